This design comes from an exercise in tuning for small area on the open sky130 flow, not from production work. RTL that was checked went through simulation tests only; none was proved equivalent to the original. Order is by start time. A run may have started before the one above it ended, and the first run may already hold edits. Some runs may be left out. An edit can pass the tests and still lose a function that they never use. Function not checked in runs 3 and 4: the RTL went through the layout flow alone. In runs 16 to 24 the design's own scripts or RTL, not TritonCTS, make the clock network. The clock port is modelled as an ideal driver, which makes a skipped or thinned clock tree look cheaper than it is; a real chip needs a root buffer or a tree. Power and IR drop assume default switching activity.

==> flow/design.v <==
`timescale 1ns / 1ps
module display_controller(
	input clk,
	input rst,
	output hSync, vSync,
	output reg bright,
	output reg[9:0] hCount, 
	output reg [9:0] vCount  
	);
	reg [1:0] div4;
	wire tick25 = (div4 == 2'd0);
	always @(posedge clk)
		if (rst)
			div4 <= 2'd0;
		else
			div4 <= div4 + 2'd1;
	always @ (posedge clk)
		begin
		if (rst)
			begin
			hCount <= 0;
			vCount <= 0;
			end
		else if (tick25)
			begin
			if (hCount < 10'd799)
				begin
				hCount <= hCount + 1;
				end
			else if (vCount < 10'd524)
				begin
				hCount <= 0;
				vCount <= vCount + 1;
				end
			else
				begin
				hCount <= 0;
				vCount <= 0;
				end
			end
		end
	assign hSync = (hCount < 96) ? 1:0;
	assign vSync = (vCount < 2) ? 1:0;
	always @(posedge clk)
		begin
		if (rst)
			bright <= 0;
		else if (tick25)
			begin
			if(hCount > 10'd143 && hCount < 10'd784 && vCount > 10'd34 && vCount < 10'd516)
				bright <= 1;
			else
				bright <= 0;
			end
		end	
endmodule
`timescale 1ns / 1ps
module pong_vga_bitchange(
	input clk,
	input rst,
	input bright,
	input p1_button_u,
	input p1_button_d,
	input p2_button_u,
	input p2_button_d,
	input start_btn,
	input [9:0] hCount, vCount,
	output reg [11:0] rgb,
	output reg [15:0] score1,
	output reg [15:0] score2
   );
	parameter BLACK = 12'b0000_0000_0000;
	parameter WHITE = 12'b1111_1111_1111;
	parameter RED   = 12'b1111_0000_0000;
	parameter GREEN = 12'b0000_1111_0000;
	localparam [49:0] PADDLE_WAIT = 50'd50;
	localparam [49:0] BALL_WAIT   = 50'd100;
	wire p1_paddle;
	wire p2_paddle;
	wire ball;
	reg enable;
	wire p1_seg1, p1_seg2, p1_seg3, p1_seg4, p1_seg5, p1_seg6, p1_seg7, p1_one;
	wire p2_seg1, p2_seg2, p2_seg3, p2_seg4, p2_seg5, p2_seg6, p2_seg7, p2_one;
	reg [27:0]  divclk;
	reg[49:0] I;
	reg[49:0] J;
	reg[49:0] K;
	reg[1:0] trajectory_sign;
	reg[9:0] p1_paddle_mid; 
	reg[9:0] p2_paddle_mid; 
	reg[9:0] ball_mid_x; 
	reg[9:0] ball_mid_y; 
	reg[1:0] ball_shift_x; 
	reg[1:0] ball_shift_y; 
	always @(posedge clk) 	
	    begin							
	        if (rst)
				divclk <= 0;
	        else
				divclk <= divclk + 1'b1;
	    end
	always@ (*)  
         begin 
            if (p1_paddle == 1 || p2_paddle == 1 || ball == 1)
                rgb = WHITE;
            else
                rgb = BLACK;
            if(score1 == 16'd0 && ((p1_seg1 == 1) || (p1_seg2 == 1) || (p1_seg3 == 1) || (p1_seg4 == 1) || (p1_seg5 == 1) || (p1_seg6 == 1)))
            	rgb = WHITE;
            if(score1 == 16'd1 && ((p1_seg2 == 1) || (p1_seg3 == 1)))
            	rgb = WHITE;
            if(score1 == 16'd2 && ((p1_seg1 == 1) || (p1_seg2 == 1) || (p1_seg7 == 1) || (p1_seg5 == 1) || (p1_seg4 == 1)))
            	rgb = WHITE;
            if(score1 == 16'd3 && ((p1_seg1 == 1) || (p1_seg2 == 1) || (p1_seg3 == 1) || (p1_seg4 == 1) || (p1_seg7 == 1)))
            	rgb = WHITE;
           	if(score1 == 16'd4 && ((p1_seg2 == 1) || (p1_seg3 == 1) || (p1_seg6 == 1) || (p1_seg7 == 1)))
           		rgb = WHITE;
           	if(score1 == 16'd5 && ((p1_seg1 == 1) || (p1_seg3 == 1) || (p1_seg4 == 1) || (p1_seg6 == 1) || (p1_seg7 == 1)))
           		rgb = WHITE;
           	if(score1 == 16'd6 && ((p1_seg1 == 1) || (p1_seg3 == 1) || (p1_seg4 == 1) || (p1_seg5 == 1) || (p1_seg6 == 1) || (p1_seg7 == 1)))
           		rgb = WHITE;
           	if(score1 == 16'd7 && ((p1_seg1 == 1) || (p1_seg2 == 1) || (p1_seg3 == 1)))
           		rgb = WHITE;
           	if(score1 == 16'd8 && ((p1_seg1 == 1) || (p1_seg2 == 1) || (p1_seg3 == 1) || (p1_seg4 == 1) || (p1_seg5 == 1) || (p1_seg6 == 1) || (p1_seg7 == 1)))
           		rgb = WHITE;
           	if(score1 == 16'd9 && ((p1_seg1 == 1) || (p1_seg2 == 1) || (p1_seg3 == 1) || (p1_seg6 == 1) || (p1_seg7 == 1)))
           		rgb = WHITE;
           	if(score1 == 16'd10 && (p1_one == 1 || (p1_seg1 == 1) || (p1_seg2 == 1) || (p1_seg3 == 1) || (p1_seg4 == 1) || (p1_seg5 == 1) || (p1_seg6 == 1)))
           		rgb = WHITE;
           	if(score2 == 16'd0 && ((p2_seg1 == 1) || (p2_seg2 == 1) || (p2_seg3 == 1) || (p2_seg4 == 1) || (p2_seg5 == 1) || (p2_seg6 == 1)))
            	rgb = WHITE;
            if(score2 == 16'd1 && ((p2_seg2 == 1) || (p2_seg3 == 1)))
            	rgb = WHITE;
            if(score2 == 16'd2 && ((p2_seg1 == 1) || (p2_seg2 == 1) || (p2_seg7 == 1) || (p2_seg5 == 1) || (p2_seg4 == 1)))
            	rgb = WHITE;
            if(score2 == 16'd3 && ((p2_seg1 == 1) || (p2_seg2 == 1) || (p2_seg3 == 1) || (p2_seg4 == 1) || (p2_seg7 == 1)))
            	rgb = WHITE;
           	if(score2 == 16'd4 && ((p2_seg2 == 1) || (p2_seg3 == 1) || (p2_seg6 == 1) || (p2_seg7 == 1)))
           		rgb = WHITE;
           	if(score2 == 16'd5 && ((p2_seg1 == 1) || (p2_seg3 == 1) || (p2_seg4 == 1) || (p2_seg6 == 1) || (p2_seg7 == 1)))
           		rgb = WHITE;
           	if(score2 == 16'd6 && ((p2_seg1 == 1) || (p2_seg3 == 1) || (p2_seg4 == 1) || (p2_seg5 == 1) || (p2_seg6 == 1) || (p2_seg7 == 1)))
           		rgb = WHITE;
           	if(score2 == 16'd7 && ((p2_seg1 == 1) || (p2_seg2 == 1) || (p2_seg3 == 1)))
           		rgb = WHITE;
           	if(score2 == 16'd8 && ((p2_seg1 == 1) || (p2_seg2 == 1) || (p2_seg3 == 1) || (p2_seg4 == 1) || (p2_seg5 == 1) || (p2_seg6 == 1) || (p2_seg7 == 1)))
           		rgb = WHITE;
           	if(score2 == 16'd9 && ((p2_seg1 == 1) || (p2_seg2 == 1) || (p2_seg3 == 1) || (p2_seg6 == 1) || (p2_seg7 == 1)))
           		rgb = WHITE;
           	if(score2 == 16'd10 && (p2_one == 1 || (p2_seg1 == 1) || (p2_seg2 == 1) || (p2_seg3 == 1) || (p2_seg4 == 1) || (p2_seg5 == 1) || (p2_seg6 == 1)))
           		rgb = WHITE;
        end
	always@ (posedge clk)
	   begin
		if (rst)
			begin
				enable <= 1'b0;
				score1 <= 16'd0;
				score2 <= 16'd0;
			end
		else
			begin
				if(start_btn == 1'b1 && enable == 1'b0)
					begin
						enable <= 1'b1;  
						if(score1 == 16'd10 || score2 == 16'd10)
							begin
								score1 <= 16'd0;
								score2 <= 16'd0;
							end
					end
				if((ball_mid_x + 5 >= 10'd727) && (enable == 1'b1) && (start_btn == 1'b0))
					begin
						enable <= 1'b0;
						score1 <= score1 + 1;
					end 
				else if((ball_mid_x - 5 <= 10'd200) && (enable == 1'b1) && (start_btn == 1'b0))
					begin
						enable <= 1'b0;
						score2 <= score2 + 1;
					end
			end
		end
	always@ (posedge clk)
	begin
		if (rst)
			begin
				I <= 50'd0;
				J <= 50'd0;
				p1_paddle_mid <= 10'd275;
				p2_paddle_mid <= 10'd275;
			end
		else if(enable == 1'b1)
			begin
				if ((p1_button_u == 1'b1) && (hCount >= 10'd144) && (hCount <= 10'd784) && (p1_paddle_mid >= 10'd64))
					begin
						if(I < PADDLE_WAIT) 
							I <= I + 50'd1;
						else
							begin
								I <= 50'd0;
								p1_paddle_mid <= p1_paddle_mid - 10'd1;
							end
					end
				else if ((p1_button_d == 1'b1) && (hCount >= 10'd144) && (hCount <= 10'd784) && (p1_paddle_mid <= 10'd484))
					begin
						if(I < PADDLE_WAIT)
							I <= I + 50'd1;
						else
							begin
								I <= 50'd0;
								p1_paddle_mid <= p1_paddle_mid + 10'd1;
							end
					end
				if ((p2_button_u == 1'b1) && (hCount >= 10'd144) && (hCount <= 10'd784) && (p2_paddle_mid >= 10'd64))
					begin
						if(J < PADDLE_WAIT)
							J <= J + 50'd1;
						else
							begin
								J <= 50'd0;
								p2_paddle_mid <= p2_paddle_mid - 10'd1;
							end
					end 
				else if ((p2_button_d == 1'b1) && (hCount >= 10'd144) && (hCount <= 10'd784) && (p2_paddle_mid <= 10'd484))
					begin
						if(J < PADDLE_WAIT)
							J <= J + 50'd1;
						else
							begin
								J <= 50'd0;
								p2_paddle_mid <= p2_paddle_mid + 10'd1;
							end
					end 
			end
		else 
			begin
				p1_paddle_mid <= 10'd275;
				p2_paddle_mid <= 10'd275;
			end
	end
	reg [9:0] bx, by;
	reg [1:0] tr, sx, sy;
	reg [49:0] kn;
	always@(*)
	begin
		bx = ball_mid_x;
		by = ball_mid_y;
		tr = trajectory_sign;
		sx = ball_shift_x;
		sy = ball_shift_y;
		kn = K;
		if(start_btn == 1'b1 && enable == 1'b0)
			begin
				tr = divclk[1:0];
				sx = 2'd1 + divclk[2];
				sy = 2'd1 + divclk[2];
			end
		if(enable == 1'b1)
			begin
				if(kn < BALL_WAIT) 
					begin
						kn = kn + 50'd1;
					end
				else
					begin
						kn = 50'd0;
						case (trajectory_sign) 
						2'b00:
				            begin
				                bx = bx - sx;
				                by = by + sy;
				            end
						2'b01:
				            begin 
				                bx = bx + sx;
				                by = by + sy;
				            end
						2'b10:
				            begin
				                bx = bx - sx;
				                by = by - sy;
				            end
						2'b11:
				            begin
				                bx = bx + sx;
				                by = by - sy;
				            end
						endcase
					end
				if(by + 5 >= 10'd516)
					if(trajectory_sign[0] == 0) 
						begin
							tr = 2'b10;
						end
					else					    
						begin
							tr = 2'b11;
						end
				else if(by - 5 <= 10'd34)
					if(trajectory_sign[0] == 0) 
						begin
							tr = 2'b00;
						end
					else                        
						begin
							tr = 2'b01;
						end
				if(((bx - 5 <= 10'd210) && (bx - 5 >= 10'd200)) && ((by < p1_paddle_mid + 30) && (by > p1_paddle_mid - 30)))
					begin
						if(trajectory_sign[1] == 1)
							begin
								tr = 2'b11;
							end
						else
							begin
								tr = 2'b01;
							end
						if((by <= p1_paddle_mid + 30) && (by >= p1_paddle_mid + 18))
							begin
								sx = 2'd2;
								sy = 2'd3;
							end
						else if ((ball_shift_y < p1_paddle_mid + 18) && (ball_shift_y >= p1_paddle_mid + 6))
							begin
								sx = 2'd2;
								sy = 2'd1;
							end
						else if ((ball_shift_y < p1_paddle_mid + 6) && (ball_shift_y >= p1_paddle_mid - 6))
							begin
								sx = 2'd1;
								sy = 2'd1;
							end
						else if ((ball_shift_y < p1_paddle_mid - 6) && (ball_shift_y >= p1_paddle_mid - 18))
							begin
								sx = 2'd2;
								sy = 2'd1;
							end
						else if ((ball_shift_y < p1_paddle_mid - 18) && (ball_shift_y >= p1_paddle_mid - 30))
							begin
								sx = 2'd2;
								sy = 2'd3;
							end
					end
				else if(((bx + 5 >= 10'd717) && (bx + 5 <= 10'd727)) && ((by < p2_paddle_mid + 30) && (by > p2_paddle_mid - 30)))
					begin
						if(trajectory_sign[1] == 1)
							begin
								tr = 2'b10;
							end
						else
							begin
								tr = 2'b00;
							end
						if((by <= p2_paddle_mid + 30) && (by >= p2_paddle_mid + 18))
							begin
								sx = 2'd2;
								sy = 2'd3;
							end
						else if ((ball_shift_y < p2_paddle_mid + 18) && (ball_shift_y >= p2_paddle_mid + 6))
							begin
								sx = 2'd2;
								sy = 2'd1;
							end
						else if ((ball_shift_y < p2_paddle_mid + 6) && (ball_shift_y >= p2_paddle_mid - 6))
							begin
								sx = 2'd1;
								sy = 2'd1;
							end
						else if ((ball_shift_y < p2_paddle_mid - 6) && (ball_shift_y >= p2_paddle_mid - 18))
							begin
								sx = 2'd2;
								sy = 2'd1;
							end
						else if ((ball_shift_y < p2_paddle_mid - 18) && (ball_shift_y >= p2_paddle_mid - 30))
							begin
								sx = 2'd2;
								sy = 2'd3;
							end
					end 
			end
		else 
			begin
				bx = 10'd464;
				by = 10'd275;
			end
	end
	always@(posedge clk)
	begin
		if (rst)
			begin
				ball_mid_x <= 10'd464;
				ball_mid_y <= 10'd275;
				trajectory_sign <= 2'b00;
				ball_shift_x <= 2'd1;
				ball_shift_y <= 2'd1;
				K <= 50'd0;
			end
		else
			begin
				ball_mid_x <= bx;
				ball_mid_y <= by;
				trajectory_sign <= tr;
				ball_shift_x <= sx;
				ball_shift_y <= sy;
				K <= kn;
			end
	end
	assign p1_paddle = ((hCount >= 10'd200) && (hCount <= 10'd210)) && (vCount <= p1_paddle_mid + 30) && (vCount >= p1_paddle_mid - 30);
	assign p2_paddle = ((hCount >= 10'd717) && (hCount <= 10'd727)) && (vCount <= p2_paddle_mid + 30) && (vCount >= p2_paddle_mid - 30);
	assign ball = ((hCount >= ball_mid_x - 5) && (hCount <= ball_mid_x + 5)) && ((vCount <= ball_mid_y + 5) && (vCount >= ball_mid_y - 5));
	assign p1_seg1 = ((hCount >= 10'd337) && (hCount <= 10'd357)) && ((vCount >= 10'd44) && (vCount <= 10'd49));
	assign p1_seg2 = ((hCount >= 10'd352) && (hCount <= 10'd357)) && ((vCount > 10'd49) && (vCount <= 10'd64));
	assign p1_seg3 = ((hCount >= 10'd352) && (hCount <= 10'd357)) && ((vCount > 10'd64) && (vCount <= 10'd79));
	assign p1_seg4 = ((hCount >= 10'd337) && (hCount <= 10'd357)) && ((vCount > 10'd79) && (vCount <= 10'd84));
	assign p1_seg5 = ((hCount >= 10'd337) && (hCount <= 10'd342)) && ((vCount > 10'd64) && (vCount <= 10'd79));
	assign p1_seg6 = ((hCount >= 10'd337) && (hCount <= 10'd342)) && ((vCount > 10'd49) && (vCount <= 10'd64));
	assign p1_seg7 = ((hCount >= 10'd337) && (hCount <= 10'd357)) && ((vCount > 10'd62) && (vCount <= 10'd67));
	assign p1_one = ((hCount >= 10'd317) && (hCount <= 10'd322)) && ((vCount >= 10'd44) && (vCount <= 10'd84));
	assign p2_seg1 = ((hCount >= 10'd570) && (hCount <= 10'd590)) && ((vCount >= 10'd44) && (vCount <= 10'd49));
	assign p2_seg2 = ((hCount >= 10'd585) && (hCount <= 10'd590)) && ((vCount > 10'd49) && (vCount <= 10'd64));
	assign p2_seg3 = ((hCount >= 10'd585) && (hCount <= 10'd590)) && ((vCount > 10'd64) && (vCount <= 10'd79));
	assign p2_seg4 = ((hCount >= 10'd570) && (hCount <= 10'd590)) && ((vCount > 10'd79) && (vCount <= 10'd84));
	assign p2_seg5 = ((hCount >= 10'd570) && (hCount <= 10'd575)) && ((vCount > 10'd64) && (vCount <= 10'd79));
	assign p2_seg6 = ((hCount >= 10'd570) && (hCount <= 10'd575)) && ((vCount > 10'd49) && (vCount <= 10'd64));
	assign p2_seg7 = ((hCount >= 10'd570) && (hCount <= 10'd590)) && ((vCount > 10'd62) && (vCount <= 10'd67));
	assign p2_one = ((hCount >= 10'd550) && (hCount <= 10'd555)) && ((vCount >= 10'd44) && (vCount <= 10'd84));
endmodule
`timescale 1ns / 1ps
module counter(
	input clk,
	input rst,
	input[15:0] displayNumber1, 
	input[15:0] displayNumber2, 
	output reg [7:0] anode,
	output reg [6:0] ssdOut	
    );
	reg [20:0] refresh;
	reg [3:0] LEDNumber;
	wire [2:0] LEDCounter;
	always @ (posedge clk)
	begin
		if (rst)
			refresh <= 21'd0;
		else
			refresh <= refresh + 21'd1;
	end
	assign LEDCounter = refresh[20:18];
	always @ (*)
	 begin
		case (LEDCounter) 
		3'b000: begin
			anode = 8'b01111111;
			LEDNumber = displayNumber1/1000;
				end
		3'b001: begin
			anode = 8'b10111111;
			LEDNumber = (displayNumber1 % 1000)/100;
				end
		3'b010: begin
			anode = 8'b11011111;
			LEDNumber = ((displayNumber1 % 1000)%100)/10;
				end
		3'b011: begin
			anode = 8'b11101111;
			LEDNumber = ((displayNumber1 % 1000)%100)%10;
				end
		3'b100: begin
			anode = 8'b11110111;
			LEDNumber = displayNumber2/1000;
				end
		3'b101: begin
			anode = 8'b11111011;
			LEDNumber = (displayNumber2 % 1000)/100;
				end
		3'b110: begin
			anode = 8'b11111101;
			LEDNumber = ((displayNumber2 % 1000)%100)/10;
				end
		3'b111: begin
			anode = 8'b11111110;
			LEDNumber = ((displayNumber2 % 1000)%100)%10;
				end		
		endcase
	end
	always @ (*)
    begin
        case (LEDNumber) 
        4'b0000: ssdOut = 7'b0000001;     
        4'b0001: ssdOut = 7'b1001111; 
        4'b0010: ssdOut = 7'b0010010; 
        4'b0011: ssdOut = 7'b0000110;  
        4'b0100: ssdOut = 7'b1001100;  
        4'b0101: ssdOut = 7'b0100100; 
        4'b0110: ssdOut = 7'b0100000;  
        4'b0111: ssdOut = 7'b0001111;  
        4'b1000: ssdOut = 7'b0000000;     
        4'b1001: ssdOut = 7'b0000100; 
        default: ssdOut = 7'b0000001; 
        endcase
    end
endmodule
`timescale 1ns / 1ps
module pong_vga_top(
	input ClkPort,
	input rst,  
	input BtnC,
	input BtnU,
	input BtnD,
	input BtnL, 
	input BtnR,
	output hSync, vSync,
	output [3:0] vgaR, vgaG, vgaB,
	output An0, An1, An2, An3, An4, An5, An6, An7,
	output Ca, Cb, Cc, Cd, Ce, Cf, Cg, Dp,
	output MemOE, MemWR, RamCS, QuadSpiFlashCS
	);
	wire bright;
	wire[9:0] hc, vc;
	wire[15:0] score;
	wire[15:0] score1;
	wire[15:0] score2;
	wire [6:0] ssdOut;
	wire [7:0] anode;
	wire [11:0] rgb;
	display_controller dc(.clk(ClkPort), .rst(rst), .hSync(hSync), .vSync(vSync), .bright(bright), .hCount(hc), .vCount(vc));
	pong_vga_bitchange vbc(.clk(ClkPort), .rst(rst), .start_btn(BtnC), .bright(bright), .p1_button_u(BtnL), .p1_button_d(BtnD), .p2_button_u(BtnU), .p2_button_d(BtnR), .hCount(hc), .vCount(vc), .rgb(rgb), .score1(score1), .score2(score2));
	counter cnt(.clk(ClkPort), .rst(rst), .displayNumber1(score1), .displayNumber2(score2), .anode(anode), .ssdOut(ssdOut));
	assign Dp = 1;
	assign {Ca, Cb, Cc, Cd, Ce, Cf, Cg} = ssdOut[6 : 0];
    assign {An7, An6, An5, An4, An3, An2, An1, An0} = {anode};
	assign vgaR = rgb[11 : 8];
	assign vgaG = rgb[7  : 4];
	assign vgaB = rgb[3  : 0];
	assign {MemOE, MemWR, RamCS, QuadSpiFlashCS} = 4'b1111;
endmodule
==> flow/run.sh <==
#!/bin/bash
# synth_recipe.tcl (not shown) runs the flow's synth.tcl, then flattens the netlist and writes it again
# the make line also repeats each setting of config.mk as NAME=value (left out here)
make -C /OpenROAD-flow-scripts/flow DESIGN_CONFIG=/design/flow/config.mk WORK_HOME=/design/flow/orfs CLKGATE_MAP_FILE= SYNTH_SCRIPT=/design/flow/synth_recipe.tcl finish
==> flow/config.mk <==
export PLATFORM = sky130hd
export DESIGN_NAME = pong_vga_top
export DESIGN_NICKNAME = pong_vga_top
export VERILOG_FILES = /design/flow/design.v
export SDC_FILE = /design/flow/constraint.sdc
export NUM_CORES = 4
export LEC_CHECK = 0
export CAP_MARGIN = 20
export CORE_MARGIN = 2
export CORE_UTILIZATION = 40
export SLEW_MARGIN = 20
==> flow/constraint.sdc <==
create_clock -name core_clock -period 120.0 [get_ports {ClkPort}]
set_input_delay 24.0000 -clock core_clock [delete_from_list [all_inputs] [get_ports {ClkPort}]]
set_output_delay 24.0000 -clock core_clock [all_outputs]
set_load 0.01 [all_outputs]
==> results of run 1 <==
[metal layers]
| metal | vias to the layer above | track usage | routed length (um) |
|---|---|---|---|
| met5 | - | 0 | 0 |
| met4 | 0 | 0.05362 | 1871 |
| met3 | 110 | 0.02497 | 4312 |
| met2 | 821 | 0.3526 | 37800 |
| met1 | 13960 | 0.3052 | 41190 |
| li1 | 14970 | - | - |
[flip-flops by register name, indices dropped and copies added, names as in the netlist]
signal and cells:
vbc.I 50, vbc.J 50, vbc.K 50, cnt.refresh 21, vbc.score1 16, vbc.score2 16, dc.hCount 10, dc.vCount 10
vbc.ball_mid_x 10, vbc.ball_mid_y 10, vbc.p1_paddle_mid 10, vbc.p2_paddle_mid 10, vbc.divclk 3, dc.div4 2, vbc.ball_shift_x 2, vbc.ball_shift_y 2
vbc.trajectory_sign 2, vbc.enable 1
[cells by family after synthesis]
family | after synthesis | share of synthesized area
compound gates | 1185 | 0.2748
xor+xnor | 261 | 0.07838
fa+ha+maj | 225 | 0.09510
buf+inv | 326 | 0.04611
flops | 275 | 0.1863
mux | 80 | 0.02803
other cells | 1 | 0.0001269
simple gates | 1739 | 0.2911
[through the flow]
| stage | area, um2 | hold WS (ns) | power [mW] |
|---|---|---|---|
| 2_1_floorplan | 29560 | 0.3925 | 0.1013 |
| 3_3_place_gp | 30480 | 0.4011 | 0.1035 |
| 3_5_place_dp | 30490 | 0.4013 | 0.1036 |
| 4_1_cts | 31640 | 0.4092 | 0.2097 |
| 5_1_grt | 31650 | 0.4326 | 0.2145 |
| 6_report | 31650 | 0.4111 | 0.2069 |
[cell type report]
| class | count | area [um2] | area share |
|---|---|---|---|
| Clock inverter | 15 | 187.7 | 0.005930 |
| Timing Repair Buffer | 64 | 563.0 | 0.01779 |
| Tap cell | 959 | 1200 | 0.03791 |
| Clock buffer | 43 | 964.7 | 0.03048 |
| Inverter | 125 | 469.2 | 0.01483 |
| Sequential cell | 275 | 5505 | 0.1739 |
| Multi-Input combinational cell | 3495 | 22760 | 0.7191 |
[power breakdown]
group	switching, mW	internal (mW)
sequential	0.000589	0.0918
clock	0.0451	0.0602
combinational	0.00575	0.00344
total	0.0514	0.155
[final timing paths]
kind / from / to / slack (ns) / depth (start not counted)
max: vbc.score2[13] / Cg / 80.28 / 46
min: dc.div4[0] / dc.div4[0] / 0.41 / 1
max reg2reg: vbc.enable / vbc.trajectory_sign[0] / 112.74 / 33
min reg2reg: dc.div4[0] / dc.div4[0] / 0.41 / 1
[placed cells by master, fill, tap and decap left out, types with 67 or more instances in the layout]
cell / Yosys / routed
inv_1: 119 / 119
o21ai_0: 222 / 222
a31oi_1: 88 / 88
nor3_1: 113 / 113
ha_1: 207 / 207
nand3_1: 157 / 157
xor2_1: 116 / 116
nand4_1: 72 / 72
dfxtp_1: 275 / 275
xnor2_1: 141 / 141
a21oi_1: 284 / 284
nor2_1: 555 / 555
a21o_1: 67 / 67
nand2_1: 330 / 330
and3_1: 90 / 90
==> notes.md, run 1 <==
EDFF count, synth 0; WP data arrival 15.72 ns; Critical Path RT between 90 and 100 ns; vias after detailed routing between 20000 and 30000; Synth top area share 0.1863; Setup Fix Bufs, Post-CTS 0; final hold vios 0; Static Leakage 12.23 nW; Final ANT Viol Nets 0; vias in the first global route around 27000; Detailed Place HPWL 63050 um; pin count of the biggest net entering global routing 68; RSZ-0062 raised after global routing no; clk root buf clkbuf_16; GR Util All Layers 0.2172; antenna violations before repair 0; CP max FO 15; endpoints failing setup 0; # placed instances 4918; Num CTS Buffers 34; Rel. slew slack 0.3328; post-cts hold buffer count 0; global-route wire length before repair 139300 um; crit-path max cell delay about 0.67 ns; Core Region between 70000 and 80000 um2; FF+latch count, synth 275; minimum clock period a little under 40 ns; WL/cell 17.12 um; Non-Filler Instances between 4000 and 5000; synth warn 3; status complete, no violations; final-layout fill cell count roughly 7600; WP buf/inv 2; DRC 0; TritonCTS Sinks approximately 280; PostCTS Resize Cnt 0; Die Height 275.8 um; H-tree levels 2; Initial DRC Count 2592; CP Launch Type flop; Mapped Area 29550 um2; Worst Hold Class reg2reg; prevailing post-synth register cell dfxtp_1; Initial DRT Pass Iterations 24; die width 275.8 um; Post-Route WL 85170 um; total power per unit cell area 6.536 nW/um2; Commonest cells post-synth 555 x nor2_1, 330 x nand2_1, 284 x a21oi_1; WS Path Type reg2out; worst vdd ir about 0.000011 V; asr flop ratio synth 0; io pins 41; register area share after synthesis 0.1863; top cell type by total area after synthesis dfxtp_1; total negative slack 0 ns; Crit-path slowest cell o2bb2ai_1; NumNets Final 4213; syn_area_per_cell ~7.2 um2; CTS clk-pin slew, worst paths 0.06 ns; share of layout cells above drive strength 1 0.05626; die area approximately 76000 um2; Final Slew Violations 0; Skew-Pair Late Insertion Delay just under 0.6 ns; Layout Skew 0.01571 ns; # port buffers 35; initial cell density of the core 0.4043; GPL Wtd Cong a little over 0.9; remaining global-route overflow 0; CTS tree built; final design utilization 0.4331; max cap viols 0; via-per-instance ratio between 6 and 7; clk buf depth 3; Post-Syn Instances 4092; Slew @ Worst Pin 0.9730 ns; Yosys cell types 130; Final period util 0.3310; Worst Setup Slack, final about 80 ns; area grow syn2layout 7.110%; delay-heaviest family, CP compound AO/OA/AOI/OAI gates; Place WS ~81 ns; Max Clk Rate 25.18 MHz; Crit. End Element output port; most frequent cell after synthesis nor2_1; antenna cells 0; Site Rows 99; Synth area leaders dfxtp_1 19%, ha_1 8.8%, nor2_1 7.1%
==> inputs of run 2 (changes only) <==
==> flow/design.v (replaced) <==
`timescale 1ns / 1ps
module display_controller(
	input clk,
	input rst,
	input tick,
	output hSync, vSync,
	output reg [9:0] hCount,
	output reg [9:0] vCount
	);
	wire hEnd = hCount[9] & hCount[8] & (&hCount[4:0]);
	wire vEnd = vCount[9] & vCount[3] & vCount[2];
	reg [9:0] hn, vn;
	reg hc, vc;
	integer i;
	always @(*) begin
		hc = tick;
		vc = tick & hEnd;
		for (i = 0; i < 10; i = i + 1) begin
			hn[i] = hCount[i] ^ hc;
			hc = hCount[i] & hc;
			vn[i] = vCount[i] ^ vc;
			vc = vCount[i] & vc;
		end
	end
	always @(posedge clk) begin
		hCount <= (rst | (tick & hEnd)) ? 10'd0 : hn;
		vCount <= (rst | (tick & hEnd & vEnd)) ? 10'd0 : vn;
	end
	assign hSync = ~(hCount[9] | hCount[8] | hCount[7] | (hCount[6] & hCount[5]));
	assign vSync = ~(|vCount[9:1]);
endmodule
`timescale 1ns / 1ps
module pong_vga_bitchange(
	input clk,
	input rst,
	input p1_button_u,
	input p1_button_d,
	input p2_button_u,
	input p2_button_d,
	input start_btn,
	input [2:0] divclk,
	input [9:0] hCount, vCount,
	output white,
	output reg [3:0] score1,
	output reg [3:0] score2
	);
	function ge(input [10:0] x, input [10:0] c);
		integer i;
		reg r;
		begin
			r = 1'b1;
			for (i = 0; i < 11; i = i + 1)
				r = c[i] ? (x[i] & r) : (x[i] | r);
			ge = r;
		end
	endfunction
	function [10:0] inc(input [10:0] x, input c);
		integer i;
		reg k;
		begin
			k = c;
			for (i = 0; i < 11; i = i + 1) begin
				inc[i] = x[i] ^ k;
				k = x[i] & k;
			end
		end
	endfunction
	function [10:0] add(input [10:0] a, input [10:0] b, input c);
		integer i;
		reg k;
		begin
			k = c;
			for (i = 0; i < 11; i = i + 1) begin
				add[i] = a[i] ^ b[i] ^ k;
				k = (a[i] & b[i]) | (k & (a[i] ^ b[i]));
			end
		end
	endfunction
	reg enable;
	reg [5:0] I, J;
	reg [6:0] K;
	reg [8:0] p1_paddle_mid, p2_paddle_mid;
	reg [9:0] ball_mid_x, ball_mid_y;
	reg [1:0] trajectory_sign;  
	reg [1:0] ball_shift_y;     
	wire run = enable & ~rst;
	wire start = start_btn & ~enable;
	wire s1_ten = score1[3] & score1[1];
	wire s2_ten = score2[3] & score2[1];
	wire goal1 = enable & ~start_btn & ge(ball_mid_x, 722);
	wire goal2 = enable & ~start_btn & ge(ball_mid_x, 5) & ~ge(ball_mid_x, 206);
	wire clr = rst | (start & (s1_ten | s2_ten));
	wire [10:0] s1n = inc(score1, goal1);
	wire [10:0] s2n = inc(score2, goal2);
	always @(posedge clk) begin
		enable <= ~rst & (start | (enable & ~goal1 & ~goal2));
		score1 <= clr ? 4'd0 : s1n[3:0];
		score2 <= clr ? 4'd0 : s2n[3:0];
	end
	wire hq = ge(hCount, 144) & ~ge(hCount, 785);
	wire u1 = p1_button_u & hq & ge(p1_paddle_mid, 64);
	wire d1 = ~u1 & p1_button_d & hq & ~ge(p1_paddle_mid, 485);
	wire u2 = p2_button_u & hq & ge(p2_paddle_mid, 64);
	wire d2 = ~u2 & p2_button_d & hq & ~ge(p2_paddle_mid, 485);
	wire st1 = enable & (u1 | d1);
	wire st2 = enable & (u2 | d2);
	wire iw = I[5] & I[4] & I[1];  
	wire jw = J[5] & J[4] & J[1];  
	wire [10:0] In = inc(I, st1);
	wire [10:0] Jn = inc(J, st2);
	wire [10:0] m1n = add(p1_paddle_mid, {11{u1 & iw}}, d1 & iw);
	wire [10:0] m2n = add(p2_paddle_mid, {11{u2 & jw}}, d2 & jw);
	always @(posedge clk) begin
		I <= (rst | (st1 & iw)) ? 6'd0 : In[5:0];
		J <= (rst | (st2 & jw)) ? 6'd0 : Jn[5:0];
		p1_paddle_mid <= run ? m1n[8:0] : 9'd275;
		p2_paddle_mid <= run ? m2n[8:0] : 9'd275;
	end
	wire kw = K[6] & K[5] & K[2];  
	wire move = enable & kw;
	wire [10:0] Kn = inc(K, enable);
	wire xr = trajectory_sign[0], yu = trajectory_sign[1];
	wire sx2 = ball_shift_y[1];
	wire [10:0] dx = move ? {{9{~xr}}, sx2 | ~xr, ~sx2} : 11'd0;
	wire [10:0] dy = move ? (yu ? {9'h1ff, ~ball_shift_y} : {9'd0, ball_shift_y}) : 11'd0;
	wire [10:0] bxs = add(ball_mid_x, dx, 1'b0);
	wire [10:0] bys = add(ball_mid_y, dy, move & yu);
	wire [9:0] bx = bxs[9:0];
	wire [9:0] by = bys[9:0];
	wire wall_lo = ge(by, 511);
	wire wall_hi = ge(by, 5) & ~ge(by, 40);
	wire [8:0] pm = bx[9] ? p2_paddle_mid : p1_paddle_mid;
	wire [10:0] e = add({1'b0, by}, ~{2'b0, pm}, 1'b1);  
	wire [10:0] es = {~e[10], e[9:0]};                   
	wire near = ge(es, 1024 - 29) & ~ge(es, 1024 + 30);
	wire edg = ge(es, 1024 + 18);
	wire hit1 = ge(bx, 205) & ~ge(bx, 216) & near;
	wire hit2 = ge(bx, 712) & ~ge(bx, 723) & near;
	always @(posedge clk) begin
		K <= (rst | move) ? 7'd0 : Kn[6:0];
		ball_mid_x <= run ? bx : 10'd464;
		ball_mid_y <= run ? by : 10'd275;
		if (rst) begin
			trajectory_sign <= 2'b00;
			ball_shift_y <= 2'd1;
		end else if (start) begin
			trajectory_sign <= divclk[1:0];
			ball_shift_y <= {divclk[2], ~divclk[2]};
		end else if (enable) begin
			if (hit1)
				trajectory_sign <= {trajectory_sign[1], 1'b1};
			else if (hit2)
				trajectory_sign <= {trajectory_sign[1], 1'b0};
			else if (wall_lo)
				trajectory_sign <= {1'b1, trajectory_sign[0]};
			else if (wall_hi)
				trajectory_sign <= {1'b0, trajectory_sign[0]};
			if ((hit1 | hit2) & edg)
				ball_shift_y <= 2'd3;
		end
	end
	wire [8:0] qm = hCount[9] ? p2_paddle_mid : p1_paddle_mid;
	wire [10:0] f = add({1'b0, vCount}, ~{2'b0, qm}, 1'b1);
	wire [10:0] fs = {~f[10], f[9:0]};
	wire pad = (ge(fs, 1024 - 30) & ~ge(fs, 1024 + 31)) &
		((ge(hCount, 200) & ~ge(hCount, 211)) | (ge(hCount, 717) & ~ge(hCount, 728)));
	wire [10:0] gx = add({1'b0, hCount}, ~{1'b0, ball_mid_x}, 1'b1);
	wire [10:0] gy = add({1'b0, vCount}, ~{1'b0, ball_mid_y}, 1'b1);
	wire [10:0] gxs = {~gx[10], gx[9:0]};
	wire [10:0] gys = {~gy[10], gy[9:0]};
	wire ball = ge(ball_mid_x, 5) & ge(ball_mid_y, 5) &
		ge(gxs, 1024 - 5) & ~ge(gxs, 1024 + 6) & ge(gys, 1024 - 5) & ~ge(gys, 1024 + 6);
	wire [3:0] s = hCount[9] ? score2 : score1;
	wire z0 = s == 4'd0, z1 = s == 4'd1, z2 = s == 4'd2, z3 = s == 4'd3, z4 = s == 4'd4,
		z5 = s == 4'd5, z6 = s == 4'd6, z7 = s == 4'd7, z8 = s == 4'd8, z9 = s == 4'd9,
		z10 = s == 4'd10;
	wire g1 = z0 | z2 | z3 | z5 | z6 | z7 | z8 | z9 | z10;
	wire g2 = z0 | z1 | z2 | z3 | z4 | z7 | z8 | z9 | z10;
	wire g3 = z0 | z1 | z3 | z4 | z5 | z6 | z7 | z8 | z9 | z10;
	wire g4 = z0 | z2 | z3 | z5 | z6 | z8 | z10;
	wire g5 = z0 | z2 | z6 | z8 | z10;
	wire g6 = z0 | z4 | z5 | z6 | z8 | z9 | z10;
	wire g7 = z2 | z3 | z4 | z5 | z6 | z8 | z9;
	wire v1  = ge(vCount, 44) & ~ge(vCount, 50);
	wire v26 = ge(vCount, 50) & ~ge(vCount, 65);
	wire v35 = ge(vCount, 65) & ~ge(vCount, 80);
	wire v4  = ge(vCount, 80) & ~ge(vCount, 85);
	wire v7  = ge(vCount, 63) & ~ge(vCount, 68);
	wire vo  = ge(vCount, 44) & ~ge(vCount, 85);
	wire hl = (ge(hCount, 337) & ~ge(hCount, 343)) | (ge(hCount, 570) & ~ge(hCount, 576));
	wire hr = (ge(hCount, 352) & ~ge(hCount, 358)) | (ge(hCount, 585) & ~ge(hCount, 591));
	wire ha = (ge(hCount, 337) & ~ge(hCount, 358)) | (ge(hCount, 570) & ~ge(hCount, 591));
	wire ho = (ge(hCount, 317) & ~ge(hCount, 323)) | (ge(hCount, 550) & ~ge(hCount, 556));
	wire dig = (ha & ((g1 & v1) | (g4 & v4) | (g7 & v7))) |
		(hr & ((g2 & v26) | (g3 & v35))) |
		(hl & ((g6 & v26) | (g5 & v35))) |
		(ho & z10 & vo);
	assign white = pad | ball | dig;
endmodule
`timescale 1ns / 1ps
module counter(
	input clk,
	input rst,
	input [3:0] displayNumber1,  
	input [3:0] displayNumber2,  
	output [2:0] fast,
	output [7:0] anode,
	output [6:0] ssdOut
	);
	reg [20:0] refresh;
	reg [20:0] nxt;
	reg c;
	integer i;
	always @(*) begin
		c = 1'b1;
		for (i = 0; i < 21; i = i + 1) begin
			nxt[i] = refresh[i] ^ c;
			c = refresh[i] & c;
		end
	end
	always @(posedge clk)
		refresh <= rst ? 21'd0 : nxt;
	assign fast = refresh[2:0];
	wire [2:0] sel = refresh[20:18];
	wire [3:0] num = sel[2] ? displayNumber2 : displayNumber1;
	wire ten = num[3] & num[1];
	wire [3:0] digit = (sel[1:0] == 2'd2) ? {3'd0, ten} :
		((sel[1:0] == 2'd3) & ~ten) ? num : 4'd0;
	assign anode = ~(8'b10000000 >> sel);
	wire d0 = digit == 4'd0, d1 = digit == 4'd1, d2 = digit == 4'd2, d3 = digit == 4'd3,
		d4 = digit == 4'd4, d5 = digit == 4'd5, d6 = digit == 4'd6, d7 = digit == 4'd7,
		d8 = digit == 4'd8, d9 = digit == 4'd9;
	assign ssdOut[6] = d1 | d4;                  
	assign ssdOut[5] = d5 | d6;                  
	assign ssdOut[4] = d2;                       
	assign ssdOut[3] = d1 | d4 | d7;             
	assign ssdOut[2] = d1 | d3 | d4 | d5 | d7 | d9;  
	assign ssdOut[1] = d1 | d2 | d3 | d7;        
	assign ssdOut[0] = d0 | d1 | d7;             
endmodule
`timescale 1ns / 1ps
module pong_vga_top(
	input ClkPort,
	input rst,  
	input BtnC,
	input BtnU,
	input BtnD,
	input BtnL,
	input BtnR,
	output hSync, vSync,
	output [3:0] vgaR, vgaG, vgaB,
	output An0, An1, An2, An3, An4, An5, An6, An7,
	output Ca, Cb, Cc, Cd, Ce, Cf, Cg, Dp,
	output MemOE, MemWR, RamCS, QuadSpiFlashCS
	);
	wire [9:0] hc, vc;
	wire [3:0] score1, score2;
	wire [6:0] ssdOut;
	wire [7:0] anode;
	wire [2:0] fast;   
	wire white;
	counter cnt(.clk(ClkPort), .rst(rst), .displayNumber1(score1), .displayNumber2(score2),
		.fast(fast), .anode(anode), .ssdOut(ssdOut));
	display_controller dc(.clk(ClkPort), .rst(rst), .tick(fast[1:0] == 2'd0),
		.hSync(hSync), .vSync(vSync), .hCount(hc), .vCount(vc));
	pong_vga_bitchange vbc(.clk(ClkPort), .rst(rst), .start_btn(BtnC), .divclk(fast),
		.p1_button_u(BtnL), .p1_button_d(BtnD), .p2_button_u(BtnU), .p2_button_d(BtnR),
		.hCount(hc), .vCount(vc), .white(white), .score1(score1), .score2(score2));
	assign Dp = 1;
	assign {Ca, Cb, Cc, Cd, Ce, Cf, Cg} = ssdOut;
	assign {An7, An6, An5, An4, An3, An2, An1, An0} = anode;
	assign vgaR = {4{white}};
	assign vgaG = {4{white}};
	assign vgaB = {4{white}};
	assign {MemOE, MemWR, RamCS, QuadSpiFlashCS} = 4'b1111;
endmodule
==> run 2 against run 1 <==
Compared with the run above:
- largest power group is now sequential cells
- still clean
- first-iteration DRC count down 90%
- synthesized cell count fell by 81%
- sequential power shrank 59%
- wire length is 81% lower
- via count down 82%
- count of clock-buffer cells in the layout decreased by 33
- area after synthesis is 74% lower
- highest routed layer unchanged
- critical endpoint is now vgaR[0]
==> notes.md, run 2 <==
crit-path max cell delay 0.72 ns (was 0.67 ns); Initial DRC Count 270 (was 2592); Crit. End Element output port (unchanged); total power per unit cell area 8.716 nW/um2 (was 6.536 nW/um2); CTS clk-pin slew, worst paths 0.08 ns (was 0.06 ns); NumNets Final 937 (was 4213); top cell type by total area after synthesis dfxtp_1 (unchanged); TritonCTS Sinks 111 (was 275); Final period util 0.2568 (was 0.3310); status complete, no violations (unchanged); initial cell density of the core 0.4094 (was 0.4043); mux cell area share after synthesis 0.03924 (was 0.02803); Slew @ Worst Pin 0.6281 ns (was 0.9730 ns); synth warn 3 (unchanged); RSZ-0062 raised after global routing no (unchanged); reg-to-reg startpoint vbc.enable (unchanged); Final Slew Violations 0 (unchanged); CP max FO 12 (was 15); vias in the first global route 5191 (was 27050); EDFF count, synth 0 (unchanged); endpoints failing setup 0 (unchanged); reg2reg setup slack 110.50 ns (was 112.74 ns); final-layout fill cell count 1837 (was 7561); Crit-path slowest cell or4_1 (was o2bb2ai_1); post-cts hold buffer count 0 (unchanged); Hold EP cnt.refresh[0] (was dc.div4[0]); routing usage on met1 0.2410 (was 0.3052); Rel. slew slack 0.5693 (was 0.3328); Simple-Gate Fraction of Synth Area 0.2125 (was 0.2911); Max Clk Rate 32.46 MHz (was 25.18 MHz); Hold Path Depth 1 (unchanged); Mapped Area 7684 um2 (was 29550 um2); main combinational cell family by area after synthesis adder cells (was simple AND/OR/NAND/NOR gates); antenna violations before repair 0 (unchanged); Final ANT Viol Nets 0 (unchanged); met3 usage 0.02355 (was 0.02497); # port buffers 35 (unchanged); Biggest register cnt.refresh; H-tree levels 3 (was 2); most frequent cells in the layout 111 x dfxtp_1, 67 x fa_1, 67 x ha_1 (was 555 x nor2_1, 330 x nand2_1, 284 x a21oi_1); Reg2Reg Depth 40 (was 33); prevailing post-synth register cell dfxtp_1 (unchanged); area grow syn2layout 10.11% (was 7.110%); max reg flops 21; Layout Skew 0.009655 ns (was 0.01571 ns); Die Height 142.6 um (was 275.8 um); Synth Area in Adders 0.2837 (was 0.09511); WL/cell 15.36 um (was 17.12 um); CTS tree built (unchanged); capturing point of the worst reg2reg path vbc.trajectory_sign[1] (was vbc.trajectory_sign[0]); Post-Syn Instances 784 (was 4092); syn_area_per_cell 9.801 um2 (was 7.221 um2); global-route wire length before repair 26630 um (was 139300 um); Skew-Pair Late Insertion Delay 0.36 ns (was 0.58 ns); Static Leakage 3.716 nW (was 12.23 nW); max cap viols 0 (unchanged); Synth area leaders dfxtp_1 29%, fa_1 17%, ha_1 11% (was dfxtp_1 19%, ha_1 8.8%, nor2_1 7.1%); die width 142.6 um (was 275.8 um); vias after detailed routing 5377 (was 29860); Commonest cells post-synth 111 x dfxtp_1, 67 x fa_1, 67 x ha_1 (was 555 x nor2_1, 330 x nand2_1, 284 x a21oi_1); Yosys cell types 70 (was 130); register area share after synthesis 0.2892 (was 0.1863); grt peak-use layer met2 (unchanged); WP data arrival 6.81 ns (was 15.72 ns); met2 usage 0.2540 (was 0.3526); pin count of the biggest net entering global routing 47 (was 68); crit-path cells inv_1, ha_1, inv_1, fa_1, fa_1, fa_1, fa_1, fa_1, fa_1, fa_1, fa_1, inv_1, fa_1, nor4b_1, nand3_1, o31ai_1, a31oi_1, o21ai_0, or4_1, clkdlybuf4s50_1; Post-Route WL 15890 um (was 85170 um); Core Region 18770 um2 (was 73080 um2); GR Util All Layers 0.1662 (was 0.2172); FF+latch count, synth 111 (was 275); share of layout cells above drive strength 1 0.05368 (was 0.05626); CP Launch Type flop (unchanged); DRC 0 (unchanged); Synth Area in Compound Gates 0.09021 (was 0.2748); die area 20330 um2 (was 76060 um2); FF/Latch Area 2222 um2 (was 5505 um2); WS Path Type reg2out (unchanged); PostCTS Resize Cnt 0 (unchanged); WP buf/inv 4 (was 2); clk buf depth 2 (was 3); final hold vios 0 (unchanged); clk root buf clkbuf_16 (unchanged); Setup Fix Bufs, Post-CTS 0 (unchanged); Detailed Place HPWL 12190 um (was 63050 um); asr flop ratio synth 0 (unchanged); most common cell after layout, fill and taps aside dfxtp_1 (was nor2_1); Num CTS Buffers 9 (was 34); Final Total Pwr 0.07374 mW (was 0.2069 mW); most frequent cell after synthesis dfxtp_1 (was nor2_1); Synth top area share 0.2892 (was 0.1863); remaining global-route overflow 0 (unchanged); Site Rows 50 (was 99); worst vdd ir 0.000007120 V (was 0.00001142 V); antenna cells 0 (unchanged); Synth Area in XOR/XNOR 0.02394 (was 0.07838); delay-heaviest family, CP adder cells (was compound AO/OA/AOI/OAI gates); Initial DRT Pass Iterations 5 (was 24); GPL Wtd Cong 0.8075 (was 0.9095); total negative slack 0 ns (unchanged); Worst Hold Class reg2reg (unchanged); minimum clock period 30.81 ns (was 39.72 ns); HP Start cnt.refresh[0] (was dc.div4[0]); via-per-instance ratio 5.195 (was 6.001); CP most frequent cell fa_1; area of the multi-input gates 5010 um2 (was 22760 um2); Critical Path RT 96.00 ns (about the same); io pins 41 (unchanged)
-- run 2: through the flow --
step	hold slack [ns]	cell area, um2	std cells	utilization	setup slack [ns]
6_report	0.5027	8461	1035	0.4508	89.19
5_1_grt	0.5501	8461	1035	0.4508	88.86
4_1_cts	0.5088	8461	1035	0.4508	89.12
3_5_place_dp	0.4905	8129	1019	0.4331	89.53
3_3_place_gp	0.4852	8129	1019	0.4331	89.65
2_1_floorplan	0.4297	7699	788	-	90.27
-- run 2: report_power, final --
part | internal, mW | leakage [nW] | switching (mW)
Combinational | 0.000949 | 2.66 | 0.00144
Sequential | 0.0372 | 0.897 | 0.000680
Clock | 0.0187 | 0.160 | 0.0148
-- run 2: area by class of cell --
cell class | instances | area share
clock inverters | 6 | 0.01213
repair buffers | 38 | 0.04348
well taps | 234 | 0.03461
multi-input cells | 573 | 0.5921
clock buffers | 10 | 0.02706
inverters | 63 | 0.02795
flip-flops and latches | 111 | 0.2626
-- run 2: layer usage --
metal  vias up  part of all wire
li1       2706                 -
met1      2572              0.51
met2        83              0.44
met3        16             0.033
met4         0             0.017
met5         -                 0
-- run 2: logic make-up (layout without fill, tap and decap cells) --
kind of cell / Yosys count / count (layout)
other cells: 1 / 5
mux: 28 / 28
compound gates: 105 / 105
xor+xnor: 21 / 21
buf+inv: 104 / 117
fa+ha+maj: 134 / 134
flops: 111 / 111
simple gates: 280 / 280
-- run 2: worst register-to-register path, delay by kind of cell, from the launching register on --
| family | cells | cell delay, ns |
|---|---|---|
| compound gates | 5 | 1.15 |
| simple gates | 6 | 1.73 |
| flops | 1 | 0.57 |
| fa+ha+maj | 19 | 5.25 |
| xor+xnor | 1 | 0.15 |
| buf+inv | 9 | 0.55 |
-- run 2: worst max path at each step --
stage	endpoint	depth (start not counted)	startpoint	slack, ns
after CTS	vgaB[2]	20	dc.vCount[0]	89.12
after global routing	vgaB[0]	20	dc.vCount[0]	88.86
final	vgaR[0]	20	dc.vCount[0]	89.19
after detailed placement	vgaB[2]	20	dc.vCount[0]	89.53
after floorplan	vgaB[0]	20	dc.vCount[0]	90.27
after global placement	vgaB[2]	20	dc.vCount[0]	89.65
==> inputs of run 3 (changes only) <==
--- a/flow/design.v
+++ b/flow/design.v
@@ -2,11 +2,16 @@
 module display_controller(
 	input clk,
 	input rst,
-	input tick,
 	output hSync, vSync,
 	output reg [9:0] hCount,
-	output reg [9:0] vCount
-	);
+	output reg [9:0] vCount,
+	output [2:0] divclk,  
+	output carry7         
+	);
+	reg [1:0] phase;  
+	wire tick = ~phase[1] & ~phase[0];
+	assign divclk = {hCount[0] ^ (phase[1] | phase[0]), phase};
+	assign carry7 = phase[1] & phase[0] & ~(|hCount[4:0]);
 	wire hEnd = hCount[9] & hCount[8] & (&hCount[4:0]);
 	wire vEnd = vCount[9] & vCount[3] & vCount[2];
 	reg [9:0] hn, vn;
@@ -23,6 +28,7 @@
 		end
 	end
 	always @(posedge clk) begin
+		phase <= rst ? 2'd0 : {phase[1] ^ phase[0], ~phase[0]};
 		hCount <= (rst | (tick & hEnd)) ? 10'd0 : hn;
 		vCount <= (rst | (tick & hEnd & vEnd)) ? 10'd0 : vn;
 	end
@@ -201,26 +207,25 @@
 module counter(
 	input clk,
 	input rst,
+	input cin,                   
 	input [3:0] displayNumber1,  
 	input [3:0] displayNumber2,  
-	output [2:0] fast,
 	output [7:0] anode,
 	output [6:0] ssdOut
 	);
-	reg [20:0] refresh;
-	reg [20:0] nxt;
+	reg [20:7] refresh;
+	reg [20:7] nxt;
 	reg c;
 	integer i;
 	always @(*) begin
-		c = 1'b1;
-		for (i = 0; i < 21; i = i + 1) begin
+		c = cin;
+		for (i = 7; i < 21; i = i + 1) begin
 			nxt[i] = refresh[i] ^ c;
 			c = refresh[i] & c;
 		end
 	end
 	always @(posedge clk)
-		refresh <= rst ? 21'd0 : nxt;
-	assign fast = refresh[2:0];
+		refresh <= rst ? 14'd0 : nxt;
 	wire [2:0] sel = refresh[20:18];
 	wire [3:0] num = sel[2] ? displayNumber2 : displayNumber1;
 	wire ten = num[3] & num[1];
@@ -257,13 +262,14 @@
 	wire [3:0] score1, score2;
 	wire [6:0] ssdOut;
 	wire [7:0] anode;
-	wire [2:0] fast;   
+	wire [2:0] divclk;  
+	wire carry7;        
 	wire white;
-	counter cnt(.clk(ClkPort), .rst(rst), .displayNumber1(score1), .displayNumber2(score2),
-		.fast(fast), .anode(anode), .ssdOut(ssdOut));
-	display_controller dc(.clk(ClkPort), .rst(rst), .tick(fast[1:0] == 2'd0),
-		.hSync(hSync), .vSync(vSync), .hCount(hc), .vCount(vc));
-	pong_vga_bitchange vbc(.clk(ClkPort), .rst(rst), .start_btn(BtnC), .divclk(fast),
+	display_controller dc(.clk(ClkPort), .rst(rst), .hSync(hSync), .vSync(vSync),
+		.hCount(hc), .vCount(vc), .divclk(divclk), .carry7(carry7));
+	counter cnt(.clk(ClkPort), .rst(rst), .cin(carry7), .displayNumber1(score1), .displayNumber2(score2),
+		.anode(anode), .ssdOut(ssdOut));
+	pong_vga_bitchange vbc(.clk(ClkPort), .rst(rst), .start_btn(BtnC), .divclk(divclk),
 		.p1_button_u(BtnL), .p1_button_d(BtnD), .p2_button_u(BtnU), .p2_button_d(BtnR),
 		.hCount(hc), .vCount(vc), .white(white), .score1(score1), .score2(score2));
 	assign Dp = 1;
--- a/flow/config.mk
+++ b/flow/config.mk
@@ -8,4 +8,5 @@
 export CAP_MARGIN = 20
 export CORE_MARGIN = 2
 export CORE_UTILIZATION = 40
+export CTS_BUF_LIST = sky130_fd_sc_hd__clkbuf_2 sky130_fd_sc_hd__clkbuf_4 sky130_fd_sc_hd__clkbuf_8
 export SLEW_MARGIN = 20
==> run 3 against run 2 <==
Compared with the run above:
- setup slack worse by 0.00080 ns
- via count increased by 0.17%
- sequential share of layout area shrank 0.079 points
- critical path depth stayed put
- count of clock-buffer cells in the layout is the same
- critical path type unchanged
- highest routed layer unchanged
==> notes.md, run 3 <==
endpoints failing setup 0 (unchanged); area grow syn2layout 8.674% (was 10.11%); Critical Path RT 96.00 ns (about the same); Max Clk Rate 32.45 MHz (was 32.46 MHz); Final period util 0.2568 (about the same); crit-path max cell delay 0.74 ns (was 0.72 ns); Static Leakage 3.547 nW (was 3.716 nW); # placed instances 1011 (was 1019); Final Slew Violations 0 (unchanged); WS Path Type reg2out (unchanged); delay-heaviest family, CP adder cells (unchanged); PostCTS Resize Cnt 0 (unchanged); synth warn 3 (unchanged); WP buf/inv 4 (unchanged); share of layout cells above drive strength 1 0.05388 (was 0.05368); clk buf depth 2 (unchanged); Rel. slew slack 0.3501 (was 0.5693); asr flop ratio synth 0 (unchanged); CTS clk-pin slew, worst paths 0.11 ns (was 0.08 ns); Initial DRC Count 292 (was 270); vias in the first global route 5230 (was 5191); prevailing post-synth register cell dfxtp_1 (unchanged); Final Instance Area 8104 um2 (was 8461 um2); Slew @ Worst Pin 0.9738 ns (was 0.6281 ns); CP Launch Type flop (unchanged); # port buffers 35 (unchanged); Crit. End Element output port (unchanged); clk root buf clkbuf_8 (was clkbuf_16); Site Rows 49 (was 50); total negative slack 0 ns (unchanged); NumNets Final 929 (was 937); syn_area_per_cell 9.585 um2 (was 9.801 um2); global-route wire length before repair 26640 um (was 26630 um); final hold vios 0 (unchanged); worst vdd ir 0.000004751 V (was 0.000007120 V); top cell type by total area after synthesis dfxtp_1 (unchanged); antenna violations before repair 0 (unchanged); placed inst area 7916 um2 (was 8129 um2); final design utilization 0.4466 (was 0.4508); RSZ-0062 raised after global routing no (unchanged); vias after detailed routing 5386 (was 5377); GR Util All Layers 0.1698 (was 0.1662); Crit-path slowest cell or4_1 (unchanged); FF+latch count, synth 106 (was 111); initial cell density of the core 0.4109 (was 0.4094); status complete, no violations (unchanged); Detailed Place HPWL 12090 um (was 12190 um); Skew-Pair Late Insertion Delay 0.41 ns (was 0.36 ns); Yosys cell types 67 (was 70); crit-path cells inv_1, ha_1, inv_1, fa_1, fa_1, fa_1, fa_1, fa_1, fa_1, fa_1, fa_1, inv_1, fa_1, nor4b_1, nand3_1, o31ai_1, a31oi_1, o311ai_1, or4_1, clkdlybuf4s50_1 (was inv_1, ha_1, inv_1, fa_1, fa_1, fa_1, fa_1, fa_1, fa_1, fa_1, fa_1, inv_1, fa_1, nor4b_1, nand3_1, o31ai_1, a31oi_1, o21ai_0, or4_1, clkdlybuf4s50_1); register area share after synthesis 0.2846 (was 0.2892); most common cell after layout, fill and taps aside dfxtp_1 (unchanged); Worst Hold Class reg2reg (unchanged); Biggest register cnt.refresh (unchanged); Synth area leaders dfxtp_1 28%, fa_1 18%, ha_1 10% (was dfxtp_1 29%, fa_1 17%, ha_1 11%); Non-Filler Instances 1027 (was 1035); most frequent cell after synthesis dfxtp_1 (unchanged); DRC 0 (unchanged); Die Height 140.5 um (was 142.6 um); antenna cells 0 (unchanged); die width 140.5 um (was 142.6 um); pin count of the biggest net entering global routing 33 (was 47); minimum clock period 30.81 ns (about the same); reg2reg setup slack 110.31 ns (was 110.50 ns); Mapped Area 7457 um2 (was 7684 um2); Num CTS Buffers 9 (unchanged); post-cts hold buffer count 0 (unchanged); most frequent cells in the layout 106 x dfxtp_1, 73 x inv_1, 67 x fa_1 (was 111 x dfxtp_1, 67 x fa_1, 67 x ha_1); WP data arrival 6.81 ns (about the same); Setup Fix Bufs, Post-CTS 0 (unchanged); max cap viols 0 (unchanged); Layout Skew 0.01683 ns (was 0.009655 ns); CTS tree built (unchanged); CP most frequent cell fa_1 (unchanged); WL/cell 15.31 um (was 15.36 um); TritonCTS Sinks 106 (was 111); Post-Syn Instances 778 (was 784); via-per-instance ratio 5.244 (was 5.195); max reg flops 14 (was 21); io pins 41 (unchanged); total power per unit cell area 7.580 nW/um2 (was 8.716 nW/um2); EDFF count, synth 0 (unchanged); Post-Route WL 15730 um (was 15890 um); H-tree levels 3 (unchanged); die area 19750 um2 (was 20330 um2); CP max FO 12 (unchanged); Commonest cells post-synth 106 x dfxtp_1, 73 x inv_1, 67 x fa_1 (was 111 x dfxtp_1, 67 x fa_1, 67 x ha_1); Synth top area share 0.2846 (was 0.2892); Core Region 18150 um2 (was 18770 um2); remaining global-route overflow 0 (unchanged); GPL Wtd Cong 0.8561 (was 0.8075); Final ANT Viol Nets 0 (unchanged); Initial DRT Pass Iterations 5 (unchanged)
==> run 3: cell types whose count changed after synthesis, moves of 5 or more <==
cell,change
dfxtp_1,-5
nand3_1,+5
inv_1,+10
or2_2,+6
o21ai_0,-7
nor2b_1,-6
ha_1,-5
nor2_1,+19
nand4_1,+5
a21oi_1,-5
==> run 3: final cells by class <==
class,instances,area [um2]
clock buffers,10,131.4
inverters,73,274.0
repair buffers,39,380.4
fillers,1776,10040
multi-input cells,564,4853
well taps,229,286.5
flip-flops and latches,106,2122
clock inverters,6,56.30
==> run 3: power by group <==
part	switching, mW	total (mW)	internal [mW]
Sequential	0.000546	0.0361	0.0356
Combinational	0.00192	0.00318	0.00125
Clock	0.0139	0.0221	0.00827
==> run 3: worst register-to-register path, delay by kind of cell (launching register included) <==
family	cells	cell delay (ns)
xor+xnor	2	0.31
buf+inv	11	1.30
simple gates	6	2.21
compound gates	4	0.64
flops	1	0.32
fa+ha+maj	16	4.83
==> run 3: metrics by stage <==
step	setup WS [ns]	hold WS, ns	power [mW]
finish	89.19	0.4774	0.06143
global route	88.79	0.5149	0.06446
CTS	89.12	0.4942	0.06264
detailed placement	89.59	0.4697	0.04008
global placement	89.70	0.4544	0.04008
floorplan	90.05	0.4142	0.03905
==> run 3: kinds of logic (layout without fill, tap and decap cells) <==
kind of cell | Yosys count | in the layout | synth area share
AND/OR/NAND/NOR | 282 | 282 | 0.2075
adder cells (fa/ha/maj) | 129 | 129 | 0.2839
buffers and inverters | 112 | 128 | 0.06694
flip-flops | 106 | 106 | 0.2846
AO/OA/AOI/OAI | 97 | 97 | 0.09027
multiplexers | 29 | 29 | 0.04044
XOR/XNOR | 22 | 22 | 0.02584
other | 1 | 5 | 0.0005029
==> run 3: path summary, 6_finish.rpt <==
path,from,to,depth (start not counted)
worst max-delay path,dc.vCount[0],vgaR[1],20
worst min-delay path,dc.phase[0],dc.phase[0],1
worst max register to register,vbc.enable,vbc.ball_shift_y[1],39
worst min register to register,dc.phase[0],dc.phase[0],1
==> run 3: per-layer routing <==
layer	wire length, um	up-vias	global-route usage
met5	0	-	0
met4	237	0	0.04263
met3	798	16	0.04103
met2	7115	127	0.2626
met1	7576	2565	0.2403
li1	-	2678	-
==> inputs of run 4 (changes only) <==
--- a/flow/config.mk
+++ b/flow/config.mk
@@ -8,5 +8,6 @@
 export CAP_MARGIN = 20
 export CORE_MARGIN = 2
 export CORE_UTILIZATION = 40
-export CTS_BUF_LIST = sky130_fd_sc_hd__clkbuf_2 sky130_fd_sc_hd__clkbuf_4 sky130_fd_sc_hd__clkbuf_8
+export CTS_BUF_LIST = sky130_fd_sc_hd__clkbuf_8
+export CTS_CLUSTER_SIZE = 20
 export SLEW_MARGIN = 20
==> run 4 against run 3 <==
Compared with the run above:
- critical path depth stayed put
- sequential cell count stayed put
- die area unchanged
- sequential power hardly changed
- final cell count unchanged
- fmax about the same
- critical path type unchanged
- critical endpoint unchanged
- largest cell class unchanged
- largest power group unchanged
==> notes.md, run 4 <==
Hold EP dc.phase[0] (unchanged); met2 WL post-DR 7203 um (was 7115 um); CP Launch Type flop (unchanged); Flop pwr share 0.591 (was 0.588); max reg flops 14 (unchanged); die area 19750 um2 (unchanged); max cap viols 0 (unchanged); Skew-Pair Late Insertion Delay 0.41 ns (about the same); remaining global-route overflow 0 (unchanged); routed length on met1 7678 um (was 7576 um); Post-Syn Instances 778 (unchanged); prevailing post-synth register cell dfxtp_1 (unchanged); Max Used Layer met4 (unchanged); most common cell after layout, fill and taps aside dfxtp_1 (unchanged); FF+latch count, synth 106 (unchanged); Final period util 0.2567 (was 0.2568); Non-Filler Instances 1027 (unchanged); register area share after synthesis 0.2846 (unchanged); syn_area_per_cell 9.585 um2 (unchanged); WL/cell 15.46 um (was 15.31 um); reg-to-reg startpoint vbc.enable (unchanged); Mapped Area 7457 um2 (unchanged); DRC 0 (unchanged); vias in the first global route 5240 (was 5230); Logic pwr share 0.052 (about the same); Rel. slew slack 0.3476 (was 0.3501); EDFF count, synth 0 (unchanged); clk buf depth 2 (unchanged); Yosys cell types 67 (unchanged); Synth area leaders dfxtp_1 28%, fa_1 18%, ha_1 10% (unchanged); via-per-instance ratio 5.244 (unchanged); Site Rows 49 (unchanged); Num CTS Buffers 9 (unchanged); reg2reg setup slack 110.30 ns (was 110.31 ns); Slew @ Worst Pin 0.9775 ns (was 0.9738 ns); WP data arrival 6.81 ns (about the same); final hold vios 0 (unchanged); WS Path Type reg2out (unchanged); die width 140.5 um (unchanged); antenna violations before repair 0 (unchanged); Worst Hold Class reg2reg (unchanged); # port buffers 35 (unchanged); Final ANT Viol Nets 0 (unchanged); H-tree levels 3 (unchanged); total negative slack 0 ns (unchanged); Static Leakage 3.547 nW (about the same); Core Region 18150 um2 (unchanged); clk root buf clkbuf_8 (unchanged); post-cts hold buffer count 0 (unchanged); PostCTS Resize Cnt 0 (unchanged); most frequent cell after synthesis dfxtp_1 (unchanged); antenna cells 0 (unchanged); switching part of the total 0.2677 (was 0.2657); GPL Wtd Cong 0.8561 (unchanged); status complete, no violations (unchanged); P_int 0.04480 mW (was 0.04511 mW); minimum clock period 30.81 ns (about the same); top cell type by total area after synthesis dfxtp_1 (unchanged); # placed instances 1011 (unchanged); initial cell density of the core 0.4109 (unchanged); Final Slew Violations 0 (unchanged); CTS tree built (unchanged); asr flop ratio synth 0 (unchanged); HP Start dc.phase[0] (unchanged); Layout Skew 0.01662 ns (was 0.01683 ns); Hold Path Depth 1 (unchanged); Synth top area share 0.2846 (unchanged); endpoints failing setup 0 (unchanged); io pins 41 (unchanged); Crit. End Element output port (unchanged); Die Height 140.5 um (unchanged); worst vdd ir 0.000004799 V (was 0.000004751 V); Post-Route WL 15870 um (was 15730 um); area grow syn2layout 8.624% (was 8.674%); Commonest cells post-synth 106 x dfxtp_1, 73 x inv_1, 67 x fa_1 (unchanged); Biggest register cnt.refresh (unchanged); Reg2Reg Depth 39 (unchanged); Max Clk Rate 32.46 MHz (was 32.45 MHz); most frequent cells in the layout 106 x dfxtp_1, 74 x inv_1, 67 x fa_1 (was 106 x dfxtp_1, 73 x inv_1, 67 x fa_1); RSZ-0062 raised after global routing no (unchanged); NumNets Final 929 (unchanged); capturing point of the worst reg2reg path vbc.ball_shift_y[1] (unchanged); Detailed Place HPWL 12090 um (unchanged); global-route wire length before repair 26700 um (was 26640 um); Initial DRT Pass Iterations 5 (unchanged); synth warn 3 (unchanged); GR Util All Layers 0.1703 (was 0.1698); TritonCTS Sinks 106 (unchanged); share of layout cells above drive strength 1 0.05263 (was 0.05388); Clk pwr share 0.357 (was 0.360); Initial DRC Count 335 (was 292); CTS clk-pin slew, worst paths 0.11 ns (about the same); P_sw 0.01638 mW (was 0.01632 mW); met3 WL 754 um (was 798 um); pin count of the biggest net entering global routing 33 (unchanged); Critical Path RT 96.00 ns (about the same); total power per unit cell area 7.553 nW/um2 (was 7.580 nW/um2); vias after detailed routing 5386 (unchanged); Setup Fix Bufs, Post-CTS 0 (unchanged); CP max FO 12 (unchanged)
-- run 4: cell counts after synthesis --
Identical to the previous run, type by type.
-- run 4: per-layer routing --
metal	GRT usage	up-vias
met1	0.2402	2574
met2	0.2642	123
met4	0.04263	0
met3	0.04103	16
li1	-	2673
met5	0	-
-- run 4: power groups by stage --
stage	Combinational, mW	Sequential [mW]	Clock [mW]
4_1_cts	0.00317	0.0361	0.0231
6_report	0.00319	0.0361	0.0218
2_1_floorplan	0.00227	0.0368	0
3_3_place_gp	0.00316	0.0369	0
3_5_place_dp	0.00314	0.0369	0
5_1_grt	0.00357	0.0362	0.0243
-- run 4: how the worst max path moves through the flow --
stage / from / end / slack [ns] / cells after the start
detailed placement: dc.hCount[0] / vgaR[1] / 89.59 / 20
finish: dc.vCount[0] / vgaR[1] / 89.19 / 20
global placement: dc.vCount[0] / vgaG[0] / 89.70 / 20
floorplan: dc.hCount[9] / vgaB[0] / 90.05 / 25
global route: dc.hCount[0] / vgaR[2] / 88.79 / 20
CTS: dc.vCount[0] / vgaR[1] / 89.12 / 20
-- run 4: cells by family after synthesis --
logic type      share of synthesized area
compound gates                    0.09027
other cells                     0.0005029
simple gates                       0.2075
buf+inv                           0.06694
fa+ha+maj                          0.2839
mux                               0.04044
flops                              0.2846
xor+xnor                          0.02584
-- run 4: metrics by stage --
step / instance area (um2) / setup slack (ns) / util / total power, mW / hold WS, ns
3_3_place_gp: 7916 / 89.70 / 0.4362 / 0.04008 / 0.4544
2_1_floorplan: 7472 / 90.05 / - / 0.03905 / 0.4142
3_5_place_dp: 7916 / 89.59 / 0.4362 / 0.04008 / 0.4697
4_1_cts: 8100 / 89.12 / 0.4464 / 0.06239 / 0.4942
6_report: 8100 / 89.19 / 0.4464 / 0.06118 / 0.4786
5_1_grt: 8100 / 88.79 / 0.4464 / 0.06413 / 0.5149
-- run 4: layout make-up --
cell class,count,area (um2)
clock buffers,9,123.9
fillers,1778,10050
flip-flops and latches,106,2122
repair buffers,39,380.4
inverters,73,274.0
well taps,229,286.5
clock inverters,7,60.06
multi-input cells,564,4853
-- run 4: worst max-delay path, stage by stage, from the launching register on --
cell             delay, ns
dfxtp_1               0.37
inv_1                 0.09
ha_1                  0.14
inv_1                 0.05
fa_1                  0.41
fa_1                  0.43
fa_1                  0.44
fa_1                  0.43
fa_1                  0.43
fa_1                  0.42
fa_1                  0.43
fa_1                  0.39
inv_1                 0.08
fa_1                  0.42
nor4b_1               0.16
nand3_1               0.06
o31ai_1               0.07
a31oi_1               0.18
o311ai_1              0.11
or4_1                 0.73
clkdlybuf4s50_1       0.57
==> inputs of run 5 (changes only) <==
--- a/flow/design.v
+++ b/flow/design.v
@@ -86,7 +86,9 @@
 	reg [5:0] I, J;
 	reg [6:0] K;
 	reg [8:0] p1_paddle_mid, p2_paddle_mid;
-	reg [9:0] ball_mid_x, ball_mid_y;
+	reg [9:0] nbx, nby;   
+	wire [9:0] ball_mid_x = ~nbx;
+	wire [9:0] ball_mid_y = ~nby;
 	reg [1:0] trajectory_sign;  
 	reg [1:0] ball_shift_y;     
 	wire run = enable & ~rst;
@@ -127,25 +129,25 @@
 	wire [10:0] Kn = inc(K, enable);
 	wire xr = trajectory_sign[0], yu = trajectory_sign[1];
 	wire sx2 = ball_shift_y[1];
-	wire [10:0] dx = move ? {{9{~xr}}, sx2 | ~xr, ~sx2} : 11'd0;
-	wire [10:0] dy = move ? (yu ? {9'h1ff, ~ball_shift_y} : {9'd0, ball_shift_y}) : 11'd0;
-	wire [10:0] bxs = add(ball_mid_x, dx, 1'b0);
-	wire [10:0] bys = add(ball_mid_y, dy, move & yu);
-	wire [9:0] bx = bxs[9:0];
-	wire [9:0] by = bys[9:0];
+	wire [10:0] ndx = move ? ~{{9{~xr}}, sx2 | ~xr, ~sx2} : 11'h7ff;
+	wire [10:0] ndy = move ? (yu ? {9'd0, ball_shift_y} : {9'h1ff, ~ball_shift_y}) : 11'd0;
+	wire [10:0] nbxs = add(nbx, ndx, 1'b1);
+	wire [10:0] nbys = add(nby, ndy, move & ~yu);
+	wire [9:0] bx = ~nbxs[9:0];
+	wire [9:0] by = ~nbys[9:0];
 	wire wall_lo = ge(by, 511);
 	wire wall_hi = ge(by, 5) & ~ge(by, 40);
 	wire [8:0] pm = bx[9] ? p2_paddle_mid : p1_paddle_mid;
-	wire [10:0] e = add({1'b0, by}, ~{2'b0, pm}, 1'b1);  
-	wire [10:0] es = {~e[10], e[9:0]};                   
+	wire [10:0] e = add({2'b0, pm}, {1'b1, nbys[9:0]}, 1'b1);  
+	wire [10:0] es = {~e[10], e[9:0]};                         
 	wire near = ge(es, 1024 - 29) & ~ge(es, 1024 + 30);
-	wire edg = ge(es, 1024 + 18);
+	wire edg = ~ge(es, 1024 - 17);
 	wire hit1 = ge(bx, 205) & ~ge(bx, 216) & near;
 	wire hit2 = ge(bx, 712) & ~ge(bx, 723) & near;
 	always @(posedge clk) begin
 		K <= (rst | move) ? 7'd0 : Kn[6:0];
-		ball_mid_x <= run ? bx : 10'd464;
-		ball_mid_y <= run ? by : 10'd275;
+		nbx <= run ? nbxs[9:0] : ~10'd464;
+		nby <= run ? nbys[9:0] : ~10'd275;
 		if (rst) begin
 			trajectory_sign <= 2'b00;
 			ball_shift_y <= 2'd1;
@@ -165,13 +167,13 @@
 				ball_shift_y <= 2'd3;
 		end
 	end
-	wire [8:0] qm = hCount[9] ? p2_paddle_mid : p1_paddle_mid;
-	wire [10:0] f = add({1'b0, vCount}, ~{2'b0, qm}, 1'b1);
+	wire [8:0] nqm = hCount[9] ? ~p2_paddle_mid : ~p1_paddle_mid;
+	wire [10:0] f = add({1'b0, vCount}, {2'b11, nqm}, 1'b1);
 	wire [10:0] fs = {~f[10], f[9:0]};
 	wire pad = (ge(fs, 1024 - 30) & ~ge(fs, 1024 + 31)) &
 		((ge(hCount, 200) & ~ge(hCount, 211)) | (ge(hCount, 717) & ~ge(hCount, 728)));
-	wire [10:0] gx = add({1'b0, hCount}, ~{1'b0, ball_mid_x}, 1'b1);
-	wire [10:0] gy = add({1'b0, vCount}, ~{1'b0, ball_mid_y}, 1'b1);
+	wire [10:0] gx = add({1'b0, hCount}, {1'b1, nbx}, 1'b1);
+	wire [10:0] gy = add({1'b0, vCount}, {1'b1, nby}, 1'b1);
 	wire [10:0] gxs = {~gx[10], gx[9:0]};
 	wire [10:0] gys = {~gy[10], gy[9:0]};
 	wire ball = ge(ball_mid_x, 5) & ge(ball_mid_y, 5) &
--- a/flow/config.mk
+++ b/flow/config.mk
@@ -7,7 +7,7 @@
 export LEC_CHECK = 0
 export CAP_MARGIN = 20
 export CORE_MARGIN = 2
-export CORE_UTILIZATION = 40
+export CORE_UTILIZATION = 75
 export CTS_BUF_LIST = sky130_fd_sc_hd__clkbuf_8
-export CTS_CLUSTER_SIZE = 20
+export PLACE_DENSITY = 0.85
 export SLEW_MARGIN = 20
==> run 5 against run 4 <==
Compared with the run above:
- count of clock-buffer cells in the layout did not move
- sequential share of layout area rose by 0.35 points
- setup slack got worse by 0.25 ns
- area after synthesis barely moved
- power fell by 1.7%
- sequential power barely moved
- critical path depth fell by 1
- synthesized cell count fell by 0.26%
- non-clock buffer count did not move
- wire length rose by 1.8%
- largest power group unchanged
- highest routed layer unchanged
==> notes.md, run 5 <==
status complete, no violations (unchanged); Rel. slew slack 0.4437 (was 0.3476); Layout Skew 0.008995 ns (was 0.01662 ns); Final Instance Area 7993 um2 (was 8100 um2); total negative slack 0 ns (unchanged); Flop pwr share 0.602 (was 0.591); P_sw 0.01560 mW (was 0.01638 mW); most frequent cell after synthesis dfxtp_1 (unchanged); endpoints failing setup 0 (unchanged); total power per unit cell area 7.522 nW/um2 (was 7.553 nW/um2); remaining global-route overflow 0 (unchanged); Final period util 0.2588 (was 0.2567); Synth area leaders dfxtp_1 28%, fa_1 18%, ha_1 10% (unchanged); via-per-instance ratio 6.090 (was 5.244); Core Region 9729 um2 (was 18150 um2); WL/cell 17.34 um (was 15.46 um); Post-Syn Instances 776 (was 778); vias after detailed routing 5676 (was 5386); final hold vios 0 (unchanged); top cell type by total area after synthesis dfxtp_1 (unchanged); RSZ-0062 raised after global routing no (unchanged); clk root buf clkbuf_8 (unchanged); H-tree levels 3 (unchanged); max cap viols 0 (unchanged); asr flop ratio synth 0 (unchanged); Max Clk Rate 32.20 MHz (was 32.46 MHz); worst vdd ir 0.000006956 V (was 0.000004799 V); WP data arrival 7.06 ns (was 6.81 ns); Static Leakage 3.386 nW (was 3.547 nW); PostCTS Resize Cnt 0 (unchanged); CTS tree built (unchanged); most frequent cells in the layout 106 x dfxtp_1, 82 x inv_1, 67 x fa_1 (was 106 x dfxtp_1, 74 x inv_1, 67 x fa_1); minimum clock period 31.06 ns (was 30.81 ns); Logic pwr share 0.044 (was 0.052); vias in the first global route 5910 (was 5240); P_int 0.04452 mW (was 0.04480 mW); Yosys cell types 66 (was 67); Num CTS Buffers 9 (unchanged); pin count of the biggest net entering global routing 33 (unchanged); # port buffers 35 (unchanged); Clk pwr share 0.354 (was 0.357); io pins 41 (unchanged); Worst Setup Slack, final 88.94 ns (was 89.19 ns); area grow syn2layout 7.145% (was 8.624%); Worst Hold Class reg2reg (unchanged); NumNets Final 930 (was 929); placed inst area 7812 um2 (was 7916 um2); GR Util All Layers 0.3202 (was 0.1703); CP Launch Type flop (unchanged); post-cts hold buffer count 0 (unchanged); antenna cells 0 (unchanged); die area 10760 um2 (was 19750 um2); prevailing post-synth register cell dfxtp_1 (unchanged); initial cell density of the core 0.7667 (was 0.4109); TritonCTS Sinks 106 (unchanged); CTS clk-pin slew, worst paths 0.11 ns (about the same); Final ANT Viol Nets 0 (unchanged); Synth top area share 0.2845 (was 0.2846); Slew @ Worst Pin 0.8314 ns (was 0.9775 ns); Detailed Place HPWL 12480 um (was 12090 um); WS Path Type reg2out (unchanged); GPL Wtd Cong 0.9213 (was 0.8561); synth warn 3 (unchanged); Post-Route WL 16160 um (was 15870 um); Setup Fix Bufs, Post-CTS 0 (unchanged); Initial DRT Pass Iterations 8 (was 5); share of layout cells above drive strength 1 0.06508 (was 0.05263); Site Rows 36 (was 49); Skew-Pair Late Insertion Delay 0.38 ns (was 0.41 ns); register area share after synthesis 0.2845 (was 0.2846); switching part of the total 0.2595 (was 0.2677); clk buf depth 2 (unchanged); global-route wire length before repair 27830 um (was 26700 um); Place WS 89.42 ns (was 89.59 ns); Critical Path RT 96.00 ns (about the same); Final Slew Violations 0 (unchanged); DRC 0 (unchanged); Die Height 103.7 um (was 140.5 um); most common cell after layout, fill and taps aside dfxtp_1 (unchanged); die width 103.7 um (was 140.5 um); max reg flops 14 (unchanged); syn_area_per_cell 9.613 um2 (was 9.585 um2); Mapped Area 7460 um2 (was 7457 um2); EDFF count, synth 0 (unchanged); Initial DRC Count 424 (was 335); reg2reg setup slack 109.67 ns (was 110.30 ns); CP max FO 12 (unchanged); FF+latch count, synth 106 (unchanged); Commonest cells post-synth 106 x dfxtp_1, 82 x inv_1, 67 x fa_1 (was 106 x dfxtp_1, 73 x inv_1, 67 x fa_1); Biggest register cnt.refresh (unchanged); antenna violations before repair 0 (unchanged); Crit. End Element output port (unchanged)
[run 5: cell types whose count changed after synthesis, moves of 4 or more]
cell,change
and3_1,+4
inv_1,+9
mux2_2,+4
mux2i_1,-5
nor2_1,-13
o21ai_0,+11
[run 5: area by class of cell]
class	count	area [um2]
sequential	106	2122
fill	601	1737
inverter	82	307.8
clock inverter	7	56.30
clock buffer	9	123.9
timing repair buffer	39	380.4
multi-input combinational	556	4836
tap	133	166.4
[run 5: cells by family (layout without fill, tap and decap cells)]
kind of cell             count (synthesis)  count (layout)  share of synthesized area
flip-flops                             106             106                     0.2845
AO/OA/AOI/OAI                          101             101                    0.09074
AND/OR/NAND/NOR                        271             271                     0.2048
buffers and inverters                  118             137                    0.06927
adder cells (fa/ha/maj)                129             129                     0.2838
XOR/XNOR                                21              21                    0.02466
other                                    1               5                  0.0005027
multiplexers                            29              29                    0.04176
[run 5: final timing paths]
path / to / start / depth (start not counted)
min reg2reg: dc.phase[0] / dc.phase[0] / 1
max: vgaG[1] / dc.hCount[0] / 19
max reg2reg: vbc.ball_shift_y[1] / vbc.enable / 33
min: dc.phase[0] / dc.phase[0] / 1
[run 5: critical path, stage by stage, from the launching register on]
cell,delay (ns)
dfxtp_1,0.46
inv_1,0.10
ha_1,0.23
fa_1,0.42
fa_1,0.45
fa_1,0.44
fa_1,0.43
fa_1,0.43
fa_1,0.43
fa_1,0.43
fa_1,0.41
inv_1,0.08
fa_1,0.43
nor4b_1,0.17
nand3_1,0.09
a211oi_1,0.08
a32oi_1,0.21
o31ai_1,0.09
or4b_1,0.72
clkdlybuf4s50_1,0.57
[run 5: per-layer routing]
| metal | global-route usage | up-vias | routed length [um] |
|---|---|---|---|
| met1 | 0.3950 | 2729 | 6459 |
| met3 | 0.04972 | 57 | 1008 |
| met4 | 0.1293 | 0 | 516 |
| met5 | 0 | - | 0 |
| met2 | 0.5639 | 231 | 8180 |
| li1 | - | 2659 | - |
[run 5: stage by stage]
step	hold WS (ns)	power (mW)	std cells	util
after floorplan	0.4144	0.03866	780	-
after global placement	0.4496	0.03934	916	0.8030
after detailed placement	0.4569	0.03955	916	0.8030
after CTS	0.4863	0.06032	932	0.8215
after global routing	0.5153	0.06228	932	0.8215
final	0.4812	0.06012	932	0.8215
[run 5: power groups by stage]
| stage | Sequential [mW] | Combinational (mW) | Clock (mW) |
|---|---|---|---|
| global placement | 0.0369 | 0.00244 | 0 |
| floorplan | 0.0367 | 0.00192 | 0 |
| CTS | 0.0362 | 0.00266 | 0.0215 |
| finish | 0.0362 | 0.00267 | 0.0213 |
| detailed placement | 0.0369 | 0.00261 | 0 |
| global route | 0.0362 | 0.00298 | 0.0231 |
==> inputs of run 6 (changes only) <==
==> flow/flow/run.sh (new file) <==
#!/bin/bash
# Own layout flow: the standard flow (standard.sh) with two changes in how
# the layout is made:
#  - ABC maps the logic with an area-oriented script (abc.script here) instead
#    of ORFS's speed script, whose buffering and upsizing aim at delay;
#  - the port buffers that global placement adds are sky130_fd_sc_hd__buf_1.
# Everything else (synthesis passes, floorplan, power grid, taps, CTS, routing)
# is the standard flow. Each tool's output goes to a log in this folder.
set -euo pipefail
here=$(pwd)
rm -rf "$here/scripts_mod"
cp -r "$FLOW_HOME/scripts" "$here/scripts_mod"
cp "$here/flow/abc.script" "$here/scripts_mod/abc_area.script"
export SCRIPTS_DIR="$here/scripts_mod"
export ABC_AREA=1
export BUFFER_PORTS_ARGS="-buffer_cell sky130_fd_sc_hd__buf_1"
bash standard.sh > "$here/standard_flow.log" 2>&1
==> flow/flow/abc.script (new file) <==
strash
dch
map -a
&get -n
&st
&dch
&nf -R 1000
&put
topo
dnsize -c
==> flow/standard.sh (new file) <==
#!/bin/bash
# synth_recipe.tcl (not shown) runs the flow's synth.tcl, then flattens the netlist and writes it again
# the make line also repeats each setting of config.mk as NAME=value (left out here)
make -C /OpenROAD-flow-scripts/flow DESIGN_CONFIG=/design/flow/config.mk WORK_HOME=/design/flow/orfs CLKGATE_MAP_FILE= SYNTH_SCRIPT=/design/flow/synth_recipe.tcl "${@:-finish}"
--- a/flow/config.mk
+++ b/flow/config.mk
@@ -7,7 +7,6 @@
 export LEC_CHECK = 0
 export CAP_MARGIN = 20
 export CORE_MARGIN = 2
-export CORE_UTILIZATION = 75
-export CTS_BUF_LIST = sky130_fd_sc_hd__clkbuf_8
-export PLACE_DENSITY = 0.85
+export CORE_UTILIZATION = 40
+export CTS_BUF_LIST = sky130_fd_sc_hd__clkbuf_2 sky130_fd_sc_hd__clkbuf_4 sky130_fd_sc_hd__clkbuf_8
 export SLEW_MARGIN = 20
removed: flow/run.sh
==> run 6 against run 5 <==
Compared with the run above:
- still clean
- hold slack better by 0.012 ns
- cell area down 4.3%
- sequential cell count unchanged
- highest routed layer unchanged
- critical endpoint is now vgaG[0]
- setup slack better by 0.76 ns
- critical path depth unchanged
- clock skew up 0.0029 ns
- via count down 7.6%
- combinational power down about 10%
- area after synthesis down 4.3%
==> notes.md, run 6 <==
placed inst area 7475 um2 (was 7812 um2); Rel. slew slack 0.3702 (was 0.4437); Logic pwr share 0.040 (was 0.044); TritonCTS Sinks 106 (unchanged); minimum clock period 30.30 ns (was 31.06 ns); CTS clk-pin slew, worst paths 0.10 ns (was 0.11 ns); CP max FO 12 (unchanged); Final Slew Violations 0 (unchanged); GPL Wtd Cong 0.8430 (was 0.9213); WS Path Type reg2out (unchanged); die width 137.6 um (was 103.7 um); Num CTS Buffers 9 (unchanged); vias in the first global route 5035 (was 5910); Core Region 17360 um2 (was 9729 um2); Place WS 90.02 ns (was 89.42 ns); worst vdd ir 0.000006301 V (was 0.000006956 V); switching part of the total 0.2564 (was 0.2595); P_sw 0.01523 mW (was 0.01560 mW); H-tree levels 3 (unchanged); clk root buf clkbuf_8 (unchanged); Flop pwr share 0.609 (was 0.602); Detailed Place HPWL 11500 um (was 12480 um); Mapped Area 7142 um2 (was 7460 um2); Post-Syn Instances 747 (was 776); Commonest cells post-synth 106 x dfxtp_1, 83 x clkinv_1, 67 x fa_1 (was 106 x dfxtp_1, 82 x inv_1, 67 x fa_1); Setup Fix Bufs, Post-CTS 0 (unchanged); Site Rows 48 (was 36); Max Used Layer met4 (unchanged); CTS tree built (unchanged); max cap viols 0 (unchanged); CP Launch Type flop (unchanged); Max Clk Rate 33.01 MHz (was 32.20 MHz); Final period util 0.2525 (was 0.2588); Layout Skew 0.01188 ns (was 0.008995 ns); area grow syn2layout 7.130% (was 7.145%); CP most frequent cell fa_1 (unchanged); initial cell density of the core 0.4115 (was 0.7667); Yosys cell types 45 (was 66); Worst Hold Class reg2reg (unchanged); Slew @ Worst Pin 0.9367 ns (was 0.8314 ns); remaining global-route overflow 0 (unchanged); die area 18940 um2 (was 10760 um2); WP data arrival 6.30 ns (was 7.06 ns); via-per-instance ratio 5.176 (was 6.090); final design utilization 0.4408 (was 0.8215); Crit-path slowest cell dfxtp_1 (was or4b_1); Clk pwr share 0.351 (was 0.354); NumNets Final 920 (was 930); top cell type by total area after synthesis dfxtp_1 (unchanged); status complete, no violations (unchanged); Worst Setup Slack, final 89.70 ns (was 88.94 ns); Critical Path RT 96.00 ns (about the same); register area share after synthesis 0.2971 (was 0.2845); met3 WL 734 um (was 1008 um); EDFF count, synth 0 (unchanged); clk buf depth 2 (unchanged); Synth top area share 0.2971 (was 0.2845); post-cts hold buffer count 0 (unchanged); crit-path max cell delay 0.45 ns (was 0.72 ns); pin count of the biggest net entering global routing 33 (unchanged); total power per unit cell area 7.763 nW/um2 (was 7.522 nW/um2); routed length on met1 7088 um (was 6459 um); FF+latch count, synth 106 (unchanged); asr flop ratio synth 0 (unchanged); max reg flops 14 (unchanged); most common cell after layout, fill and taps aside dfxtp_1 (unchanged); total negative slack 0 ns (unchanged); syn_area_per_cell 9.561 um2 (was 9.613 um2); Final Total Pwr 0.05940 mW (was 0.06012 mW); endpoints failing setup 0 (unchanged); vias after detailed routing 5243 (was 5676); Final ANT Viol Nets 0 (unchanged); antenna violations before repair 0 (unchanged); # port buffers 35 (unchanged); Final Instance Area 7651 um2 (was 7993 um2); RSZ-0062 raised after global routing no (unchanged); GR Util All Layers 0.1674 (was 0.3202); synth warn 3 (unchanged); Crit. End Element output port (unchanged); Initial DRC Count 260 (was 424); io pins 41 (unchanged); met2 WL post-DR 6489 um (was 8180 um); DRC 0 (unchanged); share of layout cells above drive strength 1 0.02538 (was 0.06508); WL/cell 14.31 um (was 17.34 um); global-route wire length before repair 24600 um (was 27830 um); crit-path cells clkinv_1, ha_1, fa_1, fa_1, fa_1, fa_1, fa_1, fa_1, fa_1, fa_1, clkinv_1, fa_1, nand4b_1, nor3_1, a31oi_1, nor4_1, nor3_1, o2111ai_1, buf_1 (was inv_1, ha_1, fa_1, fa_1, fa_1, fa_1, fa_1, fa_1, fa_1, fa_1, inv_1, fa_1, nor4b_1, nand3_1, a211oi_1, a32oi_1, o31ai_1, or4b_1, clkdlybuf4s50_1); Skew-Pair Late Insertion Delay 0.40 ns (was 0.38 ns); Static Leakage 2.998 nW (was 3.386 nW); final hold vios 0 (unchanged); Biggest register cnt.refresh (unchanged); Die Height 137.6 um (was 103.7 um); P_int 0.04416 mW (was 0.04452 mW); antenna cells 0 (unchanged); most frequent cell after synthesis dfxtp_1 (unchanged); prevailing post-synth register cell dfxtp_1 (unchanged); most frequent cells in the layout 106 x dfxtp_1, 83 x clkinv_1, 67 x fa_1 (was 106 x dfxtp_1, 82 x inv_1, 67 x fa_1); Post-Route WL 14490 um (was 16160 um); PostCTS Resize Cnt 0 (unchanged); Initial DRT Pass Iterations 5 (was 8); Synth area leaders dfxtp_1 30%, fa_1 19%, ha_1 11% (was dfxtp_1 28%, fa_1 18%, ha_1 10%)
## run 6: cell count changes in the layout (fill, tap and decap cells not counted), moves of 16 or more
| cell | delta |
|---|---|
| a21oi_1 | +16 |
| and2_0 | +48 |
| clkdlybuf4s50_1 | -35 |
| and2_1 | -50 |
| buf_1 | +35 |
| clkinv_1 | +83 |
| inv_1 | -82 |
## run 6: stage by stage
step                      cells  hold slack, ns
after detailed placement    998          0.4667
after floorplan             751          0.4178
after global routing       1013          0.5165
after CTS                  1013          0.4907
after global placement      998          0.4572
final                      1013          0.4930
## run 6: path summary, 6_finish.rpt
kind	from	endpoint	slack, ns	cells past startpoint
setup / recovery	dc.hCount[0]	vgaG[0]	89.70	19
hold reg to reg	dc.phase[0]	dc.phase[0]	0.49	1
hold / removal	dc.phase[0]	dc.phase[0]	0.49	1
setup reg to reg	vbc.enable	vbc.trajectory_sign[1]	109.40	39
## run 6: layer usage
| layer | up-vias | global-route usage |
|---|---|---|
| li1 | 2624 | - |
| met1 | 2498 | 0.2347 |
| met2 | 109 | 0.2640 |
| met3 | 12 | 0.03753 |
| met4 | 0 | 0.03723 |
| met5 | - | 0 |
## run 6: logic make-up after synthesis
family                     after synthesis  share of synthesized area
adders and majority gates              129                     0.2964
buffers and inverters                  100                    0.06149
other                                    1                  0.0005251
muxes                                   26                    0.03854
DFF                                    106                     0.2971
xor gates and xnor gates                16                    0.01962
and+or+nand+nor                        260                     0.1950
AOI/OAI and AO/OA                      109                    0.09128
## run 6: final cells by class
type	instances	area, um2
clock inverter	6	52.55
sequential	106	2122
fill	1689	9706
tap	225	281.5
timing repair buffer	39	161.4
inverter	83	311.5
clock buffer	9	123.9
multi-input combinational	545	4598
## run 6: critical path: cells and delay by family (launching register included)
kind | cells | cell delay, ns
flops | 1 | 0.45
fa+ha+maj | 10 | 3.99
compound gates | 2 | 0.42
simple gates | 4 | 0.66
buf+inv | 3 | 0.38
## run 6: power by group through the flow
stage / logic, mW / clock network [mW] / registers [mW]
floorplan: 0.00160 / 0 / 0.0368
global placement: 0.00242 / 0 / 0.0369
detailed placement: 0.00243 / 0 / 0.0370
CTS: 0.00244 / 0.0221 / 0.0362
global route: 0.00276 / 0.0233 / 0.0363
finish: 0.00240 / 0.0208 / 0.0362
==> inputs of run 7 (changes only) <==
--- a/flow/flow/run.sh
+++ b/flow/flow/run.sh
@@ -3,6 +3,8 @@
 # the layout is made:
 #  - ABC maps the logic with an area-oriented script (abc.script here) instead
 #    of ORFS's speed script, whose buffering and upsizing aim at delay;
+#  - Yosys's synth runs without its early "abc -fast", so the full adders
+#    are extracted from the written-out carry chains without inverters;
 #  - the port buffers that global placement adds are sky130_fd_sc_hd__buf_1.
 # Everything else (synthesis passes, floorplan, power grid, taps, CTS, routing)
 # is the standard flow. Each tool's output goes to a log in this folder.
@@ -13,5 +15,6 @@
 cp "$here/flow/abc.script" "$here/scripts_mod/abc_area.script"
 export SCRIPTS_DIR="$here/scripts_mod"
 export ABC_AREA=1
+export SYNTH_ARGS=-noabc
 export BUFFER_PORTS_ARGS="-buffer_cell sky130_fd_sc_hd__buf_1"
 bash standard.sh > "$here/standard_flow.log" 2>&1
==> run 7 against run 6 <==
Compared with the run above:
- wire length increased by 6.2%
- largest power group unchanged
- synthesized cell count shrank 4.7%
- cell area shrank 0.77%
- still clean
- first-iteration DRC count is 29% higher
- sequential cell count unchanged
==> notes.md, run 7 <==
status complete, no violations (unchanged); Yosys cell types 48 (was 45); syn_area_per_cell 9.869 um2 (was 9.561 um2); synth warn 3 (unchanged); Mapped Area 7027 um2 (was 7142 um2); clk buf depth 2 (unchanged); Crit. End Element output port (unchanged); NumNets Final 888 (was 920); CP Launch Type flop (unchanged); grt peak-use layer met2 (unchanged); total power per unit cell area 8.442 nW/um2 (was 7.763 nW/um2); area grow syn2layout 8.048% (was 7.130%); switching part of the total 0.2547 (was 0.2564); endpoints failing setup 0 (unchanged); most common cell after layout, fill and taps aside dfxtp_1 (unchanged); max cap viols 0 (unchanged); asr flop ratio synth 0 (unchanged); Setup Fix Bufs, Post-CTS 0 (unchanged); Final Slew Violations 0 (unchanged); Layout Skew 0.01423 ns (was 0.01188 ns); antenna violations before repair 0 (unchanged); DRC 0 (unchanged); Critical Path RT 96.00 ns (about the same); WL/cell 15.68 um (was 14.31 um); Slew @ Worst Pin 0.9471 ns (was 0.9367 ns); routing usage on met1 0.2391 (was 0.2347); register area share after synthesis 0.3020 (was 0.2971); remaining global-route overflow 0 (unchanged); WP data arrival 6.44 ns (was 6.30 ns); Die Height 136.5 um (was 137.6 um); crit-path max cell delay 0.54 ns (was 0.45 ns); die width 136.5 um (was 137.6 um); Logic pwr share 0.046 (was 0.040); CP Launch Point dc.hCount[0] (unchanged); Core Region 17240 um2 (was 17360 um2); CP most frequent cell fa_1 (unchanged); Synth area leaders dfxtp_1 30%, fa_1 19%, ha_1 11% (unchanged); final-layout fill cell count 1616 (was 1689); Max Clk Rate 32.85 MHz (was 33.01 MHz); max reg flops 14 (unchanged); final hold vios 0 (unchanged); crit-path cells clkinv_1, ha_1, clkinv_1, fa_1, fa_1, fa_1, fa_1, fa_1, fa_1, fa_1, fa_1, fa_1, nand2_1, o41ai_1, nand4_1, o221ai_1, a221oi_1, o21ai_1, buf_1 (was clkinv_1, ha_1, fa_1, fa_1, fa_1, fa_1, fa_1, fa_1, fa_1, fa_1, clkinv_1, fa_1, nand4b_1, nor3_1, a31oi_1, nor4_1, nor3_1, o2111ai_1, buf_1); Post-Route WL 15390 um (was 14490 um); Rel. slew slack 0.3632 (was 0.3702); TritonCTS Sinks 106 (unchanged); Static Leakage 3.089 nW (was 2.998 nW); prevailing post-synth register cell dfxtp_1 (unchanged); vias in the first global route 5292 (was 5035); CTS clk-pin slew, worst paths 0.11 ns (was 0.10 ns); # port buffers 35 (unchanged); PostCTS Resize Cnt 0 (unchanged); P_sw 0.01633 mW (was 0.01523 mW); post-cts hold buffer count 0 (unchanged); global-route wire length before repair 26370 um (was 24600 um); Initial DRC Count 336 (was 260); Commonest cells post-synth 106 x dfxtp_1, 74 x nor2_1, 67 x fa_1 (was 106 x dfxtp_1, 83 x clkinv_1, 67 x fa_1); antenna cells 0 (unchanged); worst vdd ir 0.000005045 V (was 0.000006301 V); CTS tree built (unchanged); share of layout cells above drive strength 1 0.03042 (was 0.02538); most frequent cell after synthesis dfxtp_1 (unchanged); P_int 0.04777 mW (was 0.04416 mW); Num CTS Buffers 9 (unchanged); Final period util 0.2537 (was 0.2525); WS Path Type reg2out (unchanged); initial cell density of the core 0.4077 (was 0.4115); H-tree levels 3 (unchanged); met2 usage 0.3000 (was 0.2640); HP Start vbc.ball_shift_y[0] (was dc.phase[0]); io pins 41 (unchanged); Flop pwr share 0.565 (was 0.609); RSZ-0062 raised after global routing no (unchanged); CP max FO 12 (unchanged); Crit-path slowest cell fa_1 (was dfxtp_1); Worst Setup Slack, final 89.56 ns (was 89.70 ns); Final ANT Viol Nets 0 (unchanged); reg-to-reg startpoint vbc.enable (unchanged); Biggest register cnt.refresh (unchanged); Detailed Place HPWL 11790 um (was 11500 um); die area 18640 um2 (was 18940 um2); via-per-instance ratio 5.463 (was 5.176); Site Rows 48 (unchanged); Worst Hold Class reg2reg (unchanged); met3 usage 0.03333 (was 0.03753); Place WS 89.90 ns (was 90.02 ns); Synth top area share 0.3020 (was 0.2971); Skew-Pair Late Insertion Delay 0.40 ns (about the same); most frequent cells in the layout 106 x dfxtp_1, 74 x nor2_1, 67 x fa_1 (was 106 x dfxtp_1, 83 x clkinv_1, 67 x fa_1); GR Util All Layers 0.1811 (was 0.1674); minimum clock period 30.44 ns (was 30.30 ns); Post-Syn Instances 712 (was 747); Initial DRT Pass Iterations 5 (unchanged); Clk pwr share 0.390 (was 0.351); GPL Wtd Cong 0.8999 (was 0.8430); pin count of the biggest net entering global routing 48 (was 33); vias after detailed routing 5359 (was 5243); total negative slack 0 ns (unchanged); EDFF count, synth 0 (unchanged); top cell type by total area after synthesis dfxtp_1 (unchanged); FF+latch count, synth 106 (unchanged); clk root buf clkbuf_8 (unchanged)
run 7: changes by cell type in the layout (fill, tap and decap cells not counted), moves of 17 or more:
| cell | change |
|---|---|
| or3_1 | +18 |
| a21oi_1 | -19 |
| nor2_1 | +17 |
| clkinv_1 | -51 |
run 7: routing by layer:
layer / vias up / share of wire
met3: 23 / 0.042
met2: 148 / 0.48
met1: 2624 / 0.46
li1: 2564 / -
met4: 0 / 0.017
met5: - / 0
run 7: cell type report:
type	instances	area, um2	area share
clock buffer	11	151.4	0.01994
clock inverter	5	67.56	0.008899
inverter	32	120.1	0.01582
multi-input combinational	561	4672	0.6154
sequential	106	2122	0.2795
tap	225	281.5	0.03708
timing repair buffer	41	177.7	0.02340
run 7: final timing paths:
path / slack (ns) / end / cells past startpoint
worst max-delay path: 89.56 / vgaB[1] / 19
worst max register to register: 108.47 / vbc.ball_shift_y[1] / 33
worst min-delay path: 0.50 / vbc.ball_shift_y[0] / 1
worst min register to register: 0.50 / vbc.ball_shift_y[0] / 1
run 7: power by group through the flow:
stage	clock [mW]	sequential, mW	combinational (mW)
6_report	0.0250	0.0362	0.00292
3_5_place_dp	0	0.0370	0.00291
3_3_place_gp	0	0.0370	0.00287
2_1_floorplan	0	0.0369	0.00193
4_1_cts	0.0257	0.0362	0.00294
5_1_grt	0.0272	0.0363	0.00338
run 7: worst max-delay path: cells and delay by family, from the launching register on:
kind | cells | cell delay (ns)
adders and majority gates | 10 | 4.13
AOI/OAI and AO/OA | 4 | 0.91
buffers and inverters | 3 | 0.37
DFF | 1 | 0.41
and+or+nand+nor | 2 | 0.20
run 7: through the flow:
stage / instance area (um2) / power (mW) / utilization / std cells / hold WS (ns)
3_3_place_gp: 7373 / 0.03984 / 0.4278 / 965 / 0.4740
4_1_cts: 7592 / 0.06482 / 0.4405 / 981 / 0.5052
2_1_floorplan: 7042 / 0.03878 / - / 716 / 0.4332
5_1_grt: 7592 / 0.06691 / 0.4405 / 981 / 0.5212
3_5_place_dp: 7373 / 0.03991 / 0.4278 / 965 / 0.4792
6_report: 7592 / 0.06410 / 0.4405 / 981 / 0.5034
run 7: cells by family (layout without fill, tap and decap cells):
| family | after synthesis | count (layout) | synth area share |
|---|---|---|---|
| muxes | 29 | 29 | 0.04362 |
| adders and majority gates | 130 | 130 | 0.3031 |
| and+or+nand+nor | 283 | 283 | 0.2078 |
| xor gates and xnor gates | 15 | 15 | 0.01870 |
| DFF | 106 | 106 | 0.3020 |
| other | 1 | 5 | 0.0005337 |
| buffers and inverters | 49 | 89 | 0.03526 |
| AOI/OAI and AO/OA | 99 | 99 | 0.08903 |
==> inputs of run 8 (changes only) <==
--- a/flow/flow/run.sh
+++ b/flow/flow/run.sh
@@ -1,5 +1,5 @@
 #!/bin/bash
-# Own layout flow: the standard flow (standard.sh) with two changes in how
+# Own layout flow: the standard flow (standard.sh) with these changes in how
 # the layout is made:
 #  - ABC maps the logic with an area-oriented script (abc.script here) instead
 #    of ORFS's speed script, whose buffering and upsizing aim at delay;
==> run 8 against run 7 <==
Compared with the run above:
- clock skew stayed put
- sequential share of layout area stayed put
- fmax stayed put
- die area stayed put
- global-route usage stayed put
- utilization stayed put
- non-clock buffer count stayed put
- area after synthesis stayed put
- hold slack stayed put
- critical endpoint unchanged
==> notes.md, run 8 <==
CP Launch Type flop (unchanged); status complete, no violations (unchanged); Worst Hold Class reg2reg (unchanged); Max Clk Rate 32.85 MHz (unchanged); die area 18640 um2 (unchanged); Synth top area share 0.3020 (unchanged); GPL Wtd Cong 0.8999 (unchanged); final design utilization 0.4405 (unchanged); die width 136.5 um (unchanged); Static Leakage 3.089 nW (unchanged); FF+latch count, synth 106 (unchanged); most frequent cell after synthesis dfxtp_1 (unchanged); WP data arrival 6.44 ns (about the same); most common cell after layout, fill and taps aside dfxtp_1 (unchanged); EDFF count, synth 0 (unchanged); vias in the first global route 5292 (unchanged); post-cts hold buffer count 0 (unchanged); prevailing post-synth register cell dfxtp_1 (unchanged); Skew-Pair Late Insertion Delay 0.40 ns (about the same); met3 usage 0.03333 (unchanged); final hold vios 0 (unchanged); Final Instance Area 7592 um2 (unchanged); pin count of the biggest net entering global routing 48 (unchanged); GR Util All Layers 0.1811 (unchanged); Initial DRT Pass Iterations 5 (unchanged); routing usage on met1 0.2391 (unchanged); placed inst area 7373 um2 (unchanged); register area share after synthesis 0.3020 (unchanged); clk buf depth 2 (unchanged); Die Height 136.5 um (unchanged); # port buffers 35 (unchanged); via-per-instance ratio 5.463 (unchanged); clk root buf clkbuf_8 (unchanged); io pins 41 (unchanged); WS Path Type reg2out (unchanged); Final Slew Violations 0 (unchanged); DRC 0 (unchanged); met2 usage 0.3000 (unchanged); Synth Area in XOR/XNOR 0.01870 (unchanged); Rel. slew slack 0.3632 (unchanged); H-tree levels 3 (unchanged); Post-Syn Instances 712 (unchanged); antenna violations before repair 0 (unchanged); global-route wire length before repair 26370 um (unchanged); area grow syn2layout 8.048% (unchanged); Crit. End Element output port (unchanged); Layout Skew 0.01423 ns (unchanged); CP max FO 12 (unchanged); RSZ-0062 raised after global routing no (unchanged); worst vdd ir 0.000005045 V (unchanged); Final ANT Viol Nets 0 (unchanged); syn_area_per_cell 9.869 um2 (unchanged); PostCTS Resize Cnt 0 (unchanged); NumNets Final 888 (unchanged); endpoints failing setup 0 (unchanged); Biggest register cnt.refresh (unchanged); synth warn 3 (unchanged); asr flop ratio synth 0 (unchanged); total power per unit cell area 8.442 nW/um2 (unchanged); antenna cells 0 (unchanged); Initial DRC Count 336 (unchanged); Synth area leaders dfxtp_1 30%, fa_1 19%, ha_1 11% (unchanged); Critical Path RT 96.00 ns (about the same); most frequent cells in the layout 106 x dfxtp_1, 74 x nor2_1, 67 x fa_1 (unchanged); grt peak-use layer met2 (unchanged); Final period util 0.2537 (unchanged); top cell type by total area after synthesis dfxtp_1 (unchanged); remaining global-route overflow 0 (unchanged); CTS tree built (unchanged); max reg flops 14 (unchanged); Setup Fix Bufs, Post-CTS 0 (unchanged); Synth Area in Adders 0.3031 (unchanged); minimum clock period 30.44 ns (unchanged); Mapped Area 7027 um2 (unchanged); Site Rows 48 (unchanged); Slew @ Worst Pin 0.9471 ns (unchanged); Final Total Pwr 0.06410 mW (unchanged); main combinational cell family by area after synthesis adder cells (unchanged); mux cell area share after synthesis 0.04363 (unchanged); max cap viols 0 (unchanged); Yosys cell types 48 (unchanged); Simple-Gate Fraction of Synth Area 0.2078 (unchanged); CTS clk-pin slew, worst paths 0.11 ns (about the same); Detailed Place HPWL 11790 um (unchanged); Num CTS Buffers 9 (unchanged); Commonest cells post-synth 106 x dfxtp_1, 74 x nor2_1, 67 x fa_1 (unchanged); Core Region 17240 um2 (unchanged); WL/cell 15.68 um (unchanged); total negative slack 0 ns (unchanged); share of layout cells above drive strength 1 0.03042 (unchanged); Post-Route WL 15390 um (unchanged); TritonCTS Sinks 106 (unchanged); Synth Area in Compound Gates 0.08903 (unchanged); vias after detailed routing 5359 (unchanged); initial cell density of the core 0.4077 (unchanged)
run 8: cell counts after synthesis:
Identical to the previous run, type by type.
run 8: kinds of logic (layout without fill, tap and decap cells):
| logic type | after synthesis | in the layout |
|---|---|---|
| AND/OR/NAND/NOR | 283 | 283 |
| adder cells (fa/ha/maj) | 130 | 130 |
| flip-flops | 106 | 106 |
| AO/OA/AOI/OAI | 99 | 99 |
| buffers and inverters | 49 | 89 |
| multiplexers | 29 | 29 |
| XOR/XNOR | 15 | 15 |
| other | 1 | 5 |
run 8: final cells by class:
class | count | area [um2]
Multi-Input combinational cell | 561 | 4672
Tap cell | 225 | 281.5
Sequential cell | 106 | 2122
Timing Repair Buffer | 41 | 177.7
Clock buffer | 11 | 151.4
Fill cell | 1616 | 9644
Clock inverter | 5 | 67.56
Inverter | 32 | 120.1
run 8: where the power goes:
group | internal, mW | total, mW | leakage [nW] | switching, mW
clock | 0.0112 | 0.0250 | 0.113 | 0.0138
combinational | 0.000988 | 0.00292 | 2.12 | 0.00193
sequential | 0.0356 | 0.0362 | 0.857 | 0.000594
total | 0.0478 | 0.0641 | 3.09 | 0.0163
run 8: critical path, cell delays in order (launching register included):
cell and delay [ns]:
dfxtp_1 0.41, clkinv_1 0.08, ha_1 0.14, clkinv_1 0.08, fa_1 0.43, fa_1 0.43, fa_1 0.42, fa_1 0.43
fa_1 0.43, fa_1 0.44, fa_1 0.44, fa_1 0.43, fa_1 0.54, nand2_1 0.06, o41ai_1 0.37, nand4_1 0.14
o221ai_1 0.09, a221oi_1 0.07, o21ai_1 0.38, buf_1 0.21
run 8: final timing paths:
check                           start             endpoint  slack [ns]  cells after the start
setup / recovery         dc.hCount[0]              vgaB[1]       89.56                     19
hold / removal    vbc.ball_shift_y[0]  vbc.ball_shift_y[0]        0.50                      1
setup reg to reg           vbc.enable  vbc.ball_shift_y[1]      108.47                     33
hold reg to reg   vbc.ball_shift_y[0]  vbc.ball_shift_y[0]        0.50                      1
run 8: stage by stage:
stage | hold slack, ns | setup slack (ns) | instances
after floorplan | 0.4332 | 89.83 | 716
final | 0.5034 | 89.56 | 981
after CTS | 0.5052 | 89.44 | 981
after global placement | 0.4740 | 90.04 | 965
after global routing | 0.5212 | 88.99 | 981
after detailed placement | 0.4792 | 89.90 | 965
run 8: layer usage:
layer  vias up  wire length (um)
met5         -                 0
met4         0               258
met3        23               644
met2       148              7395
met1      2624              7086
li1       2564                 -
==> inputs of run 9 (changes only) <==
--- a/flow/flow/run.sh
+++ b/flow/flow/run.sh
@@ -16,5 +16,6 @@
 export SCRIPTS_DIR="$here/scripts_mod"
 export ABC_AREA=1
 export SYNTH_ARGS=-noabc
+export CTS_ARGS="-sink_clustering_enable -repair_clock_nets -buf_list {sky130_fd_sc_hd__clkbuf_4 sky130_fd_sc_hd__clkbuf_8} -dont_use_dummy_load"
 export BUFFER_PORTS_ARGS="-buffer_cell sky130_fd_sc_hd__buf_1"
 bash standard.sh > "$here/standard_flow.log" 2>&1
==> run 9 against run 8 <==
Compared with the run above:
- sequential cell count stayed put
- critical path type unchanged
- clock power is 27% lower
- wire length is 0.80% lower
==> notes.md, run 9 <==
Final ANT Viol Nets 0 (unchanged); share of layout cells above drive strength 1 0.02136 (was 0.03042); Crit-path slowest cell fa_1 (unchanged); worst vdd ir 0.000005043 V (was 0.000005045 V); Crit. End Element output port (unchanged); total power per unit cell area 7.656 nW/um2 (was 8.442 nW/um2); WP buf/inv 3 (unchanged); Post-Route WL 15260 um (was 15390 um); reg2reg setup slack 108.47 ns (about the same); register area share after synthesis 0.3020 (unchanged); vias in the first global route 5271 (was 5292); endpoints failing setup 0 (unchanged); Core Region 17240 um2 (unchanged); pin count of the biggest net entering global routing 48 (unchanged); Detailed Place HPWL 11790 um (unchanged); crit-path cells clkinv_1, ha_1, clkinv_1, fa_1, fa_1, fa_1, fa_1, fa_1, fa_1, fa_1, fa_1, fa_1, nand2_1, o41ai_1, nand4_1, o221ai_1, a221oi_1, o21ai_1, buf_1 (unchanged); most common cell after layout, fill and taps aside dfxtp_1 (unchanged); Max Clk Rate 32.86 MHz (was 32.85 MHz); area grow syn2layout 6.695% (was 8.048%); Post-Syn Instances 712 (unchanged); Yosys cell types 48 (unchanged); Mapped Area 7027 um2 (unchanged); Skew-Pair Late Insertion Delay 0.40 ns (about the same); Critical Path RT 96.00 ns (about the same); Final period util 0.2536 (was 0.2537); antenna violations before repair 0 (unchanged); max reg flops 14 (unchanged); io pins 41 (unchanged); vias after detailed routing 5333 (was 5359); final-layout fill cell count 1626 (was 1616); Final Total Pwr 0.05740 mW (was 0.06410 mW); H-tree levels 3 (unchanged); CP max FO 12 (unchanged); clk root buf clkbuf_8 (unchanged); die area 18640 um2 (unchanged); crit-path max cell delay 0.54 ns (about the same); placed inst area 7373 um2 (unchanged); CP Launch Type flop (unchanged); prevailing post-synth register cell dfxtp_1 (unchanged); status complete, no violations (unchanged); global-route wire length before repair 26140 um (was 26370 um); TritonCTS Sinks 106 (unchanged); Die Height 136.5 um (unchanged); DRC 0 (unchanged); minimum clock period 30.43 ns (was 30.44 ns); total negative slack 0 ns (unchanged); # port buffers 35 (unchanged); clk buf depth 2 (unchanged); GR Util All Layers 0.1789 (was 0.1811); Initial DRC Count 384 (was 336); asr flop ratio synth 0 (unchanged); CTS clk-pin slew, worst paths 0.11 ns (about the same); delay-heaviest family, CP adder cells (unchanged); GPL Wtd Cong 0.8999 (unchanged); Layout Skew 0.03552 ns (was 0.01423 ns); Num CTS Buffers 9 (unchanged); Initial DRT Pass Iterations 5 (unchanged); remaining global-route overflow 0 (unchanged); WP data arrival 6.43 ns (was 6.44 ns); Final Slew Violations 0 (unchanged); Worst Hold Class reg2reg (unchanged); PostCTS Resize Cnt 0 (unchanged); CTS tree built (unchanged); Commonest cells post-synth 106 x dfxtp_1, 74 x nor2_1, 67 x fa_1 (unchanged); most frequent cell after synthesis dfxtp_1 (unchanged); synth warn 3 (unchanged); max cap viols 0 (unchanged); initial cell density of the core 0.4077 (unchanged); post-cts hold buffer count 0 (unchanged); Biggest register cnt.refresh (unchanged); Rel. slew slack 0.4097 (was 0.3632); Synth top area share 0.3020 (unchanged); most frequent cells in the layout 106 x dfxtp_1, 74 x nor2_1, 67 x fa_1 (unchanged); Static Leakage 3.041 nW (was 3.089 nW); syn_area_per_cell 9.869 um2 (unchanged); Final Instance Area 7497 um2 (was 7592 um2); Synth area leaders dfxtp_1 30%, fa_1 19%, ha_1 11% (unchanged); Slew @ Worst Pin 0.8780 ns (was 0.9471 ns); CP most frequent cell fa_1 (unchanged); RSZ-0062 raised after global routing no (unchanged); Setup Fix Bufs, Post-CTS 0 (unchanged); via-per-instance ratio 5.475 (was 5.463); antenna cells 0 (unchanged); die width 136.5 um (unchanged); Min Hold Slack 0.4999 ns (was 0.5034 ns); WL/cell 15.67 um (was 15.68 um); FF+latch count, synth 106 (unchanged); WS Path Type reg2out (unchanged); EDFF count, synth 0 (unchanged); top cell type by total area after synthesis dfxtp_1 (unchanged); final hold vios 0 (unchanged); Site Rows 48 (unchanged); NumNets Final 888 (unchanged)
-- run 9: area by class of cell --
type                       instances  area, um2  area share
multi-input combinational        561       4672      0.6232
sequential                       106       2122      0.2830
tap                              225      281.5     0.03755
timing repair buffer              41      177.7     0.02370
clock buffer                       9      123.9     0.01652
inverter                          32      120.1     0.01602
-- run 9: through the flow --
stage	worst slack, ns	cells	utilization
2_1_floorplan	89.83	716	-
3_3_place_gp	90.04	965	0.4278
3_5_place_dp	89.90	965	0.4278
4_1_cts	89.45	974	0.4350
5_1_grt	89.00	974	0.4350
6_report	89.57	974	0.4350
-- run 9: path summary, 6_finish.rpt --
check | cells past startpoint | end | from
worst max-delay path | 19 | vgaB[1] | dc.hCount[0]
worst max register to register | 33 | vbc.ball_shift_y[1] | vbc.enable
worst min-delay path | 1 | vbc.ball_shift_y[0] | vbc.ball_shift_y[0]
worst min register to register | 1 | vbc.ball_shift_y[0] | vbc.ball_shift_y[0]
-- run 9: per-layer routing --
metal | global-route usage | part of all wire | vias to the layer above
li1 | - | - | 2555
met1 | 0.2370 | 0.46 | 2631
met2 | 0.2967 | 0.48 | 126
met3 | 0.03444 | 0.041 | 21
met4 | 0.05382 | 0.016 | 0
met5 | 0 | 0 | -
-- run 9: power breakdown --
part | leakage (nW) | switching (mW) | internal (mW) | total [mW]
clock network | 0.0647 | 0.0115 | 0.00677 | 0.0183
logic | 2.12 | 0.00194 | 0.000987 | 0.00293
registers | 0.857 | 0.000599 | 0.0356 | 0.0362
-- run 9: cell families after synthesis --
group                      after synthesis  share of synthesized area
AOI/OAI and AO/OA                       99                    0.08903
and+or+nand+nor                        283                     0.2078
adders and majority gates              130                     0.3031
other                                    1                  0.0005337
muxes                                   29                    0.04362
buffers and inverters                   49                    0.03526
DFF                                    106                     0.3020
xor gates and xnor gates                15                    0.01870
==> inputs of run 10 (changes only) <==
--- a/flow/flow/run.sh
+++ b/flow/flow/run.sh
@@ -16,6 +16,6 @@
 export SCRIPTS_DIR="$here/scripts_mod"
 export ABC_AREA=1
 export SYNTH_ARGS=-noabc
-export CTS_ARGS="-sink_clustering_enable -repair_clock_nets -buf_list {sky130_fd_sc_hd__clkbuf_4 sky130_fd_sc_hd__clkbuf_8} -dont_use_dummy_load"
+export CTS_ARGS="-sink_clustering_enable -repair_clock_nets -buf_list {sky130_fd_sc_hd__clkbuf_2 sky130_fd_sc_hd__clkbuf_4 sky130_fd_sc_hd__clkbuf_8} -sink_clustering_size 10 -sink_clustering_max_diameter 60 -dont_use_dummy_load"
 export BUFFER_PORTS_ARGS="-buffer_cell sky130_fd_sc_hd__buf_1"
 bash standard.sh > "$here/standard_flow.log" 2>&1
==> run 10 against run 9 <==
Compared with the run above:
- hold slack is the same
- first-iteration DRC count unchanged
- global-route usage is the same
- combinational power hardly changed
- area after synthesis did not move
- critical path depth is the same
- power did not move
- critical path type unchanged
- fmax did not move
- largest power group unchanged
- highest routed layer unchanged
==> notes.md, run 10 <==
area grow syn2layout 6.695% (unchanged); Hold EP vbc.ball_shift_y[0] (unchanged); Rel. slew slack 0.4097 (unchanged); H-tree levels 3 (unchanged); post-cts hold buffer count 0 (unchanged); clk root buf clkbuf_8 (unchanged); total power per unit cell area 7.656 nW/um2 (unchanged); Hold Path Depth 1 (unchanged); die width 136.5 um (unchanged); Mapped Area 7027 um2 (unchanged); WP data arrival 6.43 ns (about the same); Num CTS Buffers 9 (unchanged); status complete, no violations (unchanged); CP Launch Type flop (unchanged); reg-to-reg startpoint vbc.enable (unchanged); Final Total Pwr 0.05740 mW (unchanged); Post-Syn Instances 712 (unchanged); GR Util All Layers 0.1789 (unchanged); Initial DRC Count 384 (unchanged); Die Height 136.5 um (unchanged); top cell type by total area after synthesis dfxtp_1 (unchanged); Commonest cells post-synth 106 x dfxtp_1, 74 x nor2_1, 67 x fa_1 (unchanged); RSZ-0062 raised after global routing no (unchanged); endpoints failing setup 0 (unchanged); remaining global-route overflow 0 (unchanged); Setup Fix Bufs, Post-CTS 0 (unchanged); register area share after synthesis 0.3020 (unchanged); total negative slack 0 ns (unchanged); Final Slew Violations 0 (unchanged); most frequent cell after synthesis dfxtp_1 (unchanged); syn_area_per_cell 9.869 um2 (unchanged); antenna violations before repair 0 (unchanged); final design utilization 0.4350 (unchanged); worst vdd ir 0.000005043 V (unchanged); initial cell density of the core 0.4077 (unchanged); GPL Wtd Cong 0.8999 (unchanged); Layout Skew 0.03552 ns (unchanged); PostCTS Resize Cnt 0 (unchanged); final hold vios 0 (unchanged); capturing point of the worst reg2reg path vbc.ball_shift_y[1] (unchanged); most common cell after layout, fill and taps aside dfxtp_1 (unchanged); CP max FO 12 (unchanged); EDFF count, synth 0 (unchanged); Yosys cell types 48 (unchanged); Final period util 0.2536 (unchanged); asr flop ratio synth 0 (unchanged); pin count of the biggest net entering global routing 48 (unchanged); CP most frequent cell fa_1 (unchanged); Core Region 17240 um2 (unchanged); reg2reg setup slack 108.47 ns (about the same); share of layout cells above drive strength 1 0.02136 (unchanged); prevailing post-synth register cell dfxtp_1 (unchanged); crit-path cells clkinv_1, ha_1, clkinv_1, fa_1, fa_1, fa_1, fa_1, fa_1, fa_1, fa_1, fa_1, fa_1, nand2_1, o41ai_1, nand4_1, o221ai_1, a221oi_1, o21ai_1, buf_1 (unchanged); io pins 41 (unchanged); Max Clk Rate 32.86 MHz (unchanged); FF+latch count, synth 106 (unchanged); # port buffers 35 (unchanged); CTS tree built (unchanged); max reg flops 14 (unchanged); most frequent cells in the layout 106 x dfxtp_1, 74 x nor2_1, 67 x fa_1 (unchanged); max cap viols 0 (unchanged); Skew-Pair Late Insertion Delay 0.40 ns (about the same); Reg2Reg Depth 33 (unchanged); Crit-path slowest cell fa_1 (unchanged); Final ANT Viol Nets 0 (unchanged); Biggest register cnt.refresh (unchanged); Crit. End Element output port (unchanged); WP buf/inv 3 (unchanged); Synth area leaders dfxtp_1 30%, fa_1 19%, ha_1 11% (unchanged); WL/cell 15.67 um (unchanged); Static Leakage 3.041 nW (unchanged); Site Rows 48 (unchanged); Synth top area share 0.3020 (unchanged); HP Start vbc.ball_shift_y[0] (unchanged); Critical Path RT 96.00 ns (about the same); synth warn 3 (unchanged); Detailed Place HPWL 11790 um (unchanged); via-per-instance ratio 5.475 (unchanged); Worst Hold Class reg2reg (unchanged); CTS clk-pin slew, worst paths 0.11 ns (about the same); global-route wire length before repair 26140 um (unchanged); vias after detailed routing 5333 (unchanged); WS Path Type reg2out (unchanged); TritonCTS Sinks 106 (unchanged); crit-path max cell delay 0.54 ns (about the same); clk buf depth 2 (unchanged); vias in the first global route 5271 (unchanged); minimum clock period 30.43 ns (unchanged); Initial DRT Pass Iterations 5 (unchanged); NumNets Final 888 (unchanged); die area 18640 um2 (unchanged); Slew @ Worst Pin 0.8780 ns (unchanged); DRC 0 (unchanged); delay-heaviest family, CP adder cells (unchanged); antenna cells 0 (unchanged); Post-Route WL 15260 um (unchanged)
run 10: cell counts after synthesis:
No cell type changed its count.
run 10: cells by family after synthesis:
family	Yosys count	share of synthesized area
AO/OA/AOI/OAI	99	0.08903
other	1	0.0005337
XOR/XNOR	15	0.01870
adder cells (fa/ha/maj)	130	0.3031
flip-flops	106	0.3020
multiplexers	29	0.04362
buffers and inverters	49	0.03526
AND/OR/NAND/NOR	283	0.2078
run 10: cell type report:
class                           instances  area (um2)
Clock buffer                            9       123.9
Fill cell                            1626        9739
Multi-Input combinational cell        561        4672
Tap cell                              225       281.5
Timing Repair Buffer                   41       177.7
Inverter                               32       120.1
Sequential cell                       106        2122
run 10: worst max-delay path by stage:
stage          slack, ns      end  depth (start not counted)    startpoint
2_1_floorplan      89.83  vgaB[0]                         19  dc.hCount[9]
3_3_place_gp       90.04  vgaB[0]                         20  dc.hCount[0]
3_5_place_dp       89.90  vgaB[1]                         20  dc.hCount[0]
4_1_cts            89.45  vgaB[1]                         20  dc.hCount[0]
5_1_grt            89.00  vgaG[2]                         19  dc.hCount[0]
6_report           89.57  vgaB[1]                         19  dc.hCount[0]
run 10: through the flow:
stage	cells	setup slack [ns]	area, um2	hold WS, ns
6_report	974	89.57	7497	0.4999
5_1_grt	974	89.00	7497	0.5173
4_1_cts	974	89.45	7497	0.5022
3_5_place_dp	965	89.90	7373	0.4792
3_3_place_gp	965	90.04	7373	0.4740
2_1_floorplan	716	89.83	7042	0.4332
run 10: routing by layer:
| layer | routed length [um] | GRT usage | vias to the layer above | share of wire |
|---|---|---|---|---|
| met1 | 7083 | 0.2370 | 2631 | 0.46 |
| met4 | 238 | 0.05382 | 0 | 0.016 |
| met5 | 0 | 0 | - | 0 |
| li1 | - | - | 2555 | - |
| met2 | 7312 | 0.2967 | 126 | 0.48 |
| met3 | 627 | 0.03444 | 21 | 0.041 |
run 10: power breakdown:
| part | total (mW) | internal, mW | switching, mW |
|---|---|---|---|
| combinational | 0.00293 | 0.000987 | 0.00194 |
| sequential | 0.0362 | 0.0356 | 0.000599 |
| clock | 0.0183 | 0.00677 | 0.0115 |
run 10: worst reg2reg max path, delay by kind of cell, from the launching register on:
kind	cells	cell delay, ns
adders and majority gates	19	8.03
and+or+nand+nor	5	1.17
AOI/OAI and AO/OA	3	0.82
DFF	1	0.51
buffers and inverters	3	0.40
xor gates and xnor gates	2	0.31
muxes	1	0.25
==> inputs of run 11 (changes only) <==
--- a/flow/design.v
+++ b/flow/design.v
@@ -85,18 +85,17 @@
 	reg enable;
 	reg [5:0] I, J;
 	reg [6:0] K;
-	reg [8:0] p1_paddle_mid, p2_paddle_mid;
-	reg [9:0] nbx, nby;   
-	wire [9:0] ball_mid_x = ~nbx;
-	wire [9:0] ball_mid_y = ~nby;
+	reg [8:0] p1_top, p2_top;
+	reg [9:0] nbx, nby;
+	wire [9:0] xo = ~nbx;
 	reg [1:0] trajectory_sign;  
 	reg [1:0] ball_shift_y;     
 	wire run = enable & ~rst;
 	wire start = start_btn & ~enable;
 	wire s1_ten = score1[3] & score1[1];
 	wire s2_ten = score2[3] & score2[1];
-	wire goal1 = enable & ~start_btn & ge(ball_mid_x, 722);
-	wire goal2 = enable & ~start_btn & ge(ball_mid_x, 5) & ~ge(ball_mid_x, 206);
+	wire goal1 = enable & ~start_btn & ge(xo, 717) & ~ge(xo, 1019);
+	wire goal2 = enable & ~start_btn & ~ge(xo, 201);
 	wire clr = rst | (start & (s1_ten | s2_ten));
 	wire [10:0] s1n = inc(score1, goal1);
 	wire [10:0] s2n = inc(score2, goal2);
@@ -106,23 +105,23 @@
 		score2 <= clr ? 4'd0 : s2n[3:0];
 	end
 	wire hq = ge(hCount, 144) & ~ge(hCount, 785);
-	wire u1 = p1_button_u & hq & ge(p1_paddle_mid, 64);
-	wire d1 = ~u1 & p1_button_d & hq & ~ge(p1_paddle_mid, 485);
-	wire u2 = p2_button_u & hq & ge(p2_paddle_mid, 64);
-	wire d2 = ~u2 & p2_button_d & hq & ~ge(p2_paddle_mid, 485);
+	wire u1 = p1_button_u & hq & ge(p1_top, 34);
+	wire d1 = ~u1 & p1_button_d & hq & ~ge(p1_top, 455);
+	wire u2 = p2_button_u & hq & ge(p2_top, 34);
+	wire d2 = ~u2 & p2_button_d & hq & ~ge(p2_top, 455);
 	wire st1 = enable & (u1 | d1);
 	wire st2 = enable & (u2 | d2);
 	wire iw = I[5] & I[4] & I[1];  
 	wire jw = J[5] & J[4] & J[1];  
 	wire [10:0] In = inc(I, st1);
 	wire [10:0] Jn = inc(J, st2);
-	wire [10:0] m1n = add(p1_paddle_mid, {11{u1 & iw}}, d1 & iw);
-	wire [10:0] m2n = add(p2_paddle_mid, {11{u2 & jw}}, d2 & jw);
+	wire [10:0] t1n = add(p1_top, {11{u1 & iw}}, d1 & iw);
+	wire [10:0] t2n = add(p2_top, {11{u2 & jw}}, d2 & jw);
 	always @(posedge clk) begin
 		I <= (rst | (st1 & iw)) ? 6'd0 : In[5:0];
 		J <= (rst | (st2 & jw)) ? 6'd0 : Jn[5:0];
-		p1_paddle_mid <= run ? m1n[8:0] : 9'd275;
-		p2_paddle_mid <= run ? m2n[8:0] : 9'd275;
+		p1_top <= run ? t1n[8:0] : 9'd245;
+		p2_top <= run ? t2n[8:0] : 9'd245;
 	end
 	wire kw = K[6] & K[5] & K[2];  
 	wire move = enable & kw;
@@ -133,21 +132,21 @@
 	wire [10:0] ndy = move ? (yu ? {9'd0, ball_shift_y} : {9'h1ff, ~ball_shift_y}) : 11'd0;
 	wire [10:0] nbxs = add(nbx, ndx, 1'b1);
 	wire [10:0] nbys = add(nby, ndy, move & ~yu);
-	wire [9:0] bx = ~nbxs[9:0];
-	wire [9:0] by = ~nbys[9:0];
-	wire wall_lo = ge(by, 511);
-	wire wall_hi = ge(by, 5) & ~ge(by, 40);
-	wire [8:0] pm = bx[9] ? p2_paddle_mid : p1_paddle_mid;
-	wire [10:0] e = add({2'b0, pm}, {1'b1, nbys[9:0]}, 1'b1);  
-	wire [10:0] es = {~e[10], e[9:0]};                         
-	wire near = ge(es, 1024 - 29) & ~ge(es, 1024 + 30);
-	wire edg = ~ge(es, 1024 - 17);
-	wire hit1 = ge(bx, 205) & ~ge(bx, 216) & near;
-	wire hit2 = ge(bx, 712) & ~ge(bx, 723) & near;
+	wire [9:0] bxo = ~nbxs[9:0];  
+	wire [9:0] byo = ~nbys[9:0];  
+	wire wall_lo = ge(byo, 506);
+	wire wall_hi = ~ge(byo, 35);
+	wire [8:0] pt = bxo[9] ? p2_top : p1_top;
+	wire [10:0] c = add({2'b0, pt}, {1'b0, nbys[9:0]}, 1'b1);
+	wire [9:0] cs = {~c[9], c[8:0]};  
+	wire near = ge(cs, 512 - 54) & ~ge(cs, 512 + 5);   
+	wire edg = ~ge(cs, 512 - 42);                      
+	wire hit1 = ge(bxo, 200) & ~ge(bxo, 211) & near;   
+	wire hit2 = ge(bxo, 707) & ~ge(bxo, 718) & near;   
 	always @(posedge clk) begin
 		K <= (rst | move) ? 7'd0 : Kn[6:0];
-		nbx <= run ? nbxs[9:0] : ~10'd464;
-		nby <= run ? nbys[9:0] : ~10'd275;
+		nbx <= run ? nbxs[9:0] : ~10'd459;
+		nby <= run ? nbys[9:0] : ~10'd270;
 		if (rst) begin
 			trajectory_sign <= 2'b00;
 			ball_shift_y <= 2'd1;
@@ -167,17 +166,13 @@
 				ball_shift_y <= 2'd3;
 		end
 	end
-	wire [8:0] nqm = hCount[9] ? ~p2_paddle_mid : ~p1_paddle_mid;
-	wire [10:0] f = add({1'b0, vCount}, {2'b11, nqm}, 1'b1);
-	wire [10:0] fs = {~f[10], f[9:0]};
-	wire pad = (ge(fs, 1024 - 30) & ~ge(fs, 1024 + 31)) &
+	wire [8:0] nqt = hCount[9] ? ~p2_top : ~p1_top;
+	wire [10:0] f = add({1'b0, vCount}, {1'b0, 1'b1, nqt}, 1'b1);  
+	wire pad = f[10] & ~ge(f[9:0], 61) &
 		((ge(hCount, 200) & ~ge(hCount, 211)) | (ge(hCount, 717) & ~ge(hCount, 728)));
-	wire [10:0] gx = add({1'b0, hCount}, {1'b1, nbx}, 1'b1);
-	wire [10:0] gy = add({1'b0, vCount}, {1'b1, nby}, 1'b1);
-	wire [10:0] gxs = {~gx[10], gx[9:0]};
-	wire [10:0] gys = {~gy[10], gy[9:0]};
-	wire ball = ge(ball_mid_x, 5) & ge(ball_mid_y, 5) &
-		ge(gxs, 1024 - 5) & ~ge(gxs, 1024 + 6) & ge(gys, 1024 - 5) & ~ge(gys, 1024 + 6);
+	wire [10:0] gx = add({1'b0, hCount}, {1'b0, nbx}, 1'b1);
+	wire [10:0] gy = add({1'b0, vCount}, {1'b0, nby}, 1'b1);
+	wire ball = gx[10] & ~ge(gx[9:0], 11) & gy[10] & ~ge(gy[9:0], 11);
 	wire [3:0] s = hCount[9] ? score2 : score1;
 	wire z0 = s == 4'd0, z1 = s == 4'd1, z2 = s == 4'd2, z3 = s == 4'd3, z4 = s == 4'd4,
 		z5 = s == 4'd5, z6 = s == 4'd6, z7 = s == 4'd7, z8 = s == 4'd8, z9 = s == 4'd9,
--- a/flow/flow/run.sh
+++ b/flow/flow/run.sh
@@ -16,6 +16,6 @@
 export SCRIPTS_DIR="$here/scripts_mod"
 export ABC_AREA=1
 export SYNTH_ARGS=-noabc
-export CTS_ARGS="-sink_clustering_enable -repair_clock_nets -buf_list {sky130_fd_sc_hd__clkbuf_2 sky130_fd_sc_hd__clkbuf_4 sky130_fd_sc_hd__clkbuf_8} -sink_clustering_size 10 -sink_clustering_max_diameter 60 -dont_use_dummy_load"
+export CTS_ARGS="-sink_clustering_enable -repair_clock_nets -buf_list {sky130_fd_sc_hd__clkbuf_4 sky130_fd_sc_hd__clkbuf_8} -dont_use_dummy_load"
 export BUFFER_PORTS_ARGS="-buffer_cell sky130_fd_sc_hd__buf_1"
 bash standard.sh > "$here/standard_flow.log" 2>&1
--- a/flow/config.mk
+++ b/flow/config.mk
@@ -7,6 +7,5 @@
 export LEC_CHECK = 0
 export CAP_MARGIN = 20
 export CORE_MARGIN = 2
-export CORE_UTILIZATION = 40
-export CTS_BUF_LIST = sky130_fd_sc_hd__clkbuf_2 sky130_fd_sc_hd__clkbuf_4 sky130_fd_sc_hd__clkbuf_8
+export CORE_UTILIZATION = 70
 export SLEW_MARGIN = 20
==> run 11 against run 10 <==
Compared with the run above:
- clock power fell by 2%
- wire length fell by 3.8%
- final cell count down 12%
- register-to-register slack got worse by 0.25 ns
- via count decreased by 4.5%
==> notes.md, run 11 <==
CTS tree built (unchanged); DRC 0 (unchanged); final design utilization 0.7536 (was 0.4350); Hold EP dc.phase[0] (was vbc.ball_shift_y[0]); # port buffers 35 (unchanged); most common cell after layout, fill and taps aside dfxtp_1 (unchanged); WP data arrival 6.19 ns (was 6.43 ns); asr flop ratio synth 0 (unchanged); P_int 0.04347 mW (was 0.04336 mW); via-per-instance ratio 5.959 (was 5.475); post-cts hold buffer count 0 (unchanged); total negative slack 0 ns (unchanged); Non-Filler Instances 855 (was 974); Final Slew Violations 0 (unchanged); most frequent cell after synthesis dfxtp_1 (unchanged); Commonest cells post-synth 106 x dfxtp_1, 67 x fa_1, 62 x ha_1 (was 106 x dfxtp_1, 74 x nor2_1, 67 x fa_1); Final period util 0.2516 (was 0.2536); Initial DRT Pass Iterations 5 (unchanged); max reg flops 14 (unchanged); Max Clk Rate 33.12 MHz (was 32.86 MHz); Biggest register cnt.refresh (unchanged); vias after detailed routing 5095 (was 5333); final-layout fill cell count 707 (was 1626); Final ANT Viol Nets 0 (unchanged); Die Height 103.6 um (was 136.5 um); CP Launch Type flop (unchanged); Synth area leaders dfxtp_1 31%, fa_1 19%, ha_1 11% (was dfxtp_1 30%, fa_1 19%, ha_1 11%); global-route wire length before repair 24950 um (was 26140 um); Critical Path RT 96.00 ns (about the same); pin count of the biggest net entering global routing 35 (was 48); Synth top area share 0.3057 (was 0.3020); Final Total Pwr 0.05707 mW (was 0.05740 mW); max cap viols 0 (unchanged); initial cell density of the core 0.7168 (was 0.4077); capturing point of the worst reg2reg path vbc.ball_shift_y[0] (was vbc.ball_shift_y[1]); CTS clk-pin slew, worst paths 0.09 ns (was 0.11 ns); area grow syn2layout 5.137% (was 6.695%); status complete, no violations (unchanged); Skew-Pair Late Insertion Delay 0.37 ns (was 0.40 ns); placed inst area 7174 um2 (was 7373 um2); reg-to-reg startpoint vbc.enable (unchanged); Final Instance Area 7298 um2 (was 7497 um2); clk buf depth 2 (unchanged); EDFF count, synth 0 (unchanged); CP max FO 28 (was 12); FF+latch count, synth 106 (unchanged); Post-Syn Instances 685 (was 712); Crit. End Element output port (unchanged); P_sw 0.01360 mW (was 0.01404 mW); switching part of the total 0.2384 (was 0.2446); syn_area_per_cell 10.13 um2 (was 9.869 um2); die width 103.6 um (was 136.5 um); remaining global-route overflow 0 (unchanged); Site Rows 36 (was 48); Slew @ Worst Pin 0.8672 ns (was 0.8780 ns); share of layout cells above drive strength 1 0.02216 (was 0.02136); Mapped Area 6942 um2 (was 7027 um2); GPL Wtd Cong 0.9245 (was 0.8999); HP Start dc.phase[0] (was vbc.ball_shift_y[0]); Static Leakage 2.985 nW (was 3.041 nW); Yosys cell types 55 (was 48); clk root buf clkbuf_8 (unchanged); NumNets Final 860 (was 888); Setup Fix Bufs, Post-CTS 0 (unchanged); reg2reg setup slack 108.22 ns (was 108.47 ns); Rel. slew slack 0.4197 (was 0.4097); Logic pwr share 0.053 (was 0.051); TritonCTS Sinks 106 (unchanged); Initial DRC Count 304 (was 384); H-tree levels 3 (unchanged); Reg2Reg Depth 35 (was 33); io pins 41 (unchanged); minimum clock period 30.19 ns (was 30.43 ns); total power per unit cell area 7.820 nW/um2 (was 7.656 nW/um2); synth warn 3 (unchanged); PostCTS Resize Cnt 0 (unchanged); die area 10730 um2 (was 18640 um2); RSZ-0062 raised after global routing no (unchanged); Min Hold Slack 0.4725 ns (was 0.4999 ns); Worst Setup Slack, final 89.81 ns (was 89.57 ns); Hold Path Depth 1 (unchanged); WS Path Type reg2out (unchanged); Post-Route WL 14680 um (was 15260 um); Flop pwr share 0.634 (was 0.631); antenna violations before repair 0 (unchanged); Worst Hold Class reg2reg (unchanged); register area share after synthesis 0.3057 (was 0.3020); GR Util All Layers 0.2910 (was 0.1789); Layout Skew 0.01991 ns (was 0.03552 ns); endpoints failing setup 0 (unchanged); WL/cell 17.17 um (was 15.67 um); vias in the first global route 5220 (was 5271); Detailed Place HPWL 11510 um (was 11790 um); # placed instances 846 (was 965); Clk pwr share 0.313 (was 0.318); most frequent cells in the layout 106 x dfxtp_1, 67 x fa_1, 62 x ha_1 (was 106 x dfxtp_1, 74 x nor2_1, 67 x fa_1); top cell type by total area after synthesis dfxtp_1 (unchanged); Place WS 90.20 ns (was 89.90 ns); Core Region 9684 um2 (was 17240 um2); antenna cells 0 (unchanged); final hold vios 0 (unchanged); prevailing post-synth register cell dfxtp_1 (unchanged); worst vdd ir 0.000008072 V (was 0.000005043 V); Num CTS Buffers 9 (unchanged)
==> run 11: changes by cell type after synthesis, sizes merged, moves of 5 or more <==
cell	delta
or3	-16
and2	+7
nor2b	+7
clkinv	-7
and3	-6
nand2b	+20
nor4	-6
a211oi	+5
nor2	-31
==> run 11: layer usage <==
| layer | wire length, um | global-route usage | part of all wire | vias up |
|---|---|---|---|---|
| li1 | - | - | - | 2450 |
| met1 | 6142 | 0.3551 | 0.42 | 2435 |
| met2 | 7523 | 0.5246 | 0.51 | 179 |
| met3 | 708 | 0.04342 | 0.048 | 31 |
| met4 | 308 | 0.1052 | 0.021 | 0 |
| met5 | 0 | 0 | 0 | - |
==> run 11: how the worst max path moves through the flow <==
| stage | startpoint | end | slack [ns] | depth (start not counted) |
|---|---|---|---|---|
| floorplan | dc.hCount[9] | vgaB[0] | 90.26 | 18 |
| global placement | dc.hCount[9] | vgaB[0] | 90.37 | 19 |
| detailed placement | dc.hCount[9] | vgaG[1] | 90.20 | 19 |
| CTS | dc.hCount[9] | vgaG[1] | 89.76 | 19 |
| global route | dc.hCount[9] | vgaG[0] | 89.51 | 19 |
| finish | dc.hCount[9] | vgaG[0] | 89.81 | 19 |
==> run 11: power groups by stage <==
stage / registers [mW] / clock network [mW] / logic [mW]
detailed placement: 0.0370 / 0 / 0.00298
global placement: 0.0369 / 0 / 0.00282
global route: 0.0362 / 0.0195 / 0.00344
floorplan: 0.0368 / 0 / 0.00207
finish: 0.0362 / 0.0179 / 0.00304
CTS: 0.0361 / 0.0183 / 0.00304
==> run 11: final cells by class <==
cell class                      count  area [um2]  area share
Multi-Input combinational cell    541        4616      0.6324
Sequential cell                   106        2122      0.2908
Timing Repair Buffer               41       176.4     0.02417
Tap cell                          133       166.4     0.02280
Clock buffer                        9       123.9     0.01697
Inverter                           25       93.84     0.01286
==> run 11: cell families after synthesis <==
kind of cell | Yosys count | synth area share
simple gates | 263 | 0.2021
fa+ha+maj | 129 | 0.3050
flops | 106 | 0.3057
compound gates | 102 | 0.09517
buf+inv | 42 | 0.03190
mux | 26 | 0.03947
xor+xnor | 16 | 0.02019
other cells | 1 | 0.0005402
==> run 11: worst max-delay path, cell delays in order (launching register included) <==
cell	delay [ns]
dfxtp_1	0.32
buf_4	0.34
mux2_1	0.21
ha_1	0.14
clkinv_1	0.08
fa_1	0.41
fa_1	0.42
fa_1	0.43
fa_1	0.43
fa_1	0.45
fa_1	0.45
fa_1	0.45
fa_1	0.41
clkinv_1	0.06
ha_1	0.11
nand4_1	0.08
o41ai_1	0.42
a21oi_1	0.12
nand2_1	0.27
buf_1	0.20
==> inputs of run 12 (changes only) <==
--- a/flow/config.mk
+++ b/flow/config.mk
@@ -7,5 +7,6 @@
 export LEC_CHECK = 0
 export CAP_MARGIN = 20
 export CORE_MARGIN = 2
-export CORE_UTILIZATION = 70
+export CORE_UTILIZATION = 40
+export CTS_BUF_LIST = sky130_fd_sc_hd__clkbuf_2 sky130_fd_sc_hd__clkbuf_4 sky130_fd_sc_hd__clkbuf_8
 export SLEW_MARGIN = 20
==> run 12 against run 11 <==
Compared with the run above:
- clock skew increased by 0.016 ns
- fmax rose by 0.46%
- critical endpoint is now vgaR[2]
- critical path depth did not move
- cell area up 1.5%
- hold slack improved by 0.0053 ns
- clock power about the same
- area after synthesis unchanged
- critical path type unchanged
- synthesized cell count unchanged
- register-to-register slack got worse by 0.07 ns
==> notes.md, run 12 <==
main combinational cell family by area after synthesis adder cells (unchanged); Static Leakage 2.983 nW (was 2.985 nW); EDFF count, synth 0 (unchanged); total power per unit cell area 7.732 nW/um2 (was 7.820 nW/um2); most common cell after layout, fill and taps aside dfxtp_1 (unchanged); # port buffers 35 (unchanged); vias in the first global route 5083 (was 5220); met3 WL 568 um (was 708 um); Skew-Pair Late Insertion Delay 0.39 ns (was 0.37 ns); initial cell density of the core 0.4056 (was 0.7168); syn_area_per_cell 10.13 um2 (unchanged); Detailed Place HPWL 11840 um (was 11510 um); Worst Hold Class reg2reg (unchanged); clk root buf clkbuf_8 (unchanged); prevailing post-synth register cell dfxtp_1 (unchanged); top cell type by total area after synthesis dfxtp_1 (unchanged); remaining global-route overflow 0 (unchanged); Crit. End Element output port (unchanged); Critical Path RT 96.00 ns (about the same); crit-path cells clkinv_1, ha_1, clkinv_1, fa_1, fa_1, fa_1, fa_1, fa_1, fa_1, fa_1, fa_1, fa_1, nor4_1, nand4_1, nand4b_1, o41ai_1, a21oi_1, nand2_1, buf_1 (was buf_4, mux2_1, ha_1, clkinv_1, fa_1, fa_1, fa_1, fa_1, fa_1, fa_1, fa_1, fa_1, clkinv_1, ha_1, nand4_1, o41ai_1, a21oi_1, nand2_1, buf_1); max cap viols 0 (unchanged); placed inst area 7283 um2 (was 7174 um2); clk buf depth 2 (unchanged); Worst Setup Slack, final 89.95 ns (was 89.81 ns); FF+latch count, synth 106 (unchanged); Max Clk Rate 33.27 MHz (was 33.12 MHz); Non-Filler Instances 946 (was 855); io pins 41 (unchanged); Final Total Pwr 0.05729 mW (was 0.05707 mW); Biggest register cnt.refresh (unchanged); total negative slack 0 ns (unchanged); Clk pwr share 0.317 (was 0.313); Initial DRC Count 322 (was 304); Core Region 17120 um2 (was 9684 um2); Reg2Reg Depth 35 (unchanged); RSZ-0062 raised after global routing no (unchanged); max reg flops 14 (unchanged); Synth Area in Adders 0.3050 (unchanged); TritonCTS Sinks 106 (unchanged); PostCTS Resize Cnt 0 (unchanged); Slew @ Worst Pin 0.8901 ns (was 0.8672 ns); WS Path Type reg2out (unchanged); H-tree levels 3 (unchanged); Final ANT Viol Nets 0 (unchanged); final hold vios 0 (unchanged); P_int 0.04344 mW (was 0.04347 mW); pin count of the biggest net entering global routing 34 (was 35); synth warn 3 (unchanged); Flop pwr share 0.631 (was 0.634); met2 WL post-DR 7182 um (was 7523 um); die area 18420 um2 (was 10730 um2); antenna violations before repair 0 (unchanged); Max Used Layer met4 (unchanged); P_sw 0.01384 mW (was 0.01360 mW); GR Util All Layers 0.1765 (was 0.2910); # placed instances 937 (was 846); Simple-Gate Fraction of Synth Area 0.2021 (unchanged); most frequent cell after synthesis dfxtp_1 (unchanged); Setup Fix Bufs, Post-CTS 0 (unchanged); Synth Area in Compound Gates 0.09517 (unchanged); Hold Path Depth 1 (unchanged); Logic pwr share 0.052 (was 0.053); Hold EP dc.phase[0] (unchanged); status complete, no violations (unchanged); WP data arrival 6.05 ns (was 6.19 ns); most frequent cells in the layout 106 x dfxtp_1, 67 x fa_1, 62 x ha_1 (unchanged); routed length on met1 6989 um (was 6142 um); Die Height 135.7 um (was 103.6 um); Synth Area in XOR/XNOR 0.02019 (unchanged); minimum clock period 30.05 ns (was 30.19 ns); Crit-path slowest cell fa_1 (unchanged); Layout Skew 0.03551 ns (was 0.01991 ns); Commonest cells post-synth 106 x dfxtp_1, 67 x fa_1, 62 x ha_1 (unchanged); area grow syn2layout 6.741% (was 5.137%); die width 135.7 um (was 103.6 um); crit-path max cell delay 0.45 ns (about the same); Synth top area share 0.3057 (unchanged); Initial DRT Pass Iterations 5 (unchanged); Site Rows 48 (was 36); CTS clk-pin slew, worst paths 0.09 ns (about the same); HP Start dc.phase[0] (unchanged); endpoints failing setup 0 (unchanged); GPL Wtd Cong 0.8538 (was 0.9245); switching part of the total 0.2416 (was 0.2384); register area share after synthesis 0.3057 (unchanged); global-route wire length before repair 25360 um (was 24950 um); antenna cells 0 (unchanged); Synth area leaders dfxtp_1 31%, fa_1 19%, ha_1 11% (unchanged); Rel. slew slack 0.4044 (was 0.4197); reg-to-reg startpoint vbc.enable (unchanged); via-per-instance ratio 5.251 (was 5.959); Place WS 90.26 ns (was 90.20 ns); Num CTS Buffers 9 (unchanged); CP most frequent cell fa_1 (unchanged); Final Instance Area 7410 um2 (was 7298 um2); Final period util 0.2504 (was 0.2516); post-cts hold buffer count 0 (unchanged); Post-Syn Instances 685 (unchanged); Post-Route WL 15030 um (was 14680 um); WL/cell 15.89 um (was 17.17 um); CP Launch Type flop (unchanged); capturing point of the worst reg2reg path vbc.ball_shift_y[0] (unchanged); share of layout cells above drive strength 1 0.02358 (was 0.02216); NumNets Final 859 (was 860); CTS tree built (unchanged); reg2reg setup slack 108.15 ns (was 108.22 ns); vias after detailed routing 4967 (was 5095); mux cell area share after synthesis 0.03947 (unchanged); DRC 0 (unchanged); Yosys cell types 55 (unchanged); CP max FO 12 (was 28); asr flop ratio synth 0 (unchanged); worst vdd ir 0.000005372 V (was 0.000008072 V); Final Slew Violations 0 (unchanged); Mapped Area 6942 um2 (unchanged)
-- run 12: cell counts after synthesis --
No cell type changed its count.
-- run 12: logic make-up (layout without fill, tap and decap cells) --
family	Yosys count	in the layout
multiplexers	26	26
flip-flops	106	106
XOR/XNOR	16	16
adder cells (fa/ha/maj)	129	129
other	1	5
AND/OR/NAND/NOR	263	263
buffers and inverters	42	74
AO/OA/AOI/OAI	102	102
-- run 12: worst max-delay path by stage --
stage               cells past startpoint    startpoint       to
finish                                 19  dc.vCount[0]  vgaR[2]
floorplan                              18  dc.hCount[9]  vgaB[0]
CTS                                    19  dc.vCount[0]  vgaB[1]
global placement                       19  dc.vCount[0]  vgaR[2]
detailed placement                     19  dc.vCount[0]  vgaB[1]
global route                           19  dc.vCount[0]  vgaB[3]
-- run 12: layer usage --
layer	up-vias	global-route usage
li1	2447	-
met1	2394	0.2324
met2	101	0.2932
met3	25	0.03704
met4	0	0.05150
met5	-	0
-- run 12: layout make-up --
class                           count  area [um2]
Clock buffer                        9       123.9
Fill cell                        1680        9707
Inverter                           25       93.84
Multi-Input combinational cell    541        4618
Sequential cell                   106        2122
Tap cell                          225       281.5
Timing Repair Buffer               40       170.2
-- run 12: worst max-delay path: cells and delay by family, from the launching register on --
family | cells | cell delay, ns
simple gates | 4 | 0.74
fa+ha+maj | 10 | 3.99
flops | 1 | 0.34
compound gates | 2 | 0.21
buf+inv | 3 | 0.36
-- run 12: power by group through the flow --
stage | logic (mW) | clock network, mW | registers, mW
after floorplan | 0.00207 | 0 | 0.0368
after global placement | 0.00289 | 0 | 0.0369
after detailed placement | 0.00298 | 0 | 0.0370
after CTS | 0.00301 | 0.0193 | 0.0361
after global routing | 0.00348 | 0.0205 | 0.0363
final | 0.00296 | 0.0182 | 0.0362
-- run 12: through the flow --
stage          hold slack [ns]  utilization
6_report                0.4778       0.4329
5_1_grt                 0.5080       0.4329
4_1_cts                 0.4751       0.4327
3_5_place_dp            0.4559       0.4255
3_3_place_gp            0.4532       0.4255
2_1_floorplan           0.4175            -
==> inputs of run 13 (changes only) <==
--- a/flow/design.v
+++ b/flow/design.v
@@ -174,16 +174,14 @@
 	wire [10:0] gy = add({1'b0, vCount}, {1'b0, nby}, 1'b1);
 	wire ball = gx[10] & ~ge(gx[9:0], 11) & gy[10] & ~ge(gy[9:0], 11);
 	wire [3:0] s = hCount[9] ? score2 : score1;
-	wire z0 = s == 4'd0, z1 = s == 4'd1, z2 = s == 4'd2, z3 = s == 4'd3, z4 = s == 4'd4,
-		z5 = s == 4'd5, z6 = s == 4'd6, z7 = s == 4'd7, z8 = s == 4'd8, z9 = s == 4'd9,
-		z10 = s == 4'd10;
-	wire g1 = z0 | z2 | z3 | z5 | z6 | z7 | z8 | z9 | z10;
-	wire g2 = z0 | z1 | z2 | z3 | z4 | z7 | z8 | z9 | z10;
-	wire g3 = z0 | z1 | z3 | z4 | z5 | z6 | z7 | z8 | z9 | z10;
-	wire g4 = z0 | z2 | z3 | z5 | z6 | z8 | z10;
-	wire g5 = z0 | z2 | z6 | z8 | z10;
-	wire g6 = z0 | z4 | z5 | z6 | z8 | z9 | z10;
-	wire g7 = z2 | z3 | z4 | z5 | z6 | z8 | z9;
+	wire g1 = s[3] | s[1] | ~(s[2] ^ s[0]);                        
+	wire g2 = s[3] | ~s[2] | ~(s[1] ^ s[0]);                       
+	wire g3 = s[3] | s[2] | ~s[1] | s[0];                          
+	wire g4 = s[2] ? (s[1] ^ s[0]) : (s[1] | ~s[0]);               
+	wire g5 = ~s[0] & (~s[2] | s[1]);                              
+	wire g6 = s[3] | (s[2] & ~(s[1] & s[0])) | ~(s[2] | s[1] | s[0]);  
+	wire g7 = s[3] ? ~s[1] : ((s[2] | s[1]) & ~(s[2] & s[1] & s[0]));  
+	wire z10 = s[3] & s[1];                                        
 	wire v1  = ge(vCount, 44) & ~ge(vCount, 50);
 	wire v26 = ge(vCount, 50) & ~ge(vCount, 65);
 	wire v35 = ge(vCount, 65) & ~ge(vCount, 80);
==> run 13 against run 12 <==
Compared with the run above:
- non-clock buffer count unchanged
- register-to-register slack better by 0.40 ns
- final cell count down 0.74%
- area after synthesis down 0.50%
- via count down 0.50%
- clock skew down 0.00064 ns
- critical path depth unchanged
- sequential power about the same
- largest cell class unchanged
- largest power group unchanged
==> notes.md, run 13 <==
status complete, no violations (unchanged); Mapped Area 6907 um2 (was 6942 um2); Crit-path slowest cell o221ai_1 (was fa_1); # port buffers 35 (unchanged); Static Leakage 3.039 nW (was 2.983 nW); NumNets Final 854 (was 859); Final Total Pwr 0.05640 mW (was 0.05729 mW); FF+latch count, synth 106 (unchanged); max cap viols 0 (unchanged); CP Launch Type flop (unchanged); Skew-Pair Late Insertion Delay 0.39 ns (about the same); TritonCTS Sinks 106 (unchanged); Simple-Gate Fraction of Synth Area 0.2060 (was 0.2021); Setup Fix Bufs, Post-CTS 0 (unchanged); EDFF count, synth 0 (unchanged); Synth Area in Adders 0.3101 (was 0.3050); antenna violations before repair 0 (unchanged); Yosys cell types 48 (was 55); Worst Hold Class reg2reg (unchanged); Site Rows 48 (unchanged); antenna cells 0 (unchanged); via-per-instance ratio 5.263 (was 5.251); synth warn 3 (unchanged); Non-Filler Instances 939 (was 946); Synth Area in XOR/XNOR 0.01902 (was 0.02019); CTS tree built (unchanged); crit-path max cell delay 0.48 ns (was 0.45 ns); remaining global-route overflow 0 (unchanged); Synth area leaders dfxtp_1 31%, fa_1 19%, ha_1 12% (was dfxtp_1 31%, fa_1 19%, ha_1 11%); share of layout cells above drive strength 1 0.02241 (was 0.02358); die width 135.4 um (was 135.7 um); top cell type by total area after synthesis dfxtp_1 (unchanged); Num CTS Buffers 9 (unchanged); io pins 41 (unchanged); worst vdd ir 0.000004937 V (was 0.000005372 V); die area 18330 um2 (was 18420 um2); GPL Wtd Cong 0.8421 (was 0.8538); crit-path cells buf_4, mux2_1, ha_1, clkinv_1, fa_1, fa_1, fa_1, fa_1, fa_1, fa_1, fa_1, fa_1, clkinv_1, ha_1, nand4_1, nor3_1, a2111oi_0, o221ai_1, buf_1 (was clkinv_1, ha_1, clkinv_1, fa_1, fa_1, fa_1, fa_1, fa_1, fa_1, fa_1, fa_1, fa_1, nor4_1, nand4_1, nand4b_1, o41ai_1, a21oi_1, nand2_1, buf_1); asr flop ratio synth 0 (unchanged); Slew @ Worst Pin 0.8517 ns (was 0.8901 ns); Final Slew Violations 0 (unchanged); CP most frequent cell fa_1 (unchanged); endpoints failing setup 0 (unchanged); register area share after synthesis 0.3072 (was 0.3057); main combinational cell family by area after synthesis adder cells (unchanged); most common cell after layout, fill and taps aside dfxtp_1 (unchanged); H-tree levels 3 (unchanged); RSZ-0062 raised after global routing no (unchanged); WP data arrival 6.40 ns (was 6.05 ns); placed inst area 7247 um2 (was 7283 um2); Critical Path RT 96.00 ns (about the same); Post-Syn Instances 678 (was 685); Biggest register cnt.refresh (unchanged); syn_area_per_cell 10.19 um2 (was 10.13 um2); CTS clk-pin slew, worst paths 0.10 ns (was 0.09 ns); DRC 0 (unchanged); Layout Skew 0.03487 ns (was 0.03551 ns); prevailing post-synth register cell dfxtp_1 (unchanged); Final ANT Viol Nets 0 (unchanged); area of the multi-input gates 4587 um2 (was 4618 um2); minimum clock period 30.40 ns (was 30.05 ns); CP max FO 23 (was 12); Final Instance Area 7373 um2 (was 7410 um2); total negative slack 0 ns (unchanged); Crit. End Element output port (unchanged); Rel. slew slack 0.4322 (was 0.4044); clk buf depth 2 (unchanged); area grow syn2layout 6.757% (was 6.741%); clk root buf clkbuf_8 (unchanged); Final period util 0.2534 (was 0.2504); mux cell area share after synthesis 0.03949 (was 0.03947); Max Clk Rate 32.89 MHz (was 33.27 MHz); Detailed Place HPWL 11140 um (was 11840 um); initial cell density of the core 0.4035 (was 0.4056); Core Region 17120 um2 (unchanged); final design utilization 0.4308 (was 0.4329); most frequent cell after synthesis dfxtp_1 (unchanged); Synth Area in Compound Gates 0.08605 (was 0.09517); Post-Route WL 14090 um (was 15030 um); WS Path Type reg2out (unchanged); # placed instances 930 (was 937); most frequent cells in the layout 106 x dfxtp_1, 67 x fa_1, 64 x ha_1 (was 106 x dfxtp_1, 67 x fa_1, 62 x ha_1); vias after detailed routing 4942 (was 4967); vias in the first global route 4996 (was 5083); max reg flops 14 (unchanged); Initial DRT Pass Iterations 4 (was 5); global-route wire length before repair 24430 um (was 25360 um); Initial DRC Count 268 (was 322); GR Util All Layers 0.1684 (was 0.1765); Synth top area share 0.3072 (was 0.3057); pin count of the biggest net entering global routing 30 (was 34); total power per unit cell area 7.649 nW/um2 (was 7.732 nW/um2); Die Height 135.4 um (was 135.7 um); PostCTS Resize Cnt 0 (unchanged); FF/Latch Area 2122 um2 (unchanged); Commonest cells post-synth 106 x dfxtp_1, 67 x fa_1, 64 x ha_1 (was 106 x dfxtp_1, 67 x fa_1, 62 x ha_1); final hold vios 0 (unchanged); final-layout fill cell count 1689 (was 1680); post-cts hold buffer count 0 (unchanged); WL/cell 15.00 um (was 15.89 um)
==> run 13: cell families (layout without fill, tap and decap cells) <==
family | count (synthesis) | in the layout
xor+xnor | 15 | 15
other cells | 1 | 5
fa+ha+maj | 131 | 131
simple gates | 263 | 263
mux | 26 | 26
buf+inv | 41 | 73
flops | 106 | 106
compound gates | 95 | 95
==> run 13: worst max-delay path, delay by kind of cell, from the launching register on <==
kind | cells | cell delay [ns]
multiplexers | 1 | 0.20
adder cells (fa/ha/maj) | 10 | 3.78
AO/OA/AOI/OAI | 2 | 0.87
AND/OR/NAND/NOR | 2 | 0.15
buffers and inverters | 4 | 0.70
flip-flops | 1 | 0.32
==> run 13: area by class of cell <==
type / count / area share
clock buffer: 9 / 0.01680
inverter: 24 / 0.01222
multi-input combinational: 535 / 0.6221
tap: 225 / 0.03818
timing repair buffer: 40 / 0.02291
sequential: 106 / 0.2878
==> run 13: final timing paths <==
path | endpoint | cells past startpoint | slack (ns) | start
max | vgaR[3] | 19 | 89.60 | dc.hCount[9]
min | dc.phase[0] | 1 | 0.49 | dc.phase[0]
min reg2reg | dc.phase[0] | 1 | 0.49 | dc.phase[0]
max reg2reg | vbc.ball_shift_y[0] | 34 | 108.55 | vbc.enable
==> run 13: stage by stage <==
step / hold WS (ns) / setup WS, ns
2_1_floorplan: 0.4178 / 90.01
3_3_place_gp: 0.4394 / 89.89
3_5_place_dp: 0.4595 / 89.96
4_1_cts: 0.4798 / 89.50
5_1_grt: 0.4911 / 89.07
6_report: 0.4899 / 89.60
==> run 13: power by group <==
part           total (mW)  switching (mW)  internal, mW
registers          0.0361        0.000571        0.0356
clock network      0.0178          0.0111       0.00676
logic             0.00245         0.00152      0.000925
total              0.0564          0.0131        0.0432
==> run 13: routing by layer <==
layer / wire [um] / GRT usage
met4: 279 / 0.05613
met5: 0 / 0
met3: 582 / 0.02581
met2: 6704 / 0.2865
met1: 6522 / 0.2202
==> inputs of run 14 (changes only) <==
--- a/flow/flow/run.sh
+++ b/flow/flow/run.sh
@@ -17,5 +17,6 @@
 export ABC_AREA=1
 export SYNTH_ARGS=-noabc
 export CTS_ARGS="-sink_clustering_enable -repair_clock_nets -buf_list {sky130_fd_sc_hd__clkbuf_4 sky130_fd_sc_hd__clkbuf_8} -dont_use_dummy_load"
+export SKIP_REPAIR_TIE_FANOUT=1
 export BUFFER_PORTS_ARGS="-buffer_cell sky130_fd_sc_hd__buf_1"
 bash standard.sh > "$here/standard_flow.log" 2>&1
==> flow/config.mk (replaced) <==
export PLATFORM = sky130hd
export DESIGN_NAME = pong_vga_top
export DESIGN_NICKNAME = pong_vga_top
export VERILOG_FILES = /design/flow/design.v
export SDC_FILE = /design/flow/constraint.sdc
export NUM_CORES = 4
export LEC_CHECK = 0
export CAP_MARGIN = 0
export CORE_MARGIN = 2
export CORE_UTILIZATION = 40
export SLEW_MARGIN = 0
==> run 14 against run 13 <==
Compared with the run above:
- sequential share of layout area rose by 0.069 points
- setup slack got worse by 0.024 ns
- first-iteration DRC count grew 9.3%
- synthesized cell count unchanged
- combinational power barely moved
- final cell count decreased by 0.43%
- power up 0.10%
- area after synthesis stayed put
- hold slack worse by 0.020 ns
- sequential cell count did not move
- fmax is essentially flat
==> notes.md, run 14 <==
Hold Path Depth 1 (unchanged); TritonCTS Sinks 106 (unchanged); minimum clock period 30.43 ns (was 30.40 ns); CTS tree built (unchanged); Rel. slew slack 0.2748 (was 0.4322); # placed instances 926 (was 930); Mapped Area 6907 um2 (unchanged); Reg2Reg Depth 34 (unchanged); final design utilization 0.4298 (was 0.4308); Num CTS Buffers 9 (unchanged); syn_area_per_cell 10.19 um2 (unchanged); synth warn 3 (unchanged); reg-to-reg startpoint vbc.enable (unchanged); clk buf depth 2 (unchanged); Skew-Pair Late Insertion Delay 0.39 ns (about the same); Yosys cell types 48 (unchanged); remaining global-route overflow 0 (unchanged); # port buffers 35 (unchanged); worst vdd ir 0.000006673 V (was 0.000004937 V); share of layout cells above drive strength 1 0.02113 (was 0.02241); Site Rows 48 (unchanged); capturing point of the worst reg2reg path vbc.ball_shift_y[0] (unchanged); register area share after synthesis 0.3072 (unchanged); Non-Filler Instances 935 (was 939); Max Clk Rate 32.86 MHz (was 32.89 MHz); Place WS 89.95 ns (was 89.96 ns); total power per unit cell area 7.675 nW/um2 (was 7.649 nW/um2); asr flop ratio synth 0 (unchanged); Min Hold Slack 0.4701 ns (was 0.4899 ns); endpoints failing setup 0 (unchanged); WS Path Type reg2out (unchanged); PostCTS Resize Cnt 0 (unchanged); initial cell density of the core 0.4035 (unchanged); WL/cell 15.01 um (was 15.00 um); GPL Wtd Cong 0.8326 (was 0.8421); Post-Route WL 14040 um (was 14090 um); Hold EP dc.phase[0] (unchanged); area of the multi-input gates 4569 um2 (was 4587 um2); Synth Area in XOR/XNOR 0.01902 (unchanged); Commonest cells post-synth 106 x dfxtp_1, 67 x fa_1, 64 x ha_1 (unchanged); most common cell after layout, fill and taps aside dfxtp_1 (unchanged); Synth Area in Adders 0.3101 (unchanged); area grow syn2layout 6.504% (was 6.757%); CTS clk-pin slew, worst paths 0.10 ns (about the same); most frequent cells in the layout 106 x dfxtp_1, 67 x fa_1, 64 x ha_1 (unchanged); Setup Fix Bufs, Post-CTS 0 (unchanged); status complete, no violations (unchanged); Final Total Pwr 0.05646 mW (was 0.05640 mW); FF/Latch Area 2122 um2 (unchanged); EDFF count, synth 0 (unchanged); vias in the first global route 4865 (was 4996); max reg flops 14 (unchanged); Biggest register cnt.refresh (unchanged); placed inst area 7232 um2 (was 7247 um2); mux cell area share after synthesis 0.03949 (unchanged); CP most frequent cell fa_1 (unchanged); Die Height 135.4 um (unchanged); Core Region 17120 um2 (unchanged); pin count of the biggest net entering global routing 30 (unchanged); antenna violations before repair 0 (unchanged); clk root buf clkbuf_8 (unchanged); main combinational cell family by area after synthesis adder cells (unchanged); max cap viols 0 (unchanged); crit-path cells buf_4, mux2_1, ha_1, clkinv_1, fa_1, fa_1, fa_1, fa_1, fa_1, fa_1, fa_1, fa_1, clkinv_1, ha_1, nor3_1, nand4_1, nor3_1, a2111oi_0, o221ai_1, buf_1 (was buf_4, mux2_1, ha_1, clkinv_1, fa_1, fa_1, fa_1, fa_1, fa_1, fa_1, fa_1, fa_1, clkinv_1, ha_1, nand4_1, nor3_1, a2111oi_0, o221ai_1, buf_1); Synth Area in Compound Gates 0.08605 (unchanged); die area 18330 um2 (unchanged); CP max FO 23 (unchanged); crit-path max cell delay 0.48 ns (about the same); Final Slew Violations 0 (unchanged); Synth top area share 0.3072 (unchanged); Synth area leaders dfxtp_1 31%, fa_1 19%, ha_1 12% (unchanged); H-tree levels 3 (unchanged); Crit-path slowest cell o221ai_1 (unchanged); reg2reg setup slack 108.58 ns (was 108.55 ns); Simple-Gate Fraction of Synth Area 0.2060 (unchanged); NumNets Final 850 (was 854); GR Util All Layers 0.1672 (was 0.1684); FF+latch count, synth 106 (unchanged); post-cts hold buffer count 0 (unchanged); Final period util 0.2536 (was 0.2534); Worst Hold Class reg2reg (unchanged); via-per-instance ratio 5.232 (was 5.263); WP data arrival 6.43 ns (was 6.40 ns); global-route wire length before repair 23960 um (was 24430 um); antenna cells 0 (unchanged); Slew @ Worst Pin 1.084 ns (was 0.8517 ns); HP Start dc.phase[0] (unchanged); Final ANT Viol Nets 0 (unchanged); final-layout fill cell count 1643 (was 1689); Initial DRT Pass Iterations 5 (was 4); top cell type by total area after synthesis dfxtp_1 (unchanged); Layout Skew 0.03368 ns (was 0.03487 ns); Detailed Place HPWL 10990 um (was 11140 um); io pins 41 (unchanged); most frequent cell after synthesis dfxtp_1 (unchanged); Initial DRC Count 293 (was 268); Static Leakage 3.026 nW (was 3.039 nW); Critical Path RT 96.00 ns (about the same); final hold vios 0 (unchanged); Post-Syn Instances 678 (unchanged); Final Instance Area 7356 um2 (was 7373 um2); DRC 0 (unchanged); vias after detailed routing 4892 (was 4942); prevailing post-synth register cell dfxtp_1 (unchanged); Crit. End Element output port (unchanged); RSZ-0062 raised after global routing no (unchanged); total negative slack 0 ns (unchanged); die width 135.4 um (unchanged); Worst Setup Slack, final 89.57 ns (was 89.60 ns); CP Launch Type flop (unchanged)
[run 14: power by group]
group | switching (mW) | leakage [nW] | internal (mW) | total [mW]
combinational | 0.00153 | 2.11 | 0.000929 | 0.00246
sequential | 0.000578 | 0.857 | 0.0356 | 0.0361
clock | 0.0111 | 0.0647 | 0.00676 | 0.0179
total | 0.0132 | 3.03 | 0.0433 | 0.0565
[run 14: kinds of logic (layout without fill, tap and decap cells)]
family / count (synthesis) / after routing
muxes: 26 / 26
DFF: 106 / 106
other: 1 / 1
buffers and inverters: 41 / 73
xor gates and xnor gates: 15 / 15
adders and majority gates: 131 / 131
and+or+nand+nor: 263 / 263
AOI/OAI and AO/OA: 95 / 95
[run 14: cell type report]
type	count	share of cell area
multi-input cells	531	0.6212
flip-flops and latches	106	0.2885
repair buffers	40	0.02296
well taps	225	0.03827
inverters	24	0.01225
clock buffers	9	0.01684
[run 14: per-layer routing]
metal  wire (um)  track usage  up-vias
met3         521      0.04003       13
met5           0            0        -
met1        6693       0.2195     2359
met4         146      0.03935        0
li1            -            -     2415
met2        6673       0.2803      105
[run 14: worst max path at each step]
| stage | from | to | slack, ns | depth (start not counted) |
|---|---|---|---|---|
| global route | dc.hCount[9] | vgaB[1] | 88.98 | 20 |
| floorplan | dc.hCount[9] | vgaB[0] | 90.01 | 18 |
| CTS | dc.hCount[9] | vgaR[1] | 89.49 | 20 |
| finish | dc.hCount[9] | vgaR[3] | 89.57 | 20 |
| detailed placement | dc.hCount[9] | vgaR[1] | 89.95 | 19 |
| global placement | dc.hCount[9] | vgaB[0] | 89.88 | 19 |
[run 14: worst max-delay path: cells and delay by family (launching register included)]
family	cells	cell delay (ns)
buffers and inverters	4	0.71
AOI/OAI and AO/OA	2	0.89
muxes	1	0.22
DFF	1	0.32
adders and majority gates	10	3.66
and+or+nand+nor	3	0.22
==> inputs of run 15 (changes only) <==
--- a/flow/flow/run.sh
+++ b/flow/flow/run.sh
@@ -18,5 +18,6 @@
 export SYNTH_ARGS=-noabc
 export CTS_ARGS="-sink_clustering_enable -repair_clock_nets -buf_list {sky130_fd_sc_hd__clkbuf_4 sky130_fd_sc_hd__clkbuf_8} -dont_use_dummy_load"
 export SKIP_REPAIR_TIE_FANOUT=1
+export REMOVE_ABC_BUFFERS=1
 export BUFFER_PORTS_ARGS="-buffer_cell sky130_fd_sc_hd__buf_1"
 bash standard.sh > "$here/standard_flow.log" 2>&1
--- a/flow/config.mk
+++ b/flow/config.mk
@@ -8,4 +8,5 @@
 export CAP_MARGIN = 0
 export CORE_MARGIN = 2
 export CORE_UTILIZATION = 40
+export GPL_TIMING_DRIVEN = 0
 export SLEW_MARGIN = 0
==> run 15 against run 14 <==
Compared with the run above:
- power grew 0.68%
- count of clock-buffer cells in the layout unchanged
- largest cell class unchanged
- clock skew shrank 0.0028 ns
- via count decreased by 0.41%
- still clean
==> notes.md, run 15 <==
CP max FO 23 (unchanged); status complete, no violations (unchanged); Crit-path slowest cell dfxtp_1 (was o221ai_1); prevailing post-synth register cell dfxtp_1 (unchanged); share of layout cells above drive strength 1 0.01700 (was 0.02113); post-cts hold buffer count 0 (unchanged); Die Height 135.4 um (unchanged); most common cell after layout, fill and taps aside dfxtp_1 (unchanged); Max Clk Rate 32.30 MHz (was 32.86 MHz); clk root buf clkbuf_8 (unchanged); Setup Fix Bufs, Post-CTS 0 (unchanged); crit-path cells mux2_1, ha_1, clkinv_1, fa_1, fa_1, fa_1, fa_1, fa_1, fa_1, fa_1, fa_1, clkinv_1, ha_1, nand4_1, nor3_1, a2111oi_0, o221ai_1, buf_1 (was buf_4, mux2_1, ha_1, clkinv_1, fa_1, fa_1, fa_1, fa_1, fa_1, fa_1, fa_1, fa_1, clkinv_1, ha_1, nor3_1, nand4_1, nor3_1, a2111oi_0, o221ai_1, buf_1); vias in the first global route 5052 (was 4865); CTS tree built (unchanged); GPL Wtd Cong 0.8610 (was 0.8326); synth warn 3 (unchanged); H-tree levels 3 (unchanged); endpoints failing setup 0 (unchanged); Initial DRT Pass Iterations 4 (was 5); most frequent cell after synthesis dfxtp_1 (unchanged); area grow syn2layout 6.196% (was 6.504%); Detailed Place HPWL 11320 um (was 10990 um); register area share after synthesis 0.3072 (unchanged); final hold vios 0 (unchanged); Slew @ Worst Pin 1.280 ns (was 1.084 ns); WP data arrival 6.96 ns (was 6.43 ns); FF+latch count, synth 106 (unchanged); EDFF count, synth 0 (unchanged); Post-Syn Instances 678 (unchanged); antenna violations before repair 0 (unchanged); total power per unit cell area 7.750 nW/um2 (was 7.675 nW/um2); CP Launch Type flop (unchanged); Skew-Pair Late Insertion Delay 0.39 ns (about the same); total negative slack 0 ns (unchanged); Rel. slew slack 0.1406 (was 0.2748); max reg flops 14 (unchanged); Place WS 89.38 ns (was 89.95 ns); Commonest cells post-synth 106 x dfxtp_1, 67 x fa_1, 64 x ha_1 (unchanged); PostCTS Resize Cnt 0 (unchanged); Final period util 0.2580 (was 0.2536); most frequent cells in the layout 106 x dfxtp_1, 67 x fa_1, 64 x ha_1 (unchanged); Static Leakage 3.011 nW (was 3.026 nW); die area 18330 um2 (unchanged); pin count of the biggest net entering global routing 30 (unchanged); Biggest register cnt.refresh (unchanged); RSZ-0062 raised after global routing no (unchanged); WL/cell 15.53 um (was 15.01 um); GR Util All Layers 0.1699 (was 0.1672); Synth area leaders dfxtp_1 31%, fa_1 19%, ha_1 12% (unchanged); worst vdd ir 0.000004800 V (was 0.000006673 V); Final Total Pwr 0.05684 mW (was 0.05646 mW); Yosys cell types 48 (unchanged); Num CTS Buffers 9 (unchanged); Crit. End Element output port (unchanged); clk buf depth 2 (unchanged); die width 135.4 um (unchanged); io pins 41 (unchanged); final design utilization 0.4285 (was 0.4298); Core Region 17120 um2 (unchanged); Mapped Area 6907 um2 (unchanged); Initial DRC Count 157 (was 293); CTS clk-pin slew, worst paths 0.08 ns (was 0.10 ns); Post-Route WL 14460 um (was 14040 um); top cell type by total area after synthesis dfxtp_1 (unchanged); Worst Setup Slack, final 89.04 ns (was 89.57 ns); NumNets Final 846 (was 850); max cap viols 0 (unchanged); Critical Path RT 96.00 ns (about the same); remaining global-route overflow 0 (unchanged); global-route wire length before repair 24500 um (was 23960 um); vias after detailed routing 4872 (was 4892); Final Slew Violations 0 (unchanged); syn_area_per_cell 10.19 um2 (unchanged); Synth top area share 0.3072 (unchanged); initial cell density of the core 0.4035 (unchanged); DRC 0 (unchanged); # port buffers 35 (unchanged); Final ANT Viol Nets 0 (unchanged); Worst Hold Class reg2reg (unchanged); TritonCTS Sinks 106 (unchanged); CP most frequent cell fa_1 (unchanged); Layout Skew 0.03092 ns (was 0.03368 ns); Site Rows 48 (unchanged); crit-path max cell delay 1.13 ns (was 0.48 ns); antenna cells 0 (unchanged); minimum clock period 30.96 ns (was 30.43 ns); asr flop ratio synth 0 (unchanged); WS Path Type reg2out (unchanged); via-per-instance ratio 5.233 (was 5.232)
## run 15: cell families (layout without fill, tap and decap cells)
logic type / count (synthesis) / in the layout / synth area share
simple gates: 263 / 263 / 0.2060
compound gates: 95 / 95 / 0.08606
xor+xnor: 15 / 15 / 0.01902
flops: 106 / 106 / 0.3072
buf+inv: 41 / 69 / 0.03152
mux: 26 / 26 / 0.03949
other cells: 1 / 1 / 0.0005430
fa+ha+maj: 131 / 131 / 0.3101
## run 15: through the flow
step	cell area (um2)	hold slack (ns)	std cells
after floorplan	6779	0.4178	661
final	7335	0.4689	931
after detailed placement	7211	0.4578	922
after global placement	7192	0.4425	921
after global routing	7335	0.5099	931
after CTS	7335	0.4786	931
## run 15: layout make-up
class,instances,area [um2]
Multi-Input combinational cell,531,4569
Fill cell,1644,9782
Tap cell,225,281.5
Sequential cell,106,2122
Inverter,24,90.09
Timing Repair Buffer,36,147.6
Clock buffer,9,123.9
## run 15: routing by layer
metal | vias up | global-route usage | routed length, um
li1 | 2404 | - | -
met1 | 2355 | 0.2084 | 6467
met2 | 92 | 0.2984 | 7134
met3 | 21 | 0.03180 | 560
met4 | 0 | 0.06134 | 293
met5 | - | 0 | 0
## run 15: critical path, delay by kind of cell (launching register included)
| kind | cells | cell delay, ns |
|---|---|---|
| simple gates | 2 | 0.19 |
| fa+ha+maj | 10 | 3.74 |
| buf+inv | 3 | 0.39 |
| compound gates | 2 | 0.82 |
| mux | 1 | 0.29 |
| flops | 1 | 1.13 |
## run 15: path summary, 6_finish.rpt
kind / cells past startpoint / to / start / slack (ns)
hold reg to reg: 1 / dc.phase[0] / dc.phase[0] / 0.47
setup / recovery: 18 / vgaG[1] / dc.hCount[9] / 89.04
setup reg to reg: 33 / vbc.ball_shift_y[0] / vbc.enable / 107.96
hold / removal: 1 / dc.phase[0] / dc.phase[0] / 0.47
## run 15: power breakdown
part / internal (mW) / total (mW) / switching (mW)
clock: 0.00677 / 0.0182 / 0.0114
sequential: 0.0356 / 0.0361 / 0.000594
combinational: 0.000932 / 0.00250 / 0.00157
total: 0.0433 / 0.0568 / 0.0136
==> inputs of run 16 (changes only) <==
==> flow/flow/run.sh (replaced) <==
#!/bin/bash
# Own layout flow: the standard flow (standard.sh) with these changes in how
# the layout is made:
#  - ABC maps the logic with an area-oriented script (abc.script here) instead
#    of ORFS's speed script, whose buffering and upsizing aim at delay;
#  - Yosys's synth runs without its early "abc -fast", so the full adders
#    are extracted from the written-out carry chains without inverters;
#  - the port buffers that global placement adds are sky130_fd_sc_hd__buf_1;
#  - one tie cell drives all the constant outputs;
#  - the clock tree is flow/clock_tree.tcl: four clkbuf_16, each driving the
#    flip-flops of one region, instead of TritonCTS's two-level tree.
# Everything else (synthesis passes, floorplan, power grid, taps, placement,
# routing) is the standard flow. Each tool's output goes to a log in this folder.
set -euo pipefail
here=$(pwd)
rm -rf "$here/scripts_mod"
cp -r "$FLOW_HOME/scripts" "$here/scripts_mod"
cp "$here/flow/abc.script" "$here/scripts_mod/abc_area.script"
# the CTS step builds the clock tree with flow/clock_tree.tcl
sed -i "s|^log_cmd clock_tree_synthesis {\*}\$cts_args|source $here/flow/clock_tree.tcl|" "$here/scripts_mod/cts.tcl"
grep -q "source $here/flow/clock_tree.tcl" "$here/scripts_mod/cts.tcl"
export SCRIPTS_DIR="$here/scripts_mod"
export ABC_AREA=1
export SYNTH_ARGS=-noabc
export SKIP_REPAIR_TIE_FANOUT=1
export REMOVE_ABC_BUFFERS=1
export BUFFER_PORTS_ARGS="-buffer_cell sky130_fd_sc_hd__buf_1"
bash standard.sh > "$here/standard_flow.log" 2>&1
==> flow/flow/clock_tree.tcl (new file) <==
# Clock tree used in place of clock_tree_synthesis (sourced by the CTS step):
# the flip-flops are split by position into 4 groups (k-means), and each group
# gets one sky130_fd_sc_hd__clkbuf_16 driven by the clock port, placed at the
# group's centre. All groups have the same buffer and depth, so the clock
# reaches every register through exactly one buffer.
set n_groups 4
set buf_cell sky130_fd_sc_hd__clkbuf_16
set block [ord::get_db_block]
set clknet [$block findNet [get_full_name [lindex [get_property [lindex [all_clocks] 0] sources] 0]]]
set sinks {}
foreach it [$clknet getITerms] {
  set bb [[$it getInst] getBBox]
  lappend sinks [list $it [expr {([$bb xMin] + [$bb xMax]) / 2.0}] [expr {([$bb yMin] + [$bb yMax]) / 2.0}]]
}
set n [llength $sinks]
puts "clock_tree.tcl: [$clknet getName] has $n sinks"
# k-means on the sink positions, started from the sinks' order along x
set sorted [lsort -real -index 1 $sinks]
set cent {}
for {set k 0} {$k < $n_groups} {incr k} {
  set s [lindex $sorted [expr {int(($k + 0.5) * $n / $n_groups)}]]
  lappend cent [list [lindex $s 1] [lindex $s 2]]
}
for {set iter 0} {$iter < 50} {incr iter} {
  set assign {}
  for {set k 0} {$k < $n_groups} {incr k} { set sx($k) 0.0; set sy($k) 0.0; set cnt($k) 0 }
  foreach s $sinks {
    set best 0
    set bd 1e30
    for {set k 0} {$k < $n_groups} {incr k} {
      set c [lindex $cent $k]
      set d [expr {abs([lindex $s 1] - [lindex $c 0]) + abs([lindex $s 2] - [lindex $c 1])}]
      if {$d < $bd} { set bd $d; set best $k }
    }
    lappend assign $best
    set sx($best) [expr {$sx($best) + [lindex $s 1]}]
    set sy($best) [expr {$sy($best) + [lindex $s 2]}]
    incr cnt($best)
  }
  set cent {}
  for {set k 0} {$k < $n_groups} {incr k} {
    if {$cnt($k) > 0} {
      lappend cent [list [expr {$sx($k) / $cnt($k)}] [expr {$sy($k) / $cnt($k)}]]
    } else {
      lappend cent [list 0 0]
    }
  }
}
set master [[ord::get_db] findMaster $buf_cell]
for {set k 0} {$k < $n_groups} {incr k} {
  set inst [odb::dbInst_create $block $master "clkbuf_grp_$k"]
  set net [odb::dbNet_create $block "clknet_grp_$k"]
  $net setSigType CLOCK
  [$inst findITerm A] connect $clknet
  [$inst findITerm X] connect $net
  set c [lindex $cent $k]
  $inst setLocation [expr {int([lindex $c 0])}] [expr {int([lindex $c 1])}]
  $inst setPlacementStatus PLACED
  set grp_net($k) $net
  puts "clock_tree.tcl: group $k: $cnt($k) sinks"
}
set i 0
foreach s $sinks {
  set k [lindex $assign $i]
  incr i
  set it [lindex $s 0]
  $it disconnect
  $it connect $grp_net($k)
}
set_propagated_clock [all_clocks]
==> run 16 against run 15 <==
Compared with the run above:
- still clean on timing, DRC and antenna
- hold slack better by 0.0051 ns
- utilization down 0.14 points
- critical path depth unchanged
- wire length down 0.78%
- clock skew up 0.0059 ns
- combinational power about the same
- register-to-register slack better by 0.02 ns
- fmax up 0.65%
- synthesized cell count unchanged
- cell area down 0.32%
- final cell count down 0.54%
- critical endpoint unchanged
- largest cell class unchanged
- highest routed layer unchanged
==> notes.md, run 16 <==
Min Hold Slack 0.4740 ns (was 0.4689 ns); pin count of the biggest net entering global routing 34 (was 30); die area 18330 um2 (unchanged); max reg flops 14 (unchanged); Core Region 17120 um2 (unchanged); Static Leakage 2.996 nW (was 3.011 nW); Place WS 89.38 ns (unchanged); Biggest register cnt.refresh (unchanged); Layout Skew 0.03686 ns (was 0.03092 ns); Rel. slew slack 0.1280 (was 0.1406); Commonest cells post-synth 106 x dfxtp_1, 67 x fa_1, 64 x ha_1 (unchanged); total power per unit cell area 7.386 nW/um2 (was 7.750 nW/um2); global-route wire length before repair 24220 um (was 24500 um); post-cts hold buffer count 0 (unchanged); WP buf/inv 3 (unchanged); synth warn 3 (unchanged); share of layout cells above drive strength 1 0.009986 (was 0.01700); Synth top area share 0.3072 (unchanged); crit-path cells mux2_1, ha_1, clkinv_1, fa_1, fa_1, fa_1, fa_1, fa_1, fa_1, fa_1, fa_1, clkinv_1, ha_1, nand4_1, nor3_1, a2111oi_0, o221ai_1, buf_1 (unchanged); Skew-Pair Late Insertion Delay 0.18 ns (was 0.39 ns); antenna cells 0 (unchanged); WS Path Type reg2out (unchanged); Yosys cell types 48 (unchanged); Final period util 0.2563 (was 0.2580); via-per-instance ratio 5.213 (was 5.233); CTS clk-pin slew, worst paths 0.11 ns (was 0.08 ns); Setup Fix Bufs, Post-CTS 0 (unchanged); top cell type by total area after synthesis dfxtp_1 (unchanged); Synth area leaders dfxtp_1 31%, fa_1 19%, ha_1 12% (unchanged); die width 135.4 um (unchanged); asr flop ratio synth 0 (unchanged); register area share after synthesis 0.3072 (unchanged); Initial DRT Pass Iterations 4 (unchanged); FF+latch count, synth 106 (unchanged); PostCTS Resize Cnt 0 (unchanged); Worst Setup Slack, final 89.24 ns (was 89.04 ns); Site Rows 48 (unchanged); most frequent cell after synthesis dfxtp_1 (unchanged); final-layout fill cell count 1645 (was 1644); max cap viols 0 (unchanged); Max Clk Rate 32.51 MHz (was 32.30 MHz); Post-Syn Instances 678 (unchanged); WP data arrival 6.76 ns (was 6.96 ns); Crit. End Element output port (unchanged); CP Launch Type flop (unchanged); DRC 0 (unchanged); FF/Latch Area 2122 um2 (unchanged); prevailing post-synth register cell dfxtp_1 (unchanged); Mapped Area 6907 um2 (unchanged); Slew @ Worst Pin 1.299 ns (was 1.280 ns); GPL Wtd Cong 0.8610 (unchanged); most common cell after layout, fill and taps aside dfxtp_1 (unchanged); most frequent cells in the layout 106 x dfxtp_1, 67 x fa_1, 64 x ha_1 (unchanged); vias in the first global route 4989 (was 5052); Worst Hold Class reg2reg (unchanged); endpoints failing setup 0 (unchanged); io pins 41 (unchanged); CP max FO 23 (unchanged); worst vdd ir 0.000007441 V (was 0.000004800 V); area of the multi-input gates 4569 um2 (unchanged); status complete, no violations (unchanged); Final ANT Viol Nets 0 (unchanged); total negative slack 0 ns (unchanged); final hold vios 0 (unchanged); Critical Path RT 96.00 ns (about the same); CP most frequent cell fa_1 (unchanged); Detailed Place HPWL 11320 um (unchanged); remaining global-route overflow 0 (unchanged); crit-path max cell delay 1.14 ns (was 1.13 ns); # port buffers 35 (unchanged); Post-Route WL 14340 um (was 14460 um); RSZ-0062 raised after global routing no (unchanged); Final Slew Violations 0 (unchanged); Die Height 135.4 um (unchanged); Crit-path slowest cell dfxtp_1 (unchanged); Initial DRC Count 164 (was 157); antenna violations before repair 0 (unchanged); delay-heaviest family, CP adder cells (unchanged); WL/cell 15.49 um (was 15.53 um); EDFF count, synth 0 (unchanged); syn_area_per_cell 10.19 um2 (unchanged); GR Util All Layers 0.1598 (was 0.1699); area grow syn2layout 5.851% (was 6.196%); NumNets Final 841 (was 846); minimum clock period 30.76 ns (was 30.96 ns); vias after detailed routing 4827 (was 4872); initial cell density of the core 0.4035 (unchanged)
-- run 16: final cells by class --
type / count / area share
plain buffers: 4 / 0.01369
flip-flops and latches: 106 / 0.2903
well taps: 225 / 0.03851
multi-input cells: 531 / 0.6250
inverters: 24 / 0.01232
repair buffers: 36 / 0.02020
-- run 16: report_power, final --
| group | internal (mW) | switching (mW) |
|---|---|---|
| combinational | 0.000930 | 0.00157 |
| sequential | 0.0356 | 0.000615 |
| clock | 0.00617 | 0.00915 |
| total | 0.0427 | 0.0113 |
-- run 16: metal layers --
layer | global-route usage | wire (um) | up-vias
li1 | - | - | 2394
met1 | 0.2074 | 6589 | 2337
met2 | 0.2941 | 7025 | 81
met3 | 0.01235 | 488 | 15
met4 | 0.02951 | 240 | 0
met5 | 0 | 0 | -
-- run 16: cells by family (layout without fill, tap and decap cells) --
family                     Yosys count  count (layout)  share of synthesized area
AOI/OAI and AO/OA                   95              95                    0.08606
muxes                               26              26                    0.03949
other                                1               1                  0.0005430
DFF                                106             106                     0.3072
and+or+nand+nor                    263             263                     0.2060
buffers and inverters               41              64                    0.03152
adders and majority gates          131             131                     0.3101
xor gates and xnor gates            15              15                    0.01902
-- run 16: final timing paths --
kind | slack (ns) | from | cells after the start | end
max reg2reg | 107.98 | vbc.enable | 33 | vbc.ball_shift_y[0]
max | 89.24 | dc.hCount[9] | 18 | vgaG[1]
min reg2reg | 0.47 | dc.phase[0] | 1 | dc.phase[0]
min | 0.47 | dc.phase[0] | 1 | dc.phase[0]
-- run 16: per-stage QoR --
| stage | power [mW] | instances | cell area (um2) | util |
|---|---|---|---|---|
| floorplan | 0.03840 | 661 | 6779 | - |
| global placement | 0.03928 | 921 | 7192 | 0.4202 |
| detailed placement | 0.03947 | 922 | 7211 | 0.4213 |
| CTS | 0.05457 | 926 | 7311 | 0.4271 |
| global route | 0.05623 | 926 | 7311 | 0.4271 |
| finish | 0.05400 | 926 | 7311 | 0.4271 |
==> inputs of run 17 (changes only) <==
--- a/flow/config.mk
+++ b/flow/config.mk
@@ -7,6 +7,6 @@
 export LEC_CHECK = 0
 export CAP_MARGIN = 0
 export CORE_MARGIN = 2
-export CORE_UTILIZATION = 40
+export CORE_UTILIZATION = 70
 export GPL_TIMING_DRIVEN = 0
 export SLEW_MARGIN = 0
==> run 17 against run 16 <==
Compared with the run above:
- still clean on timing, DRC and antenna
- register-to-register slack got worse by 0.03 ns
- sequential power hardly changed
- sequential share of layout area grew 0.36 points
- clock power fell by 3%
- die area shrank 42%
- power shrank 0.24%
- setup slack worse by 0.033 ns
- hold slack better by 0.018 ns
- cell area shrank 1.2%
- critical path depth did not move
- clock skew decreased by 0.017 ns
- via count increased by 2.7%
- critical endpoint is now vgaG[0]
==> notes.md, run 17 <==
Static Leakage 3.005 nW (was 2.996 nW); Worst Setup Slack, final 89.21 ns (was 89.24 ns); FF+latch count, synth 106 (unchanged); # port buffers 35 (unchanged); worst vdd ir 0.000007562 V (was 0.000007441 V); remaining global-route overflow 0 (unchanged); total negative slack 0 ns (unchanged); post-cts hold buffer count 0 (unchanged); GR Util All Layers 0.2670 (was 0.1598); syn_area_per_cell 10.19 um2 (unchanged); Final Instance Area 7222 um2 (was 7311 um2); RSZ-0062 raised after global routing no (unchanged); Post-Route WL 13700 um (was 14340 um); prevailing post-synth register cell dfxtp_1 (unchanged); Biggest register cnt.refresh (unchanged); Max Clk Rate 32.48 MHz (was 32.51 MHz); io pins 41 (unchanged); reg2reg setup slack 107.95 ns (was 107.98 ns); Critical Path RT 96.00 ns (about the same); Die Height 103.3 um (was 135.4 um); routed length on met1 5884 um (was 6589 um); Worst Hold Class reg2reg (unchanged); die area 10680 um2 (was 18330 um2); HP Start dc.phase[0] (unchanged); NumNets Final 842 (was 841); max cap viols 0 (unchanged); register area share after synthesis 0.3072 (unchanged); share of layout cells above drive strength 1 0.009972 (was 0.009986); reg-to-reg startpoint vbc.enable (unchanged); FF/Latch Area 2122 um2 (unchanged); met3 WL 591 um (was 488 um); antenna cells 0 (unchanged); WP data arrival 6.79 ns (was 6.76 ns); Final ANT Viol Nets 0 (unchanged); PostCTS Resize Cnt 0 (unchanged); DRC 0 (unchanged); vias after detailed routing 4956 (was 4827); Detailed Place HPWL 10960 um (was 11320 um); antenna violations before repair 0 (unchanged); minimum clock period 30.79 ns (was 30.76 ns); WS Path Type reg2out (unchanged); Initial DRT Pass Iterations 5 (was 4); die width 103.3 um (was 135.4 um); Final Slew Violations 0 (unchanged); Skew-Pair Late Insertion Delay 0.17 ns (was 0.18 ns); capturing point of the worst reg2reg path vbc.ball_shift_y[0] (unchanged); total power per unit cell area 7.459 nW/um2 (was 7.386 nW/um2); Crit. End Element output port (unchanged); Mapped Area 6907 um2 (unchanged); final hold vios 0 (unchanged); Layout Skew 0.01989 ns (was 0.03686 ns); status complete, no violations (unchanged); Synth area leaders dfxtp_1 31%, fa_1 19%, ha_1 12% (unchanged); Post-Syn Instances 678 (unchanged); Yosys cell types 48 (unchanged); initial cell density of the core 0.7132 (was 0.4035); top cell type by total area after synthesis dfxtp_1 (unchanged); CP Launch Type flop (unchanged); endpoints failing setup 0 (unchanged); placed inst area 7122 um2 (was 7211 um2); asr flop ratio synth 0 (unchanged); Commonest cells post-synth 106 x dfxtp_1, 67 x fa_1, 64 x ha_1 (unchanged); most frequent cells in the layout 106 x dfxtp_1, 67 x fa_1, 64 x ha_1 (unchanged); Synth top area share 0.3072 (unchanged); vias in the first global route 4799 (was 4989); Hold Path Depth 1 (unchanged); area of the multi-input gates 4569 um2 (unchanged); Place WS 89.43 ns (was 89.38 ns); GPL Wtd Cong 0.9133 (was 0.8610); EDFF count, synth 0 (unchanged); most common cell after layout, fill and taps aside dfxtp_1 (unchanged); Final period util 0.2566 (was 0.2563); Site Rows 36 (was 48); Slew @ Worst Pin 1.205 ns (was 1.299 ns); Reg2Reg Depth 33 (unchanged); met2 WL post-DR 6848 um (was 7025 um); CTS clk-pin slew, worst paths 0.10 ns (was 0.11 ns); WL/cell 16.40 um (was 15.49 um); CP max FO 23 (unchanged); Core Region 9684 um2 (was 17120 um2); Rel. slew slack 0.1957 (was 0.1280); Hold EP dc.phase[0] (unchanged); Initial DRC Count 200 (was 164); Setup Fix Bufs, Post-CTS 0 (unchanged); global-route wire length before repair 22540 um (was 24220 um); synth warn 3 (unchanged); Max Used Layer met4 (unchanged); pin count of the biggest net entering global routing 31 (was 34); area grow syn2layout 4.565% (was 5.851%); via-per-instance ratio 5.935 (was 5.213); max reg flops 14 (unchanged); most frequent cell after synthesis dfxtp_1 (unchanged); final-layout fill cell count 707 (was 1645)
[run 17: cell counts after synthesis]
No cell type changed its count.
[run 17: how the worst max path moves through the flow]
stage                 start  endpoint  slack, ns  depth (start not counted)
2_1_floorplan  dc.hCount[9]   vgaB[0]      89.53                         17
3_3_place_gp   dc.hCount[9]   vgaB[0]      89.48                         18
3_5_place_dp   dc.hCount[9]   vgaR[2]      89.43                         18
4_1_cts        dc.hCount[9]   vgaR[2]      89.19                         18
5_1_grt        dc.hCount[9]   vgaB[1]      88.62                         18
6_report       dc.hCount[9]   vgaG[0]      89.21                         18
[run 17: through the flow]
stage	power, mW	utilization	instances	hold WS [ns]
floorplan	0.03840	-	661	0.4178
global placement	0.03930	0.7307	829	0.4612
detailed placement	0.03965	0.7354	831	0.4770
CTS	0.05405	0.7457	835	0.4970
global route	0.05564	0.7457	835	0.5193
finish	0.05387	0.7457	835	0.4922
[run 17: cells by family (layout without fill, tap and decap cells)]
group	Yosys count	after routing	share of synthesized area
simple gates	263	263	0.2060
fa+ha+maj	131	131	0.3101
flops	106	106	0.3072
compound gates	95	95	0.08606
buf+inv	41	65	0.03152
mux	26	26	0.03949
xor+xnor	15	15	0.01902
other cells	1	1	0.0005430
[run 17: area by class of cell]
type / instances / share of cell area
multi-input cells: 531 / 0.6327
inverters: 24 / 0.01247
well taps: 133 / 0.02304
plain buffers: 4 / 0.01386
repair buffers: 37 / 0.02408
flip-flops and latches: 106 / 0.2938
[run 17: where the power goes]
group / switching, mW / internal (mW)
clock: 0.00879 / 0.00615
combinational: 0.00162 / 0.00105
sequential: 0.000685 / 0.0356
total: 0.0111 / 0.0428
[run 17: layer usage]
| layer | up-vias | track usage |
|---|---|---|
| met5 | - | 0 |
| met4 | 0 | 0.07287 |
| met3 | 25 | 0.02487 |
| met2 | 142 | 0.4835 |
| met1 | 2386 | 0.3436 |
| li1 | 2403 | - |
[run 17: critical path: stages (launching register included)]
cell and delay (ns):
dfxtp_1 1.14, mux2_1 0.31, ha_1 0.16, clkinv_1 0.08, fa_1 0.41, fa_1 0.42
fa_1 0.43, fa_1 0.42, fa_1 0.45, fa_1 0.45, fa_1 0.43, fa_1 0.41
clkinv_1 0.06, ha_1 0.22, nand4_1 0.09, nor3_1 0.06, a2111oi_0 0.40, o221ai_1 0.45
buf_1 0.24
==> inputs of run 18 (changes only) <==
--- a/flow/flow/clock_tree.tcl
+++ b/flow/flow/clock_tree.tcl
@@ -1,5 +1,6 @@
 # Clock tree used in place of clock_tree_synthesis (sourced by the CTS step):
-# the flip-flops are split by position into 4 groups (k-means), and each group
+# the flip-flops are split by position into 4 groups (k-means, then at most
+# n/4 + 1 per group, nearest first), and each group
 # gets one sky130_fd_sc_hd__clkbuf_16 driven by the clock port, placed at the
 # group's centre. All groups have the same buffer and depth, so the clock
 # reaches every register through exactly one buffer.
@@ -46,6 +47,28 @@
     }
   }
 }
+# final assignment with at most cap sinks per group, nearest pairs first
+set cap [expr {($n + $n_groups - 1) / $n_groups + 1}]
+set pairs {}
+set i 0
+foreach s $sinks {
+  for {set k 0} {$k < $n_groups} {incr k} {
+    set c [lindex $cent $k]
+    lappend pairs [list $i $k [expr {abs([lindex $s 1] - [lindex $c 0]) + abs([lindex $s 2] - [lindex $c 1])}]]
+  }
+  incr i
+}
+for {set k 0} {$k < $n_groups} {incr k} { set cnt($k) 0; set sx($k) 0.0; set sy($k) 0.0 }
+array unset grp
+foreach p [lsort -real -index 2 $pairs] {
+  lassign $p i k d
+  if {[info exists grp($i)] || $cnt($k) >= $cap} { continue }
+  set grp($i) $k
+  incr cnt($k)
+  set s [lindex $sinks $i]
+  set sx($k) [expr {$sx($k) + [lindex $s 1]}]
+  set sy($k) [expr {$sy($k) + [lindex $s 2]}]
+}
 set master [[ord::get_db] findMaster $buf_cell]
 for {set k 0} {$k < $n_groups} {incr k} {
   set inst [odb::dbInst_create $block $master "clkbuf_grp_$k"]
@@ -53,18 +76,16 @@
   $net setSigType CLOCK
   [$inst findITerm A] connect $clknet
   [$inst findITerm X] connect $net
-  set c [lindex $cent $k]
-  $inst setLocation [expr {int([lindex $c 0])}] [expr {int([lindex $c 1])}]
+  $inst setLocation [expr {int($sx($k) / $cnt($k))}] [expr {int($sy($k) / $cnt($k))}]
   $inst setPlacementStatus PLACED
   set grp_net($k) $net
   puts "clock_tree.tcl: group $k: $cnt($k) sinks"
 }
 set i 0
 foreach s $sinks {
-  set k [lindex $assign $i]
-  incr i
   set it [lindex $s 0]
   $it disconnect
-  $it connect $grp_net($k)
+  $it connect $grp_net($grp($i))
+  incr i
 }
 set_propagated_clock [all_clocks]
--- a/flow/config.mk
+++ b/flow/config.mk
@@ -7,6 +7,6 @@
 export LEC_CHECK = 0
 export CAP_MARGIN = 0
 export CORE_MARGIN = 2
-export CORE_UTILIZATION = 70
+export CORE_UTILIZATION = 40
 export GPL_TIMING_DRIVEN = 0
 export SLEW_MARGIN = 0
==> run 18 against run 17 <==
Compared with the run above:
- still clean
- via count fell by 2.4%
- area after synthesis did not move
- sequential power barely moved
- first-iteration DRC count fell by 16%
- synthesized cell count did not move
- fmax barely moved
- clock power rose by 7%
- register-to-register slack improved by 0.04 ns
- final cell count rose by 11%
- cell area rose by 1.2%
- combinational power fell by 7%
- die area rose by 72%
- largest cell class unchanged
==> notes.md, run 18 <==
Final Total Pwr 0.05458 mW (was 0.05387 mW); Final period util 0.2565 (was 0.2566); HP Start dc.phase[0] (unchanged); die area 18330 um2 (was 10680 um2); WL/cell 15.55 um (was 16.40 um); remaining global-route overflow 0 (unchanged); status complete, no violations (unchanged); initial cell density of the core 0.4035 (was 0.7132); Initial DRC Count 169 (was 200); antenna violations before repair 0 (unchanged); Hold EP dc.phase[0] (unchanged); GPL Wtd Cong 0.8610 (was 0.9133); Slew @ Worst Pin 1.268 ns (was 1.205 ns); final hold vios 0 (unchanged); total power per unit cell area 7.465 nW/um2 (was 7.459 nW/um2); capturing point of the worst reg2reg path vbc.ball_shift_y[0] (unchanged); Biggest register cnt.refresh (unchanged); Hold Path Depth 1 (unchanged); PostCTS Resize Cnt 0 (unchanged); Commonest cells post-synth 106 x dfxtp_1, 67 x fa_1, 64 x ha_1 (unchanged); CP max FO 23 (unchanged); WP data arrival 6.78 ns (was 6.79 ns); Synth area leaders dfxtp_1 31%, fa_1 19%, ha_1 12% (unchanged); Mapped Area 6907 um2 (unchanged); Final ANT Viol Nets 0 (unchanged); Final Slew Violations 0 (unchanged); post-cts hold buffer count 0 (unchanged); Min Hold Slack 0.4703 ns (was 0.4922 ns); RSZ-0062 raised after global routing no (unchanged); Max Clk Rate 32.49 MHz (was 32.48 MHz); GR Util All Layers 0.1612 (was 0.2670); Post-Syn Instances 678 (unchanged); Static Leakage 2.996 nW (was 3.005 nW); NumNets Final 841 (was 842); register area share after synthesis 0.3072 (unchanged); CP Launch Type flop (unchanged); vias in the first global route 4998 (was 4799); total negative slack 0 ns (unchanged); Worst Hold Class reg2reg (unchanged); # port buffers 35 (unchanged); global-route wire length before repair 24310 um (was 22540 um); Critical Path RT 96.00 ns (about the same); Skew-Pair Late Insertion Delay 0.17 ns (about the same); top cell type by total area after synthesis dfxtp_1 (unchanged); Yosys cell types 48 (unchanged); reg-to-reg startpoint vbc.enable (unchanged); max reg flops 14 (unchanged); EDFF count, synth 0 (unchanged); Synth top area share 0.3072 (unchanged); reg2reg setup slack 107.99 ns (was 107.95 ns); syn_area_per_cell 10.19 um2 (unchanged); Detailed Place HPWL 11320 um (was 10960 um); Site Rows 48 (was 36); Core Region 17120 um2 (was 9684 um2); most frequent cell after synthesis dfxtp_1 (unchanged); prevailing post-synth register cell dfxtp_1 (unchanged); share of layout cells above drive strength 1 0.009986 (was 0.009972); vias after detailed routing 4837 (was 4956); CTS clk-pin slew, worst paths 0.11 ns (was 0.10 ns); Rel. slew slack 0.1483 (was 0.1957); Crit. End Element output port (unchanged); Die Height 135.4 um (was 103.3 um); DRC 0 (unchanged); most common cell after layout, fill and taps aside dfxtp_1 (unchanged); Setup Fix Bufs, Post-CTS 0 (unchanged); WS Path Type reg2out (unchanged); die width 135.4 um (was 103.3 um); via-per-instance ratio 5.224 (was 5.935); synth warn 3 (unchanged); max cap viols 0 (unchanged); io pins 41 (unchanged); Initial DRT Pass Iterations 5 (unchanged); Post-Route WL 14400 um (was 13700 um); pin count of the biggest net entering global routing 30 (was 31); most frequent cells in the layout 106 x dfxtp_1, 67 x fa_1, 64 x ha_1 (unchanged); asr flop ratio synth 0 (unchanged); minimum clock period 30.78 ns (was 30.79 ns); antenna cells 0 (unchanged); FF+latch count, synth 106 (unchanged); worst vdd ir 0.000006941 V (was 0.000007562 V); endpoints failing setup 0 (unchanged); Reg2Reg Depth 33 (unchanged); area grow syn2layout 5.851% (was 4.565%); Layout Skew 0.007748 ns (was 0.01989 ns)
-- run 18: power breakdown --
group	switching, mW	internal (mW)
registers	0.000609	0.0356
logic	0.00156	0.000929
clock network	0.00971	0.00619
-- run 18: cells by family (layout without fill, tap and decap cells) --
group | count (synthesis) | in the layout | share of synthesized area
AND/OR/NAND/NOR | 263 | 263 | 0.2060
adder cells (fa/ha/maj) | 131 | 131 | 0.3101
flip-flops | 106 | 106 | 0.3072
AO/OA/AOI/OAI | 95 | 95 | 0.08606
buffers and inverters | 41 | 64 | 0.03152
multiplexers | 26 | 26 | 0.03949
XOR/XNOR | 15 | 15 | 0.01902
other | 1 | 1 | 0.0005430
-- run 18: worst max path at each step --
stage / slack, ns / from / cells past startpoint / end
4_1_cts: 89.13 / dc.hCount[9] / 18 / vgaG[2]
3_5_place_dp: 89.38 / dc.hCount[9] / 18 / vgaG[2]
2_1_floorplan: 89.53 / dc.hCount[9] / 17 / vgaB[0]
3_3_place_gp: 89.44 / dc.hCount[9] / 18 / vgaB[3]
6_report: 89.22 / dc.hCount[9] / 18 / vgaG[1]
5_1_grt: 88.65 / dc.hCount[9] / 18 / vgaG[3]
-- run 18: area by class of cell --
cell class                 instances  area, um2
buffer                             4      100.1
fill                            1642       9806
inverter                          24      90.09
multi-input combinational        531       4569
sequential                       106       2122
tap                              225      281.5
timing repair buffer              36      147.6
-- run 18: metrics by stage --
step           std cells  instance area [um2]  utilization  setup slack (ns)
2_1_floorplan        661                 6779            -             89.53
3_3_place_gp         921                 7192       0.4202             89.44
3_5_place_dp         922                 7211       0.4213             89.38
4_1_cts              926                 7311       0.4271             89.13
5_1_grt              926                 7311       0.4271             88.65
6_report             926                 7311       0.4271             89.22
-- run 18: worst max-delay path: stages (launching register included) --
cell and delay [ns]:
dfxtp_1 1.15, mux2_1 0.29, ha_1 0.15, clkinv_1 0.08, fa_1 0.42, fa_1 0.42
fa_1 0.42, fa_1 0.42, fa_1 0.43, fa_1 0.42, fa_1 0.42, fa_1 0.41
clkinv_1 0.07, ha_1 0.22, nand4_1 0.11, nor3_1 0.08, a2111oi_0 0.39, o221ai_1 0.43
buf_1 0.24
-- run 18: routing by layer --
metal | vias up | global-route usage | share of wire
met5 | - | 0 | 0
met4 | 0 | 0.03299 | 0.020
met3 | 17 | 0.01272 | 0.037
met2 | 81 | 0.2941 | 0.49
met1 | 2343 | 0.2098 | 0.46
li1 | 2396 | - | -
==> inputs of run 19 (changes only) <==
--- a/flow/flow/run.sh
+++ b/flow/flow/run.sh
@@ -1,7 +1,8 @@
 #!/bin/bash
 # Own layout flow: the standard flow (standard.sh) with these changes in how
 # the layout is made:
-#  - ABC maps the logic with an area-oriented script (abc.script here) instead
+#  - ABC maps the logic with an area-oriented script (abc.script here: a
+#    minute of &deepsyn AIG optimisation, then area mapping) instead
 #    of ORFS's speed script, whose buffering and upsizing aim at delay;
 #  - Yosys's synth runs without its early "abc -fast", so the full adders
 #    are extracted from the written-out carry chains without inverters;
==> flow/flow/abc.script (replaced) <==
strash
&get -n
&st
&deepsyn -T 60
&dch
&nf -R 1000
&put
==> run 19 against run 18 <==
Compared with the run above:
- wire length fell by 4.7%
- sequential cell count stayed put
- largest power group unchanged
- combinational power up 77%
- critical endpoint unchanged
- via count is 1.8% lower
- first-iteration DRC count rose by 59%
- clock skew is 0.0055 ns higher
- sequential power about the same
- utilization rose by 0.78 points
- hold slack better by 0.0095 ns
- final cell count fell by 3.1%
- global-route usage is 0.49 points lower
- synthesized cell count decreased by 3.7%
==> notes.md, run 19 <==
Layout Skew 0.01327 ns (was 0.007748 ns); Setup Fix Bufs, Post-CTS 0 (unchanged); Crit. End Element output port (unchanged); initial cell density of the core 0.4106 (was 0.4035); Skew-Pair Late Insertion Delay 0.17 ns (about the same); Commonest cells post-synth 106 x dfxtp_1, 67 x fa_1, 64 x ha_1 (unchanged); Initial DRT Pass Iterations 4 (was 5); endpoints failing setup 0 (unchanged); Final Slew Violations 0 (unchanged); max cap viols 0 (unchanged); antenna cells 0 (unchanged); # placed instances 892 (was 922); Synth area leaders dfxtp_1 31%, fa_1 20%, ha_1 12% (was dfxtp_1 31%, fa_1 19%, ha_1 12%); CP Launch Type flop (unchanged); total negative slack 0 ns (unchanged); Post-Syn Instances 653 (was 678); Static Leakage 2.930 nW (was 2.996 nW); DRC 0 (unchanged); minimum clock period 30.37 ns (was 30.78 ns); CP Launch Point dc.hCount[9] (unchanged); vias in the first global route 4938 (was 4998); Rel. slew slack 0.2506 (was 0.1483); Die Height 134.7 um (was 135.4 um); register area share after synthesis 0.3106 (was 0.3072); antenna violations before repair 0 (unchanged); Yosys cell types 51 (was 48); Final ANT Viol Nets 0 (unchanged); PostCTS Resize Cnt 0 (unchanged); pin count of the biggest net entering global routing 30 (unchanged); WP data arrival 6.37 ns (was 6.78 ns); CTS clk-pin slew, worst paths 0.11 ns (about the same); asr flop ratio synth 0 (unchanged); Core Region 16640 um2 (was 17120 um2); Slew @ Worst Pin 1.123 ns (was 1.268 ns); # port buffers 35 (unchanged); vias after detailed routing 4751 (was 4837); NumNets Final 817 (was 841); Min Hold Slack 0.4798 ns (was 0.4703 ns); max reg flops 14 (unchanged); top cell type by total area after synthesis dfxtp_1 (unchanged); reg-to-reg startpoint vbc.enable (unchanged); Detailed Place HPWL 11000 um (was 11320 um); Site Rows 47 (was 48); Crit-path slowest cell dfxtp_1 (unchanged); CP most frequent cell fa_1 (unchanged); Max Clk Rate 32.93 MHz (was 32.49 MHz); die area 18140 um2 (was 18330 um2); via-per-instance ratio 5.297 (was 5.224); final hold vios 0 (unchanged); Biggest register cnt.refresh (unchanged); RSZ-0062 raised after global routing no (unchanged); share of layout cells above drive strength 1 0.01182 (was 0.009986); die width 134.7 um (was 135.4 um); area grow syn2layout 5.933% (was 5.851%); Post-Route WL 13720 um (was 14400 um); worst vdd ir 0.000007238 V (was 0.000006941 V); final-layout fill cell count 1533 (was 1642); HP Start dc.phase[0] (unchanged); Critical Path RT 96.00 ns (about the same); FF+latch count, synth 106 (unchanged); Final period util 0.2531 (was 0.2565); Non-Filler Instances 897 (was 926); WL/cell 15.30 um (was 15.55 um); status complete, no violations (unchanged); Synth top area share 0.3106 (was 0.3072); Initial DRC Count 268 (was 169); CP max FO 21 (was 23); global-route wire length before repair 23480 um (was 24310 um); io pins 41 (unchanged); synth warn 3 (unchanged); post-cts hold buffer count 0 (unchanged); total power per unit cell area 7.797 nW/um2 (was 7.465 nW/um2); WS Path Type reg2out (unchanged); EDFF count, synth 0 (unchanged); syn_area_per_cell 10.46 um2 (was 10.19 um2); Worst Hold Class reg2reg (unchanged); GPL Wtd Cong 0.8869 (was 0.8610); Mapped Area 6833 um2 (was 6907 um2); remaining global-route overflow 0 (unchanged); GR Util All Layers 0.1563 (was 0.1612); crit-path max cell delay 1.07 ns (was 1.15 ns); crit-path cells mux2_1, ha_1, clkinv_1, fa_1, fa_1, fa_1, fa_1, fa_1, fa_1, fa_1, fa_1, clkinv_1, ha_1, nand4_1, nor4_1, a31oi_1, nand4_1, buf_1 (was mux2_1, ha_1, clkinv_1, fa_1, fa_1, fa_1, fa_1, fa_1, fa_1, fa_1, fa_1, clkinv_1, ha_1, nand4_1, nor3_1, a2111oi_0, o221ai_1, buf_1); most frequent cell after synthesis dfxtp_1 (unchanged); most frequent cells in the layout 106 x dfxtp_1, 67 x fa_1, 64 x ha_1 (unchanged); most common cell after layout, fill and taps aside dfxtp_1 (unchanged); prevailing post-synth register cell dfxtp_1 (unchanged)
run 19: cell count changes in the layout (fill, tap and decap cells not counted), sizes merged, moves of 3 or more:
cell,delta
nor3,-9
a21oi,-7
nand2,-4
xnor2,+8
nor2,-6
nand4,-3
nor2b,-3
o32ai,+3
nor4b,+3
xor2,-5
o41a,+3
a21boi,-3
nand2b,+3
a211oi,-4
run 19: area by class of cell:
class / count / area (um2) / area share
repair buffers: 37 / 155.1 / 0.02143
well taps: 220 / 275.3 / 0.03803
plain buffers: 4 / 100.1 / 0.01383
multi-input cells: 508 / 4503 / 0.6221
inverters: 22 / 82.58 / 0.01141
flip-flops and latches: 106 / 2122 / 0.2932
run 19: report_power, final:
group,switching (mW),internal (mW)
Sequential,0.000673,0.0357
Clock,0.00952,0.00619
Combinational,0.00266,0.00174
run 19: kinds of logic after synthesis:
kind of cell	count (synthesis)	synth area share
adder cells (fa/ha/maj)	131	0.3135
XOR/XNOR	18	0.02307
flip-flops	106	0.3106
AND/OR/NAND/NOR	243	0.1969
other	1	0.0005488
multiplexers	28	0.04285
AO/OA/AOI/OAI	87	0.08186
buffers and inverters	39	0.03076
run 19: worst paths after layout:
path,end,slack [ns],cells after the start
worst max register to register,vbc.trajectory_sign[0],108.24,35
worst max-delay path,vgaG[1],89.63,18
worst min-delay path,dc.phase[0],0.48,1
worst min register to register,dc.phase[0],0.48,1
run 19: per-stage QoR:
stage	worst slack [ns]	power, mW	area [um2]	utilization
2_1_floorplan	89.82	0.04005	6705	-
3_3_place_gp	89.82	0.04130	7112	0.4273
3_5_place_dp	89.72	0.04161	7131	0.4285
4_1_cts	89.52	0.05715	7231	0.4345
5_1_grt	89.10	0.05900	7238	0.4349
6_report	89.63	0.05644	7238	0.4349
run 19: per-layer routing:
metal	GRT usage	part of all wire
met1	0.2068	0.45
met2	0.2789	0.48
met3	0.01164	0.043
met4	0.03684	0.024
met5	0	0
run 19: worst max-delay path, delay by kind of cell, from the launching register on:
kind	cells	cell delay, ns
mux	1	0.32
fa+ha+maj	10	3.78
flops	1	1.07
simple gates	3	0.47
compound gates	1	0.17
buf+inv	3	0.38
==> inputs of run 20 (changes only) <==
--- a/flow/design.v
+++ b/flow/design.v
@@ -86,7 +86,8 @@
 	reg [5:0] I, J;
 	reg [6:0] K;
 	reg [8:0] p1_top, p2_top;
-	reg [9:0] nbx, nby;
+	reg [9:0] nbx;
+	reg [8:0] nyq;
 	wire [9:0] xo = ~nbx;
 	reg [1:0] trajectory_sign;  
 	reg [1:0] ball_shift_y;     
@@ -131,22 +132,22 @@
 	wire [10:0] ndx = move ? ~{{9{~xr}}, sx2 | ~xr, ~sx2} : 11'h7ff;
 	wire [10:0] ndy = move ? (yu ? {9'd0, ball_shift_y} : {9'h1ff, ~ball_shift_y}) : 11'd0;
 	wire [10:0] nbxs = add(nbx, ndx, 1'b1);
-	wire [10:0] nbys = add(nby, ndy, move & ~yu);
+	wire [10:0] nyqs = add({2'b0, nyq}, ndy, move & ~yu);
 	wire [9:0] bxo = ~nbxs[9:0];  
-	wire [9:0] byo = ~nbys[9:0];  
-	wire wall_lo = ge(byo, 506);
-	wire wall_hi = ~ge(byo, 35);
+	wire [8:0] byq = ~nyqs[8:0];  
+	wire wall_lo = ge(byq, 480);
+	wire wall_hi = ~ge(byq, 9);
 	wire [8:0] pt = bxo[9] ? p2_top : p1_top;
-	wire [10:0] c = add({2'b0, pt}, {1'b0, nbys[9:0]}, 1'b1);
+	wire [10:0] c = add({2'b0, pt}, {2'b11, nyqs[8:0]}, 1'b1);
 	wire [9:0] cs = {~c[9], c[8:0]};  
-	wire near = ge(cs, 512 - 54) & ~ge(cs, 512 + 5);   
-	wire edg = ~ge(cs, 512 - 42);                      
+	wire near = ge(cs, 512 - 28) & ~ge(cs, 512 + 31);   
+	wire edg = ~ge(cs, 512 - 16);                       
 	wire hit1 = ge(bxo, 200) & ~ge(bxo, 211) & near;   
 	wire hit2 = ge(bxo, 707) & ~ge(bxo, 718) & near;   
 	always @(posedge clk) begin
 		K <= (rst | move) ? 7'd0 : Kn[6:0];
 		nbx <= run ? nbxs[9:0] : ~10'd459;
-		nby <= run ? nbys[9:0] : ~10'd270;
+		nyq <= run ? nyqs[8:0] : ~9'd244;
 		if (rst) begin
 			trajectory_sign <= 2'b00;
 			ball_shift_y <= 2'd1;
@@ -171,8 +172,8 @@
 	wire pad = f[10] & ~ge(f[9:0], 61) &
 		((ge(hCount, 200) & ~ge(hCount, 211)) | (ge(hCount, 717) & ~ge(hCount, 728)));
 	wire [10:0] gx = add({1'b0, hCount}, {1'b0, nbx}, 1'b1);
-	wire [10:0] gy = add({1'b0, vCount}, {1'b0, nby}, 1'b1);
-	wire ball = gx[10] & ~ge(gx[9:0], 11) & gy[10] & ~ge(gy[9:0], 11);
+	wire [10:0] gy = add({1'b0, vCount}, {2'b01, nyq}, 1'b1);  
+	wire ball = gx[10] & ~ge(gx[9:0], 11) & gy[10] & ge(gy[9:0], 26) & ~ge(gy[9:0], 37);
 	wire [3:0] s = hCount[9] ? score2 : score1;
 	wire g1 = s[3] | s[1] | ~(s[2] ^ s[0]);                        
 	wire g2 = s[3] | ~s[2] | ~(s[1] ^ s[0]);                       
==> run 20 against run 19 <==
Compared with the run above:
- sequential cell count shrank 1
- final cell count shrank 1.3%
- sequential share of layout area is essentially flat
- via count shrank 2.1%
- highest routed layer unchanged
- synthesized cell count shrank 1.7%
- combinational power grew 41%
- cell area shrank 1.0%
- global-route usage shrank 0.42 points
- area after synthesis shrank 0.97%
- clock power is essentially flat
- utilization shrank 0.29 points
- largest power group unchanged
- hold slack gained 0.016 ns
==> notes.md, run 20 <==
CP Launch Type flop (unchanged); Commonest cells post-synth 105 x dfxtp_1, 65 x fa_1, 65 x ha_1 (was 106 x dfxtp_1, 67 x fa_1, 64 x ha_1); delay-heaviest family, CP adder cells (unchanged); crit-path max cell delay 1.18 ns (was 1.07 ns); most frequent cells in the layout 105 x dfxtp_1, 65 x fa_1, 65 x ha_1 (was 106 x dfxtp_1, 67 x fa_1, 64 x ha_1); global-route wire length before repair 22540 um (was 23480 um); endpoints failing setup 0 (unchanged); Non-Filler Instances 885 (was 897); top cell type by total area after synthesis dfxtp_1 (unchanged); Setup Fix Bufs, Post-CTS 0 (unchanged); synth warn 3 (unchanged); max cap viols 0 (unchanged); WL/cell 15.21 um (was 15.30 um); most common cell after layout, fill and taps aside dfxtp_1 (unchanged); share of layout cells above drive strength 1 0.01053 (was 0.01182); worst vdd ir 0.000006495 V (was 0.000007238 V); Rel. slew slack 0.1460 (was 0.2506); crit-path cells mux2_1, ha_1, clkinv_1, fa_1, fa_1, fa_1, fa_1, fa_1, fa_1, fa_1, fa_1, clkinv_1, ha_1, or4b_1, nor4b_1, o311a_1, nor2_1, nand4_1, buf_1 (was mux2_1, ha_1, clkinv_1, fa_1, fa_1, fa_1, fa_1, fa_1, fa_1, fa_1, fa_1, clkinv_1, ha_1, nand4_1, nor4_1, a31oi_1, nand4_1, buf_1); WS Path Type reg2out (unchanged); Skew-Pair Late Insertion Delay 0.17 ns (about the same); status complete, no violations (unchanged); Crit-path slowest cell dfxtp_1 (unchanged); area grow syn2layout 5.880% (was 5.933%); Detailed Place HPWL 10710 um (was 11000 um); WP data arrival 6.97 ns (was 6.37 ns); NumNets Final 804 (was 817); initial cell density of the core 0.4080 (was 0.4106); asr flop ratio synth 0 (unchanged); # port buffers 35 (unchanged); Site Rows 47 (unchanged); Layout Skew 0.004991 ns (was 0.01327 ns); Initial DRT Pass Iterations 4 (unchanged); WP buf/inv 3 (unchanged); antenna cells 0 (unchanged); Static Leakage 2.970 nW (was 2.930 nW); syn_area_per_cell 10.54 um2 (was 10.46 um2); FF/Latch Area 2102 um2 (was 2122 um2); Max Clk Rate 32.29 MHz (was 32.93 MHz); Final period util 0.2580 (was 0.2531); prevailing post-synth register cell dfxtp_1 (unchanged); total negative slack 0 ns (unchanged); area of the multi-input gates 4449 um2 (was 4503 um2); GPL Wtd Cong 0.8233 (was 0.8869); most frequent cell after synthesis dfxtp_1 (unchanged); FF+latch count, synth 105 (was 106); Critical Path RT 96.00 ns (about the same); Post-Syn Instances 642 (was 653); Final ANT Viol Nets 0 (unchanged); EDFF count, synth 0 (unchanged); Worst Hold Class reg2reg (unchanged); PostCTS Resize Cnt 0 (unchanged); Initial DRC Count 275 (was 268); final hold vios 0 (unchanged); CTS clk-pin slew, worst paths 0.10 ns (was 0.11 ns); Synth area leaders dfxtp_1 31%, fa_1 19%, ha_1 12% (was dfxtp_1 31%, fa_1 20%, ha_1 12%); Die Height 134.1 um (was 134.7 um); Slew @ Worst Pin 1.272 ns (was 1.123 ns); die width 134.1 um (was 134.7 um); Min Hold Slack 0.4958 ns (was 0.4798 ns); antenna violations before repair 0 (unchanged); DRC 0 (unchanged); Yosys cell types 53 (was 51); final-layout fill cell count 1632 (was 1533); vias in the first global route 4670 (was 4938); Final Slew Violations 0 (unchanged); Mapped Area 6766 um2 (was 6833 um2); Synth top area share 0.3107 (was 0.3106); GR Util All Layers 0.1521 (was 0.1563); vias after detailed routing 4653 (was 4751); via-per-instance ratio 5.258 (was 5.297); minimum clock period 30.97 ns (was 30.37 ns); total power per unit cell area 8.056 nW/um2 (was 7.797 nW/um2); register area share after synthesis 0.3107 (was 0.3106); Biggest register cnt.refresh (unchanged); Final Total Pwr 0.05772 mW (was 0.05644 mW); Post-Route WL 13460 um (was 13720 um); Core Region 16580 um2 (was 16640 um2); post-cts hold buffer count 0 (unchanged); RSZ-0062 raised after global routing no (unchanged); CP most frequent cell fa_1 (unchanged); max reg flops 14 (unchanged); CP max FO 25 (was 21); io pins 41 (unchanged); die area 17970 um2 (was 18140 um2); remaining global-route overflow 0 (unchanged); pin count of the biggest net entering global routing 31 (was 30); Crit. End Element output port (unchanged); # placed instances 881 (was 892)
## run 20: worst paths after layout
check,start,endpoint,slack [ns],depth (start not counted)
max reg2reg,vbc.enable,vbc.trajectory_sign[1],108.06,32
min reg2reg,dc.phase[0],dc.phase[0],0.50,1
max,dc.hCount[9],vgaR[2],89.03,19
min,dc.phase[0],dc.phase[0],0.50,1
## run 20: worst reg2reg max path: cells and delay by family, from the launching register on
family          cells  cell delay (ns)
flops               1             0.59
buf+inv             2             0.17
fa+ha+maj          18             7.77
mux                 1             0.30
xor+xnor            2             1.16
compound gates      5             1.01
simple gates        4             0.86
## run 20: logic make-up (layout without fill, tap and decap cells)
family                     Yosys count  count (layout)  share of synthesized area
AOI/OAI and AO/OA                   89              89                    0.08377
xor gates and xnor gates            15              15                    0.01942
adders and majority gates          130             130                     0.3125
buffers and inverters               41              64                    0.03217
DFF                                105             105                     0.3107
muxes                               29              29                    0.04549
other                                1               1                  0.0005542
and+or+nand+nor                    232             232                     0.1955
## run 20: area by class of cell
| type | instances | area share |
|---|---|---|
| multi-input cells | 496 | 0.6210 |
| flip-flops and latches | 105 | 0.2934 |
| well taps | 220 | 0.03842 |
| repair buffers | 36 | 0.02061 |
| plain buffers | 4 | 0.01397 |
| inverters | 24 | 0.01257 |
## run 20: report_power, final
group | leakage (nW) | switching [mW] | internal, mW | total [mW]
clock network | 0.0493 | 0.00929 | 0.00618 | 0.0155
logic | 2.07 | 0.00353 | 0.00269 | 0.00622
registers | 0.849 | 0.000672 | 0.0354 | 0.0360
## run 20: metal layers
metal	track usage	wire length [um]
met4	0.02807	257
met1	0.2019	6136
met3	0.007937	533
met5	0	0
met2	0.2775	6537
## run 20: metrics by stage
stage,instance area [um2],util,worst slack (ns)
2_1_floorplan,6639,-,89.42
3_3_place_gp,7046,0.4249,89.31
3_5_place_dp,7064,0.4260,89.20
4_1_cts,7164,0.4320,88.99
5_1_grt,7164,0.4320,88.48
6_report,7164,0.4320,89.03
==> inputs of run 21 (changes only) <==
--- a/flow/flow/run.sh
+++ b/flow/flow/run.sh
@@ -4,8 +4,9 @@
 #  - ABC maps the logic with an area-oriented script (abc.script here: a
 #    minute of &deepsyn AIG optimisation, then area mapping) instead
 #    of ORFS's speed script, whose buffering and upsizing aim at delay;
-#  - Yosys's synth runs without its early "abc -fast", so the full adders
-#    are extracted from the written-out carry chains without inverters;
+#  - Yosys's synth runs without its early "abc -fast", and the adders are
+#    not extracted into fa/ha cells (ADDER_MAP_FILE empty), so ABC maps the
+#    written-out carry chains together with the logic around them;
 #  - the port buffers that global placement adds are sky130_fd_sc_hd__buf_1;
 #  - one tie cell drives all the constant outputs;
 #  - the clock tree is flow/clock_tree.tcl: four clkbuf_16, each driving the
@@ -23,6 +24,7 @@
 export SCRIPTS_DIR="$here/scripts_mod"
 export ABC_AREA=1
 export SYNTH_ARGS=-noabc
+export ADDER_MAP_FILE=
 export SKIP_REPAIR_TIE_FANOUT=1
 export REMOVE_ABC_BUFFERS=1
 export BUFFER_PORTS_ARGS="-buffer_cell sky130_fd_sc_hd__buf_1"
==> run 21 against run 20 <==
Compared with the run above:
- hold slack worse by 0.022 ns
- cell area is 5.3% lower
- power is 7.5% lower
- via count is 25% higher
- largest power group unchanged
==> notes.md, run 21 <==
status complete, no violations (unchanged); Commonest cells post-synth 105 x dfxtp_1, 100 x nor2_1, 84 x a21oi_1 (was 105 x dfxtp_1, 65 x fa_1, 65 x ha_1); Crit-path slowest cell dfxtp_1 (unchanged); WP buf/inv 1 (was 3); pin count of the biggest net entering global routing 35 (was 31); most common cell after layout, fill and taps aside dfxtp_1 (unchanged); vias after detailed routing 5812 (was 4653); GR Util All Layers 0.1719 (was 0.1521); most frequent cell after synthesis dfxtp_1 (unchanged); die width 130.5 um (was 134.1 um); Post-Syn Instances 833 (was 642); vias in the first global route 4924 (was 4670); Initial DRC Count 295 (was 275); WP data arrival 3.71 ns (was 6.97 ns); syn_area_per_cell 7.680 um2 (was 10.54 um2); Detailed Place HPWL 11180 um (was 10710 um); worst vdd ir 0.000005516 V (was 0.000006495 V); Final Slew Violations 0 (unchanged); Reg2Reg Depth 23 (was 32); reg-to-reg startpoint vbc.enable (unchanged); RSZ-0062 raised after global routing no (unchanged); crit-path cells mux2i_1, xnor2_1, o21ai_0, nor4b_1, nor2_1, a21oi_1, nor2_1, a21oi_1, xnor2_1, nand4_1, nand3_1, buf_1 (was mux2_1, ha_1, clkinv_1, fa_1, fa_1, fa_1, fa_1, fa_1, fa_1, fa_1, fa_1, clkinv_1, ha_1, or4b_1, nor4b_1, o311a_1, nor2_1, nand4_1, buf_1); Crit path depth 12 (was 19); die area 17020 um2 (was 17970 um2); Layout Skew 0.01122 ns (was 0.004991 ns); Crit. End Element output port (unchanged); prevailing post-synth register cell dfxtp_1 (unchanged); Worst Hold Class reg2reg (unchanged); Hold Path Depth 1 (unchanged); CP max FO 25 (unchanged); Final Total Pwr 0.05340 mW (was 0.05772 mW); synth warn 3 (unchanged); antenna cells 0 (unchanged); max reg flops 14 (unchanged); minimum clock period 27.71 ns (was 30.97 ns); antenna violations before repair 0 (unchanged); share of layout cells above drive strength 1 0.008187 (was 0.01053); max cap viols 0 (unchanged); delay-heaviest family, CP flip-flops (was adder cells); Slew @ Worst Pin 1.122 ns (was 1.272 ns); Initial DRT Pass Iterations 4 (unchanged); post-cts hold buffer count 0 (unchanged); area grow syn2layout 6.024% (was 5.880%); FF+latch count, synth 105 (unchanged); Min Hold Slack 0.4741 ns (was 0.4958 ns); crit-path max cell delay 1.07 ns (was 1.18 ns); top cell type by total area after synthesis dfxtp_1 (unchanged); most frequent cells in the layout 105 x dfxtp_1, 100 x nor2_1, 84 x a21oi_1 (was 105 x dfxtp_1, 65 x fa_1, 65 x ha_1); Mapped Area 6397 um2 (was 6766 um2); Final ANT Viol Nets 0 (unchanged); Hold EP vbc.K[3] (was dc.phase[0]); endpoints failing setup 0 (unchanged); remaining global-route overflow 0 (unchanged); reg2reg setup slack 112.18 ns (was 108.06 ns); final-layout fill cell count 1657 (was 1632); PostCTS Resize Cnt 0 (unchanged); Rel. slew slack 0.2507 (was 0.1460); Synth top area share 0.3286 (was 0.3107); Site Rows 46 (was 47); asr flop ratio synth 0 (unchanged); capturing point of the worst reg2reg path vbc.trajectory_sign[1] (unchanged); global-route wire length before repair 24430 um (was 22540 um); Post-Route WL 15160 um (was 13460 um); Synth area leaders dfxtp_1 33%, a21oi_1 6.6%, nor2_1 5.9% (was dfxtp_1 31%, fa_1 19%, ha_1 12%); register area share after synthesis 0.3286 (was 0.3107); CP Launch Type flop (unchanged); Max Clk Rate 36.09 MHz (was 32.29 MHz); GPL Wtd Cong 0.8393 (was 0.8233); total negative slack 0 ns (unchanged); total power per unit cell area 7.873 nW/um2 (was 8.056 nW/um2); initial cell density of the core 0.4057 (was 0.4080); final design utilization 0.4301 (was 0.4320); Static Leakage 2.249 nW (was 2.970 nW); DRC 0 (unchanged); Skew-Pair Late Insertion Delay 0.17 ns (about the same); WL/cell 14.15 um (was 15.21 um); Critical Path RT 96.00 ns (about the same); WS Path Type reg2out (unchanged); Biggest register cnt.refresh (unchanged); Yosys cell types 59 (was 53); # port buffers 35 (unchanged); Setup Fix Bufs, Post-CTS 0 (unchanged); via-per-instance ratio 5.427 (was 5.258); Core Region 15770 um2 (was 16580 um2); CTS clk-pin slew, worst paths 0.11 ns (was 0.10 ns); HP Start vbc.K[3] (was dc.phase[0]); Die Height 130.5 um (was 134.1 um); EDFF count, synth 0 (unchanged); io pins 41 (unchanged); Final period util 0.2309 (was 0.2580); final hold vios 0 (unchanged); NumNets Final 864 (was 804)
[run 21: cell types whose count changed in the layout (fill, tap and decap cells not counted), sizes merged, moves of 30 or more]
cell and delta:
and2 -39, a21oi +62, nand2 +42, nor3 +48, ha -65, fa -65, xnor2 +35, o21ai +30
nor2 +61
[run 21: cells by family after synthesis]
family                     after synthesis  share of synthesized area
xor gates and xnor gates                58                    0.07940
other                                    1                  0.0005862
muxes                                   29                    0.04674
AOI/OAI and AO/OA                      227                     0.2153
buffers and inverters                   30                    0.02758
DFF                                    105                     0.3286
and+or+nand+nor                        377                     0.2924
adders and majority gates                6                   0.009388
[run 21: final cells by class]
| cell class | instances | area (um2) | area share |
|---|---|---|---|
| multi-input combinational | 698 | 4129 | 0.6087 |
| sequential | 105 | 2102 | 0.3099 |
| tap | 216 | 270.3 | 0.03984 |
| timing repair buffer | 35 | 132.6 | 0.01955 |
| buffer | 4 | 100.1 | 0.01476 |
| inverter | 13 | 48.80 | 0.007194 |
[run 21: how the worst max path moves through the flow]
stage	startpoint	endpoint	slack [ns]
3_3_place_gp	dc.hCount[9]	vgaB[0]	92.56
4_1_cts	dc.hCount[9]	vgaB[3]	92.29
3_5_place_dp	dc.hCount[9]	vgaB[3]	92.51
2_1_floorplan	dc.hCount[9]	vgaB[0]	92.70
6_report	dc.hCount[9]	vgaR[0]	92.29
5_1_grt	dc.hCount[9]	vgaG[0]	91.87
[run 21: metal layers]
layer,vias up,track usage,share of wire
met4,0,0.01439,0.0098
li1,3096,-,-
met2,68,0.2901,0.44
met1,2638,0.2527,0.52
met5,-,0,0
met3,10,0.01140,0.028
[run 21: power by group]
group | internal, mW | switching (mW) | total [mW]
Clock | 0.00617 | 0.00909 | 0.0153
Combinational | 0.000782 | 0.00146 | 0.00224
Sequential | 0.0352 | 0.000708 | 0.0359
[run 21: per-stage QoR]
stage / std cells / worst slack [ns] / instance area, um2
after detailed placement: 1067 / 92.51 / 6673
after global placement: 1067 / 92.56 / 6671
final: 1071 / 92.29 / 6783
after global routing: 1071 / 91.87 / 6783
after floorplan: 816 / 92.70 / 6270
after CTS: 1071 / 92.29 / 6773
==> inputs of run 22 (changes only) <==
--- a/flow/flow/run.sh
+++ b/flow/flow/run.sh
@@ -4,9 +4,8 @@
 #  - ABC maps the logic with an area-oriented script (abc.script here: a
 #    minute of &deepsyn AIG optimisation, then area mapping) instead
 #    of ORFS's speed script, whose buffering and upsizing aim at delay;
-#  - Yosys's synth runs without its early "abc -fast", and the adders are
-#    not extracted into fa/ha cells (ADDER_MAP_FILE empty), so ABC maps the
-#    written-out carry chains together with the logic around them;
+#  - the adders are not extracted into fa/ha cells (ADDER_MAP_FILE empty),
+#    so ABC maps the written-out carry chains with the logic around them;
 #  - the port buffers that global placement adds are sky130_fd_sc_hd__buf_1;
 #  - one tie cell drives all the constant outputs;
 #  - the clock tree is flow/clock_tree.tcl: four clkbuf_16, each driving the
@@ -23,7 +22,6 @@
 grep -q "source $here/flow/clock_tree.tcl" "$here/scripts_mod/cts.tcl"
 export SCRIPTS_DIR="$here/scripts_mod"
 export ABC_AREA=1
-export SYNTH_ARGS=-noabc
 export ADDER_MAP_FILE=
 export SKIP_REPAIR_TIE_FANOUT=1
 export REMOVE_ABC_BUFFERS=1
==> run 22 against run 21 <==
Compared with the run above:
- via count shrank 0.58%
- critical path depth fell by 4
- sequential share of layout area increased by 0.20 points
- combinational power hardly changed
- power up 0.85%
- register-to-register slack better by 0.68 ns
- fmax is essentially flat
- first-iteration DRC count rose by 2.0%
- area after synthesis decreased by 0.63%
- sequential power about the same
- setup slack lost 0.0080 ns
- hold slack gained 0.018 ns
==> notes.md, run 22 <==
status complete, no violations (unchanged); syn_area_per_cell 7.632 um2 (was 7.680 um2); GR Util All Layers 0.1804 (was 0.1719); CP Launch Type flop (unchanged); CP max FO 26 (was 25); Min Hold Slack 0.4921 ns (was 0.4741 ns); minimum clock period 27.72 ns (was 27.71 ns); worst vdd ir 0.000006775 V (was 0.000005516 V); Skew-Pair Late Insertion Delay 0.17 ns (about the same); Static Leakage 2.282 nW (was 2.249 nW); Post-Route WL 15540 um (was 15160 um); register area share after synthesis 0.3306 (was 0.3286); Commonest cells post-synth 113 x nor2_1, 105 x dfxtp_1, 87 x a21oi_1 (was 105 x dfxtp_1, 100 x nor2_1, 84 x a21oi_1); Layout Skew 0.01279 ns (was 0.01122 ns); Final ANT Viol Nets 0 (unchanged); mux cell area share after synthesis 0.04231 (was 0.04674); antenna cells 0 (unchanged); Synth top area share 0.3306 (was 0.3286); WP data arrival 3.72 ns (was 3.71 ns); Site Rows 46 (unchanged); Final period util 0.2310 (was 0.2309); final hold vios 0 (unchanged); Mapped Area 6357 um2 (was 6397 um2); Final Total Pwr 0.05385 mW (was 0.05340 mW); Initial DRT Pass Iterations 5 (was 4); die area 16920 um2 (was 17020 um2); Worst Hold Class reg2reg (unchanged); vias in the first global route 5009 (was 4924); global-route wire length before repair 25470 um (was 24430 um); CTS clk-pin slew, worst paths 0.10 ns (was 0.11 ns); prevailing post-synth register cell dfxtp_1 (unchanged); Max Clk Rate 36.08 MHz (was 36.09 MHz); total power per unit cell area 7.990 nW/um2 (was 7.873 nW/um2); die width 130.1 um (was 130.5 um); PostCTS Resize Cnt 0 (unchanged); Crit-path slowest cell dfxtp_1 (unchanged); DRC 0 (unchanged); NumNets Final 864 (unchanged); vias after detailed routing 5778 (was 5812); max reg flops 14 (unchanged); Die Height 130.1 um (was 130.5 um); Biggest register cnt.refresh (unchanged); Initial DRC Count 301 (was 295); most frequent cells in the layout 113 x nor2_1, 105 x dfxtp_1, 87 x a21oi_1 (was 105 x dfxtp_1, 100 x nor2_1, 84 x a21oi_1); remaining global-route overflow 0 (unchanged); # port buffers 35 (unchanged); Synth Area in Adders 0.006298 (was 0.009388); Critical Path RT 96.00 ns (about the same); Synth Area in Compound Gates 0.2059 (was 0.2153); Post-Syn Instances 833 (unchanged); WL/cell 14.51 um (was 14.15 um); most frequent cell after synthesis nor2_1 (was dfxtp_1); Rel. slew slack 0.06965 (was 0.2507); via-per-instance ratio 5.395 (was 5.427); post-cts hold buffer count 0 (unchanged); initial cell density of the core 0.4046 (was 0.4057); area grow syn2layout 6.022% (was 6.024%); share of layout cells above drive strength 1 0.007018 (was 0.008187); Crit. End Element output port (unchanged); Core Region 15710 um2 (was 15770 um2); GPL Wtd Cong 0.8240 (was 0.8393); main combinational cell family by area after synthesis simple AND/OR/NAND/NOR gates (unchanged); Yosys cell types 52 (was 59); most common cell after layout, fill and taps aside nor2_1 (was dfxtp_1); antenna violations before repair 0 (unchanged); endpoints failing setup 0 (unchanged); Final Slew Violations 0 (unchanged); WS Path Type reg2out (unchanged); crit-path max cell delay 1.06 ns (was 1.07 ns); io pins 41 (unchanged); max cap viols 0 (unchanged); EDFF count, synth 0 (unchanged); pin count of the biggest net entering global routing 32 (was 35); delay-heaviest family, CP simple AND/OR/NAND/NOR gates (was flip-flops); crit-path cells mux2i_1, nand2_1, xnor2_1, or3_1, a211oi_1, nor2_1, or4_1, buf_1 (was mux2i_1, xnor2_1, o21ai_0, nor4b_1, nor2_1, a21oi_1, nor2_1, a21oi_1, xnor2_1, nand4_1, nand3_1, buf_1); Simple-Gate Fraction of Synth Area 0.3009 (was 0.2924); RSZ-0062 raised after global routing no (unchanged); Synth Area in XOR/XNOR 0.08679 (was 0.07941); total negative slack 0 ns (unchanged); top cell type by total area after synthesis dfxtp_1 (unchanged); Synth area leaders dfxtp_1 33%, a21oi_1 6.8%, nor2_1 6.7% (was dfxtp_1 33%, a21oi_1 6.6%, nor2_1 5.9%); FF+latch count, synth 105 (unchanged); WP buf/inv 1 (unchanged); Slew @ Worst Pin 1.360 ns (was 1.122 ns); Detailed Place HPWL 11320 um (was 11180 um); asr flop ratio synth 0 (unchanged); synth warn 3 (unchanged); Setup Fix Bufs, Post-CTS 0 (unchanged)
[run 22: cells by family after synthesis]
| family | Yosys count |
|---|---|
| xor+xnor | 63 |
| other cells | 1 |
| fa+ha+maj | 4 |
| flops | 105 |
| compound gates | 217 |
| simple gates | 389 |
| buf+inv | 28 |
| mux | 26 |
[run 22: cell type report]
cell class	instances	area [um2]
buffer	4	100.1
fill	1654	8972
inverter	11	41.29
multi-input combinational	700	4094
sequential	105	2102
tap	216	270.3
timing repair buffer	35	132.6
[run 22: path summary, 6_finish.rpt]
check | startpoint | end | slack [ns] | cells after the start
worst max-delay path | dc.hCount[9] | vgaB[0] | 92.28 | 8
worst min-delay path | cnt.refresh[13] | cnt.refresh[13] | 0.49 | 2
worst max register to register | vbc.enable | vbc.ball_shift_y[0] | 112.86 | 31
worst min register to register | cnt.refresh[13] | cnt.refresh[13] | 0.49 | 2
[run 22: report_power, final]
part | switching (mW) | internal (mW)
Sequential | 0.000732 | 0.0352
Clock | 0.00948 | 0.00619
Combinational | 0.00152 | 0.000735
[run 22: metal layers]
layer  vias up  GRT usage  part of all wire
met5         -          0                 0
met3         7   0.009840             0.031
met2        62     0.3046              0.46
met4         0    0.01202            0.0059
li1       3077          -                 -
met1      2632     0.2667              0.51
[run 22: worst min-delay path: cells and delay by family (launching register included)]
kind,cells,cell delay [ns]
DFF,1,0.32
and+or+nand+nor,2,0.14
[run 22: stage by stage]
stage / instance area, um2 / utilization / worst slack, ns / std cells
floorplan: 6230 / - / 92.81 / 816
global placement: 6631 / 0.4220 / 92.49 / 1067
detailed placement: 6633 / 0.4221 / 92.45 / 1067
CTS: 6733 / 0.4285 / 92.26 / 1071
global route: 6740 / 0.4290 / 91.92 / 1071
finish: 6740 / 0.4290 / 92.28 / 1071
==> inputs of run 23 (changes only) <==
--- a/flow/design.v
+++ b/flow/design.v
@@ -51,14 +51,7 @@
 	output reg [3:0] score2
 	);
 	function ge(input [10:0] x, input [10:0] c);
-		integer i;
-		reg r;
-		begin
-			r = 1'b1;
-			for (i = 0; i < 11; i = i + 1)
-				r = c[i] ? (x[i] & r) : (x[i] | r);
-			ge = r;
-		end
+		ge = x >= c;
 	endfunction
 	function [10:0] inc(input [10:0] x, input c);
 		integer i;
==> run 23 against run 22 <==
Compared with the run above:
- area after synthesis decreased by 0.81%
- die area down 0.78%
- utilization rose by 0.84 points
- global-route usage fell by 0.48 points
- largest power group unchanged
- highest routed layer unchanged
==> notes.md, run 23 <==
status complete, no violations (unchanged); prevailing post-synth register cell dfxtp_1 (unchanged); Synth area leaders dfxtp_1 33%, a21oi_1 7.0%, nor2_1 6.3% (was dfxtp_1 33%, a21oi_1 6.8%, nor2_1 6.7%); # port buffers 35 (unchanged); Final Instance Area 6698 um2 (was 6740 um2); total negative slack 0 ns (unchanged); antenna violations before repair 0 (unchanged); Slew @ Worst Pin 1.254 ns (was 1.360 ns); NumNets Final 861 (was 864); remaining global-route overflow 0 (unchanged); WP buf/inv 1 (unchanged); register area share after synthesis 0.3333 (was 0.3306); global-route wire length before repair 24780 um (was 25470 um); Mapped Area 6306 um2 (was 6357 um2); placed inst area 6590 um2 (was 6633 um2); antenna cells 0 (unchanged); WP data arrival 3.56 ns (was 3.72 ns); vias after detailed routing 5799 (was 5778); post-cts hold buffer count 0 (unchanged); Setup Fix Bufs, Post-CTS 0 (unchanged); GR Util All Layers 0.1756 (was 0.1804); EDFF count, synth 0 (unchanged); GPL Wtd Cong 0.8656 (was 0.8240); synth warn 3 (unchanged); Synth top area share 0.3333 (was 0.3306); PostCTS Resize Cnt 0 (unchanged); Site Rows 45 (was 46); total power per unit cell area 8.086 nW/um2 (was 7.990 nW/um2); Post-Syn Instances 829 (was 833); CTS clk-pin slew, worst paths 0.11 ns (was 0.10 ns); vias in the first global route 4985 (was 5009); Final period util 0.2297 (was 0.2310); Max Clk Rate 36.28 MHz (was 36.08 MHz); Final ANT Viol Nets 0 (unchanged); Crit. End Element output port (unchanged); Initial DRT Pass Iterations 5 (unchanged); WS Path Type reg2out (unchanged); Biggest register cnt.refresh (unchanged); Rel. slew slack 0.1629 (was 0.06965); most frequent cells in the layout 105 x dfxtp_1, 104 x nor2_1, 88 x a21oi_1 (was 113 x nor2_1, 105 x dfxtp_1, 87 x a21oi_1); max cap viols 0 (unchanged); pin count of the biggest net entering global routing 34 (was 32); # placed instances 1059 (was 1067); Final Slew Violations 0 (unchanged); syn_area_per_cell 7.607 um2 (was 7.632 um2); Core Region 15310 um2 (was 15710 um2); Crit-path slowest cell dfxtp_1 (unchanged); Min Hold Slack 0.4820 ns (was 0.4921 ns); die area 16790 um2 (was 16920 um2); Initial DRC Count 455 (was 301); initial cell density of the core 0.4118 (was 0.4046); Static Leakage 2.195 nW (was 2.282 nW); delay-heaviest family, CP flip-flops (was simple AND/OR/NAND/NOR gates); Yosys cell types 52 (unchanged); die width 129.6 um (was 130.1 um); Non-Filler Instances 1063 (was 1071); endpoints failing setup 0 (unchanged); CP Launch Type flop (unchanged); Layout Skew 0.01088 ns (was 0.01279 ns); FF+latch count, synth 105 (unchanged); minimum clock period 27.56 ns (was 27.72 ns); crit-path cells mux2i_1, a211oi_1, o21ai_0, o21ai_0, a21oi_1, nor2b_1, nor2_1, a211oi_1, nor4_1, o211ai_1, nand2_1, buf_1 (was mux2i_1, nand2_1, xnor2_1, or3_1, a211oi_1, nor2_1, or4_1, buf_1); most common cell after layout, fill and taps aside dfxtp_1 (was nor2_1); CP max FO 29 (was 26); io pins 41 (unchanged); RSZ-0062 raised after global routing no (unchanged); share of layout cells above drive strength 1 0.009390 (was 0.007018); asr flop ratio synth 0 (unchanged); Critical Path RT 96.00 ns (about the same); worst vdd ir 0.000009228 V (was 0.000006775 V); WL/cell 14.09 um (was 14.51 um); area grow syn2layout 6.210% (was 6.022%); final hold vios 0 (unchanged); top cell type by total area after synthesis dfxtp_1 (unchanged); DRC 0 (unchanged); Worst Hold Class reg2reg (unchanged); Detailed Place HPWL 11100 um (was 11320 um); via-per-instance ratio 5.455 (was 5.395); max reg flops 14 (unchanged); Skew-Pair Late Insertion Delay 0.17 ns (about the same); crit-path max cell delay 1.17 ns (was 1.06 ns); Commonest cells post-synth 105 x dfxtp_1, 105 x nor2_1, 88 x a21oi_1 (was 113 x nor2_1, 105 x dfxtp_1, 87 x a21oi_1); Post-Route WL 14980 um (was 15540 um); Die Height 129.6 um (was 130.1 um)
run 23: final timing paths:
kind | slack (ns) | end | startpoint | cells past startpoint
hold reg to reg | 0.48 | vbc.I[5] | vbc.I[5] | 2
hold / removal | 0.48 | vbc.I[5] | vbc.I[5] | 2
setup reg to reg | 112.34 | vbc.trajectory_sign[0] | vbc.enable | 26
setup / recovery | 92.44 | vgaG[3] | dc.hCount[9] | 12
run 23: kinds of logic after synthesis:
| family | synth area share |
|---|---|
| mux | 0.04583 |
| simple gates | 0.2887 |
| buf+inv | 0.02798 |
| other cells | 0.0005947 |
| xor+xnor | 0.07917 |
| compound gates | 0.2212 |
| fa+ha+maj | 0.003175 |
| flops | 0.3333 |
run 23: metrics by stage:
stage	power (mW)	utilization	worst slack, ns
floorplan	0.03862	-	92.93
global placement	0.03980	0.4292	92.72
detailed placement	0.03985	0.4303	92.67
CTS	0.05484	0.4368	92.47
global route	0.05642	0.4373	92.11
finish	0.05416	0.4373	92.44
run 23: routing by layer:
metal	vias to the layer above	GRT usage	share of wire	wire (um)
met1	2634	0.2672	0.52	7784
met2	75	0.2738	0.43	6424
li1	3077	-	-	-
met4	0	0.02404	0.013	191
met5	-	0	0	0
met3	13	0.01899	0.039	577
run 23: where the power goes:
group	internal, mW	leakage [nW]	total, mW	switching, mW
registers	0.0353	0.849	0.0361	0.000850
logic	0.000952	1.30	0.00290	0.00194
clock network	0.00616	0.0493	0.0151	0.00898
run 23: cell type report:
type	count	area (um2)
Multi-Input combinational cell	694	4039
Fill cell	1588	8617
Buffer	4	100.1
Sequential cell	105	2102
Tap cell	211	264.0
Timing Repair Buffer	36	143.9
Inverter	13	48.80
run 23: worst register-to-register path, delay by kind of cell (launching register included):
family | cells | cell delay, ns
AOI/OAI and AO/OA | 12 | 3.27
adders and majority gates | 2 | 0.81
and+or+nand+nor | 9 | 1.77
muxes | 1 | 0.24
xor gates and xnor gates | 2 | 0.82
DFF | 1 | 0.66
==> inputs of run 24 (changes only) <==
--- a/flow/flow/run.sh
+++ b/flow/flow/run.sh
@@ -1,8 +1,8 @@
 #!/bin/bash
 # Own layout flow: the standard flow (standard.sh) with these changes in how
 # the layout is made:
-#  - ABC maps the logic with an area-oriented script (abc.script here: a
-#    minute of &deepsyn AIG optimisation, then area mapping) instead
+#  - ABC maps the logic with an area-oriented script (abc.script here:
+#    150 s of &deepsyn AIG optimisation, then area mapping) instead
 #    of ORFS's speed script, whose buffering and upsizing aim at delay;
 #  - the adders are not extracted into fa/ha cells (ADDER_MAP_FILE empty),
 #    so ABC maps the written-out carry chains with the logic around them;
==> flow/flow/abc.script (replaced) <==
strash
&get -n
&st
&deepsyn -T 150
&dch
&nf -R 1000
&put
==> run 24 against run 23 <==
Compared with the run above:
- global-route usage rose by 0.52 points
- via count rose by 1.5%
- setup slack improved by 0.021 ns
- first-iteration DRC count fell by 15%
- fmax barely moved
- final cell count fell by 1.0%
- largest cell class unchanged
- still clean on timing, DRC and antenna
- clock power rose by 5%
- utilization barely moved
- critical path depth fell by 3
==> notes.md, run 24 <==
Synth Area in XOR/XNOR 0.07212 (was 0.07917); EDFF count, synth 0 (unchanged); Rel. slew slack 0.1276 (was 0.1629); Synth Area in Compound Gates 0.2320 (was 0.2212); CP Launch Point dc.hCount[9] (unchanged); Crit. End Element output port (unchanged); total power per unit cell area 8.122 nW/um2 (was 8.086 nW/um2); Post-Route WL 15350 um (was 14980 um); Synth top area share 0.3329 (was 0.3333); most frequent cells in the layout 112 x nor2_1, 105 x dfxtp_1, 80 x a21oi_1 (was 105 x dfxtp_1, 104 x nor2_1, 88 x a21oi_1); Static Leakage 2.247 nW (was 2.195 nW); DRC 0 (unchanged); WL/cell 14.59 um (was 14.09 um); PostCTS Resize Cnt 0 (unchanged); reg2reg setup slack 111.72 ns (was 112.34 ns); Hold Path Depth 1 (was 2); Crit-path slowest cell dfxtp_1 (unchanged); Synth Area in Adders 0.004755 (was 0.003175); Commonest cells post-synth 113 x nor2_1, 105 x dfxtp_1, 80 x a21oi_1 (was 105 x dfxtp_1, 105 x nor2_1, 88 x a21oi_1); pin count of the biggest net entering global routing 33 (was 34); max reg flops 14 (unchanged); prevailing post-synth register cell dfxtp_1 (unchanged); CP most frequent cell o21ai_0; Synth area leaders dfxtp_1 33%, nor2_1 6.7%, a21oi_1 6.3% (was dfxtp_1 33%, a21oi_1 7.0%, nor2_1 6.3%); final hold vios 0 (unchanged); io pins 41 (unchanged); Slew @ Worst Pin 1.307 ns (was 1.254 ns); CTS clk-pin slew, worst paths 0.11 ns (about the same); vias in the first global route 5132 (was 4985); FF+latch count, synth 105 (unchanged); Critical Path RT 96.00 ns (about the same); via-per-instance ratio 5.597 (was 5.455); vias after detailed routing 5888 (was 5799); CP Launch Type flop (unchanged); die width 129.6 um (about the same); Final period util 0.2295 (was 0.2297); syn_area_per_cell 7.720 um2 (was 7.607 um2); die area 16810 um2 (was 16790 um2); Setup Fix Bufs, Post-CTS 0 (unchanged); share of layout cells above drive strength 1 0.008323 (was 0.009390); register area share after synthesis 0.3329 (was 0.3333); crit-path max cell delay 1.21 ns (was 1.17 ns); WP data arrival 3.54 ns (was 3.56 ns); antenna cells 0 (unchanged); global-route wire length before repair 25540 um (was 24780 um); final design utilization 0.4376 (was 0.4373); Mapped Area 6315 um2 (was 6306 um2); crit-path cells mux2i_1, o21ai_0, o21ai_0, nor4_1, o221ai_1, a21oi_1, o211ai_1, nand3_1, buf_1 (was mux2i_1, a211oi_1, o21ai_0, o21ai_0, a21oi_1, nor2b_1, nor2_1, a211oi_1, nor4_1, o211ai_1, nand2_1, buf_1); endpoints failing setup 0 (unchanged); Final ANT Viol Nets 0 (unchanged); status complete, no violations (unchanged); remaining global-route overflow 0 (unchanged); WP buf/inv 1 (unchanged); initial cell density of the core 0.4123 (was 0.4118); Max Clk Rate 36.31 MHz (was 36.28 MHz); Biggest register cnt.refresh (unchanged); Detailed Place HPWL 11080 um (was 11100 um); capturing point of the worst reg2reg path vbc.trajectory_sign[0] (unchanged); GPL Wtd Cong 0.8795 (was 0.8656); mux cell area share after synthesis 0.04815 (was 0.04583); delay-heaviest family, CP flip-flops (unchanged); Worst Hold Class reg2reg (unchanged); worst vdd ir 0.000006508 V (was 0.000009228 V); Yosys cell types 57 (was 52); Site Rows 45 (unchanged); reg-to-reg startpoint vbc.enable (unchanged); total negative slack 0 ns (unchanged); Core Region 15310 um2 (unchanged); GR Util All Layers 0.1808 (was 0.1756); Initial DRT Pass Iterations 5 (unchanged); # port buffers 35 (unchanged); Skew-Pair Late Insertion Delay 0.17 ns (about the same); Layout Skew 0.01616 ns (was 0.01088 ns); Simple-Gate Fraction of Synth Area 0.2816 (was 0.2887); area grow syn2layout 6.123% (was 6.210%); WS Path Type reg2out (unchanged); Final Slew Violations 0 (unchanged); Initial DRC Count 385 (was 455); RSZ-0062 raised after global routing no (unchanged); CP max FO 30 (was 29); minimum clock period 27.54 ns (was 27.56 ns); Die Height 129.6 um (about the same); most common cell after layout, fill and taps aside nor2_1 (was dfxtp_1); asr flop ratio synth 0 (unchanged); NumNets Final 850 (was 861); final-layout fill cell count 1625 (was 1588); Crit path depth 9 (was 12); max cap viols 0 (unchanged); Setup crit end vgaR[1] (was vgaG[3]); top cell type by total area after synthesis dfxtp_1 (unchanged); most frequent cell after synthesis nor2_1; post-cts hold buffer count 0 (unchanged); synth warn 3 (unchanged); antenna violations before repair 0 (unchanged); Reg2Reg Depth 29 (was 26); Post-Syn Instances 818 (was 829); main combinational cell family by area after synthesis simple AND/OR/NAND/NOR gates (unchanged)
[run 24: changes by cell type in the layout (fill, tap and decap cells not counted), moves of 8 or more]
cell	delta
a21oi_1	-8
nand2_1	-13
nor2_1	+8
nor3_1	-9
o21a_1	+8
xnor2_1	-12
xor2_1	+8
[run 24: stage by stage]
step	power [mW]	instance area (um2)	instances	hold WS [ns]	worst slack, ns
4_1_cts	0.05522	6701	1052	0.4745	92.43
5_1_grt	0.05673	6701	1052	0.4968	92.04
3_3_place_gp	0.03937	6583	1047	0.4399	92.65
2_1_floorplan	0.03834	6187	801	0.4326	92.95
6_report	0.05443	6701	1052	0.4700	92.46
3_5_place_dp	0.03944	6601	1048	0.4476	92.64
[run 24: worst min-delay path by stage]
| stage | from | to |
|---|---|---|
| finish | vbc.K[4] | vbc.K[4] |
| floorplan | vbc.J[5] | vbc.J[5] |
| CTS | vbc.K[4] | vbc.K[4] |
| detailed placement | vbc.K[4] | vbc.K[4] |
| global route | vbc.K[4] | vbc.K[4] |
| global placement | vbc.K[4] | vbc.K[4] |
[run 24: cell families after synthesis]
logic type,after synthesis
AOI/OAI and AO/OA,237
xor gates and xnor gates,52
adders and majority gates,3
buffers and inverters,30
DFF,105
muxes,30
other,1
and+or+nand+nor,360
[run 24: area by class of cell]
class	count	area, um2	area share
Multi-Input combinational cell	683	4039	0.6027
Tap cell	211	264.0	0.03940
Buffer	4	100.1	0.01494
Sequential cell	105	2102	0.3137
Timing Repair Buffer	36	147.6	0.02203
Inverter	13	48.80	0.007282
[run 24: routing by layer]
metal | wire length (um) | part of all wire | GRT usage
met1 | 8096 | 0.53 | 0.2769
met5 | 0 | 0 | 0
met3 | 588 | 0.038 | 0.01197
met4 | 333 | 0.022 | 0.03352
met2 | 6331 | 0.41 | 0.2806
[run 24: power by group]
group / total (mW) / switching, mW / leakage [nW] / internal, mW
Sequential: 0.0360 / 0.000724 / 0.849 / 0.0352
Clock: 0.0158 / 0.00957 / 0.0493 / 0.00619
Combinational: 0.00271 / 0.00178 / 1.35 / 0.000927
Total: 0.0544 / 0.0121 / 2.25 / 0.0424

==> separate check: timing with driven ports <==
In the flow no input, the clock included, has a driving cell. The finished layouts below were timed again as built, in two steps. Step 1: set_driving_cell puts a clkbuf_16 on ClkPort and a buf_2 on each other input, an assumption about the parent block. Step 2 adds t to the input delays and takes it off the output delays; t is the mean of the earliest and latest rising clock arrival at the registers after step 1. Input paths then give back, and output paths get back, about the clock's delay inside the block. a / b / c = ideal / step 1 / step 2; a / b = the first two.
run	t (ns)	slack for setup (ns)	worst register clock-pin slew, ns
run 1	0.622	80.279 / 80.225 / 80.847	0.07 / 0.07
run 2	0.400	89.188 / 89.147 / 89.547	0.08 / 0.08
run 3	0.435	89.187 / 89.148 / 89.584	0.11 / 0.11
run 4	0.439	89.193 / 89.154 / 89.592	0.11 / 0.11
run 5	0.415	88.944 / 88.907 / 89.322	0.11 / 0.11
run 6	0.425	89.704 / 89.667 / 90.093	0.11 / 0.11
run 7	0.434	89.560 / 89.521 / 89.956	0.11 / 0.11
run 8	0.434	89.560 / 89.521 / 89.956	0.11 / 0.11
run 9	0.417	89.568 / 89.529 / 89.946	0.11 / 0.11
run 10	0.417	89.568 / 89.529 / 89.946	0.11 / 0.11
run 11	0.395	89.809 / 89.775 / 90.170	0.10 / 0.10
run 12	0.411	89.947 / 89.912 / 90.324	0.11 / 0.11
run 13	0.405	89.596 / 89.560 / 89.966	0.10 / 0.10
run 14	0.407	89.572 / 89.535 / 89.942	0.10 / 0.10
run 15	0.412	89.042 / 89.005 / 89.418	0.11 / 0.11
run 16	0.255	89.241 / 89.150 / 89.405	0.12 / 0.12
run 17	0.244	89.208 / 89.124 / 89.368	0.11 / 0.11
run 18	0.255	89.218 / 89.130 / 89.384	0.11 / 0.11
run 19	0.257	89.630 / 89.539 / 89.795	0.11 / 0.11
run 20	0.253	89.034 / 88.944 / 89.197	0.10 / 0.10
run 21	0.257	92.288 / 92.194 / 92.451	0.11 / 0.11
run 22	0.260	92.280 / 92.188 / 92.447	0.11 / 0.11
run 23	0.257	92.437 / 92.343 / 92.600	0.11 / 0.11
run 24	0.253	92.458 / 92.370 / 92.623	0.11 / 0.11
After both steps every run listed still meets setup and hold.
